Background: an optimization exercise with open tools, aiming at small area. Do not read the settings as production practice.
The RTL was checked by simulation tests, not by an equivalence proof against the original design.
Runs are listed by start time; runs that overlapped did not see each other's results, and the first one shown may already differ from the original design.
Some runs may be left out. An edit can pass the tests and still lose a function that they never use.
Power figures rest on the tool's default switching activity, not on a simulated workload.

==> flow/design.v <==
module trading_core #(
    parameter RSI_PERIOD = 14
)(
    input  logic        clk,
    input  logic        rst,
    input  logic [31:0] price_in,
    input  logic        price_valid,
    output logic [1:0]  action,         
    output logic        action_valid,
    output logic [15:0] rsi_value       
);
    logic [31:0] prices [0:15];   
    logic [3:0]  write_ptr;
    logic [4:0]  num_samples;     
    logic [31:0] gains_sum;
    logic [31:0] losses_sum;
    logic [31:0] avg_gain;
    logic [31:0] avg_loss;
    logic [15:0] rsi;
    logic        holding;
    logic [31:0] entry_price;
    typedef enum logic [2:0] {
        IDLE,
        CALC_RSI,
        DECIDE,
        OUTPUT
    } state_t;
    state_t state;
    logic [3:0] calc_step;
    localparam HOLD = 2'b00;
    localparam BUY  = 2'b01;
    localparam SELL = 2'b10;
    always_ff @(posedge clk) begin
        if (rst) begin
            state <= IDLE;
            write_ptr <= 4'd0;
            num_samples <= 5'd0;
            holding <= 1'b0;
            action <= HOLD;
            action_valid <= 1'b0;
            rsi <= 16'd5000;   
            calc_step <= 4'd0;
        end else begin
            case (state)
                IDLE: begin
                    action_valid <= 1'b0;
                    if (price_valid) begin
                        prices[write_ptr] <= price_in;
                        write_ptr <= write_ptr + 4'd1;
                        if (num_samples < 5'd16)
                            num_samples <= num_samples + 5'd1;
                        if (num_samples >= RSI_PERIOD) begin
                            state <= CALC_RSI;
                            calc_step <= 4'd0;
                            gains_sum <= 32'd0;
                            losses_sum <= 32'd0;
                        end
                    end
                end
                CALC_RSI: begin
                    if (calc_step < RSI_PERIOD - 1) begin
                        logic [3:0] idx_curr, idx_prev;
                        logic signed [31:0] change;
                        idx_curr = write_ptr - calc_step - 4'd1;
                        idx_prev = write_ptr - calc_step - 4'd2;
                        change = $signed(prices[idx_curr]) - $signed(prices[idx_prev]);
                        if (change > 0)
                            gains_sum <= gains_sum + change;
                        else if (change < 0)
                            losses_sum <= losses_sum + (-change);
                        calc_step <= calc_step + 4'd1;
                    end else begin
                        avg_gain <= gains_sum >> 4;
                        avg_loss <= losses_sum >> 4;
                        state <= DECIDE;
                    end
                end
                DECIDE: begin
                    if (avg_loss == 32'd0) begin
                        rsi <= 16'd10000;   
                    end else if (avg_gain == 32'd0) begin
                        rsi <= 16'd0;
                    end else begin
                        logic [47:0] num, den;
                        logic [31:0] ratio;
                        num = avg_gain << 16;
                        den = avg_gain + avg_loss;
                        ratio = num / den;
                        rsi <= (ratio * 10000) >> 16;
                    end
                    state <= OUTPUT;
                end
                OUTPUT: begin
                    if (!holding && rsi < 16'd3000) begin   
                        action <= BUY;
                        holding <= 1'b1;
                        entry_price <= prices[write_ptr - 4'd1];
                    end else if (holding && rsi > 16'd7000) begin   
                        action <= SELL;
                        holding <= 1'b0;
                    end else begin
                        action <= HOLD;
                    end
                    action_valid <= 1'b1;
                    state <= IDLE;
                end
            endcase
        end
    end
    assign rsi_value = rsi;
endmodule
module uart_txrx #(
    parameter CLK_FREQ = 50_000_000,
    parameter BAUD_RATE = 9600
)(
    input  logic       clk,
    input  logic       rst,
    input  logic       rx,
    output logic       tx,
    input  logic [7:0] tx_data,
    input  logic       tx_start,
    output logic       tx_busy,
    output logic [7:0] rx_data,
    output logic       rx_ready
);
    localparam CLKS_PER_BIT = CLK_FREQ / BAUD_RATE;
    typedef enum logic [2:0] {
        TX_IDLE,
        TX_START,
        TX_DATA,
        TX_STOP,
        TX_DONE
    } tx_state_t;
    tx_state_t tx_state;
    logic [31:0] tx_clk_count;
    logic [2:0]  tx_bit_index;
    logic [7:0]  tx_data_reg;
    always_ff @(posedge clk) begin
        if (rst) begin
            tx_state <= TX_IDLE;
            tx <= 1'b1;
            tx_busy <= 1'b0;
            tx_clk_count <= 32'd0;
            tx_bit_index <= 3'd0;
        end else begin
            case (tx_state)
                TX_IDLE: begin
                    tx <= 1'b1;
                    tx_busy <= 1'b0;
                    tx_clk_count <= 32'd0;
                    tx_bit_index <= 3'd0;
                    if (tx_start) begin
                        tx_data_reg <= tx_data;
                        tx_busy <= 1'b1;
                        tx_state <= TX_START;
                    end
                end
                TX_START: begin
                    tx <= 1'b0;   
                    if (tx_clk_count < CLKS_PER_BIT - 1) begin
                        tx_clk_count <= tx_clk_count + 1;
                    end else begin
                        tx_clk_count <= 32'd0;
                        tx_state <= TX_DATA;
                    end
                end
                TX_DATA: begin
                    tx <= tx_data_reg[tx_bit_index];
                    if (tx_clk_count < CLKS_PER_BIT - 1) begin
                        tx_clk_count <= tx_clk_count + 1;
                    end else begin
                        tx_clk_count <= 32'd0;
                        if (tx_bit_index < 7) begin
                            tx_bit_index <= tx_bit_index + 1;
                        end else begin
                            tx_bit_index <= 3'd0;
                            tx_state <= TX_STOP;
                        end
                    end
                end
                TX_STOP: begin
                    tx <= 1'b1;   
                    if (tx_clk_count < CLKS_PER_BIT - 1) begin
                        tx_clk_count <= tx_clk_count + 1;
                    end else begin
                        tx_clk_count <= 32'd0;
                        tx_state <= TX_DONE;
                    end
                end
                TX_DONE: begin
                    tx_busy <= 1'b0;
                    tx_state <= TX_IDLE;
                end
            endcase
        end
    end
    typedef enum logic [2:0] {
        RX_IDLE,
        RX_START,
        RX_DATA,
        RX_STOP,
        RX_DONE
    } rx_state_t;
    rx_state_t rx_state;
    logic [31:0] rx_clk_count;
    logic [2:0]  rx_bit_index;
    logic [7:0]  rx_data_reg;
    logic        rx_sync1, rx_sync2;   
    always_ff @(posedge clk) begin
        if (rst) begin
            rx_sync1 <= 1'b1;
            rx_sync2 <= 1'b1;
        end else begin
            rx_sync1 <= rx;
            rx_sync2 <= rx_sync1;
        end
    end
    always_ff @(posedge clk) begin
        if (rst) begin
            rx_state <= RX_IDLE;
            rx_ready <= 1'b0;
            rx_clk_count <= 32'd0;
            rx_bit_index <= 3'd0;
            rx_data <= 8'd0;
        end else begin
            case (rx_state)
                RX_IDLE: begin
                    rx_ready <= 1'b0;
                    rx_clk_count <= 32'd0;
                    rx_bit_index <= 3'd0;
                    if (rx_sync2 == 1'b0) begin   
                        rx_state <= RX_START;
                    end
                end
                RX_START: begin
                    if (rx_clk_count < (CLKS_PER_BIT / 2) - 1) begin
                        rx_clk_count <= rx_clk_count + 1;
                    end else begin
                        if (rx_sync2 == 1'b0) begin   
                            rx_clk_count <= 32'd0;
                            rx_state <= RX_DATA;
                        end else begin
                            rx_state <= RX_IDLE;   
                        end
                    end
                end
                RX_DATA: begin
                    if (rx_clk_count < CLKS_PER_BIT - 1) begin
                        rx_clk_count <= rx_clk_count + 1;
                    end else begin
                        rx_clk_count <= 32'd0;
                        rx_data_reg[rx_bit_index] <= rx_sync2;
                        if (rx_bit_index < 7) begin
                            rx_bit_index <= rx_bit_index + 1;
                        end else begin
                            rx_bit_index <= 3'd0;
                            rx_state <= RX_STOP;
                        end
                    end
                end
                RX_STOP: begin
                    if (rx_clk_count < CLKS_PER_BIT - 1) begin
                        rx_clk_count <= rx_clk_count + 1;
                    end else begin
                        rx_clk_count <= 32'd0;
                        rx_data <= rx_data_reg;
                        rx_ready <= 1'b1;
                        rx_state <= RX_DONE;
                    end
                end
                RX_DONE: begin
                    rx_ready <= 1'b0;
                    rx_state <= RX_IDLE;
                end
            endcase
        end
    end
endmodule
module hft_accelerator #(
    parameter CLK_FREQ = 5_000_000,
    parameter BAUD_RATE = 115200
)(
    input  logic clk,
    input  logic rst,
    input  logic uart_rx,
    output logic uart_tx
);
    logic [7:0] rx_data;
    logic       rx_ready;
    logic [7:0] tx_data;
    logic       tx_start;
    logic       tx_busy;
    typedef enum logic [2:0] {
        WAIT_PRICE,
        RCV_BYTE0,
        RCV_BYTE1,
        RCV_BYTE2,
        RCV_BYTE3,
        PROCESS
    } rx_state_t;
    rx_state_t rx_state;
    logic [31:0] price_buffer;
    logic [1:0]  byte_count;
    logic [31:0] current_price;
    logic        price_valid;
    logic [1:0]  action;
    logic        action_valid;
    logic [15:0] rsi_value;
    typedef enum logic [1:0] {
        TX_IDLE,
        TX_ACTION,
        TX_RSI_LOW,
        TX_RSI_HIGH
    } tx_state_t;
    tx_state_t tx_state;
    uart_txrx #(
        .CLK_FREQ(CLK_FREQ),
        .BAUD_RATE(BAUD_RATE)
    ) uart (
        .clk(clk),
        .rst(rst),
        .rx(uart_rx),
        .tx(uart_tx),
        .tx_data(tx_data),
        .tx_start(tx_start),
        .tx_busy(tx_busy),
        .rx_data(rx_data),
        .rx_ready(rx_ready)
    );
    trading_core trading (
        .clk(clk),
        .rst(rst),
        .price_in(current_price),
        .price_valid(price_valid),
        .action(action),
        .action_valid(action_valid),
        .rsi_value(rsi_value)
    );
    always_ff @(posedge clk) begin
        if (rst) begin
            rx_state <= WAIT_PRICE;
            byte_count <= 2'd0;
            price_valid <= 1'b0;
            current_price <= 32'd0;
        end else begin
            price_valid <= 1'b0;   
            case (rx_state)
                WAIT_PRICE: begin
                    if (rx_ready) begin
                        price_buffer[31:24] <= rx_data;
                        rx_state <= RCV_BYTE1;
                    end
                end
                RCV_BYTE1: begin
                    if (rx_ready) begin
                        price_buffer[23:16] <= rx_data;
                        rx_state <= RCV_BYTE2;
                    end
                end
                RCV_BYTE2: begin
                    if (rx_ready) begin
                        price_buffer[15:8] <= rx_data;
                        rx_state <= RCV_BYTE3;
                    end
                end
                RCV_BYTE3: begin
                    if (rx_ready) begin
                        price_buffer[7:0] <= rx_data;
                        rx_state <= PROCESS;
                    end
                end
                PROCESS: begin
                    current_price <= price_buffer;
                    price_valid <= 1'b1;
                    rx_state <= WAIT_PRICE;
                end
            endcase
        end
    end
    always_ff @(posedge clk) begin
        if (rst) begin
            tx_state <= TX_IDLE;
            tx_start <= 1'b0;
            tx_data <= 8'd0;
        end else begin
            tx_start <= 1'b0;   
            case (tx_state)
                TX_IDLE: begin
                    if (action_valid) begin
                        tx_data <= {6'd0, action};   
                        tx_start <= 1'b1;
                        tx_state <= TX_ACTION;
                    end
                end
                TX_ACTION: begin
                    if (!tx_busy && !tx_start) begin
                        tx_data <= rsi_value[7:0];   
                        tx_start <= 1'b1;
                        tx_state <= TX_RSI_LOW;
                    end
                end
                TX_RSI_LOW: begin
                    if (!tx_busy && !tx_start) begin
                        tx_data <= rsi_value[15:8];   
                        tx_start <= 1'b1;
                        tx_state <= TX_RSI_HIGH;
                    end
                end
                TX_RSI_HIGH: begin
                    if (!tx_busy && !tx_start) begin
                        tx_state <= TX_IDLE;
                    end
                end
            endcase
        end
    end
endmodule
==> flow/run.sh <==
#!/bin/bash
# synth_recipe.tcl (not shown) runs the flow's synth.tcl, then flattens the netlist and writes it again
# the make line also repeats each setting of config.mk as NAME=value (left out here)
make -C /OpenROAD-flow-scripts/flow DESIGN_CONFIG=/design/flow/config.mk WORK_HOME=/design/flow/orfs CLKGATE_MAP_FILE= SYNTH_SCRIPT=/design/flow/synth_recipe.tcl finish
==> flow/config.mk <==
export PLATFORM = sky130hd
export DESIGN_NAME = hft_accelerator
export DESIGN_NICKNAME = hft_accelerator
export VERILOG_FILES = /design/flow/design.v
export SDC_FILE = /design/flow/constraint.sdc
export NUM_CORES = 4
export LEC_CHECK = 0
export CAP_MARGIN = 20
export CORE_MARGIN = 2
export CORE_UTILIZATION = 40
export SLEW_MARGIN = 20
==> flow/constraint.sdc <==
create_clock -name core_clock -period 200.0 [get_ports {clk}]
set_input_delay 40.0000 -clock core_clock [delete_from_list [all_inputs] [get_ports {clk}]]
set_output_delay 40.0000 -clock core_clock [all_outputs]
set_load 0.01 [all_outputs]
==> results by group, run 1 <==
Detailed routing
  • Drt via density: 6.07
  • ANT nets after route: 0
  • Total wire length after detailed routing: 350000 um
  • Via count of the routed design: about 95000
  • Count of TritonRoute iterations in the first routing pass: 7
  • Wirelength per Cell: 22.4 um
  • DRT iter0 DRCs: approximately 8800
  • Remaining DRCs: 0

Worst hold path
  • Worst hold stages: 0
  • Beginning of the worst hold path: tx_data[5]$_SDFFE_PP0P_
  • Hold Crit Endpoint: uart.tx_data_reg[5]$_DFFE_PP_
  • Path class of the lowest-slack min-delay path: reg -> reg

Pwr
  • Clock network power: 161 uW
  • Power Dens Cells: between 3 and 4 nW/um^2
  • Fraction of power consumed by the clock network: 0.367
  • Logic power comb: 82.2 uW
  • Power group with the highest consumption: sequential cells
  • Sequential power: ~200 uW
  • Internal cell power: 319 uW
  • Leakage: 0.0449 uW
  • Net switching share of the total power: 0.270
  • Net Switching: 118 uW
  • Part of the total power dissipated in combinational logic: 0.188
  • Proportion of power drawn by flip-flops and latches: 0.445
  • VDD IR-drop max: 8.45 uV

Layout
  • Register with the highest flop count: trading.prices
  • Max FFs per register: 512
  • Cell Count, Final, Fillers Out: between 15000 and 20000
  • Final net count: 13300
  • Filler Cell Count: between 20000 and 30000
  • Synthesis-to-layout area growth: 6.68%
  • Final antenna diode count: 0
  • Final std cell area, no fill: 113000 sq um
  • Layout cells sized above 1: 0.105

Critical path
  • Cell at the slowest stage of the critical path: sky130_fd_sc_hd__or4_1
  • Worst setup slack for register-to-register paths: 15550 ps
  • Arrival @ worst endpoint: 184990 ps
  • Worst-case reg-to-reg path depth: 875
  • CP most frequent cell: sky130_fd_sc_hd__nor2_1
  • Number of gates on the worst path with buffers counted: a little over 900
  • First element of the critical path: trading.avg_gain[0]$_DFFE_PP_
  • Maximum fanout along the worst path: 64
  • Kind of cell adding the most delay to the critical path: compound AO/OA/AOI/OAI gates
  • Kind of launch point of the worst setup path: flip-flop
  • Worst r2r src: trading.avg_gain[0]$_DFFE_PP_
  • Worst Path Class, Setup: reg -> reg
  • Worst R2R End: trading.rsi[12]$_SDFFE_PP1P_
  • Worst path bufs/invs: 53
  • Worst EP required: 200540 ps
  • Peak per-stage delay on the critical path: just over 800 ps
  • Kind of end point of the critical path: flip-flop
  • End point of the critical path: trading.rsi[12]$_SDFFE_PP1P_

Floorplan
  • Die Outline Area: 269000 sq um
  • Starting Density: 0.403
  • Vertical extent of the die: 519 um
  • Placeable core area: ~260000 sq um
  • Standard-cell rows: ~190
  • IO Pins: 4
  • Die width: 519 um

STA
  • Post-route clock skew: 53.1 ps
  • Peak clock frequency supported by timing: 5.42 MHz
  • Rel. slew slack: 0.237
  • Post-route fraction of the period consumed by the critical path: 0.922
  • Final setup violation count: 0
  • Final Critical Period: 184450 ps
  • Total count of max-transition violations in the final report: 0
  • Final-report hold violation count: 0
  • Total Neg Setup Slack: 0 ps
  • Worst-Margin Slew: ~1100 ps

Clock network
  • Clock latency at the later pin of the worst-skew pair: 690 ps
  • Cts bufs inserted: 82
  • Count of H-tree levels built during CTS: 3
  • Root Driver: sky130_fd_sc_hd__clkbuf_16
  • Clock-pin slew on the worst setup and hold paths: 60 ps
  • Number of buffers between clock root and the deepest sink: 3
  • TritonCTS clock tree: yes
  • Number of clock sinks: 851

Global routing
  • Antenna violations before repair: 2
  • Wire length of the first global-routing pass: roughly 530000 um
  • Largest net degree at the start of global routing: 129
  • Vias in the first global route: around 90000
  • Grt total ovfl: 0
  • All-layer global routing usage: 0.249

Synth
  • Count of mapped cells out of synthesis: 12200
  • Share of synthesized registers carrying an async set or reset: 0
  • Main synth FF type: sky130_fd_sc_hd__edfxtp_1
  • Synthesis-stage register bit count: 851
  • Portion of the post-synthesis area used by sequential elements: 0.225
  • Synthesized area per cell: 8.66 sq um
  • Number of warning messages in the yosys log: 3
  • Count of cell types in the netlist: 155
  • EDFF count, synth: 680
  • Synthesized cell area: 106000 sq um

Placed design
  • Half-perimeter wire length after placement: 264000 um
  • Number of buffer cells added on primary ports: 3
  • Placed inst area: around 110000 sq um
  • Dpl cells: 15500
  • Routability-driven placement congestion ratio: between 0.9 and 1

Run status
  • Run status: finished clean

Run
  • Number of max-capacitance violations reported: 0
[timing repair]
action,4_1_cts,5_1_grt
resized for setup,0,63
hold buffers,0,0
endpoints found under the hold margin,0,0
setup endpoints to repair,0,16
buffers inserted,0,9
[cell usage after synthesis, types with 26 or more instances]
| library cell | number | area share |
|---|---|---|
| sky130_fd_sc_hd__clkbuf_1 | 250 | 0.0089 |
| sky130_fd_sc_hd__o21a_1 | 294 | 0.021 |
| sky130_fd_sc_hd__nor3_1 | 350 | 0.017 |
| sky130_fd_sc_hd__o211ai_1 | 75 | 0.0053 |
| sky130_fd_sc_hd__xnor2_1 | 613 | 0.051 |
| sky130_fd_sc_hd__nor2b_1 | 118 | 0.0070 |
| sky130_fd_sc_hd__o31ai_1 | 76 | 0.0054 |
| sky130_fd_sc_hd__o31a_1 | 32 | 0.0026 |
| sky130_fd_sc_hd__mux4_2 | 322 | 0.068 |
| sky130_fd_sc_hd__buf_6 | 26 | 0.0028 |
| sky130_fd_sc_hd__a221oi_1 | 26 | 0.0022 |
| sky130_fd_sc_hd__o21ai_1 | 52 | 0.0025 |
| sky130_fd_sc_hd__and4_1 | 34 | 0.0028 |
| sky130_fd_sc_hd__a31o_2 | 26 | 0.0022 |
| sky130_fd_sc_hd__nand4_1 | 187 | 0.011 |
| sky130_fd_sc_hd__dfxtp_1 | 171 | 0.032 |
| sky130_fd_sc_hd__a2111oi_0 | 28 | 0.0023 |
| sky130_fd_sc_hd__nand3_1 | 254 | 0.012 |
| sky130_fd_sc_hd__fa_1 | 63 | 0.012 |
| sky130_fd_sc_hd__a31oi_1 | 116 | 0.0069 |
| sky130_fd_sc_hd__a41oi_1 | 29 | 0.0024 |
| sky130_fd_sc_hd__nand2b_1 | 93 | 0.0055 |
| sky130_fd_sc_hd__a21oi_1 | 1246 | 0.059 |
| sky130_fd_sc_hd__ha_1 | 1184 | 0.14 |
| sky130_fd_sc_hd__o21bai_1 | 280 | 0.020 |
| sky130_fd_sc_hd__or2_2 | 103 | 0.0061 |
| sky130_fd_sc_hd__mux2i_1 | 59 | 0.0056 |
| sky130_fd_sc_hd__nor2_1 | 1304 | 0.046 |
| sky130_fd_sc_hd__a211o_1 | 30 | 0.0025 |
| sky130_fd_sc_hd__and3_1 | 98 | 0.0058 |
| sky130_fd_sc_hd__nor4_1 | 112 | 0.0066 |
| sky130_fd_sc_hd__a21boi_0 | 28 | 0.0020 |
| sky130_fd_sc_hd__o2111ai_1 | 27 | 0.0022 |
| sky130_fd_sc_hd__buf_4 | 52 | 0.0037 |
| sky130_fd_sc_hd__a21o_1 | 307 | 0.022 |
| sky130_fd_sc_hd__o21ai_0 | 478 | 0.023 |
| sky130_fd_sc_hd__nand2_1 | 835 | 0.030 |
| sky130_fd_sc_hd__buf_1 | 59 | 0.0021 |
| sky130_fd_sc_hd__edfxtp_1 | 680 | 0.19 |
| sky130_fd_sc_hd__or3_1 | 92 | 0.0054 |
| sky130_fd_sc_hd__mux2_2 | 234 | 0.025 |
| sky130_fd_sc_hd__and2_1 | 147 | 0.0087 |
| sky130_fd_sc_hd__inv_1 | 608 | 0.022 |
| sky130_fd_sc_hd__a211oi_1 | 97 | 0.0069 |
| sky130_fd_sc_hd__xor2_1 | 283 | 0.023 |
[metal layers]
| layer | track usage | vias to the layer above | wire length, um |
|---|---|---|---|
| met1 | 0.349 | 45200 | 157000 |
| li1 | - | 45700 | - |
| met2 | 0.406 | 3446 | 158000 |
| met5 | 0 | - | 0 |
| met4 | 0.0727 | 0 | 11100 |
| met3 | 0.0224 | 601 | 24100 |
[through the flow]
step	power, uW	hold WS, ps	utilization	worst slack (ps)
after global routing	456	410	0.430	-115
after detailed placement	281	404	0.418	10850
final	437	415	0.430	15550
after floorplan	261	389	-	36830
after CTS	441	409	0.429	10100
after global placement	280	415	0.418	14010
[kinds of logic after synthesis]
| logic type | after synthesis | synth area share |
|---|---|---|
| mux | 622 | 0.0999 |
| other cells | 1 | 0.0000354 |
| xor+xnor | 902 | 0.0752 |
| buf+inv | 1042 | 0.0412 |
| fa+ha+maj | 1247 | 0.152 |
| simple gates | 3942 | 0.182 |
| compound gates | 3626 | 0.225 |
| flops | 851 | 0.225 |
[placed cells by master (no fill, tap or decap), types with 34 or more instances in the layout]
cell,count
sky130_fd_sc_hd__a211oi_1,92
sky130_fd_sc_hd__fa_1,61
sky130_fd_sc_hd__a21o_1,307
sky130_fd_sc_hd__o21a_1,293
sky130_fd_sc_hd__o21ai_0,476
sky130_fd_sc_hd__nand4_1,187
sky130_fd_sc_hd__nor4_1,112
sky130_fd_sc_hd__or2_2,104
sky130_fd_sc_hd__o21bai_1,279
sky130_fd_sc_hd__a21oi_1,1242
sky130_fd_sc_hd__o31ai_1,75
sky130_fd_sc_hd__xnor2_1,608
sky130_fd_sc_hd__edfxtp_1,680
sky130_fd_sc_hd__a31oi_1,116
sky130_fd_sc_hd__nor3_1,337
sky130_fd_sc_hd__inv_1,593
sky130_fd_sc_hd__and2_1,147
sky130_fd_sc_hd__buf_4,156
sky130_fd_sc_hd__mux2_2,234
sky130_fd_sc_hd__o21ai_1,53
sky130_fd_sc_hd__o211ai_1,75
sky130_fd_sc_hd__clkbuf_16,83
sky130_fd_sc_hd__and4_1,34
sky130_fd_sc_hd__dfxtp_1,171
sky130_fd_sc_hd__nor2_1,1280
sky130_fd_sc_hd__or3_1,89
sky130_fd_sc_hd__nand2b_1,92
sky130_fd_sc_hd__ha_1,1179
sky130_fd_sc_hd__xor2_1,280
sky130_fd_sc_hd__nand3_1,250
sky130_fd_sc_hd__and3_1,97
sky130_fd_sc_hd__mux4_2,322
sky130_fd_sc_hd__mux2i_1,59
sky130_fd_sc_hd__nand2_1,828
sky130_fd_sc_hd__nor2b_1,118
[layout make-up]
cell class | instances | area (sq um) | area share
Timing Repair inverter | 1 | 5.00 | 0.0000443
Clock buffer | 101 | 2180 | 0.0193
Inverter | 629 | 2400 | 0.0213
Tap cell | 3515 | 4400 | 0.0389
Clock inverter | 51 | 604 | 0.00535
Sequential cell | 851 | 23800 | 0.211
Multi-Input combinational cell | 10300 | 78300 | 0.693
Timing Repair Buffer | 162 | 1240 | 0.0110
==> inputs of run 2 (changes only) <==
==> flow/design.v (replaced) <==
module hft_accelerator #(
    parameter CLK_FREQ = 5_000_000,
    parameter BAUD_RATE = 115200
)(
    input  logic clk,
    input  logic rst,
    input  logic uart_rx,
    output logic uart_tx
);
    localparam int CPB = CLK_FREQ / BAUD_RATE;    
    localparam logic [31:0] K_BUY  = 32'd12288000;
    localparam logic [31:0] K_SELL = 32'd28676096;
    logic [31:0] pr [14];           
    logic [13:0] tl;                
    logic [31:0] acc;               
    logic [15:0] qr;                
    logic [4:0]  ph;                
    logic [5:0]  pc;                
    logic        run;               
    logic        rxact, txact;      
    logic [5:0]  timer;             
    logic [3:0]  bitc;              
    logic [1:0]  bcnt;              
    logic [3:0]  npr;               
    logic        rxs;               
    logic        tx, nb;            
    logic        c0, c1, pos, sub, alnz, adel, holding;
    wire ph0   = (ph == 5'd0);
    wire ph31  = (ph == 5'd31);
    wire ph_lo28 = ~&ph[4:2];                                
    wire t_end = (timer == 6'(CPB - 1));
    wire g_rng  = run & (pc >= 6'd35) & (pc <= 6'd60);
    wire g_cmp  = g_rng & ~pc[0];                            
    wire g_add  = g_rng &  pc[0];                            
    wire l_pass = run & (pc == 6'd34);                       
    wire d_pass = run & (pc == 6'd33);                       
    wire div_p  = run & (pc >= 6'd17) & (pc <= 6'd32);       
    wire qwr_p  = run & (pc[5:4] == 2'b01);                  
    wire mul_p  = run & (pc >= 6'd7) & (pc <= 6'd16);        
    wire mfirst = (pc == 6'd16);
    wire mlast  = run & (pc == 6'd7);
    logic bconst;
    always_comb begin
        case (pc[3:0])
            4'd0, 4'd13, 4'd12, 4'd11, 4'd7: bconst = 1'b1;
            default:                         bconst = 1'b0;
        endcase
    end
    wire rx_shift = rxact & (bcnt == 2'd0) & (bitc == 4'd15) & ~timer[5];
    wire shift    = rx_shift | g_add | l_pass;
    wire rx_wr    = rxact & ~bitc[3] & ~timer[5] & (ph == {~bcnt, bitc[2:0]});
    wire a    = pr[12][31];
    wire b    = pr[13][31];
    wire at   = acc[31];
    wire a27  = acc[27] & ph_lo28;           
    wire m27  = pr[13][27] & ph_lo28;        
    wire xdel = adel & ~ph0;                 
    wire gl   = g_add | l_pass;
    wire en   = l_pass | pos;
    wire qwr  = qwr_p & (ph[3:0] == pc[3:0]);
    wire qin  = qwr ? sub : qr[15];
    wire qs   = alnz ? (~ph[4] & qin) : (ph == 5'd16);
    logic x1, y1;
    always_comb begin
        if (d_pass)                         x1 = a27;
        else if (div_p | (mul_p & ~mfirst)) x1 = xdel;
        else if (gl)                        x1 = at;
        else                                x1 = 1'b0;
        if (d_pass)      y1 = m27;
        else if (div_p)  y1 = b ^ sub;
        else if (mul_p)  y1 = bconst & qs;
        else             y1 = gl & en & a;
    end
    wire ci1 = ph0 ? (div_p & sub) : c0;
    wire s1  = x1 ^ y1 ^ ci1;
    wire co1 = (x1 & y1) | (x1 & ci1) | (y1 & ci1);
    wire y2  = gl & en & ~b;
    wire ci2 = ph0 ? (gl & en) : c1;
    wire s2  = s1 ^ y2 ^ ci2;
    wire co2 = (s1 & y2) | (s1 & ci2) | (y2 & ci2);
    wire bwi  = ~ph0 & c0;
    wire dd   = a ^ b ^ bwi;
    wire bwo  = (~a & b) | (~(a ^ b) & bwi);
    wire nzo  = (~ph0 & c1) | dd;
    wire kb   = K_BUY[ph];
    wire ks   = K_SELL[ph];
    wire b1i  = ~ph0 & c1;
    wire b1o  = (~s1 & kb) | (~(s1 ^ kb) & b1i);
    wire b2i  = ~ph0 & pos;
    wire b2o  = (~s1 & ks) | (~(s1 ^ ks) & b2i);
    logic [13:0] pin;                        
    always_comb begin
        pin[0] = rx_wr ? rxs : (shift ? pr[13][31] : pr[0][31]);
        for (int k = 1; k < 13; k++)
            pin[k] = shift ? tl[k-1] : tl[k];
        if (l_pass)      pin[13] = s2;
        else if (d_pass) pin[13] = s1;
        else             pin[13] = shift ? pr[12][31] : pr[13][31];
    end
    for (genvar k = 0; k < 14; k++) begin : g_ring
        assign tl[k] = pr[k][31];
        always_ff @(posedge clk)
            pr[k] <= {pr[k][30:0], pin[k]};
    end
    always_ff @(posedge clk) begin
        acc[31:1] <= acc[30:0];
        if (run & (pc == 6'd60))  acc[0] <= 1'b0;
        else if (g_add)           acc[0] <= s2;
        else if (d_pass)          acc[0] <= a27;
        else if (div_p | mul_p)   acc[0] <= s1;
        else                      acc[0] <= at;
        qr <= {qr[14:0], qin};
        adel <= at;
        rxs <= uart_rx;
    end
    always_ff @(posedge clk) begin
        if (g_cmp) begin
            c0 <= bwo;
            c1 <= nzo;
            if (ph31) pos <= ~dd & nzo;
        end else if (gl) begin
            c0 <= co1;
            c1 <= co2;
        end else if (d_pass | div_p | mul_p) begin
            c0 <= co1;
        end
        if (mlast) begin
            c1  <= ph31 ? (~holding & b1o) : b1o;     
            pos <= ph31 ? ( holding & ~b2o) : b2o;    
        end
        if (d_pass) begin
            sub  <= 1'b1;
            alnz <= (~ph0 & alnz) | m27;
        end else if (div_p & ph31) begin
            sub <= ~s1;
        end
        if (rst)                holding <= 1'b0;
        else if (mlast & ph31)  holding <= holding ? b2o : b1o;
    end
    always_ff @(posedge clk) begin
        if (rst) begin
            ph    <= 5'd0;
            run   <= 1'b0;
            rxact <= 1'b0;
            txact <= 1'b0;
            bcnt  <= 2'd0;
            npr   <= 4'd0;
            tx    <= 1'b1;
        end else begin
            ph <= ph + 5'd1;
            if (rxact | txact) begin
                if (t_end) begin
                    timer <= 6'd0;
                    bitc  <= bitc + 4'd1;
                end else begin
                    timer <= timer + 6'd1;
                end
            end
            if (~rxact & ~run & ~txact & ~rxs) begin
                rxact <= 1'b1;
                timer <= 6'd0;
                bitc  <= 4'd15;
            end
            if (rxact & t_end & (bitc == 4'd7)) begin
                rxact <= 1'b0;
                bcnt  <= bcnt + 2'd1;
                if (bcnt == 2'd3) begin
                    if (npr == 4'd14) begin
                        run <= 1'b1;
                        pc  <= 6'd61;
                    end else begin
                        npr <= npr + 4'd1;
                    end
                end
            end
            if (run & ph31) begin
                pc <= pc - 6'd1;
                if (pc == 6'd7) begin
                    run   <= 1'b0;
                    txact <= 1'b1;
                    timer <= 6'd0;
                    bitc  <= 4'd0;
                    tx    <= 1'b0;
                end
            end
            if (txact & ~bitc[3] & (ph == {bcnt, bitc[2:0]}))
                nb <= (bcnt == 2'd0) ? ((bitc[2:0] == 3'd0) ? c1 :
                                        (bitc[2:0] == 3'd1) ? pos : 1'b0)
                                     : acc[27];
            if (txact & t_end) begin
                if (bitc == 4'd9) begin
                    bitc <= 4'd0;
                    if (bcnt == 2'd2) begin
                        txact <= 1'b0;
                        bcnt  <= 2'd0;
                    end else begin
                        bcnt <= bcnt + 2'd1;
                        tx   <= 1'b0;
                    end
                end else begin
                    tx <= (bitc == 4'd8) ? 1'b1 : nb;
                end
            end
        end
    end
    assign uart_tx = tx;
endmodule
==> run 2 against run 1 <==
Critical endpoint is now nb$_DFFE_PP_. Non-clock buffer count is 159 lower. Wire length is 95% lower. Clock skew is 36 ps lower. Largest power group unchanged. Power is 54% lower. Hold slack worse by 97 ps. Maximum frequency grew to 4.5 times the previous value. Still clean on timing, DRC and antenna. Clock power is 44% lower. Setup slack better by 140000 ps. Utilization is 3.9 points higher. Largest cell class is now flip-flops and latches. Die area is 87% lower.
==> results by group, run 2 <==
Floorplan
  • Starting Density: 0.404
  • Vertical extent of the die: 185 um
  • IO Pins: 4
  • Die width: 185 um
  • Standard-cell rows: 66
  • Placeable core area: roughly 32000 sq um
  • Die Outline Area: around 34000 sq um

Clock network
  • Number of buffers between clock root and the deepest sink: 3
  • Clock-pin slew on the worst setup and hold paths: around 70 ps
  • Count of H-tree levels built during CTS: 2
  • TritonCTS clock tree: yes
  • Number of clock sinks: 536
  • Cts bufs inserted: 47
  • Post-CTS setup-driven buffer insertion count: 0
  • Hold buffer count at cts: 0
  • Root Driver: sky130_fd_sc_hd__clkbuf_16
  • Post-CTS resize count: 0
  • Clock latency at the later pin of the worst-skew pair: 550 ps

STA
  • Post-route clock skew: 17.4 ps
  • Peak clock frequency supported by timing: 24.1 MHz
  • Total count of max-transition violations in the final report: 0
  • Worst-Margin Slew: around 850 ps
  • Total Neg Setup Slack: 0 ps
  • Final-report hold violation count: 0
  • Rel. slew slack: 0.431
  • Post-route fraction of the period consumed by the critical path: 0.207
  • Final Critical Period: 41410 ps
  • Final setup violation count: 0
  • RSZ-0062 raised after global routing: false

Synth
  • Count of cell types in the netlist: 61
  • Number of warning messages in the yosys log: 2
  • Main synth FF type: sky130_fd_sc_hd__dfxtp_1
  • Portion of synthesized cell area occupied by the leading cell type: 0.789
  • Portion of the post-synthesis area used by sequential elements: 0.837
  • EDFF count, synth: 21
  • Count of mapped cells out of synthesis: 848
  • Dominant cell type by area after synthesis: sky130_fd_sc_hd__dfxtp_1
  • Top area cells in the synthesized netlist: sky130_fd_sc_hd__dfxtp_1 79%, sky130_fd_sc_hd__edfxtp_1 4.8%, sky130_fd_sc_hd__ha_1 2.4%, sky130_fd_sc_hd__nor2_1 1.1%, sky130_fd_sc_hd__xor2_1 1.1%
  • Synthesis-stage register bit count: 536
  • Synthesized area per cell: 15.4 sq um
  • Synthesized cell area: 13100 sq um
  • Ranking of synthesized cells by instance count: 515 x sky130_fd_sc_hd__dfxtp_1, 39 x sky130_fd_sc_hd__nor2_1, 32 x sky130_fd_sc_hd__nand2_1
  • Most common cell in the netlist: sky130_fd_sc_hd__dfxtp_1
  • Share of synthesized registers carrying an async set or reset: 0

Layout
  • Synthesis-to-layout area growth: 16.1%
  • Commonest cells after routing, fill and taps aside: 515 x sky130_fd_sc_hd__dfxtp_1, 49 x sky130_fd_sc_hd__clkbuf_16, 39 x sky130_fd_sc_hd__nor2_1
  • Cell Count, Final, Fillers Out: 1361
  • Final std cell area, no fill: 15200 sq um
  • Most frequent standard cell in the layout excluding fill and tap cells: sky130_fd_sc_hd__dfxtp_1
  • Layout Utilization: 0.469
  • Biggest registers after layout: pr: 448 flops, acc: 32 flops, qr: 16 flops
  • Final net count: 913
  • Layout cells sized above 1: 0.107
  • Max FFs per register: 448
  • Final antenna diode count: 0
  • Register with the highest flop count: pr

Global routing
  • Vias in the first global route: 5513
  • Grt total ovfl: 0
  • Antenna violations before repair: 0
  • Wire length of the first global-routing pass: ~28000 um
  • Largest net degree at the start of global routing: 17
  • All-layer global routing usage: 0.102

Placed design
  • Half-perimeter wire length after placement: 9150 um
  • Dpl cells: 1276
  • Placed inst area: 13600 sq um
  • Number of buffer cells added on primary ports: 3
  • Routability-driven placement congestion ratio: 0.813

Detailed routing
  • Drt via density: 4.13
  • Met1 layer wirelength in the final routing: 9060 um
  • ANT nets after route: 0
  • Remaining DRCs: 0
  • Wirelength per Cell: 12.3 um
  • Met3 layer wire length in the routed design: around 690 um
  • Highest layer used for signal routing: met4
  • Wire length on met2: between 6000 and 7000 um
  • Total wire length after detailed routing: 16700 um
  • Via count of the routed design: 5625
  • Count of TritonRoute iterations in the first routing pass: 4
  • DRT iter0 DRCs: 243

Run status
  • Run status: finished clean

Critical path
  • Kind of end point of the critical path: flip-flop
  • Kind of launch point of the worst setup path: input pin
  • Worst Path Class, Setup: in -> reg
  • Worst setup slack for register-to-register paths: 195810 ps
  • Maximum fanout along the worst path: 15
  • Arrival @ worst endpoint: 41650 ps
  • Worst EP required: between 200000 and 250000 ps

Pwr
  • VDD IR-drop max: 7.87 uV
  • Power Dens Cells: 13.2 nW/um^2
  • Leakage: 0.00605 uW
  • Power Total: 201 uW

Worst hold path
  • Path class of the lowest-slack min-delay path: reg -> reg

Run
  • Number of max-capacitance violations reported: 0
==> run 2: cell count changes in the layout (fill, tap and decap cells not counted), sizes merged, moves of 322 or more <==
cell	change
a21oi	-1244
dfxtp	+344
edfxtp	-659
ha	-1159
inv	-598
mux4	-322
nand2	-814
nor2	-1268
nor3	-354
o21ai	-531
xnor2	-605
==> run 2: per-layer routing <==
metal  GRT usage  vias up
met5           0        -
met4      0.0476        0
met3      0.0285       40
met2       0.136       83
met1       0.152     2658
li1            -     2844
==> run 2: final timing paths <==
path,cells after the start,to,startpoint
max reg2reg,12,pr[13][0]$_DFF_P_,pc[0]$_SDFFCE_PN1P_
min,0,pr[7][30]$_DFF_P_,pr[7][29]$_DFF_P_
min reg2reg,0,pr[7][30]$_DFF_P_,pr[7][29]$_DFF_P_
max,4,nb$_DFFE_PP_,rst
==> run 2: cell type report <==
cell class	count	area (sq um)
timing repair buffer	3	30.0
fill	2851	17200
clock buffer	68	1400
sequential	536	10900
tap	442	553
inverter	22	82.6
multi-input combinational	273	1960
clock inverter	17	218
==> run 2: critical path: stages <==
cell                              delay [ps]
sky130_fd_sc_hd__clkdlybuf4s50_1         700
sky130_fd_sc_hd__inv_1                   540
sky130_fd_sc_hd__nand2_1                 100
sky130_fd_sc_hd__nor4_1                  310
==> run 2: where the power goes <==
| group | internal, uW | switching [uW] | total [uW] | leakage, uW |
|---|---|---|---|---|
| Combinational | 0.655 | 0.928 | 1.58 | 0.000911 |
| Clock | 53.1 | 37.7 | 90.7 | 0.000796 |
| Sequential | 108 | 0.410 | 108 | 0.00434 |
==> run 2: per-stage QoR <==
step           setup WS, ps  hold slack (ps)
6_report             158590              317
5_1_grt              158410              324
4_1_cts              158560              322
3_5_place_dp         158030              312
3_3_place_gp         158000              311
2_1_floorplan        159060              310
==> run 2: kinds of logic (layout without fill, tap and decap cells) <==
| group | Yosys count | count (layout) | synth area share |
|---|---|---|---|
| AOI/OAI and AO/OA | 56 | 56 | 0.0298 |
| xor gates and xnor gates | 27 | 27 | 0.0181 |
| adders and majority gates | 27 | 27 | 0.0270 |
| buffers and inverters | 39 | 110 | 0.0134 |
| DFF | 536 | 536 | 0.837 |
| muxes | 21 | 21 | 0.0177 |
| and+or+nand+nor | 142 | 142 | 0.0571 |
==> inputs of run 3 (changes only) <==
--- a/flow/config.mk
+++ b/flow/config.mk
@@ -7,5 +7,8 @@
 export LEC_CHECK = 0
 export CAP_MARGIN = 20
 export CORE_MARGIN = 2
-export CORE_UTILIZATION = 40
+export CORE_UTILIZATION = 70
+export CTS_BUF_LIST = sky130_fd_sc_hd__clkbuf_16
+export CTS_CLUSTER_DIAMETER = 60
+export CTS_CLUSTER_SIZE = 30
 export SLEW_MARGIN = 20
==> run 3 against run 2 <==
Register-to-register slack improved by 40 ps. Wire length increased by 16%. Critical path depth decreased by 3. Critical path type is now reg -> out. Design area decreased by 6.8%. Setup slack improved by 12 ps. Utilization increased by 31 points. Clock power decreased by 33%. Final cell count decreased by 19%. Synthesized cell count unchanged. Still clean. Maximum frequency about the same. Sequential share of layout area increased by 5.2 points. Sequential power about the same.
==> results by group, run 3 <==
Run status
  • Run status: finished clean

Placed design
  • Number of buffer cells added on primary ports: 3
  • Half-perimeter wire length after placement: 10700 um
  • Setup slack after placement: about 160000 ps
  • Placed inst area: approximately 13000 sq um
  • Routability-driven placement congestion ratio: 0.840

Synth
  • Count of mapped cells out of synthesis: around 850
  • Synthesized cell area: between 10000 and 15000 sq um
  • Count of cell types in the netlist: 61
  • Main synth FF type: sky130_fd_sc_hd__dfxtp_1
  • Share of synthesized registers carrying an async set or reset: 0
  • Portion of the post-synthesis area used by sequential elements: 0.837
  • Dominant cell type by area after synthesis: sky130_fd_sc_hd__dfxtp_1
  • EDFF count, synth: 21
  • Synthesis-stage register bit count: 536
  • Synthesized area per cell: about 15 sq um
  • Number of warning messages in the yosys log: 2
  • Ranking of synthesized cells by instance count: 515 x sky130_fd_sc_hd__dfxtp_1, 39 x sky130_fd_sc_hd__nor2_1, 32 x sky130_fd_sc_hd__nand2_1
  • Portion of synthesized cell area occupied by the leading cell type: 0.789
  • Top area cells in the synthesized netlist: sky130_fd_sc_hd__dfxtp_1 79%, sky130_fd_sc_hd__edfxtp_1 4.8%, sky130_fd_sc_hd__ha_1 2.4%, sky130_fd_sc_hd__nor2_1 1.1%, sky130_fd_sc_hd__xor2_1 1.1%
  • Most common cell in the netlist: sky130_fd_sc_hd__dfxtp_1

Floorplan
  • Die width: 141 um
  • Vertical extent of the die: 141 um
  • Placeable core area: 18100 sq um
  • Starting Density: 0.720
  • IO Pins: 4
  • Standard-cell rows: 49
  • Die Outline Area: a little under 20000 sq um

Pwr
  • Leakage: about 0.0057 uW
  • VDD IR-drop max: around 8.6 uV
  • Power Dens Cells: 12.1 nW/um^2

Critical path
  • Kind of end point of the critical path: primary output
  • Arrival @ worst endpoint: 1400 ps
  • Kind of cell adding the most delay to the critical path: buffers and inverters
  • Cells along the critical path: clkdlybuf4s50_1
  • Worst path bufs/invs: 1
  • Worst Path Class, Setup: reg -> out
  • Cell at the slowest stage of the critical path: sky130_fd_sc_hd__clkdlybuf4s50_1
  • Peak per-stage delay on the critical path: between 500 and 600 ps
  • Kind of launch point of the worst setup path: flip-flop
  • Worst EP required: ~160000 ps
  • Maximum fanout along the worst path: 2

Detailed routing
  • Total wire length after detailed routing: 19300 um
  • Wirelength per Cell: 17.6 um
  • Via count of the routed design: roughly 5600
  • Drt via density: 5.10
  • Remaining DRCs: 0
  • Count of TritonRoute iterations in the first routing pass: 5
  • ANT nets after route: 0
  • DRT iter0 DRCs: 307

Worst hold path
  • Path class of the lowest-slack min-delay path: reg -> reg

Global routing
  • Largest net degree at the start of global routing: 31
  • Wire length of the first global-routing pass: between 30000 and 40000 um
  • All-layer global routing usage: 0.204
  • Antenna violations before repair: 0
  • Vias in the first global route: 5982
  • Grt total ovfl: 0

Clock network
  • Cts bufs inserted: 25
  • Post-CTS setup-driven buffer insertion count: 0
  • Clock-pin slew on the worst setup and hold paths: 100 ps
  • Hold buffer count at cts: 0
  • Clock latency at the later pin of the worst-skew pair: 550 ps
  • Number of buffers between clock root and the deepest sink: 3
  • Post-CTS resize count: 0
  • Count of H-tree levels built during CTS: 1
  • Root Driver: sky130_fd_sc_hd__clkbuf_16
  • TritonCTS clock tree: yes
  • Number of clock sinks: 536

STA
  • Final setup violation count: 0
  • Peak clock frequency supported by timing: 24.2 MHz
  • Hold Slack: 311 ps
  • Total Neg Setup Slack: 0 ps
  • Rel. slew slack: 0.388
  • Post-route fraction of the period consumed by the critical path: 0.207
  • Post-route clock skew: 28.8 ps
  • Total count of max-transition violations in the final report: 0
  • Post-layout worst setup margin: 158600 ps
  • RSZ-0062 raised after global routing: false
  • Final Critical Period: 41400 ps
  • Worst-Margin Slew: 915 ps
  • Final-report hold violation count: 0

Layout
  • Filler Cell Count: 1009
  • Layout cells sized above 1: 0.0667
  • Commonest cells after routing, fill and taps aside: 515 x sky130_fd_sc_hd__dfxtp_1, 39 x sky130_fd_sc_hd__nor2_1, 32 x sky130_fd_sc_hd__nand2_1
  • Final antenna diode count: 0
  • Layout Utilization: 0.780
  • Register with the highest flop count: pr
  • Final std cell area, no fill: 14200 sq um
  • Area taken by flip-flops and latches: approximately 11000 sq um
  • Max FFs per register: between 400 and 500
  • Final net count: just under 900
  • Synthesis-to-layout area growth: 8.25%
  • Most frequent standard cell in the layout excluding fill and tap cells: sky130_fd_sc_hd__dfxtp_1
  • Biggest registers after layout: pr: 448 flops, acc: 32 flops, qr: 16 flops
  • Area occupied by multi-input gates: 1960 sq um

Run
  • Number of max-capacitance violations reported: 0
run 3: path summary, 6_finish.rpt:
| check | start | to | slack [ps] | cells after the start |
|---|---|---|---|---|
| max | tx$_SDFF_PP1_ | uart_tx | 158600 | 1 |
| min | pr[3][4]$_DFF_P_ | pr[3][5]$_DFF_P_ | 310 | 0 |
| max reg2reg | pc[0]$_SDFFCE_PN1P_ | c1$_DFFE_PP_ | 195850 | 12 |
| min reg2reg | pr[3][4]$_DFF_P_ | pr[3][5]$_DFF_P_ | 310 | 0 |
run 3: final cells by class:
cell class / instances / share of cell area
clock inverters: 11 / 0.0162
multi-input cells: 273 / 0.138
inverters: 22 / 0.00584
clock buffers: 25 / 0.0442
well taps: 229 / 0.0202
flip-flops and latches: 536 / 0.773
repair buffers: 3 / 0.00212
run 3: through the flow:
step	std cells	total power [uW]
6_report	1099	171
5_1_grt	1099	176
4_1_cts	1099	172
3_5_place_dp	1063	112
3_3_place_gp	1063	112
2_1_floorplan	848	112
run 3: logic make-up after synthesis:
logic type	Yosys count	share of synthesized area
flops	536	0.837
simple gates	142	0.0571
mux	21	0.0177
compound gates	56	0.0298
xor+xnor	27	0.0181
fa+ha+maj	27	0.0270
buf+inv	39	0.0134
run 3: power by group:
| part | internal (uW) | leakage (uW) | total (uW) | switching (uW) |
|---|---|---|---|---|
| clock network | 28.1 | 0.000412 | 61.2 | 33.1 |
| registers | 108 | 0.00434 | 108 | 0.431 |
| logic | 0.670 | 0.000911 | 1.71 | 1.04 |
run 3: metal layers:
layer  part of all wire  GRT usage
met5                  0          0
met4              0.020     0.0532
met3              0.037     0.0333
met2               0.47      0.337
met1               0.47      0.285
==> inputs of run 4 (changes only) <==
--- a/flow/config.mk
+++ b/flow/config.mk
@@ -8,7 +8,7 @@
 export CAP_MARGIN = 20
 export CORE_MARGIN = 2
 export CORE_UTILIZATION = 70
-export CTS_BUF_LIST = sky130_fd_sc_hd__clkbuf_16
-export CTS_CLUSTER_DIAMETER = 60
-export CTS_CLUSTER_SIZE = 30
+export CTS_BUF_LIST = sky130_fd_sc_hd__clkbuf_8
+export CTS_CLUSTER_DIAMETER = 50
+export CTS_CLUSTER_SIZE = 16
 export SLEW_MARGIN = 20
==> run 4 against run 3 <==
Synthesized cell count unchanged. Setup slack got worse by 21 ps. First-iteration DRC count decreased by 16%. Final cell count increased by 1.8%. Design area decreased by 0.93%. Synthesized area unchanged. Hold slack improved by 6.8 ps. Sequential power about the same. Non-clock buffer count unchanged. Via count decreased by 0.34%. Largest cell class unchanged. Highest routed layer unchanged.
==> results by group, run 4 <==
Synth
  • Count of mapped cells out of synthesis: between 800 and 900
  • Synthesized cell area: 13100 sq um
  • Main synth FF type: sky130_fd_sc_hd__dfxtp_1
  • Synthesis-stage register bit count: ~540
  • Top area cells in the synthesized netlist: sky130_fd_sc_hd__dfxtp_1 79%, sky130_fd_sc_hd__edfxtp_1 4.8%, sky130_fd_sc_hd__ha_1 2.4%, sky130_fd_sc_hd__nor2_1 1.1%, sky130_fd_sc_hd__xor2_1 1.1%
  • Most common cell in the netlist: sky130_fd_sc_hd__dfxtp_1
  • Share of synthesized registers carrying an async set or reset: 0
  • EDFF count, synth: 21
  • Number of warning messages in the yosys log: 2
  • Portion of synthesized cell area occupied by the leading cell type: 0.789
  • Count of cell types in the netlist: 61
  • Portion of the post-synthesis area used by sequential elements: 0.837
  • Dominant cell type by area after synthesis: sky130_fd_sc_hd__dfxtp_1
  • Ranking of synthesized cells by instance count: 515 x sky130_fd_sc_hd__dfxtp_1, 39 x sky130_fd_sc_hd__nor2_1, 32 x sky130_fd_sc_hd__nand2_1
  • Synthesized area per cell: 15.4 sq um

STA
  • Total count of max-transition violations in the final report: 0
  • Post-route fraction of the period consumed by the critical path: 0.207
  • Final Critical Period: roughly 41000 ps
  • Worst-Margin Slew: between 900 and 1000 ps
  • Peak clock frequency supported by timing: around 24 MHz
  • Post-layout worst setup margin: between 150000 and 200000 ps
  • Total Neg Setup Slack: 0 ps
  • Final setup violation count: 0
  • Rel. slew slack: 0.390
  • Final-report hold violation count: 0
  • Post-route clock skew: 24.9 ps
  • RSZ-0062 raised after global routing: false

Layout
  • Layout cells sized above 1: 0.0854
  • Filler Cell Count: 1011
  • Final antenna diode count: 0
  • Final std cell area, no fill: 14000 sq um
  • Final net count: 909
  • Most frequent standard cell in the layout excluding fill and tap cells: sky130_fd_sc_hd__dfxtp_1
  • Synthesis-to-layout area growth: 7.25%
  • Commonest cells after routing, fill and taps aside: 515 x sky130_fd_sc_hd__dfxtp_1, 44 x sky130_fd_sc_hd__clkbuf_8, 39 x sky130_fd_sc_hd__nor2_1
  • Max FFs per register: 448
  • Biggest registers after layout: pr: 448 flops, acc: 32 flops, qr: 16 flops
  • Register with the highest flop count: pr

Clock network
  • Hold buffer count at cts: 0
  • Count of H-tree levels built during CTS: 2
  • Number of clock sinks: ~540
  • Post-CTS resize count: 0
  • Root Driver: sky130_fd_sc_hd__clkbuf_8
  • Post-CTS setup-driven buffer insertion count: 0
  • Number of buffers between clock root and the deepest sink: 3
  • TritonCTS clock tree: yes
  • Clock latency at the later pin of the worst-skew pair: 560 ps
  • Clock-pin slew on the worst setup and hold paths: 90 ps
  • Cts bufs inserted: 43

Detailed routing
  • Drt via density: between 4 and 5
  • Count of TritonRoute iterations in the first routing pass: 5
  • ANT nets after route: 0
  • Wirelength per Cell: around 16 um
  • Total wire length after detailed routing: 17800 um
  • DRT iter0 DRCs: 259
  • Remaining DRCs: 0
  • Via count of the routed design: 5582

Critical path
  • Cell at the slowest stage of the critical path: sky130_fd_sc_hd__clkdlybuf4s50_1
  • Worst setup slack for register-to-register paths: a little under 200000 ps
  • Arrival @ worst endpoint: 1420 ps
  • Worst EP required: 160000 ps
  • Maximum fanout along the worst path: 2
  • Worst Path Class, Setup: reg -> out
  • Kind of launch point of the worst setup path: flip-flop
  • Worst path bufs/invs: 1
  • Kind of cell adding the most delay to the critical path: buffers and inverters
  • Cells along the critical path: clkdlybuf4s50_1
  • Peak per-stage delay on the critical path: 540 ps
  • Kind of end point of the critical path: primary output

Worst hold path
  • Path class of the lowest-slack min-delay path: reg -> reg

Placed design
  • Number of buffer cells added on primary ports: 3
  • Setup slack after placement: 158020 ps
  • Placed inst area: 13300 sq um
  • Routability-driven placement congestion ratio: 0.840
  • Half-perimeter wire length after placement: 10700 um

Pwr
  • Leakage: 0.00562 uW
  • Power Dens Cells: 11.6 nW/um^2
  • VDD IR-drop max: 9.65 uV

Floorplan
  • Vertical extent of the die: 141 um
  • Die width: 141 um
  • IO Pins: 4
  • Starting Density: 0.720
  • Die Outline Area: 19800 sq um
  • Standard-cell rows: 49
  • Placeable core area: about 18000 sq um

Global routing
  • All-layer global routing usage: 0.190
  • Largest net degree at the start of global routing: 18
  • Wire length of the first global-routing pass: 29700 um
  • Grt total ovfl: 0
  • Vias in the first global route: 5869
  • Antenna violations before repair: 0

Run status
  • Run status: finished clean

Run
  • Number of max-capacitance violations reported: 0
==> run 4: path summary, 6_finish.rpt <==
| kind | from | end | cells after the start |
|---|---|---|---|
| setup / recovery | tx$_SDFF_PP1_ | uart_tx | 1 |
| hold reg to reg | acc[9]$_DFF_P_ | acc[10]$_DFF_P_ | 0 |
| setup reg to reg | pc[0]$_SDFFCE_PN1P_ | c1$_DFFE_PP_ | 12 |
| hold / removal | acc[9]$_DFF_P_ | acc[10]$_DFF_P_ | 0 |
==> run 4: through the flow <==
stage / hold slack (ps) / utilization / cells / power (uW)
finish: 317 / 0.773 / 1119 / 163
global route: 315 / 0.773 / 1119 / 168
CTS: 321 / 0.773 / 1119 / 164
detailed placement: 312 / 0.733 / 1063 / 112
global placement: 311 / 0.733 / 1063 / 112
floorplan: 310 / - / 848 / 112
==> run 4: cell families (layout without fill, tap and decap cells) <==
logic type / after synthesis / count (layout) / share of synthesized area
xor gates and xnor gates: 27 / 27 / 0.0181
muxes: 21 / 21 / 0.0177
AOI/OAI and AO/OA: 56 / 56 / 0.0298
DFF: 536 / 536 / 0.837
adders and majority gates: 27 / 27 / 0.0270
and+or+nand+nor: 142 / 142 / 0.0571
buffers and inverters: 39 / 81 / 0.0134
==> run 4: where the power goes <==
part | internal (uW) | switching [uW] | total, uW
Clock | 21.1 | 31.9 | 52.9
Combinational | 0.665 | 0.997 | 1.66
Sequential | 108 | 0.405 | 108
==> run 4: final cells by class <==
cell class | count | area, sq um | area share
sequential | 536 | 10900 | 0.780
multi-input combinational | 273 | 1960 | 0.140
clock buffer | 44 | 606 | 0.0432
tap | 229 | 287 | 0.0204
clock inverter | 12 | 118 | 0.00839
inverter | 22 | 82.6 | 0.00589
timing repair buffer | 3 | 30.0 | 0.00214
==> run 4: layer usage <==
layer	GRT usage	vias to the layer above	share of wire
li1	-	2806	-
met1	0.269	2650	0.49
met2	0.299	99	0.45
met3	0.0414	27	0.042
met4	0.0605	0	0.019
met5	0	-	0
==> inputs of run 5 (changes only) <==
--- a/flow/design.v
+++ b/flow/design.v
@@ -15,7 +15,6 @@
     logic [31:0] acc;               
     logic [15:0] qr;                
     logic [4:0]  ph;                
-    logic [5:0]  pc;                
     logic        run;               
     logic        rxact, txact;      
     logic [5:0]  timer;             
@@ -29,21 +28,22 @@
     wire ph31  = (ph == 5'd31);
     wire ph_lo28 = ~&ph[4:2];                                
     wire t_end = (timer == 6'(CPB - 1));
-    wire g_rng  = run & (pc >= 6'd35) & (pc <= 6'd60);
-    wire g_cmp  = g_rng & ~pc[0];                            
-    wire g_add  = g_rng &  pc[0];                            
-    wire l_pass = run & (pc == 6'd34);                       
-    wire d_pass = run & (pc == 6'd33);                       
-    wire div_p  = run & (pc >= 6'd17) & (pc <= 6'd32);       
-    wire qwr_p  = run & (pc[5:4] == 2'b01);                  
-    wire mul_p  = run & (pc >= 6'd7) & (pc <= 6'd16);        
-    wire mfirst = (pc == 6'd16);
-    wire mlast  = run & (pc == 6'd7);
+    wire [5:0] pc = timer;
+    wire g_rng  = run & (pc >= 6'd3) & (pc <= 6'd28);
+    wire g_cmp  = g_rng &  pc[0];                            
+    wire g_add  = g_rng & ~pc[0];                            
+    wire l_pass = run & (pc == 6'd29);                       
+    wire d_pass = run & (pc == 6'd30);                       
+    wire div_p  = run & (pc >= 6'd31) & (pc <= 6'd46);       
+    wire qwr_p  = run & (pc[5:4] == 2'b10);                  
+    wire mul_p  = run & (pc >= 6'd47) & (pc <= 6'd56);       
+    wire mfirst = (pc == 6'd47);
+    wire mlast  = run & (pc == 6'd56);
     logic bconst;
     always_comb begin
         case (pc[3:0])
-            4'd0, 4'd13, 4'd12, 4'd11, 4'd7: bconst = 1'b1;
-            default:                         bconst = 1'b0;
+            4'd15, 4'd2, 4'd3, 4'd4, 4'd8: bconst = 1'b1;
+            default:                       bconst = 1'b0;
         endcase
     end
     wire rx_shift = rxact & (bcnt == 2'd0) & (bitc == 4'd15) & ~timer[5];
@@ -57,7 +57,7 @@
     wire xdel = adel & ~ph0;                 
     wire gl   = g_add | l_pass;
     wire en   = l_pass | pos;
-    wire qwr  = qwr_p & (ph[3:0] == pc[3:0]);
+    wire qwr  = qwr_p & (ph[3:0] == ~pc[3:0]);
     wire qin  = qwr ? sub : qr[15];
     wire qs   = alnz ? (~ph[4] & qin) : (ph == 5'd16);
     logic x1, y1;
@@ -104,7 +104,7 @@
     end
     always_ff @(posedge clk) begin
         acc[31:1] <= acc[30:0];
-        if (run & (pc == 6'd60))  acc[0] <= 1'b0;
+        if (run & (pc == 6'd3))   acc[0] <= 1'b0;
         else if (g_add)           acc[0] <= s2;
         else if (d_pass)          acc[0] <= a27;
         else if (div_p | mul_p)   acc[0] <= s1;
@@ -166,16 +166,16 @@
                 bcnt  <= bcnt + 2'd1;
                 if (bcnt == 2'd3) begin
                     if (npr == 4'd14) begin
-                        run <= 1'b1;
-                        pc  <= 6'd61;
+                        run   <= 1'b1;
+                        timer <= 6'd2;
                     end else begin
                         npr <= npr + 4'd1;
                     end
                 end
             end
             if (run & ph31) begin
-                pc <= pc - 6'd1;
-                if (pc == 6'd7) begin
+                timer <= timer + 6'd1;
+                if (pc == 6'd56) begin
                     run   <= 1'b0;
                     txact <= 1'b1;
                     timer <= 6'd0;
--- a/flow/config.mk
+++ b/flow/config.mk
@@ -7,8 +7,8 @@
 export LEC_CHECK = 0
 export CAP_MARGIN = 20
 export CORE_MARGIN = 2
-export CORE_UTILIZATION = 70
-export CTS_BUF_LIST = sky130_fd_sc_hd__clkbuf_8
-export CTS_CLUSTER_DIAMETER = 50
-export CTS_CLUSTER_SIZE = 16
+export CORE_UTILIZATION = 85
+export CTS_BUF_LIST = sky130_fd_sc_hd__clkbuf_4
+export CTS_CLUSTER_DIAMETER = 40
+export CTS_CLUSTER_SIZE = 10
 export SLEW_MARGIN = 20
==> run 5 against run 4 <==
The run now fails in detailed placement (3_5_place_dp). Synthesized area is 2.2% lower. Synthesized cell count is 1.7% lower.
==> results by group, run 5 <==
Run status
  • Run status: did not finish
  • Stopped at: detailed placement (3_5_place_dp)
  • Run Error: [ERROR DPL-0033] detailed placement checks failed during check placement.

Floorplan
  • Starting Density: 0.876
  • Die width: 127 um
  • IO Pins: 4
  • Standard-cell rows: 44
  • Vertical extent of the die: 127 um

Synth
  • Count of mapped cells out of synthesis: 834
  • Most common cell in the netlist: sky130_fd_sc_hd__dfxtp_1
  • Dominant cell type by area after synthesis: sky130_fd_sc_hd__dfxtp_1
  • Portion of synthesized cell area occupied by the leading cell type: 0.806
  • Top area cells in the synthesized netlist: sky130_fd_sc_hd__dfxtp_1 81%, sky130_fd_sc_hd__edfxtp_1 3.5%, sky130_fd_sc_hd__ha_1 2.2%, sky130_fd_sc_hd__mux2_2 1.3%, sky130_fd_sc_hd__nand2_1 0.91%
  • Portion of the post-synthesis area used by sequential elements: 0.842
  • EDFF count, synth: 15
  • Synthesized area per cell: 15.3 sq um
  • Synthesized cell area: 12800 sq um
  • Synthesis-stage register bit count: 530
  • Number of warning messages in the yosys log: 2
  • Ranking of synthesized cells by instance count: 515 x sky130_fd_sc_hd__dfxtp_1, 31 x sky130_fd_sc_hd__nand2_1, 24 x sky130_fd_sc_hd__nor2_1
  • Main synth FF type: sky130_fd_sc_hd__dfxtp_1
  • Share of synthesized registers carrying an async set or reset: 0
  • Count of cell types in the netlist: 55

Placed design
  • Number of buffer cells added on primary ports: 3
  • Half-perimeter wire length after placement: between 15000 and 20000 um
  • Routability-driven placement congestion ratio: 0.850
-- run 5: cells by family after synthesis --
| group | Yosys count | share of synthesized area |
|---|---|---|
| AO/OA/AOI/OAI | 75 | 0.0389 |
| buffers and inverters | 36 | 0.0119 |
| flip-flops | 530 | 0.842 |
| XOR/XNOR | 19 | 0.0130 |
| adder cells (fa/ha/maj) | 24 | 0.0247 |
| AND/OR/NAND/NOR | 131 | 0.0530 |
| multiplexers | 19 | 0.0168 |
-- run 5: power by group through the flow --
stage             registers (uW)  logic (uW)  clock network (uW)
global placement             109        2.20                   0
floorplan                    109        2.12                   0
-- run 5: worst max path at each step --
stage	startpoint	end	slack, ps	depth (start not counted)
floorplan	rst	bitc[0]$_DFFE_PN_	158960	3
global placement	rst	timer[0]$_DFFE_PN_	158440	2
-- run 5: metrics by stage --
stage	instances	cell area, sq um	setup WS (ps)
after floorplan	834	12800	158960
after global placement	1005	13000	158440
==> inputs of run 6 (changes only) <==
--- a/flow/config.mk
+++ b/flow/config.mk
@@ -8,7 +8,7 @@
 export CAP_MARGIN = 20
 export CORE_MARGIN = 2
 export CORE_UTILIZATION = 85
-export CTS_BUF_LIST = sky130_fd_sc_hd__clkbuf_4
-export CTS_CLUSTER_DIAMETER = 40
-export CTS_CLUSTER_SIZE = 10
+export CTS_BUF_LIST = sky130_fd_sc_hd__clkbuf_8
+export CTS_CLUSTER_DIAMETER = 60
+export CTS_CLUSTER_SIZE = 20
 export SLEW_MARGIN = 20
==> run 6 against run 5 <==
The run again fails in detailed placement (3_5_place_dp). Synthesized cell count stayed put. Synthesized area stayed put.
==> results by group, run 6 <==
Synth
  • Ranking of synthesized cells by instance count: 515 x sky130_fd_sc_hd__dfxtp_1, 31 x sky130_fd_sc_hd__nand2_1, 24 x sky130_fd_sc_hd__nor2_1
  • Top area cells in the synthesized netlist: sky130_fd_sc_hd__dfxtp_1 81%, sky130_fd_sc_hd__edfxtp_1 3.5%, sky130_fd_sc_hd__ha_1 2.2%, sky130_fd_sc_hd__mux2_2 1.3%, sky130_fd_sc_hd__nand2_1 0.91%
  • Number of warning messages in the yosys log: 2
  • EDFF count, synth: 15
  • Count of cell types in the netlist: 55
  • Main combinational cell family by area after synthesis: simple AND/OR/NAND/NOR gates
  • Compound-Gate Fraction of Synth Area: 0.0389
  • Count of mapped cells out of synthesis: around 830
  • Synthesized area per cell: 15.3 sq um
  • Dominant cell type by area after synthesis: sky130_fd_sc_hd__dfxtp_1
  • Post-Synth Simple-Gate Area: 0.0530
  • Portion of the post-synthesis area used by sequential elements: 0.842
  • Share of synthesized registers carrying an async set or reset: 0
  • Main synth FF type: sky130_fd_sc_hd__dfxtp_1
  • Most common cell in the netlist: sky130_fd_sc_hd__dfxtp_1
  • Post-synthesis xor/xnor area fraction: 0.0130
  • Portion of synthesized cell area occupied by the leading cell type: 0.806
  • Portion of netlist area occupied by mux cells: 0.0168
  • Synthesized cell area: 12800 sq um
  • Share of synthesized cell area in full adder, half adder and majority cells: 0.0247
  • Synthesis-stage register bit count: 530

Floorplan
  • Die width: 127 um
  • Standard-cell rows: 44
  • Vertical extent of the die: 127 um
  • Starting Density: 0.876
  • IO Pins: 4

Placed design
  • Half-perimeter wire length after placement: 18500 um
  • Routability-driven placement congestion ratio: ~0.85
  • Number of buffer cells added on primary ports: 3

Run status
  • Stopped at: detailed placement (3_5_place_dp)
  • Run status: did not finish
  • Run Error: [ERROR DPL-0033] detailed placement checks failed during check placement.
## run 6: worst max path at each step
stage,slack (ps),cells past startpoint,to,start
after floorplan,158960,3,bitc[0]$_DFFE_PN_,rst
after global placement,158440,2,timer[0]$_DFFE_PN_,rst
## run 6: per-stage QoR
step / hold slack (ps) / instance area (sq um) / power, uW / worst slack (ps)
2_1_floorplan: 310 / 12800 / 111 / 158960
3_3_place_gp: 311 / 13000 / 112 / 158440
## run 6: power groups by stage
stage             Clock, uW  Sequential [uW]  Combinational, uW
global placement          0              109               2.20
floorplan                 0              109               2.12
## run 6: cell families after synthesis
| kind of cell | Yosys count |
|---|---|
| adders and majority gates | 24 |
| DFF | 530 |
| muxes | 19 |
| AOI/OAI and AO/OA | 75 |
| buffers and inverters | 36 |
| and+or+nand+nor | 131 |
| xor gates and xnor gates | 19 |
==> inputs of run 7 (changes only) <==
--- a/flow/config.mk
+++ b/flow/config.mk
@@ -7,8 +7,8 @@
 export LEC_CHECK = 0
 export CAP_MARGIN = 20
 export CORE_MARGIN = 2
-export CORE_UTILIZATION = 85
-export CTS_BUF_LIST = sky130_fd_sc_hd__clkbuf_8
-export CTS_CLUSTER_DIAMETER = 60
+export CORE_UTILIZATION = 72
+export CTS_BUF_LIST = sky130_fd_sc_hd__clkbuf_4 sky130_fd_sc_hd__clkbuf_8
+export CTS_CLUSTER_DIAMETER = 40
 export CTS_CLUSTER_SIZE = 20
 export SLEW_MARGIN = 20
==> run 7 against run 6 <==
Now clean on timing, DRC and antenna. Synthesized area unchanged. Synthesized cell count stayed put.
==> results by group, run 7 <==
Global routing
  • Wire length of the first global-routing pass: a little over 30000 um
  • Vias in the first global route: 5724
  • Met1 usage in global routing: 0.304
  • Global routing's busiest layer: met2
  • Antenna violations before repair: 0
  • All-layer global routing usage: 0.212
  • Global routing usage on met3: 0.0449
  • M2 GR Usage: 0.324
  • Grt total ovfl: 0
  • Largest net degree at the start of global routing: 22

Clock network
  • Cts bufs inserted: 39
  • Number of clock sinks: 530
  • Clock latency at the later pin of the worst-skew pair: 560 ps
  • Post-CTS setup-driven buffer insertion count: 0
  • Hold buffer count at cts: 0
  • Post-CTS resize count: 0
  • Root Driver: sky130_fd_sc_hd__clkbuf_8
  • TritonCTS clock tree: yes
  • Number of buffers between clock root and the deepest sink: 3
  • Count of H-tree levels built during CTS: 2
  • Clock-pin slew on the worst setup and hold paths: 110 ps

Floorplan
  • Die Outline Area: 18800 sq um
  • IO Pins: 4
  • Die width: roughly 140 um
  • Vertical extent of the die: 137 um
  • Starting Density: 0.737
  • Placeable core area: 17400 sq um
  • Standard-cell rows: 48

Layout
  • Final antenna diode count: 0
  • Biggest registers after layout: pr: 448 flops, acc: 32 flops, qr: 16 flops
  • Cell Count, Final, Fillers Out: 1107
  • Synthesis-to-layout area growth: 8.09%
  • Most frequent standard cell in the layout excluding fill and tap cells: sky130_fd_sc_hd__dfxtp_1
  • Max FFs per register: approximately 450
  • Final std cell area, no fill: 13800 sq um
  • Commonest cells after routing, fill and taps aside: 515 x sky130_fd_sc_hd__dfxtp_1, 40 x sky130_fd_sc_hd__clkbuf_8, 31 x sky130_fd_sc_hd__nand2_1
  • Register with the highest flop count: pr
  • Layout cells sized above 1: 0.0975
  • Final net count: 889

Synth
  • Number of warning messages in the yosys log: 2
  • Portion of netlist area occupied by mux cells: 0.0168
  • Dominant cell type by area after synthesis: sky130_fd_sc_hd__dfxtp_1
  • Ranking of synthesized cells by instance count: 515 x sky130_fd_sc_hd__dfxtp_1, 31 x sky130_fd_sc_hd__nand2_1, 24 x sky130_fd_sc_hd__nor2_1
  • Portion of the post-synthesis area used by sequential elements: 0.842
  • EDFF count, synth: 15
  • Count of cell types in the netlist: 55
  • Compound-Gate Fraction of Synth Area: 0.0389
  • Most common cell in the netlist: sky130_fd_sc_hd__dfxtp_1
  • Post-synthesis xor/xnor area fraction: 0.0130
  • Synthesized cell area: about 13000 sq um
  • Main combinational cell family by area after synthesis: simple AND/OR/NAND/NOR gates
  • Count of mapped cells out of synthesis: about 830
  • Main synth FF type: sky130_fd_sc_hd__dfxtp_1
  • Portion of synthesized cell area occupied by the leading cell type: 0.806
  • Top area cells in the synthesized netlist: sky130_fd_sc_hd__dfxtp_1 81%, sky130_fd_sc_hd__edfxtp_1 3.5%, sky130_fd_sc_hd__ha_1 2.2%, sky130_fd_sc_hd__mux2_2 1.3%, sky130_fd_sc_hd__nand2_1 0.91%
  • Synthesis-stage register bit count: 530
  • Post-Synth Simple-Gate Area: 0.0530
  • Share of synthesized registers carrying an async set or reset: 0
  • Share of synthesized cell area in full adder, half adder and majority cells: 0.0247
  • Synthesized area per cell: 15.3 sq um

Detailed routing
  • Count of TritonRoute iterations in the first routing pass: 5
  • Drt via density: 5.18
  • Wirelength per Cell: 16.9 um
  • Remaining DRCs: 0
  • DRT iter0 DRCs: 332
  • Via count of the routed design: about 5700
  • ANT nets after route: 0
  • Total wire length after detailed routing: 18700 um

Critical path
  • Kind of cell adding the most delay to the critical path: buffers and inverters
  • Arrival @ worst endpoint: 1410 ps
  • Cell at the slowest stage of the critical path: sky130_fd_sc_hd__clkdlybuf4s50_1
  • Maximum fanout along the worst path: 2
  • Worst Path Class, Setup: reg -> out
  • Worst EP required: 160000 ps
  • First element of the critical path: tx$_SDFF_PP1_
  • Kind of launch point of the worst setup path: flip-flop
  • Worst r2r src: timer[0]$_DFFE_PN_
  • Peak per-stage delay on the critical path: 550 ps
  • Kind of end point of the critical path: primary output
  • Cells along the critical path: clkdlybuf4s50_1
  • Worst path bufs/invs: 1

Placed design
  • Dpl cells: 1046
  • Routability-driven placement congestion ratio: 0.851
  • Half-perimeter wire length after placement: 11100 um
  • Placed inst area: 13000 sq um
  • Number of buffer cells added on primary ports: 3

STA
  • Post-route clock skew: 37.5 ps
  • Total Neg Setup Slack: 0 ps
  • Rel. slew slack: 0.570
  • Peak clock frequency supported by timing: around 24 MHz
  • Post-route fraction of the period consumed by the critical path: 0.207
  • Final Critical Period: just over 40000 ps
  • RSZ-0062 raised after global routing: false
  • Final-report hold violation count: 0
  • Total count of max-transition violations in the final report: 0
  • Final setup violation count: 0
  • Worst-Margin Slew: 645 ps

Pwr
  • Leakage: 0.00552 uW
  • Power Dens Cells: 12.0 nW/um^2
  • Power Total: 166 uW
  • VDD IR-drop max: around 8.7 uV

Run
  • Number of max-capacitance violations reported: 0

Worst hold path
  • Path class of the lowest-slack min-delay path: reg -> reg
  • Beginning of the worst hold path: acc[12]$_DFF_P_

Run status
  • Run status: finished clean
## run 7: cell type report
class | count | area [sq um]
Clock buffer | 45 | 588
Multi-Input combinational cell | 268 | 1870
Fill cell | 842 | 3540
Tap cell | 225 | 282
Clock inverter | 16 | 205
Inverter | 18 | 67.6
Sequential cell | 530 | 10800
Timing Repair Buffer | 5 | 45.0
## run 7: per-stage QoR
step / hold slack [ps] / setup slack (ps) / util
after CTS: 291 / 158550 / 0.796
after global routing: 299 / 158520 / 0.796
after floorplan: 310 / 158960 / -
final: 297 / 158590 / 0.796
after detailed placement: 312 / 158400 / 0.750
after global placement: 312 / 158410 / 0.750
## run 7: worst paths after layout
kind / slack, ps / cells past startpoint / endpoint
max reg2reg: 195600 / 14 / c1$_DFFE_PP_
min: 300 / 0 / acc[13]$_DFF_P_
max: 158590 / 1 / uart_tx
min reg2reg: 300 / 0 / acc[13]$_DFF_P_
## run 7: power by group
part / leakage, uW / internal, uW / switching [uW]
clock: 0.000406 / 25.3 / 31.5
sequential: 0.00429 / 106 / 0.704
combinational: 0.000832 / 0.984 / 1.45
total: 0.00552 / 133 / 33.6
## run 7: routing by layer
metal | vias up | part of all wire
met5 | - | 0
met4 | 0 | 0.028
met3 | 53 | 0.058
met2 | 206 | 0.45
met1 | 2683 | 0.46
li1 | 2796 | -
## run 7: logic make-up after synthesis
kind of cell,Yosys count
buffers and inverters,36
DFF,530
adders and majority gates,24
xor gates and xnor gates,19
AOI/OAI and AO/OA,75
muxes,19
and+or+nand+nor,131
==> inputs of run 8 (changes only) <==
--- a/flow/config.mk
+++ b/flow/config.mk
@@ -8,7 +8,7 @@
 export CAP_MARGIN = 20
 export CORE_MARGIN = 2
 export CORE_UTILIZATION = 72
-export CTS_BUF_LIST = sky130_fd_sc_hd__clkbuf_4 sky130_fd_sc_hd__clkbuf_8
-export CTS_CLUSTER_DIAMETER = 40
-export CTS_CLUSTER_SIZE = 20
+export CTS_BUF_LIST = sky130_fd_sc_hd__clkbuf_8
+export CTS_CLUSTER_DIAMETER = 50
+export CTS_CLUSTER_SIZE = 18
 export SLEW_MARGIN = 20
==> run 8 against run 7 <==
Critical path type unchanged. Count of clock-buffer cells in the layout down 7. Clock power down 13%. Design area down 1.2%. Critical endpoint unchanged. Synthesized area unchanged. Clock skew down 4.3 ps. Power down 4.4%. Sequential share of layout area up 0.95 points. Flip-flop and latch count unchanged. Still clean. Maximum frequency about the same.
==> results by group, run 8 <==
Global routing
  • Antenna violations before repair: 1
  • Largest net degree at the start of global routing: 20
  • Wire length of the first global-routing pass: 30000 um
  • All-layer global routing usage: 0.209
  • Vias in the first global route: between 5000 and 6000
  • Grt total ovfl: 0

STA
  • Worst-Margin Slew: ~610 ps
  • Post-route fraction of the period consumed by the critical path: 0.207
  • Total count of max-transition violations in the final report: 0
  • Rel. slew slack: 0.589
  • Final setup violation count: 0
  • Final Critical Period: 41450 ps
  • RSZ-0062 raised after global routing: false
  • Peak clock frequency supported by timing: 24.1 MHz
  • Total Neg Setup Slack: 0 ps
  • Post-layout worst setup margin: 158550 ps
  • Final-report hold violation count: 0
  • Post-route clock skew: around 33 ps

Layout
  • Area occupied by multi-input gates: 1870 sq um
  • Final antenna diode count: 0
  • Layout Utilization: 0.787
  • Area taken by flip-flops and latches: about 11000 sq um
  • Layout cells sized above 1: 0.0817
  • Most frequent standard cell in the layout excluding fill and tap cells: sky130_fd_sc_hd__dfxtp_1
  • Register with the highest flop count: pr
  • Synthesis-to-layout area growth: 6.79%
  • Commonest cells after routing, fill and taps aside: 515 x sky130_fd_sc_hd__dfxtp_1, 38 x sky130_fd_sc_hd__clkbuf_8, 31 x sky130_fd_sc_hd__nand2_1
  • Filler Cell Count: 865
  • Biggest registers after layout: pr: 448 flops, acc: 32 flops, qr: 16 flops
  • Max FFs per register: 448
  • Final net count: 887

Critical path
  • Worst-case reg-to-reg path depth: 14
  • Arrival @ worst endpoint: ~1500 ps
  • Cells along the critical path: clkdlybuf4s50_1
  • Worst path bufs/invs: 1
  • Kind of end point of the critical path: primary output
  • Kind of launch point of the worst setup path: flip-flop
  • Worst Path Class, Setup: reg -> out
  • Maximum fanout along the worst path: 2
  • Cell at the slowest stage of the critical path: sky130_fd_sc_hd__clkdlybuf4s50_1
  • Number of gates on the worst path with buffers counted: 1
  • Worst EP required: 160000 ps
  • Peak per-stage delay on the critical path: 550 ps
  • Kind of cell adding the most delay to the critical path: buffers and inverters
  • Worst setup slack for register-to-register paths: 195670 ps

Pwr
  • VDD IR-drop max: 11.2 uV
  • Power Dens Cells: approximately 12 nW/um^2
  • Proportion of power drawn by flip-flops and latches: 0.673
  • Fraction of power consumed by the clock network: 0.311
  • Part of the total power dissipated in combinational logic: 0.015
  • Leakage: about 0.0054 uW
  • Net switching share of the total power: 0.203
  • Net Switching: 32.3 uW
  • Internal cell power: 126 uW

Floorplan
  • Standard-cell rows: 48
  • Placeable core area: about 17000 sq um
  • Starting Density: 0.737
  • Vertical extent of the die: 137 um
  • Die Outline Area: 18800 sq um
  • Die width: 137 um
  • IO Pins: 4

Detailed routing
  • DRT iter0 DRCs: 333
  • ANT nets after route: 0
  • Wirelength per Cell: 16.8 um
  • Total wire length after detailed routing: approximately 18000 um
  • Remaining DRCs: 0
  • Via count of the routed design: between 5000 and 6000
  • Count of TritonRoute iterations in the first routing pass: 5
  • Drt via density: 5.15

Synth
  • Count of cell types in the netlist: 55
  • Synthesized cell area: between 10000 and 15000 sq um
  • Count of mapped cells out of synthesis: 834
  • Ranking of synthesized cells by instance count: 515 x sky130_fd_sc_hd__dfxtp_1, 31 x sky130_fd_sc_hd__nand2_1, 24 x sky130_fd_sc_hd__nor2_1
  • Synthesized area per cell: 15.3 sq um
  • Portion of the post-synthesis area used by sequential elements: 0.842
  • Dominant cell type by area after synthesis: sky130_fd_sc_hd__dfxtp_1
  • Share of synthesized registers carrying an async set or reset: 0
  • Top area cells in the synthesized netlist: sky130_fd_sc_hd__dfxtp_1 81%, sky130_fd_sc_hd__edfxtp_1 3.5%, sky130_fd_sc_hd__ha_1 2.2%, sky130_fd_sc_hd__mux2_2 1.3%, sky130_fd_sc_hd__nand2_1 0.91%
  • Portion of synthesized cell area occupied by the leading cell type: 0.806
  • Most common cell in the netlist: sky130_fd_sc_hd__dfxtp_1
  • EDFF count, synth: 15
  • Main synth FF type: sky130_fd_sc_hd__dfxtp_1
  • Synthesis-stage register bit count: 530
  • Number of warning messages in the yosys log: 2

Placed design
  • Half-perimeter wire length after placement: 11100 um
  • Setup slack after placement: 158400 ps
  • Routability-driven placement congestion ratio: ~0.85
  • Number of buffer cells added on primary ports: 3

Worst hold path
  • Path class of the lowest-slack min-delay path: reg -> reg
  • Worst hold stages: 0

Clock network
  • Number of clock sinks: 530
  • Cts bufs inserted: 37
  • Root Driver: sky130_fd_sc_hd__clkbuf_8
  • TritonCTS clock tree: yes
  • Number of buffers between clock root and the deepest sink: 3
  • Hold buffer count at cts: 0
  • Count of H-tree levels built during CTS: 2
  • Post-CTS resize count: 0
  • Post-CTS setup-driven buffer insertion count: 0
  • Clock latency at the later pin of the worst-skew pair: between 500 and 600 ps
  • Clock-pin slew on the worst setup and hold paths: 120 ps

Run status
  • Run status: finished clean

Run
  • Number of max-capacitance violations reported: 0
[run 8: cell counts after synthesis]
Identical to the previous run, type by type.
[run 8: per-stage QoR]
step,hold slack (ps),area [sq um],total power [uW],cells
2_1_floorplan,310,12800,111,834
3_3_place_gp,312,13000,112,1046
3_5_place_dp,312,13000,112,1046
4_1_cts,320,13700,160,1094
5_1_grt,325,13700,164,1094
6_report,308,13700,159,1094
[run 8: kinds of logic (layout without fill, tap and decap cells)]
| kind of cell | after synthesis | in the layout | synth area share |
|---|---|---|---|
| adder cells (fa/ha/maj) | 24 | 24 | 0.0247 |
| AO/OA/AOI/OAI | 75 | 75 | 0.0389 |
| multiplexers | 19 | 19 | 0.0168 |
| AND/OR/NAND/NOR | 131 | 131 | 0.0530 |
| flip-flops | 530 | 530 | 0.842 |
| buffers and inverters | 36 | 71 | 0.0119 |
| XOR/XNOR | 19 | 19 | 0.0130 |
[run 8: metal layers]
layer,GRT usage,up-vias,part of all wire
li1,-,2783,-
met1,0.302,2632,0.47
met2,0.318,175,0.45
met3,0.0526,46,0.060
met4,0.0601,0,0.022
met5,0,-,0
[run 8: final timing paths]
check / end / from
setup / recovery: uart_tx / tx$_SDFF_PP1_
hold / removal: pr[3][25]$_DFF_P_ / pr[3][24]$_DFF_P_
setup reg to reg: c1$_DFFE_PP_ / timer[0]$_DFFE_PN_
hold reg to reg: pr[3][25]$_DFF_P_ / pr[3][24]$_DFF_P_
[run 8: power by group through the flow]
| stage | Sequential (uW) | Clock [uW] | Combinational [uW] |
|---|---|---|---|
| after global placement | 109 | 0 | 2.22 |
| after CTS | 107 | 50.7 | 2.36 |
| after floorplan | 109 | 0 | 2.12 |
| after detailed placement | 109 | 0 | 2.34 |
| after global routing | 107 | 54.2 | 2.68 |
| final | 107 | 49.4 | 2.42 |
[run 8: cell type report]
class / instances / share of cell area
flip-flops and latches: 530 / 0.788
well taps: 225 / 0.0206
inverters: 18 / 0.00495
multi-input cells: 268 / 0.137
clock buffers: 38 / 0.0383
repair buffers: 5 / 0.00330
clock inverters: 10 / 0.00761
==> inputs of run 9 (changes only) <==
--- a/flow/config.mk
+++ b/flow/config.mk
@@ -8,7 +8,7 @@
 export CAP_MARGIN = 20
 export CORE_MARGIN = 2
 export CORE_UTILIZATION = 72
-export CTS_BUF_LIST = sky130_fd_sc_hd__clkbuf_8
-export CTS_CLUSTER_DIAMETER = 50
-export CTS_CLUSTER_SIZE = 18
+export CTS_BUF_LIST = sky130_fd_sc_hd__clkbuf_4
+export CTS_CLUSTER_DIAMETER = 40
+export CTS_CLUSTER_SIZE = 10
 export SLEW_MARGIN = 20
==> run 9 against run 8 <==
Still clean. First-iteration DRC count increased by 0.90%. Design area fell by 0.16%. Hold slack worse by 15 ps. Clock skew increased by 17 ps. Power fell by 0.69%. Non-clock buffer count did not move. Critical path type unchanged.
==> results by group, run 9 <==
Run status
  • Run status: finished clean

Worst hold path
  • Path class of the lowest-slack min-delay path: reg -> reg
  • Worst hold stages: 0

Synth
  • Ranking of synthesized cells by instance count: 515 x sky130_fd_sc_hd__dfxtp_1, 31 x sky130_fd_sc_hd__nand2_1, 24 x sky130_fd_sc_hd__nor2_1
  • Post-Synth Simple-Gate Area: 0.0530
  • Count of cell types in the netlist: 55
  • Portion of netlist area occupied by mux cells: 0.0168
  • Synthesized cell area: 12800 sq um
  • Post-synthesis xor/xnor area fraction: 0.0130
  • Portion of the post-synthesis area used by sequential elements: 0.842
  • EDFF count, synth: 15
  • Number of warning messages in the yosys log: 2
  • Dominant cell type by area after synthesis: sky130_fd_sc_hd__dfxtp_1
  • Share of synthesized registers carrying an async set or reset: 0
  • Portion of synthesized cell area occupied by the leading cell type: 0.806
  • Synthesis-stage register bit count: 530
  • Compound-Gate Fraction of Synth Area: 0.0389
  • Top area cells in the synthesized netlist: sky130_fd_sc_hd__dfxtp_1 81%, sky130_fd_sc_hd__edfxtp_1 3.5%, sky130_fd_sc_hd__ha_1 2.2%, sky130_fd_sc_hd__mux2_2 1.3%, sky130_fd_sc_hd__nand2_1 0.91%
  • Count of mapped cells out of synthesis: 834
  • Main synth FF type: sky130_fd_sc_hd__dfxtp_1
  • Synthesized area per cell: 15.3 sq um
  • Share of synthesized cell area in full adder, half adder and majority cells: 0.0247
  • Most common cell in the netlist: sky130_fd_sc_hd__dfxtp_1
  • Main combinational cell family by area after synthesis: simple AND/OR/NAND/NOR gates

Clock network
  • Number of clock sinks: 530
  • TritonCTS clock tree: yes
  • Number of buffers between clock root and the deepest sink: 3
  • Hold buffer count at cts: 0
  • Clock latency at the later pin of the worst-skew pair: 730 ps
  • Clock-pin slew on the worst setup and hold paths: 100 ps
  • Post-CTS setup-driven buffer insertion count: 0
  • Cts bufs inserted: 61
  • Post-CTS resize count: 0
  • Count of H-tree levels built during CTS: 2
  • Root Driver: sky130_fd_sc_hd__clkbuf_4

Critical path
  • Worst path bufs/invs: 1
  • Arrival @ worst endpoint: 1590 ps
  • Worst Path Class, Setup: reg -> out
  • Peak per-stage delay on the critical path: 550 ps
  • Kind of cell adding the most delay to the critical path: buffers and inverters
  • Worst EP required: 160000 ps
  • Kind of launch point of the worst setup path: flip-flop
  • Worst-case reg-to-reg path depth: 14
  • Kind of end point of the critical path: primary output
  • Worst setup slack for register-to-register paths: 195590 ps
  • Number of gates on the worst path with buffers counted: 1
  • Maximum fanout along the worst path: 2
  • Cell at the slowest stage of the critical path: sky130_fd_sc_hd__clkdlybuf4s50_1
  • Cells along the critical path: clkdlybuf4s50_1

Global routing
  • Antenna violations before repair: 1
  • Vias in the first global route: 5859
  • Largest net degree at the start of global routing: 20
  • All-layer global routing usage: 0.207
  • Grt total ovfl: 0
  • Wire length of the first global-routing pass: 29800 um

STA
  • Final-report hold violation count: 0
  • Final setup violation count: 0
  • Total count of max-transition violations in the final report: 0
  • RSZ-0062 raised after global routing: false
  • Post-route clock skew: approximately 50 ps
  • Total Neg Setup Slack: 0 ps
  • Worst-Margin Slew: between 600 and 700 ps
  • Final Critical Period: 41590 ps
  • Rel. slew slack: 0.587
  • Post-route fraction of the period consumed by the critical path: 0.208
  • Peak clock frequency supported by timing: 24.0 MHz

Pwr
  • Power Dens Cells: roughly 12 nW/um^2
  • VDD IR-drop max: 8.06 uV
  • Power Total: 158 uW
  • Leakage: about 0.0055 uW

Detailed routing
  • Wirelength per Cell: between 15 and 20 um
  • Count of TritonRoute iterations in the first routing pass: 5
  • Drt via density: 5.20
  • DRT iter0 DRCs: about 340
  • Via count of the routed design: 5829
  • ANT nets after route: 0
  • Remaining DRCs: 0
  • Total wire length after detailed routing: 18500 um

Run
  • Number of max-capacitance violations reported: 0

Layout
  • Final net count: 911
  • Commonest cells after routing, fill and taps aside: 515 x sky130_fd_sc_hd__dfxtp_1, 66 x sky130_fd_sc_hd__clkbuf_4, 31 x sky130_fd_sc_hd__nand2_1
  • Register with the highest flop count: pr
  • Layout cells sized above 1: 0.110
  • Synthesis-to-layout area growth: 6.63%
  • Biggest registers after layout: pr: 448 flops, acc: 32 flops, qr: 16 flops
  • Filler Cell Count: between 900 and 1000
  • Max FFs per register: 448
  • Most frequent standard cell in the layout excluding fill and tap cells: sky130_fd_sc_hd__dfxtp_1

Floorplan
  • IO Pins: 4
  • Standard-cell rows: 48
  • Die width: 137 um
  • Starting Density: 0.737
  • Vertical extent of the die: 137 um
  • Placeable core area: 17400 sq um
  • Die Outline Area: 18800 sq um

Placed design
  • Half-perimeter wire length after placement: 11100 um
  • Routability-driven placement congestion ratio: 0.851
  • Number of buffer cells added on primary ports: 3
run 9: changes by cell type in the layout (fill, tap and decap cells not counted):
cell / change
sky130_fd_sc_hd__clkinvlp_4: +1
sky130_fd_sc_hd__clkinv_8: -1
sky130_fd_sc_hd__diode_2: +1
sky130_fd_sc_hd__clkbuf_4: +66
sky130_fd_sc_hd__bufinv_16: +1
sky130_fd_sc_hd__clkbuf_8: -38
sky130_fd_sc_hd__inv_1: -2
sky130_fd_sc_hd__inv_4: +1
sky130_fd_sc_hd__clkinv_1: +1
sky130_fd_sc_hd__clkinv_4: -1
sky130_fd_sc_hd__inv_8: -1
run 9: through the flow:
stage | instances | hold slack, ps | worst slack (ps) | utilization | instance area, sq um
floorplan | 834 | 310 | 158960 | - | 12800
global placement | 1046 | 312 | 158410 | 0.750 | 13000
detailed placement | 1046 | 312 | 158400 | 0.750 | 13000
CTS | 1121 | 297 | 158360 | 0.785 | 13600
global route | 1122 | 280 | 158340 | 0.785 | 13600
finish | 1122 | 293 | 158410 | 0.785 | 13600
run 9: area by class of cell:
cell class,count,area [sq um],share of cell area
sequential,530,10800,0.789
multi-input combinational,268,1870,0.137
clock buffer,66,495,0.0364
tap,225,282,0.0207
clock inverter,9,108,0.00789
inverter,18,67.6,0.00496
timing repair buffer,5,45.0,0.00330
antenna,1,2.50,0.000184
run 9: logic make-up after synthesis:
kind of cell / Yosys count
adder cells (fa/ha/maj): 24
XOR/XNOR: 19
flip-flops: 530
AND/OR/NAND/NOR: 131
buffers and inverters: 36
multiplexers: 19
AO/OA/AOI/OAI: 75
run 9: worst paths after layout:
| kind | end | startpoint |
|---|---|---|
| setup / recovery | uart_tx | tx$_SDFF_PP1_ |
| hold / removal | pr[11][3]$_DFF_P_ | pr[11][2]$_DFF_P_ |
| setup reg to reg | c1$_DFFE_PP_ | timer[0]$_DFFE_PN_ |
| hold reg to reg | pr[11][3]$_DFF_P_ | pr[11][2]$_DFF_P_ |
run 9: layer usage:
metal,up-vias,GRT usage,routed length (um)
met5,-,0,0
met4,0,0.0836,452
met3,42,0.0467,1040
met2,204,0.318,8450
met1,2732,0.289,8510
li1,2851,-,-
run 9: power breakdown:
| group | leakage, uW | total [uW] | switching [uW] | internal [uW] |
|---|---|---|---|---|
| combinational | 0.000832 | 2.42 | 1.43 | 0.983 |
| sequential | 0.00429 | 107 | 0.698 | 106 |
| clock | 0.000351 | 48.3 | 30.2 | 18.2 |
| total | 0.00547 | 158 | 32.3 | 125 |
==> inputs of run 10 (changes only) <==
==> flow/flow/run.sh (new file) <==
#!/bin/bash
set -euo pipefail
export CTS_ARGS="-sink_clustering_enable -repair_clock_nets -dont_use_dummy_load -buf_list sky130_fd_sc_hd__clkbuf_8 -root_buf sky130_fd_sc_hd__clkbuf_16 -sink_clustering_size 16 -sink_clustering_max_diameter 45"
bash standard.sh > standard_flow.log 2>&1
==> flow/standard.sh (new file) <==
#!/bin/bash
# synth_recipe.tcl (not shown) runs the flow's synth.tcl, then flattens the netlist and writes it again
# the make line also repeats each setting of config.mk as NAME=value (left out here)
make -C /OpenROAD-flow-scripts/flow DESIGN_CONFIG=/design/flow/config.mk WORK_HOME=/design/flow/orfs CLKGATE_MAP_FILE= SYNTH_SCRIPT=/design/flow/synth_recipe.tcl "${@:-finish}"
--- a/flow/config.mk
+++ b/flow/config.mk
@@ -8,7 +8,4 @@
 export CAP_MARGIN = 20
 export CORE_MARGIN = 2
 export CORE_UTILIZATION = 72
-export CTS_BUF_LIST = sky130_fd_sc_hd__clkbuf_4
-export CTS_CLUSTER_DIAMETER = 40
-export CTS_CLUSTER_SIZE = 10
 export SLEW_MARGIN = 20
removed: flow/run.sh
==> run 10 against run 9 <==
Still clean on timing, DRC and antenna. Sequential power about the same. Combinational power rose by 2%. Clock power up 4%. Synthesized area unchanged. Non-clock buffer count unchanged. First-iteration DRC count is 7.7% lower. Sequential share of layout area barely moved. Critical path type unchanged.
==> results by group, run 10 <==
Synth
  • Count of mapped cells out of synthesis: 834
  • Portion of the post-synthesis area used by sequential elements: 0.842
  • Most common cell in the netlist: sky130_fd_sc_hd__dfxtp_1
  • Share of synthesized registers carrying an async set or reset: 0
  • Number of warning messages in the yosys log: 2
  • Dominant cell type by area after synthesis: sky130_fd_sc_hd__dfxtp_1
  • Synthesized cell area: 12800 sq um
  • Synthesis-stage register bit count: 530
  • EDFF count, synth: 15
  • Portion of synthesized cell area occupied by the leading cell type: 0.806
  • Main synth FF type: sky130_fd_sc_hd__dfxtp_1
  • Top area cells in the synthesized netlist: sky130_fd_sc_hd__dfxtp_1 81%, sky130_fd_sc_hd__edfxtp_1 3.5%, sky130_fd_sc_hd__ha_1 2.2%, sky130_fd_sc_hd__mux2_2 1.3%, sky130_fd_sc_hd__nand2_1 0.91%
  • Count of cell types in the netlist: 55
  • Ranking of synthesized cells by instance count: 515 x sky130_fd_sc_hd__dfxtp_1, 31 x sky130_fd_sc_hd__nand2_1, 24 x sky130_fd_sc_hd__nor2_1
  • Synthesized area per cell: 15.3 sq um

Layout
  • Final std cell area, no fill: roughly 14000 sq um
  • Commonest cells after routing, fill and taps aside: 515 x sky130_fd_sc_hd__dfxtp_1, 35 x sky130_fd_sc_hd__clkbuf_8, 31 x sky130_fd_sc_hd__nand2_1
  • Filler Cell Count: 854
  • Synthesis-to-layout area growth: 6.64%
  • Layout cells sized above 1: 0.0755
  • Biggest registers after layout: pr: 448 flops, acc: 32 flops, qr: 16 flops
  • Max FFs per register: roughly 450
  • Final antenna diode count: 0
  • Register with the highest flop count: pr
  • Final net count: 890
  • Most frequent standard cell in the layout excluding fill and tap cells: sky130_fd_sc_hd__dfxtp_1

Critical path
  • Worst Path Class, Setup: reg -> out
  • Cells along the critical path: clkdlybuf4s50_1
  • Maximum fanout along the worst path: 2
  • Worst EP required: around 160000 ps
  • Cell at the slowest stage of the critical path: sky130_fd_sc_hd__clkdlybuf4s50_1
  • Peak per-stage delay on the critical path: between 500 and 600 ps
  • Worst path bufs/invs: 1
  • Kind of launch point of the worst setup path: flip-flop
  • Arrival @ worst endpoint: 1330 ps
  • Kind of cell adding the most delay to the critical path: buffers and inverters
  • Kind of end point of the critical path: primary output

Worst hold path
  • Path class of the lowest-slack min-delay path: reg -> reg

Detailed routing
  • Drt via density: 5.31
  • Via count of the routed design: 5767
  • Count of TritonRoute iterations in the first routing pass: 19
  • Total wire length after detailed routing: between 20000 and 25000 um
  • DRT iter0 DRCs: 310
  • Wirelength per Cell: around 18 um
  • ANT nets after route: 0
  • Remaining DRCs: 0

Global routing
  • Antenna violations before repair: 0
  • Vias in the first global route: 5939
  • Largest net degree at the start of global routing: 20
  • All-layer global routing usage: 0.225
  • Grt total ovfl: 0
  • Wire length of the first global-routing pass: 31900 um

STA
  • Worst-Margin Slew: 633 ps
  • Final Critical Period: 41330 ps
  • Total count of max-transition violations in the final report: 0
  • Total Neg Setup Slack: 0 ps
  • Post-route clock skew: 56.4 ps
  • Rel. slew slack: 0.578
  • Final setup violation count: 0
  • Post-route fraction of the period consumed by the critical path: 0.207
  • Peak clock frequency supported by timing: 24.2 MHz
  • RSZ-0062 raised after global routing: false
  • Final-report hold violation count: 0

Clock network
  • Clock-pin slew on the worst setup and hold paths: 90 ps
  • Root Driver: sky130_fd_sc_hd__clkbuf_16
  • Clock latency at the later pin of the worst-skew pair: 500 ps
  • Post-CTS setup-driven buffer insertion count: 0
  • Count of H-tree levels built during CTS: 2
  • Cts bufs inserted: 40
  • Hold buffer count at cts: 0
  • Number of buffers between clock root and the deepest sink: 3
  • Post-CTS resize count: 0
  • TritonCTS clock tree: yes
  • Number of clock sinks: 530

Floorplan
  • Standard-cell rows: between 40 and 50
  • Placeable core area: 17400 sq um
  • Die Outline Area: 18800 sq um
  • IO Pins: 4
  • Vertical extent of the die: 137 um
  • Die width: approximately 140 um
  • Starting Density: 0.737

Pwr
  • Leakage: 0.00543 uW
  • VDD IR-drop max: 9.91 uV
  • Power Dens Cells: about 12 nW/um^2

Run status
  • Run status: finished clean

Placed design
  • Number of buffer cells added on primary ports: 3
  • Routability-driven placement congestion ratio: roughly 0.85
  • Half-perimeter wire length after placement: around 11000 um
  • Placed inst area: 13000 sq um

Run
  • Number of max-capacitance violations reported: 0
[run 10: cell counts after synthesis]
Identical to the previous run, type by type.
[run 10: final timing paths]
path / start / end / slack [ps] / cells past startpoint
max reg2reg: timer[0]$_DFFE_PN_ / c1$_DFFE_PP_ / 195620 / 14
min: pr[0][2]$_DFF_P_ / pr[0][3]$_DFF_P_ / 300 / 0
max: tx$_SDFF_PP1_ / uart_tx / 158670 / 1
min reg2reg: pr[0][2]$_DFF_P_ / pr[0][3]$_DFF_P_ / 300 / 0
[run 10: layout make-up]
class	count	area (sq um)	share of cell area
clock buffer	40	607	0.0445
inverter	18	67.6	0.00496
multi-input combinational	268	1870	0.137
sequential	530	10800	0.789
tap	225	282	0.0207
timing repair buffer	5	45.0	0.00330
[run 10: cell families after synthesis]
kind of cell | synth area share
muxes | 0.0168
AOI/OAI and AO/OA | 0.0389
buffers and inverters | 0.0119
and+or+nand+nor | 0.0530
xor gates and xnor gates | 0.0130
adders and majority gates | 0.0247
DFF | 0.842
[run 10: stage by stage]
step	total power, uW	instances	setup slack (ps)	util	hold slack (ps)
after global placement	112	1046	158410	0.750	312
after CTS	161	1086	158660	0.785	296
after global routing	164	1086	158620	0.785	301
final	160	1086	158670	0.785	301
after floorplan	111	834	158960	-	310
after detailed placement	112	1046	158400	0.750	312
[run 10: power by group]
group          switching [uW]  internal (uW)  total, uW
Clock                    29.9           20.3       50.2
Sequential              0.694            106        107
Combinational            1.47          0.986       2.46
[run 10: layer usage]
layer / vias up / GRT usage / wire length (um)
met5: - / 0 / 0
met4: 0 / 0.0670 / 482
met3: 63 / 0.0482 / 1090
met2: 201 / 0.372 / 9680
met1: 2729 / 0.303 / 8800
li1: 2774 / - / -
==> inputs of run 11 (changes only) <==
==> flow/flow/run.sh (replaced) <==
#!/bin/bash
# The standard layout (standard.sh) with two changes:
#  * synthesis maps combinational logic with an area-oriented ABC script and
#    without half/full-adder cell extraction (registers are unchanged);
#  * the clock tree is built from clkbuf_8 leaf buffers in small clusters,
#    without dummy loads.
set -euo pipefail
W=$(pwd)
export FLOW_SYNTH_TCL=$W/synth_recipe.tcl
export AREA_ABC_SCRIPT=$W/flow/abc_area.script
export CTS_ARGS="-sink_clustering_enable -repair_clock_nets -dont_use_dummy_load -buf_list sky130_fd_sc_hd__clkbuf_8 -root_buf sky130_fd_sc_hd__clkbuf_16 -sink_clustering_size 16 -sink_clustering_max_diameter 45"
sed -e "s|SYNTH_SCRIPT=[^ ]*|SYNTH_SCRIPT=$W/flow/area_synth.tcl ADDER_MAP_FILE=|" standard.sh > area_standard.sh
grep -q "SYNTH_SCRIPT=$W/flow/area_synth.tcl" area_standard.sh
bash area_standard.sh > flow_make.log 2>&1
==> flow/flow/abc_area.script (new file) <==
strash
&get -n
&fraig -x
&put
dc2
strash
&get -n
&dch -f
&nf -R 1000
&put
==> flow/flow/area_synth.tcl (new file) <==
# The standard synthesis (synth_recipe.tcl), except that ABC maps the
# combinational logic with an area-oriented script (flow/abc_area.script) and
# without the speed script's timing constraints. Registers are not affected:
# the flip-flop mapping and naming happen before ABC runs.
proc abc {args} {
  set out {}
  set skip 0
  foreach a $args {
    if {$skip} { set skip 0; continue }
    if {$a eq "-script" || $a eq "-constr" || $a eq "-D"} { set skip 1; continue }
    lappend out $a
  }
  if {[lsearch $out "-dff"] >= 0} { yosys abc {*}$args; return }
  yosys abc -script $::env(AREA_ABC_SCRIPT) {*}$out
}
source $::env(FLOW_SYNTH_TCL)
==> run 11 against run 10 <==
Count of clock-buffer cells in the layout is the same. Hold slack got worse by 24 ps. Synthesized area shrank 4.4%. Critical endpoint unchanged.
==> results by group, run 11 <==
Run status
  • Run status: finished clean

STA
  • Post-route fraction of the period consumed by the critical path: 0.207
  • Final Critical Period: 41330 ps
  • Total count of max-transition violations in the final report: 0
  • Rel. slew slack: 0.457
  • Worst-Margin Slew: 808 ps
  • Final setup violation count: 0
  • Peak clock frequency supported by timing: 24.2 MHz
  • Post-route clock skew: 75.8 ps
  • Final-report hold violation count: 0
  • RSZ-0062 raised after global routing: false
  • Hold Slack: 277 ps
  • Total Neg Setup Slack: 0 ps

Detailed routing
  • Count of TritonRoute iterations in the first routing pass: 5
  • Wirelength per Cell: around 19 um
  • ANT nets after route: 0
  • Drt via density: 5.39
  • Total wire length after detailed routing: 20000 um
  • Via count of the routed design: 5624
  • Remaining DRCs: 0
  • DRT iter0 DRCs: between 400 and 500

Layout
  • Layout Utilization: 0.794
  • Biggest registers after layout: pr: 448 flops, acc: 32 flops, qr: 16 flops
  • Register with the highest flop count: pr
  • Layout cells sized above 1: 0.0510
  • Synthesis-to-layout area growth: 7.67%
  • Commonest cells after routing, fill and taps aside: 515 x sky130_fd_sc_hd__dfxtp_1, 35 x sky130_fd_sc_hd__clkbuf_8, 34 x sky130_fd_sc_hd__nand2_1
  • Final net count: 829
  • Area occupied by multi-input gates: 1470 sq um
  • Area taken by flip-flops and latches: 10800 sq um
  • Most frequent standard cell in the layout excluding fill and tap cells: sky130_fd_sc_hd__dfxtp_1
  • Max FFs per register: about 450
  • Filler Cell Count: 776
  • Final antenna diode count: 0

Floorplan
  • Die width: 134 um
  • Die Outline Area: 18000 sq um
  • IO Pins: 4
  • Standard-cell rows: 47
  • Vertical extent of the die: 134 um
  • Starting Density: 0.737
  • Placeable core area: 16600 sq um

Synth
  • Number of warning messages in the yosys log: 2
  • Synthesized area per cell: 15.7 sq um
  • Ranking of synthesized cells by instance count: 515 x sky130_fd_sc_hd__dfxtp_1, 34 x sky130_fd_sc_hd__nand2_1, 33 x sky130_fd_sc_hd__nor2_1
  • Count of mapped cells out of synthesis: 781
  • Main synth FF type: sky130_fd_sc_hd__dfxtp_1
  • Count of cell types in the netlist: 41
  • Dominant cell type by area after synthesis: sky130_fd_sc_hd__dfxtp_1
  • Synthesized cell area: about 12000 sq um
  • Portion of synthesized cell area occupied by the leading cell type: 0.843
  • Portion of the post-synthesis area used by sequential elements: 0.880
  • EDFF count, synth: 15
  • Share of synthesized registers carrying an async set or reset: 0
  • Top area cells in the synthesized netlist: sky130_fd_sc_hd__dfxtp_1 84%, sky130_fd_sc_hd__edfxtp_1 3.7%, sky130_fd_sc_hd__o21ai_0 1.2%, sky130_fd_sc_hd__mux2_1 1.1%, sky130_fd_sc_hd__nand2_1 1.0%
  • Most common cell in the netlist: sky130_fd_sc_hd__dfxtp_1
  • Synthesis-stage register bit count: between 500 and 600

Global routing
  • Met1 usage in global routing: 0.318
  • Global routing usage on met3: 0.0491
  • Global routing's busiest layer: met2
  • Wire length of the first global-routing pass: 32500 um
  • Vias in the first global route: around 5900
  • Grt total ovfl: 0
  • M2 GR Usage: 0.380
  • Largest net degree at the start of global routing: 18
  • All-layer global routing usage: 0.237
  • Antenna violations before repair: 1

Worst hold path
  • Hold Crit Endpoint: pr[0][8]$_DFF_P_
  • Path class of the lowest-slack min-delay path: reg -> reg
  • Worst hold stages: 0
  • Beginning of the worst hold path: pr[0][7]$_DFF_P_

Run
  • Number of max-capacitance violations reported: 0

Placed design
  • Half-perimeter wire length after placement: 10900 um
  • Routability-driven placement congestion ratio: approximately 0.84
  • Number of buffer cells added on primary ports: 3

Critical path
  • Cells along the critical path: clkdlybuf4s50_1
  • Worst Path Class, Setup: reg -> out
  • Maximum fanout along the worst path: 2
  • Worst EP required: 160000 ps
  • Kind of cell adding the most delay to the critical path: buffers and inverters
  • Peak per-stage delay on the critical path: 540 ps
  • Worst R2R End: c1$_DFFE_PP_
  • Worst setup slack for register-to-register paths: 195590 ps
  • Cell at the slowest stage of the critical path: sky130_fd_sc_hd__clkdlybuf4s50_1
  • Kind of end point of the critical path: primary output
  • Worst-case reg-to-reg path depth: 14
  • Arrival @ worst endpoint: 1330 ps
  • Worst r2r src: timer[3]$_DFFE_PN_
  • Kind of launch point of the worst setup path: flip-flop
  • Worst path bufs/invs: 1

Clock network
  • Post-CTS resize count: 0
  • Post-CTS setup-driven buffer insertion count: 0
  • Count of H-tree levels built during CTS: 2
  • Clock-pin slew on the worst setup and hold paths: 90 ps
  • Number of buffers between clock root and the deepest sink: 3
  • Cts bufs inserted: 40
  • Hold buffer count at cts: 0
  • Root Driver: sky130_fd_sc_hd__clkbuf_16
  • Number of clock sinks: 530
  • Clock latency at the later pin of the worst-skew pair: 520 ps
  • TritonCTS clock tree: yes

Pwr
  • Leakage: between 0.005 and 0.006 uW
  • Power Total: 159 uW
  • VDD IR-drop max: 8.65 uV
  • Power Dens Cells: 12.1 nW/um^2
[run 11: worst max path at each step]
| stage | start | end | slack, ps | depth (start not counted) |
|---|---|---|---|---|
| 2_1_floorplan | rst | ph[1]$_SDFF_PP0_ | 159370 | 2 |
| 3_3_place_gp | rst | bitc[0]$_DFFE_PN_ | 158280 | 2 |
| 3_5_place_dp | rst | npr[2]$_SDFFE_PP0P_ | 158280 | 4 |
| 4_1_cts | tx$_SDFF_PP1_ | uart_tx | 158650 | 1 |
| 5_1_grt | rst | ph[4]$_SDFF_PP0_ | 158590 | 4 |
| 6_report | tx$_SDFF_PP1_ | uart_tx | 158670 | 1 |
[run 11: stage by stage]
| stage | setup slack, ps | cells | cell area (sq um) |
|---|---|---|---|
| detailed placement | 158280 | 1004 | 12500 |
| CTS | 158650 | 1044 | 13100 |
| global route | 158590 | 1044 | 13200 |
| global placement | 158280 | 1004 | 12500 |
| floorplan | 159370 | 781 | 12200 |
| finish | 158670 | 1044 | 13200 |
[run 11: routing by layer]
layer	wire length, um	up-vias
li1	-	2643
met1	8550	2627
met2	9420	269
met3	1260	85
met4	796	0
met5	0	-
[run 11: final cells by class]
type	count	share of cell area
timing repair buffer	3	0.00228
tap	220	0.0209
multi-input combinational	245	0.111
clock buffer	40	0.0461
sequential	530	0.818
inverter	6	0.00171
[run 11: cells by family after synthesis]
| group | synth area share |
|---|---|
| AO/OA/AOI/OAI | 0.0379 |
| AND/OR/NAND/NOR | 0.0543 |
| flip-flops | 0.880 |
| adder cells (fa/ha/maj) | 0.000819 |
| XOR/XNOR | 0.0122 |
| multiplexers | 0.0127 |
| buffers and inverters | 0.00184 |
[run 11: power breakdown]
group	total, uW	internal, uW	switching, uW
Combinational	1.79	0.695	1.10
Sequential	107	106	0.720
Clock	50.3	20.3	30.0
Total	159	127	31.8
==> inputs of run 12 (changes only) <==
--- a/flow/flow/run.sh
+++ b/flow/flow/run.sh
@@ -8,7 +8,7 @@
 W=$(pwd)
 export FLOW_SYNTH_TCL=$W/synth_recipe.tcl
 export AREA_ABC_SCRIPT=$W/flow/abc_area.script
-export CTS_ARGS="-sink_clustering_enable -repair_clock_nets -dont_use_dummy_load -buf_list sky130_fd_sc_hd__clkbuf_8 -root_buf sky130_fd_sc_hd__clkbuf_16 -sink_clustering_size 16 -sink_clustering_max_diameter 45"
+export CTS_ARGS="-sink_clustering_enable -repair_clock_nets -dont_use_dummy_load -buf_list sky130_fd_sc_hd__clkbuf_8 -root_buf sky130_fd_sc_hd__clkbuf_16 -sink_clustering_size 18 -sink_clustering_max_diameter 40"
 sed -e "s|SYNTH_SCRIPT=[^ ]*|SYNTH_SCRIPT=$W/flow/area_synth.tcl ADDER_MAP_FILE=|" standard.sh > area_standard.sh
 grep -q "SYNTH_SCRIPT=$W/flow/area_synth.tcl" area_standard.sh
 bash area_standard.sh > flow_make.log 2>&1
--- a/flow/config.mk
+++ b/flow/config.mk
@@ -7,5 +7,5 @@
 export LEC_CHECK = 0
 export CAP_MARGIN = 20
 export CORE_MARGIN = 2
-export CORE_UTILIZATION = 72
+export CORE_UTILIZATION = 78
 export SLEW_MARGIN = 20
==> run 12 against run 11 <==
Sequential share of layout area up 0.19 points. Critical endpoint unchanged. Synthesized area unchanged. Sequential power hardly changed. Global-route usage is 8.6 points higher. Largest power group unchanged. Clock power decreased by 1%. Maximum frequency about the same.
==> results by group, run 12 <==
Layout
  • Final std cell area, no fill: 13100 sq um
  • Biggest registers after layout: pr: 448 flops, acc: 32 flops, qr: 16 flops
  • Final net count: 828
  • Most frequent standard cell in the layout excluding fill and tap cells: sky130_fd_sc_hd__dfxtp_1
  • Commonest cells after routing, fill and taps aside: 515 x sky130_fd_sc_hd__dfxtp_1, 34 x sky130_fd_sc_hd__nand2_1, 33 x sky130_fd_sc_hd__nor2_1, 33 x sky130_fd_sc_hd__clkbuf_8, 29 x sky130_fd_sc_hd__o21ai_0
  • Max FFs per register: 448
  • Filler Cell Count: 520
  • Layout cells sized above 1: 0.0486
  • Synthesis-to-layout area growth: 7.42%
  • Area taken by flip-flops and latches: 10800 sq um
  • Area occupied by multi-input gates: 1460 sq um
  • Register with the highest flop count: pr

Detailed routing
  • Total wire length after detailed routing: between 20000 and 25000 um
  • Wirelength per Cell: between 20 and 25 um
  • Via count of the routed design: between 6000 and 7000
  • DRT iter0 DRCs: 773
  • ANT nets after route: 0
  • Remaining DRCs: 0
  • Count of TritonRoute iterations in the first routing pass: 6
  • Drt via density: between 5 and 6

STA
  • Total count of max-transition violations in the final report: 0
  • RSZ-0062 raised after global routing: false
  • Rel. slew slack: 0.419
  • Post-route fraction of the period consumed by the critical path: 0.207
  • Final-report hold violation count: 0
  • Total Neg Setup Slack: 0 ps
  • Final Critical Period: around 41000 ps
  • Post-route clock skew: about 38 ps
  • Worst-Margin Slew: 867 ps
  • Peak clock frequency supported by timing: 24.2 MHz
  • Post-layout worst setup margin: between 150000 and 200000 ps
  • Final setup violation count: 0

Pwr
  • VDD IR-drop max: around 9 uV
  • Power Total: between 150 and 200 uW
  • Leakage: just over 0.005 uW
  • Power Dens Cells: approximately 12 nW/um^2

Global routing
  • All-layer global routing usage: 0.323
  • Wire length of the first global-routing pass: 38600 um
  • Vias in the first global route: approximately 6300
  • Grt total ovfl: 0
  • Largest net degree at the start of global routing: 19
  • Antenna violations before repair: 5

Critical path
  • Kind of end point of the critical path: primary output
  • Arrival @ worst endpoint: between 1000 and 1500 ps
  • Worst EP required: around 160000 ps
  • Cells along the critical path: clkdlybuf4s50_1
  • Peak per-stage delay on the critical path: 530 ps
  • Maximum fanout along the worst path: 2
  • Kind of launch point of the worst setup path: flip-flop
  • Cell at the slowest stage of the critical path: sky130_fd_sc_hd__clkdlybuf4s50_1
  • Worst Path Class, Setup: reg -> out
  • Worst path bufs/invs: 1
  • Kind of cell adding the most delay to the critical path: buffers and inverters

Synth
  • EDFF count, synth: 15
  • Synthesized area per cell: 15.7 sq um
  • Synthesis-stage register bit count: between 500 and 600
  • Count of cell types in the netlist: 41
  • Main synth FF type: sky130_fd_sc_hd__dfxtp_1
  • Top area cells in the synthesized netlist: sky130_fd_sc_hd__dfxtp_1 84%, sky130_fd_sc_hd__edfxtp_1 3.7%, sky130_fd_sc_hd__o21ai_0 1.2%, sky130_fd_sc_hd__mux2_1 1.1%, sky130_fd_sc_hd__nand2_1 1.0%
  • Number of warning messages in the yosys log: 2
  • Most common cell in the netlist: sky130_fd_sc_hd__dfxtp_1
  • Portion of the post-synthesis area used by sequential elements: 0.880
  • Synthesized cell area: 12200 sq um
  • Dominant cell type by area after synthesis: sky130_fd_sc_hd__dfxtp_1
  • Ranking of synthesized cells by instance count: 515 x sky130_fd_sc_hd__dfxtp_1, 34 x sky130_fd_sc_hd__nand2_1, 33 x sky130_fd_sc_hd__nor2_1
  • Share of synthesized registers carrying an async set or reset: 0
  • Count of mapped cells out of synthesis: around 780
  • Portion of synthesized cell area occupied by the leading cell type: 0.843

Placed design
  • Routability-driven placement congestion ratio: 0.869
  • Number of buffer cells added on primary ports: 3
  • Setup slack after placement: 158310 ps
  • Placed inst area: ~13000 sq um
  • Half-perimeter wire length after placement: 12800 um

Clock network
  • TritonCTS clock tree: yes
  • Post-CTS setup-driven buffer insertion count: 0
  • Clock latency at the later pin of the worst-skew pair: 510 ps
  • Number of buffers between clock root and the deepest sink: 3
  • Post-CTS resize count: 0
  • Root Driver: sky130_fd_sc_hd__clkbuf_16
  • Clock-pin slew on the worst setup and hold paths: 110 ps
  • Hold buffer count at cts: 0
  • Count of H-tree levels built during CTS: 2
  • Cts bufs inserted: 38
  • Number of clock sinks: 530

Floorplan
  • Placeable core area: 15300 sq um
  • Die width: 129 um
  • Standard-cell rows: 45
  • Die Outline Area: 16700 sq um
  • Starting Density: 0.801
  • Vertical extent of the die: 129 um
  • IO Pins: 4

Run status
  • Run status: finished clean

Worst hold path
  • Path class of the lowest-slack min-delay path: reg -> reg

Run
  • Number of max-capacitance violations reported: 0
## run 12: cell counts after synthesis
No cell type changed its count.
## run 12: power by group
part	switching (uW)	leakage, uW	total (uW)	internal [uW]
Clock	30.2	0.000299	49.7	19.5
Combinational	1.39	0.000516	2.10	0.713
Sequential	0.861	0.00429	107	107
## run 12: final timing paths
kind	from	to	slack [ps]	cells past startpoint
hold / removal	pr[13][23]$_DFF_P_	pr[13][24]$_DFF_P_	300	0
setup / recovery	tx$_SDFF_PP1_	uart_tx	158640	1
hold reg to reg	pr[13][23]$_DFF_P_	pr[13][24]$_DFF_P_	300	0
setup reg to reg	timer[1]$_DFFE_PN_	acc[0]$_SDFF_PP0_	194870	14
## run 12: cells by family after synthesis
| kind of cell | count (synthesis) | share of synthesized area |
|---|---|---|
| compound gates | 76 | 0.0379 |
| xor+xnor | 17 | 0.0122 |
| fa+ha+maj | 1 | 0.000819 |
| mux | 14 | 0.0127 |
| flops | 530 | 0.880 |
| buf+inv | 6 | 0.00184 |
| simple gates | 137 | 0.0543 |
## run 12: metal layers
metal | vias to the layer above | track usage | part of all wire
li1 | 2637 | - | -
met4 | 0 | 0.196 | 0.077
met5 | - | 0 | 0
met2 | 402 | 0.525 | 0.48
met1 | 2840 | 0.377 | 0.35
met3 | 164 | 0.104 | 0.087
## run 12: metrics by stage
| step | hold slack [ps] | instances | util |
|---|---|---|---|
| after floorplan | 310 | 781 | - |
| after global placement | 310 | 996 | 0.821 |
| after detailed placement | 312 | 996 | 0.821 |
| after CTS | 296 | 1034 | 0.859 |
| after global routing | 295 | 1034 | 0.860 |
| final | 297 | 1037 | 0.861 |
## run 12: final cells by class
| class | instances | share of cell area |
|---|---|---|
| antenna | 3 | 0.000572 |
| timing repair buffer | 4 | 0.00286 |
| tap | 211 | 0.0201 |
| multi-input combinational | 245 | 0.111 |
| inverter | 6 | 0.00172 |
| sequential | 530 | 0.820 |
| clock buffer | 38 | 0.0441 |
==> inputs of run 13 (changes only) <==
--- a/flow/flow/run.sh
+++ b/flow/flow/run.sh
@@ -8,7 +8,7 @@
 W=$(pwd)
 export FLOW_SYNTH_TCL=$W/synth_recipe.tcl
 export AREA_ABC_SCRIPT=$W/flow/abc_area.script
-export CTS_ARGS="-sink_clustering_enable -repair_clock_nets -dont_use_dummy_load -buf_list sky130_fd_sc_hd__clkbuf_8 -root_buf sky130_fd_sc_hd__clkbuf_16 -sink_clustering_size 18 -sink_clustering_max_diameter 40"
+export CTS_ARGS="-sink_clustering_enable -repair_clock_nets -dont_use_dummy_load -buf_list sky130_fd_sc_hd__clkbuf_4 -root_buf sky130_fd_sc_hd__clkbuf_16 -sink_clustering_size 11 -sink_clustering_max_diameter 35"
 sed -e "s|SYNTH_SCRIPT=[^ ]*|SYNTH_SCRIPT=$W/flow/area_synth.tcl ADDER_MAP_FILE=|" standard.sh > area_standard.sh
 grep -q "SYNTH_SCRIPT=$W/flow/area_synth.tcl" area_standard.sh
 bash area_standard.sh > flow_make.log 2>&1
--- a/flow/config.mk
+++ b/flow/config.mk
@@ -7,5 +7,5 @@
 export LEC_CHECK = 0
 export CAP_MARGIN = 20
 export CORE_MARGIN = 2
-export CORE_UTILIZATION = 78
+export CORE_UTILIZATION = 72
 export SLEW_MARGIN = 20
==> run 13 against run 12 <==
Maximum frequency about the same. Highest routed layer unchanged. Utilization down 7.2 points. Largest power group unchanged. Via count down 7.0%. Sequential share of layout area up 0.38 points. Still clean on timing, DRC and antenna. Register-to-register slack better by 650 ps.
==> results by group, run 13 <==
Critical path
  • Worst setup slack for register-to-register paths: 195520 ps
  • Worst path bufs/invs: 1
  • Cells along the critical path: clkdlybuf4s50_1
  • Kind of end point of the critical path: primary output
  • Worst Path Class, Setup: reg -> out
  • Maximum fanout along the worst path: 2
  • Worst EP required: 160000 ps
  • Worst R2R End: pr[13][0]$_DFF_P_
  • Arrival @ worst endpoint: roughly 1300 ps
  • Number of gates on the worst path with buffers counted: 1
  • Peak per-stage delay on the critical path: 540 ps
  • Worst-case reg-to-reg path depth: 14
  • Worst r2r src: timer[2]$_DFFE_PN_
  • Kind of cell adding the most delay to the critical path: buffers and inverters
  • Kind of launch point of the worst setup path: flip-flop
  • Cell at the slowest stage of the critical path: sky130_fd_sc_hd__clkdlybuf4s50_1

Synth
  • Portion of the post-synthesis area used by sequential elements: 0.880
  • Synthesis-stage register bit count: 530
  • Main synth FF type: sky130_fd_sc_hd__dfxtp_1
  • Number of warning messages in the yosys log: 2
  • Synthesized area per cell: about 16 sq um
  • Synthesized cell area: around 12000 sq um
  • Most common cell in the netlist: sky130_fd_sc_hd__dfxtp_1
  • Count of cell types in the netlist: 41
  • Top area cells in the synthesized netlist: sky130_fd_sc_hd__dfxtp_1 84%, sky130_fd_sc_hd__edfxtp_1 3.7%, sky130_fd_sc_hd__o21ai_0 1.2%, sky130_fd_sc_hd__mux2_1 1.1%, sky130_fd_sc_hd__nand2_1 1.0%
  • Ranking of synthesized cells by instance count: 515 x sky130_fd_sc_hd__dfxtp_1, 34 x sky130_fd_sc_hd__nand2_1, 33 x sky130_fd_sc_hd__nor2_1
  • Count of mapped cells out of synthesis: 781
  • Dominant cell type by area after synthesis: sky130_fd_sc_hd__dfxtp_1
  • Share of synthesized registers carrying an async set or reset: 0
  • EDFF count, synth: 15
  • Portion of synthesized cell area occupied by the leading cell type: 0.843

STA
  • Worst-Margin Slew: slightly above 800 ps
  • Final setup violation count: 0
  • Rel. slew slack: 0.444
  • Peak clock frequency supported by timing: 24.2 MHz
  • Post-route clock skew: 73.0 ps
  • Final-report hold violation count: 0
  • Post-route fraction of the period consumed by the critical path: 0.207
  • RSZ-0062 raised after global routing: false
  • Final Critical Period: 41330 ps
  • Total count of max-transition violations in the final report: 0
  • Total Neg Setup Slack: 0 ps

Floorplan
  • IO Pins: 4
  • Starting Density: 0.737
  • Die Outline Area: 18000 sq um
  • Die width: around 130 um
  • Standard-cell rows: 47
  • Placeable core area: 16600 sq um
  • Vertical extent of the die: 134 um

Layout
  • Area occupied by multi-input gates: between 1000 and 1500 sq um
  • Max FFs per register: 448
  • Layout cells sized above 1: 0.0702
  • Cell Count, Final, Fillers Out: 1061
  • Final std cell area, no fill: about 13000 sq um
  • Synthesis-to-layout area growth: 6.92%
  • Biggest registers after layout: pr: 448 flops, acc: 32 flops, qr: 16 flops
  • Area taken by flip-flops and latches: 10800 sq um
  • Most frequent standard cell in the layout excluding fill and tap cells: sky130_fd_sc_hd__dfxtp_1
  • Filler Cell Count: 824
  • Final antenna diode count: 0
  • Final net count: 846
  • Commonest cells after routing, fill and taps aside: 515 x sky130_fd_sc_hd__dfxtp_1, 52 x sky130_fd_sc_hd__clkbuf_4, 34 x sky130_fd_sc_hd__nand2_1
  • Layout Utilization: 0.788
  • Register with the highest flop count: pr

Clock network
  • Hold buffer count at cts: 0
  • TritonCTS clock tree: yes
  • Post-CTS setup-driven buffer insertion count: 0
  • Root Driver: sky130_fd_sc_hd__clkbuf_16
  • Clock latency at the later pin of the worst-skew pair: 520 ps
  • Cts bufs inserted: 57
  • Clock-pin slew on the worst setup and hold paths: 100 ps
  • Number of buffers between clock root and the deepest sink: 3
  • Number of clock sinks: 530
  • Count of H-tree levels built during CTS: 2
  • Post-CTS resize count: 0

Pwr
  • Leakage: 0.00510 uW
  • VDD IR-drop max: 9.14 uV
  • Power Dens Cells: 11.9 nW/um^2

Detailed routing
  • Drt via density: 5.30
  • Remaining DRCs: 0
  • DRT iter0 DRCs: 270
  • Wirelength per Cell: approximately 18 um
  • ANT nets after route: 0
  • Total wire length after detailed routing: 19300 um
  • Via count of the routed design: 5621
  • Count of TritonRoute iterations in the first routing pass: 6

Placed design
  • Half-perimeter wire length after placement: 10900 um
  • Routability-driven placement congestion ratio: roughly 0.84
  • Number of buffer cells added on primary ports: 3
  • Placed inst area: 12500 sq um
  • Dpl cells: 1004

Worst hold path
  • Hold Crit Endpoint: pr[6][17]$_DFF_P_
  • Path class of the lowest-slack min-delay path: reg -> reg
  • Worst hold stages: 0
  • Beginning of the worst hold path: pr[6][16]$_DFF_P_

Run
  • Number of max-capacitance violations reported: 0

Global routing
  • Grt total ovfl: 0
  • Wire length of the first global-routing pass: 31300 um
  • Antenna violations before repair: 1
  • Largest net degree at the start of global routing: 18
  • All-layer global routing usage: 0.227
  • Vias in the first global route: slightly below 6000

Run status
  • Run status: finished clean
run 13: layer usage:
metal,wire length [um],GRT usage,vias to the layer above
met5,0,0,-
met4,679,0.112,0
met3,1100,0.0472,72
met2,9270,0.366,229
met1,8280,0.297,2625
li1,-,-,2695
run 13: where the power goes:
group	internal (uW)	switching, uW
Sequential	107	0.722
Clock	16.6	29.6
Combinational	0.695	1.13
run 13: cell families (layout without fill, tap and decap cells):
logic type                 Yosys count  count (layout)  synth area share
AOI/OAI and AO/OA                   76              76            0.0379
adders and majority gates            1               1          0.000819
muxes                               14              14            0.0127
xor gates and xnor gates            17              17            0.0122
and+or+nand+nor                    137             137            0.0543
DFF                                530             530             0.880
buffers and inverters                6              66           0.00184
run 13: worst max-delay path by stage:
stage | endpoint | start | slack [ps]
2_1_floorplan | ph[1]$_SDFF_PP0_ | rst | 159370
3_3_place_gp | bitc[0]$_DFFE_PN_ | rst | 158280
3_5_place_dp | npr[2]$_SDFFE_PP0P_ | rst | 158280
4_1_cts | uart_tx | tx$_SDFF_PP1_ | 158650
5_1_grt | ph[4]$_SDFF_PP0_ | rst | 158580
6_report | uart_tx | tx$_SDFF_PP1_ | 158670
run 13: cell type report:
class | count | area share
clock buffer | 57 | 0.0394
inverter | 6 | 0.00172
multi-input combinational | 245 | 0.112
sequential | 530 | 0.823
tap | 220 | 0.0211
timing repair buffer | 3 | 0.00230
run 13: stage by stage:
step / worst slack [ps] / power, uW / hold WS (ps)
final: 158670 / 155 / 281
after detailed placement: 158280 / 111 / 312
after CTS: 158650 / 156 / 279
after global placement: 158280 / 111 / 311
after global routing: 158580 / 160 / 269
after floorplan: 159370 / 111 / 310
==> inputs of run 14 (changes only) <==
--- a/flow/flow/run.sh
+++ b/flow/flow/run.sh
@@ -8,7 +8,7 @@
 W=$(pwd)
 export FLOW_SYNTH_TCL=$W/synth_recipe.tcl
 export AREA_ABC_SCRIPT=$W/flow/abc_area.script
-export CTS_ARGS="-sink_clustering_enable -repair_clock_nets -dont_use_dummy_load -buf_list sky130_fd_sc_hd__clkbuf_4 -root_buf sky130_fd_sc_hd__clkbuf_16 -sink_clustering_size 11 -sink_clustering_max_diameter 35"
+export CTS_ARGS="-sink_clustering_enable -repair_clock_nets -dont_use_dummy_load -buf_list sky130_fd_sc_hd__clkbuf_4 -root_buf sky130_fd_sc_hd__clkbuf_8 -sink_clustering_size 11 -sink_clustering_max_diameter 35"
 sed -e "s|SYNTH_SCRIPT=[^ ]*|SYNTH_SCRIPT=$W/flow/area_synth.tcl ADDER_MAP_FILE=|" standard.sh > area_standard.sh
 grep -q "SYNTH_SCRIPT=$W/flow/area_synth.tcl" area_standard.sh
 bash area_standard.sh > flow_make.log 2>&1
==> run 14 against run 13 <==
Still clean. Die area unchanged. Flip-flop and latch count unchanged. Non-clock buffer count unchanged. Synthesized area unchanged. Setup slack got worse by 59 ps. Clock power decreased by 7.1%. Critical path depth unchanged. Utilization decreased by 0.34 points. Sequential power about the same. Wire length decreased by 6.2%. Via count decreased by 2.0%. Clock skew decreased by 1.5 ps. Largest cell class unchanged. Largest power group unchanged.
==> results by group, run 14 <==
Run status
  • Run status: finished clean

Clock network
  • TritonCTS clock tree: yes
  • Post-CTS resize count: 0
  • Post-CTS setup-driven buffer insertion count: 0
  • Count of H-tree levels built during CTS: 2
  • Hold buffer count at cts: 0
  • Number of buffers between clock root and the deepest sink: 3
  • Clock latency at the later pin of the worst-skew pair: 570 ps
  • Root Driver: sky130_fd_sc_hd__clkbuf_8
  • Number of clock sinks: 530
  • Cts bufs inserted: 57
  • Clock-pin slew on the worst setup and hold paths: 100 ps

Worst hold path
  • Path class of the lowest-slack min-delay path: reg -> reg
  • Beginning of the worst hold path: pr[6][16]$_DFF_P_

Critical path
  • Worst Path Class, Setup: reg -> out
  • Kind of end point of the critical path: primary output
  • Worst r2r src: timer[2]$_DFFE_PN_
  • Cell at the slowest stage of the critical path: sky130_fd_sc_hd__clkdlybuf4s50_1
  • Kind of cell adding the most delay to the critical path: buffers and inverters
  • Peak per-stage delay on the critical path: 540 ps
  • First element of the critical path: tx$_SDFF_PP1_
  • Worst path bufs/invs: 1
  • Kind of launch point of the worst setup path: flip-flop
  • Arrival @ worst endpoint: 1390 ps
  • Cells along the critical path: clkdlybuf4s50_1
  • Worst EP required: about 160000 ps
  • Maximum fanout along the worst path: 2

STA
  • Post-route clock skew: 71.5 ps
  • Worst-Margin Slew: 806 ps
  • RSZ-0062 raised after global routing: false
  • Total count of max-transition violations in the final report: 0
  • Post-route fraction of the period consumed by the critical path: 0.207
  • Final Critical Period: 41390 ps
  • Peak clock frequency supported by timing: ~24 MHz
  • Final setup violation count: 0
  • Post-layout worst setup margin: around 160000 ps
  • Total Neg Setup Slack: 0 ps
  • Rel. slew slack: 0.458
  • Final-report hold violation count: 0

Synth
  • Dominant cell type by area after synthesis: sky130_fd_sc_hd__dfxtp_1
  • Synthesized cell area: ~12000 sq um
  • Share of synthesized registers carrying an async set or reset: 0
  • Synthesized area per cell: 15.7 sq um
  • Number of warning messages in the yosys log: 2
  • Count of cell types in the netlist: 41
  • Main synth FF type: sky130_fd_sc_hd__dfxtp_1
  • Count of mapped cells out of synthesis: 781
  • EDFF count, synth: 15
  • Portion of the post-synthesis area used by sequential elements: 0.880
  • Top area cells in the synthesized netlist: sky130_fd_sc_hd__dfxtp_1 84%, sky130_fd_sc_hd__edfxtp_1 3.7%, sky130_fd_sc_hd__o21ai_0 1.2%, sky130_fd_sc_hd__mux2_1 1.1%, sky130_fd_sc_hd__nand2_1 1.0%
  • Ranking of synthesized cells by instance count: 515 x sky130_fd_sc_hd__dfxtp_1, 34 x sky130_fd_sc_hd__nand2_1, 33 x sky130_fd_sc_hd__nor2_1
  • Portion of synthesized cell area occupied by the leading cell type: 0.843
  • Synthesis-stage register bit count: 530
  • Most common cell in the netlist: sky130_fd_sc_hd__dfxtp_1

Layout
  • Most frequent standard cell in the layout excluding fill and tap cells: sky130_fd_sc_hd__dfxtp_1
  • Register with the highest flop count: pr
  • Layout cells sized above 1: 0.0702
  • Biggest registers after layout: pr: 448 flops, acc: 32 flops, qr: 16 flops
  • Final antenna diode count: 0
  • Synthesis-to-layout area growth: 6.46%
  • Max FFs per register: 448
  • Final std cell area, no fill: 13000 sq um
  • Final net count: ~850
  • Commonest cells after routing, fill and taps aside: 515 x sky130_fd_sc_hd__dfxtp_1, 52 x sky130_fd_sc_hd__clkbuf_4, 34 x sky130_fd_sc_hd__nand2_1

Global routing
  • Vias in the first global route: 5771
  • All-layer global routing usage: 0.212
  • Grt total ovfl: 0
  • Largest net degree at the start of global routing: 18
  • Wire length of the first global-routing pass: between 20000 and 30000 um
  • Antenna violations before repair: 0

Placed design
  • Number of buffer cells added on primary ports: 3
  • Half-perimeter wire length after placement: roughly 11000 um
  • Placed inst area: 12500 sq um
  • Routability-driven placement congestion ratio: 0.845
  • Setup slack after placement: 158280 ps

Pwr
  • Leakage: about 0.0051 uW
  • Power Dens Cells: between 10 and 15 nW/um^2
  • VDD IR-drop max: 9.15 uV

Detailed routing
  • Drt via density: about 5.2
  • Via count of the routed design: 5511
  • Total wire length after detailed routing: 18100 um
  • DRT iter0 DRCs: 264
  • Wirelength per Cell: 17.1 um
  • Remaining DRCs: 0
  • Count of TritonRoute iterations in the first routing pass: 5
  • ANT nets after route: 0

Run
  • Number of max-capacitance violations reported: 0

Floorplan
  • Vertical extent of the die: 134 um
  • IO Pins: 4
  • Die Outline Area: 18000 sq um
  • Starting Density: 0.737
  • Die width: 134 um
  • Standard-cell rows: 47
  • Placeable core area: roughly 17000 sq um
[run 14: cell counts after synthesis]
No cell type changed its count.
[run 14: final timing paths]
check                           slack (ps)                end  cells past startpoint
worst max-delay path                158610            uart_tx                      1
worst min-delay path                   280  pr[6][17]$_DFF_P_                      0
worst min register to register         280  pr[6][17]$_DFF_P_                      0
worst max register to register      195750       c1$_DFFE_PP_                     15
[run 14: cell families (layout without fill, tap and decap cells)]
group | after synthesis | count (layout) | share of synthesized area
DFF | 530 | 530 | 0.880
adders and majority gates | 1 | 1 | 0.000819
muxes | 14 | 14 | 0.0127
AOI/OAI and AO/OA | 76 | 76 | 0.0379
buffers and inverters | 6 | 66 | 0.00184
and+or+nand+nor | 137 | 137 | 0.0543
xor gates and xnor gates | 17 | 17 | 0.0122
[run 14: worst register-to-register path: cells and delay by family (launching register included)]
family | cells | cell delay, ps
AOI/OAI and AO/OA | 7 | 1560
and+or+nand+nor | 7 | 1360
xor gates and xnor gates | 1 | 610
DFF | 1 | 550
[run 14: layout make-up]
| class | count | area, sq um |
|---|---|---|
| Fill cell | 834 | 3570 |
| Tap cell | 220 | 275 |
| Clock buffer | 57 | 459 |
| Inverter | 6 | 22.5 |
| Timing Repair Buffer | 3 | 30.0 |
| Sequential cell | 530 | 10800 |
| Multi-Input combinational cell | 245 | 1470 |
[run 14: power by group]
group,total [uW],switching [uW],internal (uW)
combinational,1.78,1.08,0.695
clock,43.0,28.6,14.4
sequential,107,0.711,107
total,152,30.4,122
[run 14: routing by layer]
metal / vias to the layer above / track usage / wire length, um
met4: 0 / 0.107 / 566
met2: 206 / 0.323 / 8350
met3: 64 / 0.0518 / 998
li1: 2691 / - / -
met1: 2550 / 0.289 / 8220
met5: - / 0 / 0
[run 14: through the flow]
stage / util / total power, uW / cells / hold WS, ps
3_5_place_dp: 0.756 / 111 / 1004 / 312
2_1_floorplan: - / 111 / 781 / 310
3_3_place_gp: 0.756 / 111 / 1004 / 311
6_report: 0.785 / 152 / 1061 / 282
4_1_cts: 0.784 / 153 / 1061 / 279
5_1_grt: 0.785 / 157 / 1061 / 269
==> inputs of run 15 (changes only) <==
==> flow/flow/abc_area.script (replaced) <==
strash
&get -n
&fraig -x
&deepsyn -T 60
&put
strash
&get -n
&dch -f
&nf -R 1000
&put
strash
&get -n
&dch -f
&nf -R 1000
&put
==> run 15 against run 14 <==
Register-to-register slack better by 400 ps. Utilization down 0.27 points. Count of clock-buffer cells in the layout down 1. Combinational power down 5%. Highest routed layer unchanged. Sequential share of layout area up 0.58 points. Setup slack worse by 59 ps.
==> results by group, run 15 <==
Critical path
  • Worst R2R End: c1$_DFFE_PP_
  • Worst EP required: 160000 ps
  • Worst r2r src: ph[0]$_SDFF_PP0_
  • Cell at the slowest stage of the critical path: sky130_fd_sc_hd__clkdlybuf4s50_1
  • Worst Path Class, Setup: reg -> out
  • Worst-case reg-to-reg path depth: 12
  • Kind of end point of the critical path: primary output
  • Worst setup slack for register-to-register paths: 196150 ps
  • Peak per-stage delay on the critical path: 530 ps
  • Maximum fanout along the worst path: 2
  • Kind of cell adding the most delay to the critical path: buffers and inverters
  • Kind of launch point of the worst setup path: flip-flop
  • Worst path bufs/invs: 1
  • Cells along the critical path: clkdlybuf4s50_1
  • Arrival @ worst endpoint: 1450 ps

Worst hold path
  • Hold Crit Endpoint: acc[7]$_DFF_P_
  • Worst hold stages: 0
  • Beginning of the worst hold path: acc[6]$_DFF_P_
  • Path class of the lowest-slack min-delay path: reg -> reg

Pwr
  • VDD IR-drop max: 9.14 uV
  • Power Dens Cells: 11.7 nW/um^2
  • Leakage: between 0.005 and 0.006 uW

Layout
  • Final std cell area, no fill: about 13000 sq um
  • Area taken by flip-flops and latches: approximately 11000 sq um
  • Final net count: 837
  • Filler Cell Count: about 860
  • Max FFs per register: 448
  • Final antenna diode count: 0
  • Commonest cells after routing, fill and taps aside: 515 x sky130_fd_sc_hd__dfxtp_1, 51 x sky130_fd_sc_hd__clkbuf_4, 33 x sky130_fd_sc_hd__nor2_1
  • Area occupied by multi-input gates: 1360 sq um
  • Synthesis-to-layout area growth: 6.22%
  • Layout cells sized above 1: 0.0673
  • Register with the highest flop count: pr
  • Biggest registers after layout: pr: 448 flops, acc: 32 flops, qr: 16 flops
  • Most frequent standard cell in the layout excluding fill and tap cells: sky130_fd_sc_hd__dfxtp_1

Floorplan
  • Standard-cell rows: 47
  • IO Pins: 4
  • Starting Density: 0.736
  • Vertical extent of the die: 134 um
  • Placeable core area: 16500 sq um
  • Die width: 134 um
  • Die Outline Area: 18000 sq um

Synth
  • Top area cells in the synthesized netlist: sky130_fd_sc_hd__dfxtp_1 85%, sky130_fd_sc_hd__edfxtp_1 3.7%, sky130_fd_sc_hd__mux2_1 1.1%, sky130_fd_sc_hd__nor2_1 1.0%, sky130_fd_sc_hd__a21oi_1 0.99%
  • Synthesized cell area: 12200 sq um
  • Ranking of synthesized cells by instance count: 515 x sky130_fd_sc_hd__dfxtp_1, 33 x sky130_fd_sc_hd__nor2_1, 30 x sky130_fd_sc_hd__nand2_1
  • Share of synthesized registers carrying an async set or reset: 0
  • Dominant cell type by area after synthesis: sky130_fd_sc_hd__dfxtp_1
  • Synthesis-stage register bit count: 530
  • Count of cell types in the netlist: 42
  • Main synth FF type: sky130_fd_sc_hd__dfxtp_1
  • Count of mapped cells out of synthesis: 773
  • Most common cell in the netlist: sky130_fd_sc_hd__dfxtp_1
  • Number of warning messages in the yosys log: 2
  • Synthesized area per cell: 15.7 sq um
  • Portion of synthesized cell area occupied by the leading cell type: 0.848
  • EDFF count, synth: 15
  • Portion of the post-synthesis area used by sequential elements: 0.885

Run status
  • Run status: finished clean

Clock network
  • Hold buffer count at cts: 0
  • TritonCTS clock tree: yes
  • Number of buffers between clock root and the deepest sink: 3
  • Root Driver: sky130_fd_sc_hd__clkbuf_8
  • Clock-pin slew on the worst setup and hold paths: about 110 ps
  • Cts bufs inserted: between 50 and 60
  • Clock latency at the later pin of the worst-skew pair: 570 ps
  • Count of H-tree levels built during CTS: 2
  • Number of clock sinks: 530
  • Post-CTS setup-driven buffer insertion count: 0
  • Post-CTS resize count: 0

Detailed routing
  • Via count of the routed design: 5431
  • Wirelength per Cell: 17.0 um
  • Drt via density: 5.16
  • DRT iter0 DRCs: approximately 310
  • ANT nets after route: 0
  • Total wire length after detailed routing: between 15000 and 20000 um
  • Count of TritonRoute iterations in the first routing pass: 6
  • Remaining DRCs: 0

STA
  • Post-layout worst setup margin: between 150000 and 200000 ps
  • Total count of max-transition violations in the final report: 0
  • Post-route fraction of the period consumed by the critical path: 0.207
  • Final-report hold violation count: 0
  • Total Neg Setup Slack: 0 ps
  • Worst-Margin Slew: 903 ps
  • Peak clock frequency supported by timing: around 24 MHz
  • Rel. slew slack: 0.392
  • Final Critical Period: 41450 ps
  • Post-route clock skew: 46.8 ps
  • Final setup violation count: 0
  • RSZ-0062 raised after global routing: false

Global routing
  • Largest net degree at the start of global routing: 16
  • Grt total ovfl: 0
  • Vias in the first global route: about 5600
  • All-layer global routing usage: 0.214
  • Wire length of the first global-routing pass: 29300 um
  • Antenna violations before repair: 0

Placed design
  • Placed inst area: 12500 sq um
  • Number of buffer cells added on primary ports: 3
  • Half-perimeter wire length after placement: 11000 um
  • Setup slack after placement: 158170 ps
  • Routability-driven placement congestion ratio: 0.833

Run
  • Number of max-capacitance violations reported: 0
## run 15: kinds of logic (layout without fill, tap and decap cells)
group	count (synthesis)	in the layout	share of synthesized area
flops	530	530	0.885
simple gates	130	130	0.0518
compound gates	72	72	0.0362
xor+xnor	14	14	0.0101
mux	14	14	0.0128
buf+inv	12	71	0.00370
fa+ha+maj	1	1	0.000823
## run 15: worst reg2reg max path: cells and delay by family (launching register included)
kind	cells	cell delay (ps)
simple gates	5	1280
flops	1	530
xor+xnor	2	670
compound gates	4	940
buf+inv	1	180
## run 15: routing by layer
| metal | up-vias | GRT usage | routed length, um | share of wire |
|---|---|---|---|---|
| met2 | 163 | 0.332 | 8310 | 0.46 |
| met1 | 2567 | 0.287 | 8220 | 0.46 |
| li1 | 2656 | - | - | - |
| met4 | 0 | 0.0839 | 444 | 0.025 |
| met3 | 45 | 0.0620 | 905 | 0.051 |
| met5 | - | 0 | 0 | 0 |
## run 15: worst max path at each step
| stage | from | end | slack (ps) | cells past startpoint |
|---|---|---|---|---|
| global placement | rst | bcnt[0]$_SDFF_PP0_ | 158180 | 3 |
| floorplan | rst | bcnt[0]$_SDFF_PP0_ | 159410 | 2 |
| detailed placement | rst | bcnt[0]$_SDFF_PP0_ | 158170 | 3 |
| global route | tx$_SDFF_PP1_ | uart_tx | 158490 | 1 |
| finish | tx$_SDFF_PP1_ | uart_tx | 158550 | 1 |
| CTS | tx$_SDFF_PP1_ | uart_tx | 158520 | 1 |
## run 15: through the flow
step	total power (uW)	util	std cells	hold WS (ps)
5_1_grt	157	0.782	1052	288
2_1_floorplan	111	-	773	310
3_3_place_gp	111	0.755	996	312
4_1_cts	153	0.782	1052	303
6_report	152	0.782	1052	317
3_5_place_dp	111	0.755	996	312
## run 15: report_power, final
group,leakage (uW),internal (uW),switching (uW)
clock,0.000271,14.2,28.5
combinational,0.000515,0.657,1.03
sequential,0.00429,107,0.690
total,0.00508,122,30.3
## run 15: layout make-up
cell class,instances,share of cell area
Sequential cell,530,0.833
Multi-Input combinational cell,231,0.105
Clock buffer,56,0.0350
Tap cell,220,0.0213
Inverter,12,0.00349
Timing Repair Buffer,3,0.00232
==> inputs of run 16 (changes only) <==
--- a/flow/flow/run.sh
+++ b/flow/flow/run.sh
@@ -8,7 +8,7 @@
 W=$(pwd)
 export FLOW_SYNTH_TCL=$W/synth_recipe.tcl
 export AREA_ABC_SCRIPT=$W/flow/abc_area.script
-export CTS_ARGS="-sink_clustering_enable -repair_clock_nets -dont_use_dummy_load -buf_list sky130_fd_sc_hd__clkbuf_4 -root_buf sky130_fd_sc_hd__clkbuf_8 -sink_clustering_size 11 -sink_clustering_max_diameter 35"
+export CTS_ARGS="-sink_clustering_enable -repair_clock_nets -dont_use_dummy_load -buf_list sky130_fd_sc_hd__clkbuf_2 -root_buf sky130_fd_sc_hd__clkbuf_8 -sink_clustering_size 6 -sink_clustering_max_diameter 25"
 sed -e "s|SYNTH_SCRIPT=[^ ]*|SYNTH_SCRIPT=$W/flow/area_synth.tcl ADDER_MAP_FILE=|" standard.sh > area_standard.sh
 grep -q "SYNTH_SCRIPT=$W/flow/area_synth.tcl" area_standard.sh
 bash area_standard.sh > flow_make.log 2>&1
==> run 16 against run 15 <==
Wire length grew 2.4%. Design area grew 1.1%. Sequential power barely moved. Still clean on timing, DRC and antenna. Utilization rose by 0.89 points. Combinational power about the same. Synthesized area unchanged. Highest routed layer unchanged. Setup slack improved by 16 ps. Critical path type unchanged. Register-to-register slack lost 100 ps. Hold slack lost 33 ps. Die area is the same. Synthesized cell count unchanged.
==> results by group, run 16 <==
Floorplan
  • Die Outline Area: 18000 sq um
  • Starting Density: 0.736
  • Die width: 134 um
  • Standard-cell rows: 47
  • IO Pins: 4
  • Placeable core area: 16500 sq um
  • Vertical extent of the die: 134 um

Critical path
  • Maximum fanout along the worst path: 2
  • Worst Path Class, Setup: reg -> out
  • Worst R2R End: c1$_DFFE_PP_
  • Arrival @ worst endpoint: 1430 ps
  • Peak per-stage delay on the critical path: 540 ps
  • Kind of cell adding the most delay to the critical path: buffers and inverters
  • Worst-case reg-to-reg path depth: 12
  • Kind of end point of the critical path: primary output
  • Worst path bufs/invs: 1
  • Number of gates on the worst path with buffers counted: 1
  • First element of the critical path: tx$_SDFF_PP1_
  • End point of the critical path: uart_tx
  • Kind of launch point of the worst setup path: flip-flop
  • Cells along the critical path: clkdlybuf4s50_1
  • Worst setup slack for register-to-register paths: just under 200000 ps
  • Cell at the slowest stage of the critical path: sky130_fd_sc_hd__clkdlybuf4s50_1
  • Worst r2r src: ph[0]$_SDFF_PP0_
  • Worst EP required: 160000 ps

Layout
  • Register with the highest flop count: pr
  • Commonest cells after routing, fill and taps aside: 515 x sky130_fd_sc_hd__dfxtp_1, 95 x sky130_fd_sc_hd__clkbuf_2, 33 x sky130_fd_sc_hd__nor2_1
  • Final net count: ~890
  • Final antenna diode count: 0
  • Layout cells sized above 1: 0.118
  • Max FFs per register: 448
  • Layout Utilization: 0.791
  • Most frequent standard cell in the layout excluding fill and tap cells: sky130_fd_sc_hd__dfxtp_1
  • Biggest registers after layout: pr: 448 flops, acc: 32 flops, qr: 16 flops
  • Synthesis-to-layout area growth: 7.44%

Clock network
  • Number of clock sinks: 530
  • Hold buffer count at cts: 0
  • Post-CTS setup-driven buffer insertion count: 0
  • Root Driver: sky130_fd_sc_hd__clkbuf_8
  • Clock-pin slew on the worst setup and hold paths: 100 ps
  • Number of buffers between clock root and the deepest sink: 3
  • Clock latency at the later pin of the worst-skew pair: 560 ps
  • TritonCTS clock tree: yes
  • Count of H-tree levels built during CTS: 3
  • Cts bufs inserted: 104
  • Post-CTS resize count: 0

Detailed routing
  • Via count of the routed design: around 5700
  • Total wire length after detailed routing: 18300 um
  • Count of TritonRoute iterations in the first routing pass: 6
  • Remaining DRCs: 0
  • DRT iter0 DRCs: between 300 and 400
  • ANT nets after route: 0
  • Wirelength per Cell: roughly 17 um
  • Drt via density: a little over 5

Synth
  • Synthesized cell area: 12200 sq um
  • Main synth FF type: sky130_fd_sc_hd__dfxtp_1
  • EDFF count, synth: 15
  • Top area cells in the synthesized netlist: sky130_fd_sc_hd__dfxtp_1 85%, sky130_fd_sc_hd__edfxtp_1 3.7%, sky130_fd_sc_hd__mux2_1 1.1%, sky130_fd_sc_hd__nor2_1 1.0%, sky130_fd_sc_hd__a21oi_1 0.99%
  • Most common cell in the netlist: sky130_fd_sc_hd__dfxtp_1
  • Portion of the post-synthesis area used by sequential elements: 0.885
  • Number of warning messages in the yosys log: 2
  • Portion of synthesized cell area occupied by the leading cell type: 0.848
  • Share of synthesized registers carrying an async set or reset: 0
  • Dominant cell type by area after synthesis: sky130_fd_sc_hd__dfxtp_1
  • Count of cell types in the netlist: 42
  • Ranking of synthesized cells by instance count: 515 x sky130_fd_sc_hd__dfxtp_1, 33 x sky130_fd_sc_hd__nor2_1, 30 x sky130_fd_sc_hd__nand2_1
  • Count of mapped cells out of synthesis: 773
  • Synthesis-stage register bit count: 530
  • Synthesized area per cell: 15.7 sq um

Placed design
  • Routability-driven placement congestion ratio: 0.833
  • Setup slack after placement: 158170 ps
  • Number of buffer cells added on primary ports: 3
  • Half-perimeter wire length after placement: 11000 um

STA
  • Total Neg Setup Slack: 0 ps
  • Final setup violation count: 0
  • Hold Slack: 284 ps
  • Total count of max-transition violations in the final report: 0
  • Final-report hold violation count: 0
  • Peak clock frequency supported by timing: 24.1 MHz
  • Post-layout worst setup margin: 158570 ps
  • RSZ-0062 raised after global routing: false
  • Rel. slew slack: 0.408
  • Final Critical Period: 41430 ps
  • Worst-Margin Slew: approximately 900 ps
  • Post-route fraction of the period consumed by the critical path: 0.207
  • Post-route clock skew: between 60 and 70 ps

Global routing
  • Grt total ovfl: 0
  • Vias in the first global route: a little over 6000
  • All-layer global routing usage: 0.221
  • Wire length of the first global-routing pass: 30400 um
  • Antenna violations before repair: 0
  • Largest net degree at the start of global routing: 16

Worst hold path
  • Path class of the lowest-slack min-delay path: reg -> reg

Run status
  • Run status: finished clean

Pwr
  • VDD IR-drop max: 8.25 uV
  • Power Dens Cells: 12.0 nW/um^2
  • Leakage: 0.00527 uW

Run
  • Number of max-capacitance violations reported: 0
[run 16: cell count changes in the layout (fill, tap and decap cells not counted), sizes merged]
| cell | before | now |
|---|---|---|
| clkbuf | 56 | 104 |
[run 16: layout make-up]
| type | instances | area, sq um |
|---|---|---|
| fillers | 865 | 3460 |
| repair buffers | 3 | 30.0 |
| clock buffers | 104 | 599 |
| flip-flops and latches | 530 | 10800 |
| inverters | 12 | 45.0 |
| multi-input cells | 231 | 1360 |
| well taps | 220 | 275 |
[run 16: how the worst min path moves through the flow]
stage                 startpoint                 to  slack (ps)  depth (start not counted)
2_1_floorplan     acc[9]$_DFF_P_    acc[10]$_DFF_P_         310                          0
3_3_place_gp   pr[1][30]$_DFF_P_  pr[1][31]$_DFF_P_         310                          0
3_5_place_dp   pr[0][19]$_DFF_P_  pr[0][20]$_DFF_P_         310                          0
4_1_cts            qr[3]$_DFF_P_      qr[4]$_DFF_P_         270                          0
5_1_grt            qr[3]$_DFF_P_      qr[4]$_DFF_P_         280                          0
6_report           qr[3]$_DFF_P_      qr[4]$_DFF_P_         280                          0
[run 16: cells by family after synthesis]
group | Yosys count | synth area share
compound gates | 72 | 0.0362
xor+xnor | 14 | 0.0101
fa+ha+maj | 1 | 0.000823
buf+inv | 12 | 0.00370
flops | 530 | 0.885
mux | 14 | 0.0128
simple gates | 130 | 0.0518
[run 16: layer usage]
metal | vias up | share of wire | GRT usage
met5 | - | 0 | 0
met4 | 0 | 0.026 | 0.101
met3 | 52 | 0.057 | 0.0763
met2 | 176 | 0.47 | 0.343
met1 | 2696 | 0.44 | 0.282
li1 | 2772 | - | -
[run 16: report_power, final]
part	leakage (uW)	internal (uW)	switching (uW)
registers	0.00429	107	0.699
clock network	0.000459	16.7	31.4
logic	0.000515	0.658	1.04
total	0.00527	124	33.1
[run 16: through the flow]
step                      cell area [sq um]  instances  power, uW
after floorplan                       12200        773        111
after global placement                12500        996        111
after detailed placement              12500        996        111
after CTS                             13100       1100        159
after global routing                  13100       1100        164
final                                 13100       1100        157
==> inputs of run 17 (changes only) <==
--- a/flow/flow/run.sh
+++ b/flow/flow/run.sh
@@ -8,7 +8,7 @@
 W=$(pwd)
 export FLOW_SYNTH_TCL=$W/synth_recipe.tcl
 export AREA_ABC_SCRIPT=$W/flow/abc_area.script
-export CTS_ARGS="-sink_clustering_enable -repair_clock_nets -dont_use_dummy_load -buf_list sky130_fd_sc_hd__clkbuf_2 -root_buf sky130_fd_sc_hd__clkbuf_8 -sink_clustering_size 6 -sink_clustering_max_diameter 25"
+export CTS_ARGS="-sink_clustering_enable -repair_clock_nets -dont_use_dummy_load -buf_list sky130_fd_sc_hd__clkbuf_4 -root_buf sky130_fd_sc_hd__clkbuf_8 -sink_clustering_size 11 -sink_clustering_max_diameter 35"
 sed -e "s|SYNTH_SCRIPT=[^ ]*|SYNTH_SCRIPT=$W/flow/area_synth.tcl ADDER_MAP_FILE=|" standard.sh > area_standard.sh
 grep -q "SYNTH_SCRIPT=$W/flow/area_synth.tcl" area_standard.sh
 bash area_standard.sh > flow_make.log 2>&1
--- a/flow/config.mk
+++ b/flow/config.mk
@@ -7,5 +7,5 @@
 export LEC_CHECK = 0
 export CAP_MARGIN = 20
 export CORE_MARGIN = 2
-export CORE_UTILIZATION = 72
+export CORE_UTILIZATION = 78
 export SLEW_MARGIN = 20
==> run 17 against run 16 <==
Synthesized area is the same. Synthesized cell count unchanged. The run now fails in detailed placement (3_5_place_dp).
==> results by group, run 17 <==
Placed design
  • Routability-driven placement congestion ratio: 0.874
  • Half-perimeter wire length after placement: 13200 um
  • Number of buffer cells added on primary ports: 3

Floorplan
  • Die width: 129 um
  • Standard-cell rows: 45
  • IO Pins: 4
  • Starting Density: 0.800
  • Vertical extent of the die: 129 um

Synth
  • Most common cell in the netlist: sky130_fd_sc_hd__dfxtp_1
  • Portion of synthesized cell area occupied by the leading cell type: 0.848
  • Synthesized area per cell: approximately 16 sq um
  • Top area cells in the synthesized netlist: sky130_fd_sc_hd__dfxtp_1 85%, sky130_fd_sc_hd__edfxtp_1 3.7%, sky130_fd_sc_hd__mux2_1 1.1%, sky130_fd_sc_hd__nor2_1 1.0%, sky130_fd_sc_hd__a21oi_1 0.99%
  • Synthesized cell area: between 10000 and 15000 sq um
  • Main synth FF type: sky130_fd_sc_hd__dfxtp_1
  • Synthesis-stage register bit count: 530
  • Portion of the post-synthesis area used by sequential elements: 0.885
  • EDFF count, synth: 15
  • Count of cell types in the netlist: 42
  • Ranking of synthesized cells by instance count: 515 x sky130_fd_sc_hd__dfxtp_1, 33 x sky130_fd_sc_hd__nor2_1, 30 x sky130_fd_sc_hd__nand2_1
  • Number of warning messages in the yosys log: 2
  • Share of synthesized registers carrying an async set or reset: 0
  • Count of mapped cells out of synthesis: 773
  • Dominant cell type by area after synthesis: sky130_fd_sc_hd__dfxtp_1

Run status
  • Run status: did not finish
  • Run Error: [ERROR DPL-0033] detailed placement checks failed during check placement.
  • Stopped at: detailed placement (3_5_place_dp)
==> run 17: cell counts after synthesis <==
Identical to the previous run, type by type.
==> run 17: cells by family after synthesis <==
logic type	after synthesis	share of synthesized area
buffers and inverters	12	0.00370
xor gates and xnor gates	14	0.0101
adders and majority gates	1	0.000823
and+or+nand+nor	130	0.0518
muxes	14	0.0128
DFF	530	0.885
AOI/OAI and AO/OA	72	0.0362
==> run 17: power groups by stage <==
stage | Sequential [uW] | Combinational (uW) | Clock (uW)
after global placement | 110 | 1.60 | 0
after floorplan | 110 | 1.23 | 0
==> run 17: per-stage QoR <==
step / cell area (sq um) / power [uW] / hold WS, ps / setup WS [ps] / instances
3_3_place_gp: 12400 / 111 / 312 / 158220 / 965
2_1_floorplan: 12200 / 111 / 310 / 159410 / 773
==> run 17: worst max path at each step <==
stage	end	slack [ps]	cells after the start
after floorplan	bcnt[0]$_SDFF_PP0_	159410	2
after global placement	bcnt[0]$_SDFF_PP0_	158220	3
==> inputs of run 18 (changes only) <==
--- a/flow/design.v
+++ b/flow/design.v
@@ -84,7 +84,7 @@
     wire nzo  = (~ph0 & c1) | dd;
     wire kb   = K_BUY[ph];
     wire ks   = K_SELL[ph];
-    wire b1i  = ~ph0 & c1;
+    wire b1i  = ~ph0 & sub;
     wire b1o  = (~s1 & kb) | (~(s1 ^ kb) & b1i);
     wire b2i  = ~ph0 & pos;
     wire b2o  = (~s1 & ks) | (~(s1 ^ ks) & b2i);
@@ -93,8 +93,7 @@
         pin[0] = rx_wr ? rxs : (shift ? pr[13][31] : pr[0][31]);
         for (int k = 1; k < 13; k++)
             pin[k] = shift ? tl[k-1] : tl[k];
-        if (l_pass)      pin[13] = s2;
-        else if (d_pass) pin[13] = s1;
+        if (l_pass | d_pass) pin[13] = s2;
         else             pin[13] = shift ? pr[12][31] : pr[13][31];
     end
     for (genvar k = 0; k < 14; k++) begin : g_ring
@@ -105,27 +104,19 @@
     always_ff @(posedge clk) begin
         acc[31:1] <= acc[30:0];
         if (run & (pc == 6'd3))   acc[0] <= 1'b0;
-        else if (g_add)           acc[0] <= s2;
         else if (d_pass)          acc[0] <= a27;
-        else if (div_p | mul_p)   acc[0] <= s1;
+        else if (g_add | div_p | mul_p) acc[0] <= s2;
         else                      acc[0] <= at;
         qr <= {qr[14:0], qin};
         adel <= at;
         rxs <= uart_rx;
     end
     always_ff @(posedge clk) begin
-        if (g_cmp) begin
-            c0 <= bwo;
-            c1 <= nzo;
-            if (ph31) pos <= ~dd & nzo;
-        end else if (gl) begin
-            c0 <= co1;
-            c1 <= co2;
-        end else if (d_pass | div_p | mul_p) begin
-            c0 <= co1;
-        end
+        c0 <= g_cmp ? bwo : co1;
+        c1 <= g_cmp ? nzo : co2;
+        if (g_cmp & ph31) pos <= ~dd & nzo;
         if (mlast) begin
-            c1  <= ph31 ? (~holding & b1o) : b1o;     
+            sub <= ph31 ? (~holding & b1o) : b1o;     
             pos <= ph31 ? ( holding & ~b2o) : b2o;    
         end
         if (d_pass) begin
@@ -184,7 +175,7 @@
                 end
             end
             if (txact & ~bitc[3] & (ph == {bcnt, bitc[2:0]}))
-                nb <= (bcnt == 2'd0) ? ((bitc[2:0] == 3'd0) ? c1 :
+                nb <= (bcnt == 2'd0) ? ((bitc[2:0] == 3'd0) ? sub :
                                         (bitc[2:0] == 3'd1) ? pos : 1'b0)
                                      : acc[27];
             if (txact & t_end) begin
--- a/flow/config.mk
+++ b/flow/config.mk
@@ -7,5 +7,5 @@
 export LEC_CHECK = 0
 export CAP_MARGIN = 20
 export CORE_MARGIN = 2
-export CORE_UTILIZATION = 78
+export CORE_UTILIZATION = 72
 export SLEW_MARGIN = 20
==> run 18 against run 17 <==
Now clean on timing, DRC and antenna. Synthesized area decreased by 0.22%. Synthesized cell count decreased by 0.91%.
==> results by group, run 18 <==
Run status
  • Run status: finished clean

Layout
  • Area occupied by multi-input gates: 1390 sq um
  • Register with the highest flop count: pr
  • Filler Cell Count: 830
  • Most frequent standard cell in the layout excluding fill and tap cells: sky130_fd_sc_hd__dfxtp_1
  • Layout cells sized above 1: 0.0702
  • Final net count: 831
  • Max FFs per register: between 400 and 500
  • Synthesis-to-layout area growth: 6.42%
  • Biggest registers after layout: pr: 448 flops, acc: 32 flops, qr: 16 flops
  • Final antenna diode count: 0
  • Commonest cells after routing, fill and taps aside: 517 x sky130_fd_sc_hd__dfxtp_1, 51 x sky130_fd_sc_hd__clkbuf_4, 36 x sky130_fd_sc_hd__nor2_1
  • Area taken by flip-flops and latches: 10700 sq um

Synth
  • EDFF count, synth: 13
  • Count of mapped cells out of synthesis: about 770
  • Top area cells in the synthesized netlist: sky130_fd_sc_hd__dfxtp_1 85%, sky130_fd_sc_hd__edfxtp_1 3.2%, sky130_fd_sc_hd__mux2_1 1.2%, sky130_fd_sc_hd__nor2_1 1.1%, sky130_fd_sc_hd__a21oi_1 0.87%
  • Synthesized area per cell: 15.8 sq um
  • Portion of netlist area occupied by mux cells: 0.0137
  • Portion of synthesized cell area occupied by the leading cell type: 0.853
  • Share of synthesized cell area in full adder, half adder and majority cells: 0.000825
  • Dominant cell type by area after synthesis: sky130_fd_sc_hd__dfxtp_1
  • Synthesized cell area: around 12000 sq um
  • Share of synthesized registers carrying an async set or reset: 0
  • Compound-Gate Fraction of Synth Area: 0.0369
  • Synthesis-stage register bit count: 530
  • Post-Synth Simple-Gate Area: 0.0517
  • Ranking of synthesized cells by instance count: 517 x sky130_fd_sc_hd__dfxtp_1, 36 x sky130_fd_sc_hd__nor2_1, 22 x sky130_fd_sc_hd__nand2_1
  • Main combinational cell family by area after synthesis: simple AND/OR/NAND/NOR gates
  • Most common cell in the netlist: sky130_fd_sc_hd__dfxtp_1
  • Post-synthesis xor/xnor area fraction: 0.0101
  • Portion of the post-synthesis area used by sequential elements: 0.885
  • Number of warning messages in the yosys log: 2
  • Count of cell types in the netlist: a little over 40
  • Main synth FF type: sky130_fd_sc_hd__dfxtp_1

Detailed routing
  • ANT nets after route: 0
  • Via count of the routed design: 5388
  • Met1 layer wirelength in the final routing: between 8000 and 9000 um
  • Met3 layer wire length in the routed design: 953 um
  • Highest layer used for signal routing: met4
  • Count of TritonRoute iterations in the first routing pass: 5
  • Wire length on met2: 8990 um
  • DRT iter0 DRCs: 320
  • Remaining DRCs: 0
  • Total wire length after detailed routing: 19000 um
  • Wirelength per Cell: ~18 um
  • Drt via density: 5.15

Clock network
  • Post-CTS resize count: 0
  • Post-CTS setup-driven buffer insertion count: 0
  • Number of clock sinks: 530
  • Cts bufs inserted: 56
  • Count of H-tree levels built during CTS: 2
  • Number of buffers between clock root and the deepest sink: 3
  • TritonCTS clock tree: yes
  • Root Driver: sky130_fd_sc_hd__clkbuf_8
  • Clock-pin slew on the worst setup and hold paths: 100 ps
  • Hold buffer count at cts: 0
  • Clock latency at the later pin of the worst-skew pair: 560 ps

Critical path
  • Worst path bufs/invs: 1
  • Kind of launch point of the worst setup path: flip-flop
  • Cells along the critical path: clkdlybuf4s50_1
  • Worst r2r src: timer[4]$_DFFE_PN_
  • First element of the critical path: tx$_SDFF_PP1_
  • Worst setup slack for register-to-register paths: around 200000 ps
  • Peak per-stage delay on the critical path: 550 ps
  • Cell at the slowest stage of the critical path: sky130_fd_sc_hd__clkdlybuf4s50_1
  • Worst EP required: 160000 ps
  • Worst Path Class, Setup: reg -> out
  • Kind of cell adding the most delay to the critical path: buffers and inverters
  • Maximum fanout along the worst path: 2
  • Arrival @ worst endpoint: 1450 ps
  • Kind of end point of the critical path: primary output

Worst hold path
  • Path class of the lowest-slack min-delay path: reg -> reg
  • Beginning of the worst hold path: pr[4][12]$_DFF_P_

Floorplan
  • Die width: about 130 um
  • IO Pins: 4
  • Standard-cell rows: 47
  • Die Outline Area: 17900 sq um
  • Placeable core area: 16500 sq um
  • Starting Density: 0.735
  • Vertical extent of the die: approximately 130 um

STA
  • Hold Slack: between 200 and 300 ps
  • Rel. slew slack: 0.377
  • Post-route clock skew: 56.7 ps
  • Final-report hold violation count: 0
  • Final setup violation count: 0
  • Worst-Margin Slew: 922 ps
  • Peak clock frequency supported by timing: 24.1 MHz
  • Post-route fraction of the period consumed by the critical path: 0.207
  • Total Neg Setup Slack: 0 ps
  • Final Critical Period: between 40000 and 50000 ps
  • RSZ-0062 raised after global routing: false
  • Total count of max-transition violations in the final report: 0

Placed design
  • Number of buffer cells added on primary ports: 3
  • Routability-driven placement congestion ratio: 0.825
  • Half-perimeter wire length after placement: 12100 um

Run
  • Number of max-capacitance violations reported: 0

Pwr
  • Power Total: 152 uW
  • Power Dens Cells: around 12 nW/um^2
  • VDD IR-drop max: 8.20 uV
  • Leakage: 0.00510 uW

Global routing
  • Antenna violations before repair: 0
  • Largest net degree at the start of global routing: 16
  • All-layer global routing usage: 0.227
  • Vias in the first global route: 5739
  • Grt total ovfl: 0
  • Wire length of the first global-routing pass: 30700 um
## run 18: through the flow
| step | worst slack (ps) | cells | area [sq um] | util |
|---|---|---|---|---|
| after global placement | 158270 | 990 | 12500 | 0.754 |
| after CTS | 158510 | 1046 | 12900 | 0.781 |
| after detailed placement | 158160 | 990 | 12500 | 0.754 |
| after global routing | 158480 | 1046 | 12900 | 0.782 |
| after floorplan | 159410 | 766 | 12100 | - |
| final | 158550 | 1046 | 12900 | 0.782 |
## run 18: area by class of cell
cell class                      count  share of cell area
Tap cell                          220              0.0213
Sequential cell                   530               0.831
Inverter                            6             0.00174
Timing Repair Buffer                4             0.00291
Multi-Input combinational cell    230               0.108
Clock buffer                       56              0.0350
## run 18: path summary, 6_finish.rpt
check                         end  cells after the start
max                       uart_tx                      1
min             pr[4][13]$_DFF_P_                      0
max reg2reg  holding$_SDFFE_PP0P_                     15
min reg2reg     pr[4][13]$_DFF_P_                      0
## run 18: per-layer routing
layer  vias up  GRT usage
li1       2638          -
met1      2534      0.308
met2       173      0.357
met3        43     0.0503
met4         0     0.0993
met5         -          0
## run 18: power by group
part           internal [uW]  switching, uW
registers                107          0.870
logic                  0.622          0.905
clock network           14.2           28.7
## run 18: kinds of logic after synthesis
| group | count (synthesis) |
|---|---|
| buffers and inverters | 6 |
| xor gates and xnor gates | 14 |
| AOI/OAI and AO/OA | 72 |
| DFF | 530 |
| muxes | 15 |
| and+or+nand+nor | 128 |
| adders and majority gates | 1 |
==> inputs of run 19 (changes only) <==
--- a/flow/flow/run.sh
+++ b/flow/flow/run.sh
@@ -8,7 +8,7 @@
 W=$(pwd)
 export FLOW_SYNTH_TCL=$W/synth_recipe.tcl
 export AREA_ABC_SCRIPT=$W/flow/abc_area.script
-export CTS_ARGS="-sink_clustering_enable -repair_clock_nets -dont_use_dummy_load -buf_list sky130_fd_sc_hd__clkbuf_4 -root_buf sky130_fd_sc_hd__clkbuf_8 -sink_clustering_size 11 -sink_clustering_max_diameter 35"
+export CTS_ARGS="-sink_clustering_enable -repair_clock_nets -dont_use_dummy_load -buf_list sky130_fd_sc_hd__clkbuf_4 -root_buf sky130_fd_sc_hd__clkbuf_8 -sink_clustering_size 12 -sink_clustering_max_diameter 30"
 sed -e "s|SYNTH_SCRIPT=[^ ]*|SYNTH_SCRIPT=$W/flow/area_synth.tcl ADDER_MAP_FILE=|" standard.sh > area_standard.sh
 grep -q "SYNTH_SCRIPT=$W/flow/area_synth.tcl" area_standard.sh
 bash area_standard.sh > flow_make.log 2>&1
==> run 19 against run 18 <==
First-iteration DRC count fell by 14%. Combinational power barely moved. Power fell by 0.32%. Via count fell by 0.13%. Synthesized area did not move. Wire length fell by 0.69%. Count of clock-buffer cells in the layout fell by 1. Flip-flop and latch count did not move. Clock power fell by 1%. Sequential share of layout area barely moved. Synthesized cell count did not move. Largest power group unchanged. Highest routed layer unchanged.
==> results by group, run 19 <==
Clock network
  • Hold buffer count at cts: 0
  • Number of clock sinks: 530
  • Post-CTS setup-driven buffer insertion count: 0
  • Post-CTS resize count: 0
  • Clock latency at the later pin of the worst-skew pair: 580 ps
  • TritonCTS clock tree: yes
  • Cts bufs inserted: 55
  • Number of buffers between clock root and the deepest sink: 3
  • Clock-pin slew on the worst setup and hold paths: 110 ps
  • Root Driver: sky130_fd_sc_hd__clkbuf_8
  • Count of H-tree levels built during CTS: 2

Global routing
  • Vias in the first global route: between 5000 and 6000
  • Antenna violations before repair: 0
  • Wire length of the first global-routing pass: 30400 um
  • Largest net degree at the start of global routing: 16
  • All-layer global routing usage: 0.225
  • Grt total ovfl: 0

Layout
  • Commonest cells after routing, fill and taps aside: 517 x sky130_fd_sc_hd__dfxtp_1, 50 x sky130_fd_sc_hd__clkbuf_4, 36 x sky130_fd_sc_hd__nor2_1
  • Filler Cell Count: 834
  • Register with the highest flop count: pr
  • Layout cells sized above 1: 0.0691
  • Layout Utilization: 0.781
  • Most frequent standard cell in the layout excluding fill and tap cells: sky130_fd_sc_hd__dfxtp_1
  • Biggest registers after layout: pr: 448 flops, acc: 32 flops, qr: 16 flops
  • Synthesis-to-layout area growth: 6.36%
  • Final antenna diode count: 0
  • Max FFs per register: about 450
  • Final net count: a little over 800

Critical path
  • Cell at the slowest stage of the critical path: sky130_fd_sc_hd__clkdlybuf4s50_1
  • Kind of end point of the critical path: primary output
  • Worst path bufs/invs: 1
  • Arrival @ worst endpoint: between 1000 and 1500 ps
  • Kind of cell adding the most delay to the critical path: buffers and inverters
  • Worst Path Class, Setup: reg -> out
  • Worst r2r src: timer[4]$_DFFE_PN_
  • Worst setup slack for register-to-register paths: about 200000 ps
  • Cells along the critical path: clkdlybuf4s50_1
  • Maximum fanout along the worst path: 2
  • Worst-case reg-to-reg path depth: 15
  • Worst EP required: about 160000 ps
  • First element of the critical path: tx$_SDFF_PP1_
  • Worst R2R End: holding$_SDFFE_PP0P_
  • Kind of launch point of the worst setup path: flip-flop
  • Peak per-stage delay on the critical path: 550 ps

STA
  • Final setup violation count: 0
  • Total count of max-transition violations in the final report: 0
  • Final Critical Period: 41430 ps
  • Post-route clock skew: 85.7 ps
  • Rel. slew slack: 0.384
  • Total Neg Setup Slack: 0 ps
  • Peak clock frequency supported by timing: 24.1 MHz
  • Final-report hold violation count: 0
  • Worst-Margin Slew: 911 ps
  • RSZ-0062 raised after global routing: false
  • Post-route fraction of the period consumed by the critical path: 0.207

Run
  • Number of max-capacitance violations reported: 0

Pwr
  • Power Dens Cells: 11.8 nW/um^2
  • VDD IR-drop max: 8.83 uV
  • Power Total: 152 uW
  • Leakage: a little over 0.005 uW

Synth
  • Number of warning messages in the yosys log: 2
  • Main synth FF type: sky130_fd_sc_hd__dfxtp_1
  • Count of cell types in the netlist: 41
  • Synthesis-stage register bit count: 530
  • Top area cells in the synthesized netlist: sky130_fd_sc_hd__dfxtp_1 85%, sky130_fd_sc_hd__edfxtp_1 3.2%, sky130_fd_sc_hd__mux2_1 1.2%, sky130_fd_sc_hd__nor2_1 1.1%, sky130_fd_sc_hd__a21oi_1 0.87%
  • Portion of synthesized cell area occupied by the leading cell type: 0.853
  • Most common cell in the netlist: sky130_fd_sc_hd__dfxtp_1
  • Portion of the post-synthesis area used by sequential elements: 0.885
  • Synthesized cell area: 12100 sq um
  • Synthesized area per cell: 15.8 sq um
  • Share of synthesized registers carrying an async set or reset: 0
  • Dominant cell type by area after synthesis: sky130_fd_sc_hd__dfxtp_1
  • EDFF count, synth: 13
  • Count of mapped cells out of synthesis: 766
  • Ranking of synthesized cells by instance count: 517 x sky130_fd_sc_hd__dfxtp_1, 36 x sky130_fd_sc_hd__nor2_1, 22 x sky130_fd_sc_hd__nand2_1

Worst hold path
  • Worst hold stages: 0
  • Beginning of the worst hold path: pr[4][8]$_DFF_P_
  • Path class of the lowest-slack min-delay path: reg -> reg
  • Hold Crit Endpoint: pr[4][9]$_DFF_P_

Detailed routing
  • Total wire length after detailed routing: 18900 um
  • Drt via density: between 5 and 6
  • DRT iter0 DRCs: 276
  • ANT nets after route: 0
  • Via count of the routed design: approximately 5400
  • Remaining DRCs: 0
  • Wirelength per Cell: 18.1 um
  • Count of TritonRoute iterations in the first routing pass: 5

Placed design
  • Half-perimeter wire length after placement: 12100 um
  • Routability-driven placement congestion ratio: 0.825
  • Number of buffer cells added on primary ports: 3

Floorplan
  • Vertical extent of the die: 134 um
  • Die width: between 100 and 150 um
  • Starting Density: 0.735
  • Die Outline Area: 17900 sq um
  • IO Pins: 4
  • Standard-cell rows: 47
  • Placeable core area: 16500 sq um

Run status
  • Run status: finished clean
## run 19: cell count changes in the layout (fill, tap and decap cells not counted), sizes merged
cell / change
clkbuf: -1
## run 19: area by class of cell
cell class,instances,area [sq um],share of cell area
sequential,530,10700,0.832
multi-input combinational,230,1390,0.108
clock buffer,55,444,0.0344
tap,220,275,0.0213
timing repair buffer,4,37.5,0.00291
inverter,6,22.5,0.00174
## run 19: worst max path at each step
| stage | to | slack (ps) | depth (start not counted) |
|---|---|---|---|
| global placement | ph[1]$_SDFF_PP0_ | 158270 | 3 |
| floorplan | ph[1]$_SDFF_PP0_ | 159410 | 2 |
| global route | uart_tx | 158500 | 1 |
| finish | uart_tx | 158570 | 1 |
| detailed placement | rxact$_SDFFE_PP0P_ | 158160 | 4 |
| CTS | uart_tx | 158520 | 1 |
## run 19: cells by family (layout without fill, tap and decap cells)
group,Yosys count,count (layout),share of synthesized area
flip-flops,530,530,0.885
AND/OR/NAND/NOR,128,128,0.0517
AO/OA/AOI/OAI,72,72,0.0369
multiplexers,15,15,0.0137
XOR/XNOR,14,14,0.0101
buffers and inverters,6,65,0.00186
adder cells (fa/ha/maj),1,1,0.000825
## run 19: power breakdown
| part | internal (uW) | switching [uW] | total [uW] |
|---|---|---|---|
| Sequential | 107 | 0.877 | 108 |
| Clock | 13.9 | 28.4 | 42.4 |
| Combinational | 0.623 | 0.912 | 1.53 |
## run 19: routing by layer
layer / part of all wire / routed length [um] / global-route usage / up-vias
met5: 0 / 0 / 0 / -
met4: 0.033 / 630 / 0.0993 / 0
met3: 0.057 / 1070 / 0.0529 / 55
met2: 0.47 / 8950 / 0.357 / 167
met1: 0.44 / 8250 / 0.299 / 2514
li1: - / - / - / 2645
## run 19: per-stage QoR
stage | cell area [sq um] | instances | setup slack, ps | hold WS [ps]
after global routing | 12900 | 1045 | 158500 | 273
after detailed placement | 12500 | 990 | 158160 | 312
final | 12900 | 1045 | 158570 | 275
after CTS | 12900 | 1045 | 158520 | 273
after global placement | 12500 | 990 | 158270 | 310
after floorplan | 12100 | 766 | 159410 | 310
==> inputs of run 20 (changes only) <==
--- a/flow/flow/run.sh
+++ b/flow/flow/run.sh
@@ -8,7 +8,7 @@
 W=$(pwd)
 export FLOW_SYNTH_TCL=$W/synth_recipe.tcl
 export AREA_ABC_SCRIPT=$W/flow/abc_area.script
-export CTS_ARGS="-sink_clustering_enable -repair_clock_nets -dont_use_dummy_load -buf_list sky130_fd_sc_hd__clkbuf_4 -root_buf sky130_fd_sc_hd__clkbuf_8 -sink_clustering_size 12 -sink_clustering_max_diameter 30"
+export CTS_ARGS="-sink_clustering_enable -repair_clock_nets -dont_use_dummy_load -buf_list sky130_fd_sc_hd__clkbuf_4 -root_buf sky130_fd_sc_hd__clkbuf_4 -sink_clustering_size 11 -sink_clustering_max_diameter 35"
 sed -e "s|SYNTH_SCRIPT=[^ ]*|SYNTH_SCRIPT=$W/flow/area_synth.tcl ADDER_MAP_FILE=|" standard.sh > area_standard.sh
 grep -q "SYNTH_SCRIPT=$W/flow/area_synth.tcl" area_standard.sh
 bash area_standard.sh > flow_make.log 2>&1
--- a/flow/config.mk
+++ b/flow/config.mk
@@ -7,5 +7,5 @@
 export LEC_CHECK = 0
 export CAP_MARGIN = 20
 export CORE_MARGIN = 2
-export CORE_UTILIZATION = 72
+export CORE_UTILIZATION = 65
 export SLEW_MARGIN = 20
==> run 20 against run 19 <==
Via count shrank 4.1%. Synthesized cell count is the same. Synthesized area is the same. Sequential share of layout area grew 0.14 points. Setup slack lost 52 ps. Die area grew 10%. Critical path depth is the same. Hold slack lost 7.3 ps. Critical endpoint unchanged.
==> results by group, run 20 <==
Detailed routing
  • DRT iter0 DRCs: 362
  • Total wire length after detailed routing: 14800 um
  • Count of TritonRoute iterations in the first routing pass: 4
  • Via count of the routed design: 5163
  • Drt via density: 4.89
  • Wirelength per Cell: 14.0 um
  • Remaining DRCs: 0
  • ANT nets after route: 0

STA
  • Final-report hold violation count: 0
  • Total count of max-transition violations in the final report: 0
  • Rel. slew slack: 0.326
  • Final Critical Period: a little over 40000 ps
  • Post-route clock skew: 93.8 ps
  • Hold Slack: 267 ps
  • Worst-Margin Slew: 1000 ps
  • Total Neg Setup Slack: 0 ps
  • Final setup violation count: 0
  • Post-route fraction of the period consumed by the critical path: 0.207
  • RSZ-0062 raised after global routing: false
  • Peak clock frequency supported by timing: 24.1 MHz

Synth
  • Portion of synthesized cell area occupied by the leading cell type: 0.853
  • Portion of the post-synthesis area used by sequential elements: 0.885
  • Dominant cell type by area after synthesis: sky130_fd_sc_hd__dfxtp_1
  • Top area cells in the synthesized netlist: sky130_fd_sc_hd__dfxtp_1 85%, sky130_fd_sc_hd__edfxtp_1 3.2%, sky130_fd_sc_hd__mux2_1 1.2%, sky130_fd_sc_hd__nor2_1 1.1%, sky130_fd_sc_hd__a21oi_1 0.87%
  • Main synth FF type: sky130_fd_sc_hd__dfxtp_1
  • Share of synthesized registers carrying an async set or reset: 0
  • EDFF count, synth: 13
  • Ranking of synthesized cells by instance count: 517 x sky130_fd_sc_hd__dfxtp_1, 36 x sky130_fd_sc_hd__nor2_1, 22 x sky130_fd_sc_hd__nand2_1
  • Count of mapped cells out of synthesis: roughly 770
  • Synthesized area per cell: 15.8 sq um
  • Most common cell in the netlist: sky130_fd_sc_hd__dfxtp_1
  • Synthesis-stage register bit count: 530
  • Number of warning messages in the yosys log: 2
  • Synthesized cell area: 12100 sq um
  • Count of cell types in the netlist: 41

Global routing
  • Met1 usage in global routing: 0.245
  • Global routing's busiest layer: met1
  • Grt total ovfl: 0
  • All-layer global routing usage: 0.157
  • Largest net degree at the start of global routing: 16
  • Vias in the first global route: 5172
  • M2 GR Usage: 0.210
  • Global routing usage on met3: 0.0380
  • Wire length of the first global-routing pass: 25100 um
  • Antenna violations before repair: 0

Critical path
  • Worst EP required: 160000 ps
  • Worst R2R End: holding$_SDFFE_PP0P_
  • Kind of cell adding the most delay to the critical path: buffers and inverters
  • Worst Path Class, Setup: reg -> out
  • Peak per-stage delay on the critical path: 540 ps
  • Worst-case reg-to-reg path depth: 15
  • Arrival @ worst endpoint: 1480 ps
  • Kind of end point of the critical path: primary output
  • Worst path bufs/invs: 1
  • Cell at the slowest stage of the critical path: sky130_fd_sc_hd__clkdlybuf4s50_1
  • Kind of launch point of the worst setup path: flip-flop
  • Cells along the critical path: clkdlybuf4s50_1
  • Worst r2r src: timer[4]$_DFFE_PN_
  • Worst setup slack for register-to-register paths: 196130 ps
  • Maximum fanout along the worst path: 2

Clock network
  • Hold buffer count at cts: 0
  • Post-CTS setup-driven buffer insertion count: 0
  • Root Driver: sky130_fd_sc_hd__clkbuf_4
  • TritonCTS clock tree: yes
  • Count of H-tree levels built during CTS: 2
  • Post-CTS resize count: 0
  • Cts bufs inserted: between 50 and 60
  • Clock latency at the later pin of the worst-skew pair: 680 ps
  • Clock-pin slew on the worst setup and hold paths: around 100 ps
  • Number of clock sinks: between 500 and 600
  • Number of buffers between clock root and the deepest sink: 3

Layout
  • Synthesis-to-layout area growth: 6.18%
  • Layout Utilization: 0.710
  • Final net count: 831
  • Layout cells sized above 1: 0.0702
  • Most frequent standard cell in the layout excluding fill and tap cells: sky130_fd_sc_hd__dfxtp_1
  • Commonest cells after routing, fill and taps aside: 517 x sky130_fd_sc_hd__dfxtp_1, 56 x sky130_fd_sc_hd__clkbuf_4, 36 x sky130_fd_sc_hd__nor2_1
  • Register with the highest flop count: pr
  • Cell Count, Final, Fillers Out: 1055
  • Max FFs per register: 448
  • Final antenna diode count: 0
  • Biggest registers after layout: pr: 448 flops, acc: 32 flops, qr: 16 flops

Placed design
  • Dpl cells: 999
  • Routability-driven placement congestion ratio: 0.831
  • Half-perimeter wire length after placement: roughly 8400 um
  • Number of buffer cells added on primary ports: 3

Worst hold path
  • Beginning of the worst hold path: pr[0][15]$_DFF_P_
  • Hold Crit Endpoint: pr[0][16]$_DFF_P_
  • Path class of the lowest-slack min-delay path: reg -> reg
  • Worst hold stages: 0

Floorplan
  • Die width: 141 um
  • Die Outline Area: between 15000 and 20000 sq um
  • Starting Density: 0.669
  • Standard-cell rows: 49
  • Placeable core area: between 15000 and 20000 sq um
  • Vertical extent of the die: around 140 um
  • IO Pins: 4

Pwr
  • VDD IR-drop max: 7.60 uV
  • Power Dens Cells: 11.6 nW/um^2
  • Leakage: 0.00509 uW

Run status
  • Run status: finished clean

Run
  • Number of max-capacitance violations reported: 0
run 20: cell counts after synthesis:
No cell type changed its count.
run 20: kinds of logic after synthesis:
family	count (synthesis)	share of synthesized area
compound gates	72	0.0369
mux	15	0.0137
simple gates	128	0.0517
fa+ha+maj	1	0.000825
xor+xnor	14	0.0101
buf+inv	6	0.00186
flops	530	0.885
run 20: per-stage QoR:
step	total power, uW	setup WS (ps)	instance area, sq um
finish	150	158520	12900
CTS	152	158460	12900
global route	156	158440	12900
floorplan	111	159410	12100
detailed placement	112	158120	12500
global placement	111	158170	12500
run 20: worst max-delay path by stage:
| stage | cells after the start | endpoint | slack, ps | from |
|---|---|---|---|---|
| after floorplan | 2 | ph[1]$_SDFF_PP0_ | 159410 | rst |
| after global placement | 3 | ph[1]$_SDFF_PP0_ | 158170 | rst |
| after detailed placement | 3 | ph[1]$_SDFF_PP0_ | 158120 | rst |
| after CTS | 1 | uart_tx | 158460 | tx$_SDFF_PP1_ |
| after global routing | 1 | uart_tx | 158440 | tx$_SDFF_PP1_ |
| final | 1 | uart_tx | 158520 | tx$_SDFF_PP1_ |
run 20: per-layer routing:
metal	up-vias	wire length, um
li1	2645	-
met1	2373	7890
met2	107	5810
met3	38	658
met4	0	397
met5	-	0
run 20: final cells by class:
class                      count  area [sq um]
clock buffer                  56           420
sequential                   530         10700
multi-input combinational    230          1380
inverter                       6          22.5
tap                          229           287
timing repair buffer           4          37.5
fill                        1186          5260
run 20: power by group:
group | switching (uW) | internal [uW] | leakage, uW
sequential | 0.728 | 107 | 0.00429
clock | 27.9 | 12.9 | 0.000258
combinational | 0.816 | 0.603 | 0.000534
total | 29.4 | 120 | 0.00509
==> inputs of run 21 (changes only) <==
--- a/flow/config.mk
+++ b/flow/config.mk
@@ -7,5 +7,5 @@
 export LEC_CHECK = 0
 export CAP_MARGIN = 20
 export CORE_MARGIN = 2
-export CORE_UTILIZATION = 65
+export CORE_UTILIZATION = 72
 export SLEW_MARGIN = 20
==> run 21 against run 20 <==
Via count rose by 5.3%. Synthesized cell count did not move. Maximum frequency fell by 0.19%. Critical endpoint unchanged. Largest cell class unchanged. Highest routed layer unchanged.
==> results by group, run 21 <==
Run status
  • Run status: finished clean

Critical path
  • Worst EP required: 160000 ps
  • Arrival @ worst endpoint: 1560 ps
  • Kind of launch point of the worst setup path: flip-flop
  • Kind of cell adding the most delay to the critical path: buffers and inverters
  • Worst-case reg-to-reg path depth: 14
  • Cells along the critical path: clkdlybuf4s50_1
  • Cell at the slowest stage of the critical path: sky130_fd_sc_hd__clkdlybuf4s50_1
  • Worst setup slack for register-to-register paths: 195510 ps
  • Worst Path Class, Setup: reg -> out
  • Worst r2r src: timer[0]$_DFFE_PN_
  • Maximum fanout along the worst path: 2
  • Worst R2R End: holding$_SDFFE_PP0P_
  • Peak per-stage delay on the critical path: 550 ps
  • Kind of end point of the critical path: primary output
  • Worst path bufs/invs: 1

Pwr
  • VDD IR-drop max: approximately 8 uV
  • Power Total: approximately 150 uW
  • Power Dens Cells: between 10 and 15 nW/um^2
  • Leakage: 0.00509 uW

Layout
  • Register with the highest flop count: pr
  • Layout cells sized above 1: 0.0702
  • Most frequent standard cell in the layout excluding fill and tap cells: sky130_fd_sc_hd__dfxtp_1
  • Filler Cell Count: 840
  • Commonest cells after routing, fill and taps aside: 517 x sky130_fd_sc_hd__dfxtp_1, 56 x sky130_fd_sc_hd__clkbuf_4, 36 x sky130_fd_sc_hd__nor2_1
  • Final net count: around 830
  • Biggest registers after layout: pr: 448 flops, acc: 32 flops, qr: 16 flops
  • Area occupied by multi-input gates: around 1400 sq um
  • Max FFs per register: 448
  • Layout Utilization: 0.780
  • Synthesis-to-layout area growth: 6.18%
  • Area taken by flip-flops and latches: 10700 sq um

Detailed routing
  • DRT iter0 DRCs: about 350
  • Remaining DRCs: 0
  • Count of TritonRoute iterations in the first routing pass: 5
  • ANT nets after route: 0
  • Wirelength per Cell: 18.5 um
  • Drt via density: just over 5
  • Via count of the routed design: 5436
  • Total wire length after detailed routing: 19400 um

STA
  • Final-report hold violation count: 0
  • Total count of max-transition violations in the final report: 0
  • Peak clock frequency supported by timing: around 24 MHz
  • Final Critical Period: around 42000 ps
  • Post-route clock skew: 78.3 ps
  • RSZ-0062 raised after global routing: false
  • Final setup violation count: 0
  • Post-route fraction of the period consumed by the critical path: 0.208
  • Worst-Margin Slew: between 900 and 1000 ps
  • Rel. slew slack: 0.368
  • Total Neg Setup Slack: 0 ps

Synth
  • Synthesis-stage register bit count: 530
  • Dominant cell type by area after synthesis: sky130_fd_sc_hd__dfxtp_1
  • Ranking of synthesized cells by instance count: 517 x sky130_fd_sc_hd__dfxtp_1, 36 x sky130_fd_sc_hd__nor2_1, 22 x sky130_fd_sc_hd__nand2_1
  • Synthesized cell area: 12100 sq um
  • Count of cell types in the netlist: 41
  • Most common cell in the netlist: sky130_fd_sc_hd__dfxtp_1
  • Portion of synthesized cell area occupied by the leading cell type: 0.853
  • Synthesized area per cell: 15.8 sq um
  • Portion of the post-synthesis area used by sequential elements: 0.885
  • Number of warning messages in the yosys log: 2
  • Share of synthesized registers carrying an async set or reset: 0
  • Count of mapped cells out of synthesis: 766
  • EDFF count, synth: 13
  • Main synth FF type: sky130_fd_sc_hd__dfxtp_1
  • Top area cells in the synthesized netlist: sky130_fd_sc_hd__dfxtp_1 85%, sky130_fd_sc_hd__edfxtp_1 3.2%, sky130_fd_sc_hd__mux2_1 1.2%, sky130_fd_sc_hd__nor2_1 1.1%, sky130_fd_sc_hd__a21oi_1 0.87%

Run
  • Number of max-capacitance violations reported: 0

Clock network
  • Number of buffers between clock root and the deepest sink: 3
  • TritonCTS clock tree: yes
  • Root Driver: sky130_fd_sc_hd__clkbuf_4
  • Post-CTS setup-driven buffer insertion count: 0
  • Hold buffer count at cts: 0
  • Count of H-tree levels built during CTS: 2
  • Clock latency at the later pin of the worst-skew pair: 690 ps
  • Post-CTS resize count: 0
  • Clock-pin slew on the worst setup and hold paths: 110 ps
  • Number of clock sinks: 530
  • Cts bufs inserted: 56

Placed design
  • Routability-driven placement congestion ratio: a little over 0.8
  • Number of buffer cells added on primary ports: 3
  • Half-perimeter wire length after placement: 12100 um

Global routing
  • Grt total ovfl: 0
  • Largest net degree at the start of global routing: 16
  • Antenna violations before repair: 1
  • Wire length of the first global-routing pass: approximately 31000 um
  • Vias in the first global route: about 5800
  • All-layer global routing usage: 0.230

Worst hold path
  • Worst hold stages: 0
  • Hold Crit Endpoint: pr[4][13]$_DFF_P_
  • Beginning of the worst hold path: pr[4][12]$_DFF_P_
  • Path class of the lowest-slack min-delay path: reg -> reg

Floorplan
  • Placeable core area: 16500 sq um
  • Standard-cell rows: 47
  • Vertical extent of the die: ~130 um
  • Starting Density: 0.735
  • Die width: 134 um
  • Die Outline Area: 17900 sq um
  • IO Pins: 4
run 21: final cells by class:
type	count	area share
Antenna cell	1	0.000194
Clock buffer	56	0.0326
Tap cell	220	0.0214
Timing Repair Buffer	4	0.00291
Sequential cell	530	0.833
Multi-Input combinational cell	230	0.108
Inverter	6	0.00175
run 21: metal layers:
metal  global-route usage  routed length, um
met1                0.311               8540
met2                0.361               9120
met3               0.0525               1120
met4                0.102                605
met5                    0                  0
run 21: stage by stage:
stage	instances	setup slack, ps	hold WS [ps]	cell area (sq um)
5_1_grt	1047	158350	270	12900
3_3_place_gp	990	158270	310	12500
2_1_floorplan	766	159410	310	12100
3_5_place_dp	990	158160	312	12500
4_1_cts	1046	158390	272	12900
6_report	1047	158440	273	12900
run 21: how the worst max path moves through the flow:
| stage | cells past startpoint | from | endpoint | slack (ps) |
|---|---|---|---|---|
| 2_1_floorplan | 2 | rst | ph[1]$_SDFF_PP0_ | 159410 |
| 3_3_place_gp | 3 | rst | ph[1]$_SDFF_PP0_ | 158270 |
| 3_5_place_dp | 4 | rst | rxact$_SDFFE_PP0P_ | 158160 |
| 4_1_cts | 1 | tx$_SDFF_PP1_ | uart_tx | 158390 |
| 5_1_grt | 1 | tx$_SDFF_PP1_ | uart_tx | 158350 |
| 6_report | 1 | tx$_SDFF_PP1_ | uart_tx | 158440 |
run 21: cells by family (layout without fill, tap and decap cells):
family	Yosys count	after routing	synth area share
AO/OA/AOI/OAI	72	72	0.0369
XOR/XNOR	14	14	0.0101
adder cells (fa/ha/maj)	1	1	0.000825
buffers and inverters	6	66	0.00186
flip-flops	530	530	0.885
multiplexers	15	15	0.0137
other	0	1	0
AND/OR/NAND/NOR	128	128	0.0517
run 21: power by group:
group	switching [uW]	total (uW)	internal [uW]	leakage (uW)
logic	0.933	1.56	0.623	0.000537
clock network	28.6	41.5	12.9	0.000258
registers	0.877	108	107	0.00429
total	30.4	151	120	0.00509
==> inputs of run 22 (changes only) <==
--- a/flow/flow/run.sh
+++ b/flow/flow/run.sh
@@ -8,7 +8,7 @@
 W=$(pwd)
 export FLOW_SYNTH_TCL=$W/synth_recipe.tcl
 export AREA_ABC_SCRIPT=$W/flow/abc_area.script
-export CTS_ARGS="-sink_clustering_enable -repair_clock_nets -dont_use_dummy_load -buf_list sky130_fd_sc_hd__clkbuf_4 -root_buf sky130_fd_sc_hd__clkbuf_4 -sink_clustering_size 11 -sink_clustering_max_diameter 35"
+export CTS_ARGS="-sink_clustering_enable -repair_clock_nets -dont_use_dummy_load -buf_list sky130_fd_sc_hd__clkbuf_4 -root_buf sky130_fd_sc_hd__clkbuf_4 -sink_clustering_size 12 -sink_clustering_max_diameter 35"
 sed -e "s|SYNTH_SCRIPT=[^ ]*|SYNTH_SCRIPT=$W/flow/area_synth.tcl ADDER_MAP_FILE=|" standard.sh > area_standard.sh
 grep -q "SYNTH_SCRIPT=$W/flow/area_synth.tcl" area_standard.sh
 bash area_standard.sh > flow_make.log 2>&1
--- a/flow/config.mk
+++ b/flow/config.mk
@@ -7,5 +7,5 @@
 export LEC_CHECK = 0
 export CAP_MARGIN = 20
 export CORE_MARGIN = 2
-export CORE_UTILIZATION = 72
+export CORE_UTILIZATION = 60
 export SLEW_MARGIN = 20
==> run 22 against run 21 <==
Setup slack improved by 70 ps. Design area grew 0.26%. Final cell count rose by 4.6%. First-iteration DRC count shrank 16%. Critical endpoint unchanged.
==> results by group, run 22 <==
Layout
  • Max FFs per register: 448
  • Layout cells sized above 1: 0.0668
  • Most frequent standard cell in the layout excluding fill and tap cells: sky130_fd_sc_hd__dfxtp_1
  • Biggest registers after layout: pr: 448 flops, acc: 32 flops, qr: 16 flops
  • Cell Count, Final, Fillers Out: 1095
  • Register with the highest flop count: pr
  • Synthesis-to-layout area growth: 6.46%
  • Commonest cells after routing, fill and taps aside: 517 x sky130_fd_sc_hd__dfxtp_1, 54 x sky130_fd_sc_hd__clkbuf_4, 36 x sky130_fd_sc_hd__nor2_1
  • Final net count: 828

Clock network
  • Post-CTS setup-driven buffer insertion count: 0
  • Count of H-tree levels built during CTS: 2
  • TritonCTS clock tree: yes
  • Cts bufs inserted: 54
  • Number of clock sinks: 530
  • Clock-pin slew on the worst setup and hold paths: 110 ps
  • Root Driver: sky130_fd_sc_hd__clkbuf_4
  • Hold buffer count at cts: 0
  • Clock latency at the later pin of the worst-skew pair: 660 ps
  • Post-CTS resize count: 0
  • Number of buffers between clock root and the deepest sink: 3

Synth
  • Synthesized area per cell: 15.8 sq um
  • Dominant cell type by area after synthesis: sky130_fd_sc_hd__dfxtp_1
  • Count of cell types in the netlist: 41
  • Main synth FF type: sky130_fd_sc_hd__dfxtp_1
  • Count of mapped cells out of synthesis: 766
  • Synthesized cell area: 12100 sq um
  • Ranking of synthesized cells by instance count: 517 x sky130_fd_sc_hd__dfxtp_1, 36 x sky130_fd_sc_hd__nor2_1, 22 x sky130_fd_sc_hd__nand2_1
  • Portion of synthesized cell area occupied by the leading cell type: 0.853
  • EDFF count, synth: 13
  • Most common cell in the netlist: sky130_fd_sc_hd__dfxtp_1
  • Synthesis-stage register bit count: 530
  • Number of warning messages in the yosys log: 2
  • Share of synthesized registers carrying an async set or reset: 0
  • Top area cells in the synthesized netlist: sky130_fd_sc_hd__dfxtp_1 85%, sky130_fd_sc_hd__edfxtp_1 3.2%, sky130_fd_sc_hd__mux2_1 1.2%, sky130_fd_sc_hd__nor2_1 1.1%, sky130_fd_sc_hd__a21oi_1 0.87%
  • Portion of the post-synthesis area used by sequential elements: 0.885

Placed design
  • Half-perimeter wire length after placement: just under 9000 um
  • Routability-driven placement congestion ratio: roughly 0.81
  • Number of buffer cells added on primary ports: 3
  • Dpl cells: between 1000 and 1500
  • Setup slack after placement: between 150000 and 200000 ps

Global routing
  • Antenna violations before repair: 1
  • Global routing's busiest layer: met1
  • Vias in the first global route: 5294
  • Global routing usage on met3: 0.0409
  • All-layer global routing usage: 0.148
  • Grt total ovfl: 0
  • M2 GR Usage: 0.203
  • Wire length of the first global-routing pass: 25700 um
  • Met1 usage in global routing: 0.221
  • Largest net degree at the start of global routing: 16

Critical path
  • Maximum fanout along the worst path: 2
  • Kind of launch point of the worst setup path: flip-flop
  • Cell at the slowest stage of the critical path: sky130_fd_sc_hd__clkdlybuf4s50_1
  • Worst EP required: 160000 ps
  • First element of the critical path: tx$_SDFF_PP1_
  • Worst r2r src: timer[0]$_DFFE_PN_
  • Kind of end point of the critical path: primary output
  • Arrival @ worst endpoint: ~1500 ps
  • Worst path bufs/invs: 1
  • Worst Path Class, Setup: reg -> out
  • Peak per-stage delay on the critical path: 530 ps
  • Kind of cell adding the most delay to the critical path: buffers and inverters
  • Cells along the critical path: clkdlybuf4s50_1

STA
  • Final-report hold violation count: 0
  • Worst-Margin Slew: 1020 ps
  • Total Neg Setup Slack: 0 ps
  • Post-route clock skew: approximately 64 ps
  • Rel. slew slack: 0.315
  • RSZ-0062 raised after global routing: false
  • Total count of max-transition violations in the final report: 0
  • Final Critical Period: between 40000 and 50000 ps
  • Post-layout worst setup margin: between 150000 and 200000 ps
  • Final setup violation count: 0
  • Peak clock frequency supported by timing: 24.1 MHz
  • Post-route fraction of the period consumed by the critical path: 0.207

Floorplan
  • IO Pins: 4
  • Die width: 146 um
  • Die Outline Area: 21400 sq um
  • Placeable core area: 20000 sq um
  • Vertical extent of the die: 146 um
  • Standard-cell rows: 52
  • Starting Density: 0.606

Run status
  • Run status: finished clean

Detailed routing
  • DRT iter0 DRCs: 292
  • Remaining DRCs: 0
  • Drt via density: 4.79
  • Wirelength per Cell: ~14 um
  • ANT nets after route: 0
  • Total wire length after detailed routing: 15100 um
  • Count of TritonRoute iterations in the first routing pass: 5
  • Via count of the routed design: 5246

Pwr
  • VDD IR-drop max: 7.80 uV
  • Power Dens Cells: 11.6 nW/um^2
  • Leakage: just over 0.005 uW

Run
  • Number of max-capacitance violations reported: 0

Worst hold path
  • Path class of the lowest-slack min-delay path: reg -> reg
  • Beginning of the worst hold path: pr[12][12]$_DFF_P_
[run 22: cell counts after synthesis]
Identical to the previous run, type by type.
[run 22: cell families (layout without fill, tap and decap cells)]
kind of cell / Yosys count / after routing / synth area share
xor gates and xnor gates: 14 / 14 / 0.0101
AOI/OAI and AO/OA: 72 / 72 / 0.0369
muxes: 15 / 15 / 0.0137
and+or+nand+nor: 128 / 128 / 0.0517
buffers and inverters: 6 / 63 / 0.00186
other: 0 / 2 / 0
adders and majority gates: 1 / 1 / 0.000825
DFF: 530 / 530 / 0.885
[run 22: per-stage QoR]
stage / hold slack [ps] / cell area (sq um) / total power, uW / utilization
finish: 271 / 12900 / 149 / 0.645
global route: 252 / 12900 / 156 / 0.645
CTS: 264 / 12900 / 152 / 0.645
detailed placement: 312 / 12500 / 112 / 0.624
global placement: 311 / 12500 / 111 / 0.624
floorplan: 310 / 12100 / 111 / -
[run 22: worst paths after layout]
check                         end  slack (ps)  cells past startpoint
max                       uart_tx      158510                      1
min            pr[12][13]$_DFF_P_         270                      0
max reg2reg  holding$_SDFFE_PP0P_      195880                     14
min reg2reg    pr[12][13]$_DFF_P_         270                      0
[run 22: power breakdown]
| group | internal [uW] | total, uW | switching, uW |
|---|---|---|---|
| Clock | 12.4 | 40.2 | 27.7 |
| Combinational | 0.596 | 1.41 | 0.816 |
| Sequential | 107 | 108 | 0.747 |
| Total | 120 | 149 | 29.3 |
[run 22: area by class of cell]
type	instances	area, sq um
multi-input combinational	230	1380
fill	1489	7120
antenna	2	5.00
sequential	530	10700
tap	270	338
inverter	6	22.5
timing repair buffer	3	30.0
clock buffer	54	405
[run 22: layer usage]
metal,share of wire,vias up
met3,0.051,37
met2,0.40,116
met5,0,-
li1,-,2641
met1,0.52,2452
met4,0.025,0
==> inputs of run 23 (changes only) <==
--- a/flow/flow/run.sh
+++ b/flow/flow/run.sh
@@ -8,7 +8,7 @@
 W=$(pwd)
 export FLOW_SYNTH_TCL=$W/synth_recipe.tcl
 export AREA_ABC_SCRIPT=$W/flow/abc_area.script
-export CTS_ARGS="-sink_clustering_enable -repair_clock_nets -dont_use_dummy_load -buf_list sky130_fd_sc_hd__clkbuf_4 -root_buf sky130_fd_sc_hd__clkbuf_4 -sink_clustering_size 12 -sink_clustering_max_diameter 35"
+export CTS_ARGS="-sink_clustering_enable -repair_clock_nets -dont_use_dummy_load -buf_list sky130_fd_sc_hd__clkbuf_4 -root_buf sky130_fd_sc_hd__clkbuf_2 -sink_clustering_size 12 -sink_clustering_max_diameter 35"
 sed -e "s|SYNTH_SCRIPT=[^ ]*|SYNTH_SCRIPT=$W/flow/area_synth.tcl ADDER_MAP_FILE=|" standard.sh > area_standard.sh
 grep -q "SYNTH_SCRIPT=$W/flow/area_synth.tcl" area_standard.sh
 bash area_standard.sh > flow_make.log 2>&1
==> run 23 against run 22 <==
Still clean. Global-route usage hardly changed. Count of clock-buffer cells in the layout unchanged. Non-clock buffer count unchanged. Synthesized cell count unchanged. Clock power shrank 2%. Via count fell by 0.74%. Final cell count unchanged. Wire length is essentially flat.
==> results by group, run 23 <==
Pwr
  • Leakage: 0.00507 uW
  • Proportion of power drawn by flip-flops and latches: 0.725
  • Power Dens Cells: about 12 nW/um^2
  • VDD IR-drop max: 7.73 uV
  • Power Total: 149 uW
  • Part of the total power dissipated in combinational logic: 0.009
  • Fraction of power consumed by the clock network: 0.266
  • Internal cell power: 119 uW
  • Net Switching: 29.3 uW
  • Net switching share of the total power: 0.197

STA
  • Final setup violation count: 0
  • Final-report hold violation count: 0
  • Worst-Margin Slew: 1020 ps
  • Peak clock frequency supported by timing: 24.0 MHz
  • Total Neg Setup Slack: 0 ps
  • Post-route clock skew: roughly 79 ps
  • Rel. slew slack: 0.315
  • Post-layout worst setup margin: 158370 ps
  • Final Critical Period: 41630 ps
  • Post-route fraction of the period consumed by the critical path: 0.208
  • Total count of max-transition violations in the final report: 0
  • RSZ-0062 raised after global routing: false

Run status
  • Run status: finished clean

Clock network
  • Post-CTS setup-driven buffer insertion count: 0
  • Count of H-tree levels built during CTS: 2
  • Root Driver: sky130_fd_sc_hd__clkbuf_2
  • Number of buffers between clock root and the deepest sink: 3
  • TritonCTS clock tree: yes
  • Post-CTS resize count: 0
  • Hold buffer count at cts: 0
  • Cts bufs inserted: 54
  • Number of clock sinks: 530
  • Clock latency at the later pin of the worst-skew pair: 810 ps
  • Clock-pin slew on the worst setup and hold paths: 110 ps

Layout
  • Final net count: 828
  • Most frequent standard cell in the layout excluding fill and tap cells: sky130_fd_sc_hd__dfxtp_1
  • Cell Count, Final, Fillers Out: ~1100
  • Synthesis-to-layout area growth: 6.36%
  • Max FFs per register: 448
  • Commonest cells after routing, fill and taps aside: 517 x sky130_fd_sc_hd__dfxtp_1, 49 x sky130_fd_sc_hd__clkbuf_4, 36 x sky130_fd_sc_hd__nor2_1
  • Filler Cell Count: 1488
  • Register with the highest flop count: pr
  • Biggest registers after layout: pr: 448 flops, acc: 32 flops, qr: 16 flops
  • Layout cells sized above 1: 0.0668

Floorplan
  • Starting Density: 0.606
  • Placeable core area: between 20000 and 25000 sq um
  • Vertical extent of the die: approximately 150 um
  • IO Pins: 4
  • Die Outline Area: 21400 sq um
  • Standard-cell rows: 52
  • Die width: 146 um

Synth
  • Top area cells in the synthesized netlist: sky130_fd_sc_hd__dfxtp_1 85%, sky130_fd_sc_hd__edfxtp_1 3.2%, sky130_fd_sc_hd__mux2_1 1.2%, sky130_fd_sc_hd__nor2_1 1.1%, sky130_fd_sc_hd__a21oi_1 0.87%
  • Dominant cell type by area after synthesis: sky130_fd_sc_hd__dfxtp_1
  • Post-synthesis xor/xnor area fraction: 0.0101
  • Number of warning messages in the yosys log: 2
  • Portion of netlist area occupied by mux cells: 0.0137
  • Synthesized cell area: ~12000 sq um
  • Count of cell types in the netlist: just over 40
  • Ranking of synthesized cells by instance count: 517 x sky130_fd_sc_hd__dfxtp_1, 36 x sky130_fd_sc_hd__nor2_1, 22 x sky130_fd_sc_hd__nand2_1
  • Post-Synth Simple-Gate Area: 0.0517
  • Share of synthesized cell area in full adder, half adder and majority cells: 0.000825
  • Compound-Gate Fraction of Synth Area: 0.0369
  • Count of mapped cells out of synthesis: 766
  • Portion of synthesized cell area occupied by the leading cell type: 0.853
  • Main synth FF type: sky130_fd_sc_hd__dfxtp_1
  • Portion of the post-synthesis area used by sequential elements: 0.885
  • Most common cell in the netlist: sky130_fd_sc_hd__dfxtp_1
  • Synthesized area per cell: 15.8 sq um
  • Main combinational cell family by area after synthesis: simple AND/OR/NAND/NOR gates
  • Share of synthesized registers carrying an async set or reset: 0
  • Synthesis-stage register bit count: 530
  • EDFF count, synth: 13

Detailed routing
  • Wirelength per Cell: 13.8 um
  • Remaining DRCs: 0
  • Via count of the routed design: 5207
  • Count of TritonRoute iterations in the first routing pass: 4
  • ANT nets after route: 0
  • Total wire length after detailed routing: 15100 um
  • Drt via density: 4.76
  • DRT iter0 DRCs: 290

Critical path
  • Worst Path Class, Setup: reg -> out
  • Cells along the critical path: clkdlybuf4s50_1
  • Kind of launch point of the worst setup path: flip-flop
  • Cell at the slowest stage of the critical path: sky130_fd_sc_hd__clkdlybuf4s50_1
  • Peak per-stage delay on the critical path: 530 ps
  • Maximum fanout along the worst path: 2
  • Arrival @ worst endpoint: 1630 ps
  • Kind of cell adding the most delay to the critical path: buffers and inverters
  • Worst EP required: 160000 ps
  • Kind of end point of the critical path: primary output
  • Worst path bufs/invs: 1

Global routing
  • Vias in the first global route: 5293
  • Antenna violations before repair: 1
  • Largest net degree at the start of global routing: 16
  • Wire length of the first global-routing pass: 25800 um
  • All-layer global routing usage: 0.148
  • Grt total ovfl: 0

Placed design
  • Setup slack after placement: 158220 ps
  • Number of buffer cells added on primary ports: 3
  • Routability-driven placement congestion ratio: 0.812
  • Dpl cells: 1039
  • Half-perimeter wire length after placement: between 8000 and 9000 um

Worst hold path
  • Path class of the lowest-slack min-delay path: reg -> reg

Run
  • Number of max-capacitance violations reported: 0
## run 23: cell counts after synthesis
Identical to the previous run, type by type.
## run 23: final cells by class
class / count / area [sq um] / share of cell area
Clock buffer: 54 / 393 / 0.0304
Multi-Input combinational cell: 230 / 1380 / 0.107
Sequential cell: 530 / 10700 / 0.832
Timing Repair Buffer: 3 / 30.0 / 0.00233
Antenna cell: 2 / 5.00 / 0.000388
Inverter: 6 / 22.5 / 0.00174
Tap cell: 270 / 338 / 0.0262
## run 23: path summary, 6_finish.rpt
kind	from	cells past startpoint	endpoint	slack [ps]
setup / recovery	tx$_SDFF_PP1_	1	uart_tx	158370
hold / removal	pr[12][12]$_DFF_P_	0	pr[12][13]$_DFF_P_	260
setup reg to reg	timer[0]$_DFFE_PN_	14	holding$_SDFFE_PP0P_	195860
hold reg to reg	pr[12][12]$_DFF_P_	0	pr[12][13]$_DFF_P_	260
## run 23: cell families (layout without fill, tap and decap cells)
| family | count (synthesis) | in the layout |
|---|---|---|
| DFF | 530 | 530 |
| and+or+nand+nor | 128 | 128 |
| AOI/OAI and AO/OA | 72 | 72 |
| muxes | 15 | 15 |
| xor gates and xnor gates | 14 | 14 |
| buffers and inverters | 6 | 63 |
| adders and majority gates | 1 | 1 |
| other | 0 | 2 |
## run 23: power by group through the flow
stage | sequential, uW | combinational (uW) | clock (uW)
final | 108 | 1.41 | 39.5
after global routing | 108 | 1.59 | 45.9
after CTS | 108 | 1.41 | 41.8
after detailed placement | 110 | 1.40 | 0
after global placement | 110 | 1.37 | 0
after floorplan | 110 | 1.07 | 0
## run 23: metal layers
layer  up-vias  share of wire  track usage
met4         0          0.025       0.0660
met3        35          0.057       0.0409
met1      2419           0.52        0.221
met2       112           0.40        0.203
met5         -              0            0
li1       2641              -            -
## run 23: per-stage QoR
stage               hold WS (ps)  utilization  instance area, sq um
finish                       257        0.644                 12900
global placement             311        0.624                 12500
floorplan                    310            -                 12100
global route                 231        0.644                 12900
detailed placement           312        0.624                 12500
CTS                          244        0.644                 12900
==> inputs of run 24 (changes only) <==
--- a/flow/flow/run.sh
+++ b/flow/flow/run.sh
@@ -8,7 +8,7 @@
 W=$(pwd)
 export FLOW_SYNTH_TCL=$W/synth_recipe.tcl
 export AREA_ABC_SCRIPT=$W/flow/abc_area.script
-export CTS_ARGS="-sink_clustering_enable -repair_clock_nets -dont_use_dummy_load -buf_list sky130_fd_sc_hd__clkbuf_4 -root_buf sky130_fd_sc_hd__clkbuf_2 -sink_clustering_size 12 -sink_clustering_max_diameter 35"
+export CTS_ARGS="-sink_clustering_enable -repair_clock_nets -dont_use_dummy_load -buf_list sky130_fd_sc_hd__clkbuf_4 -root_buf sky130_fd_sc_hd__clkbuf_4 -sink_clustering_size 12 -sink_clustering_max_diameter 40"
 sed -e "s|SYNTH_SCRIPT=[^ ]*|SYNTH_SCRIPT=$W/flow/area_synth.tcl ADDER_MAP_FILE=|" standard.sh > area_standard.sh
 grep -q "SYNTH_SCRIPT=$W/flow/area_synth.tcl" area_standard.sh
 bash area_standard.sh > flow_make.log 2>&1
--- a/flow/config.mk
+++ b/flow/config.mk
@@ -7,5 +7,5 @@
 export LEC_CHECK = 0
 export CAP_MARGIN = 20
 export CORE_MARGIN = 2
-export CORE_UTILIZATION = 60
+export CORE_UTILIZATION = 55
 export SLEW_MARGIN = 20
==> run 24 against run 23 <==
Highest routed layer unchanged. Synthesized area unchanged. Clock power up 1%. Sequential power hardly changed. Still clean. Global-route usage down 1.4 points. Count of clock-buffer cells in the layout did not move. Power is 0.30% higher. Flip-flop and latch count unchanged.
==> results by group, run 24 <==
Synth
  • Share of synthesized registers carrying an async set or reset: 0
  • Number of warning messages in the yosys log: 2
  • Count of mapped cells out of synthesis: 766
  • EDFF count, synth: 13
  • Main synth FF type: sky130_fd_sc_hd__dfxtp_1
  • Synthesized area per cell: 15.8 sq um
  • Synthesized cell area: 12100 sq um
  • Portion of the post-synthesis area used by sequential elements: 0.885
  • Count of cell types in the netlist: slightly above 40
  • Ranking of synthesized cells by instance count: 517 x sky130_fd_sc_hd__dfxtp_1, 36 x sky130_fd_sc_hd__nor2_1, 22 x sky130_fd_sc_hd__nand2_1
  • Portion of synthesized cell area occupied by the leading cell type: 0.853
  • Dominant cell type by area after synthesis: sky130_fd_sc_hd__dfxtp_1
  • Top area cells in the synthesized netlist: sky130_fd_sc_hd__dfxtp_1 85%, sky130_fd_sc_hd__edfxtp_1 3.2%, sky130_fd_sc_hd__mux2_1 1.2%, sky130_fd_sc_hd__nor2_1 1.1%, sky130_fd_sc_hd__a21oi_1 0.87%
  • Synthesis-stage register bit count: 530
  • Most common cell in the netlist: sky130_fd_sc_hd__dfxtp_1

Detailed routing
  • Via count of the routed design: 5189
  • Wirelength per Cell: 13.5 um
  • Total wire length after detailed routing: 14900 um
  • ANT nets after route: 0
  • Count of TritonRoute iterations in the first routing pass: 4
  • DRT iter0 DRCs: about 250
  • Remaining DRCs: 0
  • Drt via density: roughly 4.7

Placed design
  • Placed inst area: roughly 13000 sq um
  • Number of buffer cells added on primary ports: 3
  • Routability-driven placement congestion ratio: 0.793
  • Dpl cells: 1050
  • Half-perimeter wire length after placement: 8610 um

Run
  • Number of max-capacitance violations reported: 0

Global routing
  • Vias in the first global route: 5234
  • Grt total ovfl: 0
  • Largest net degree at the start of global routing: 16
  • Wire length of the first global-routing pass: between 20000 and 30000 um
  • All-layer global routing usage: 0.134
  • Antenna violations before repair: 1

Floorplan
  • Die width: 153 um
  • Vertical extent of the die: 153 um
  • Starting Density: 0.558
  • Placeable core area: 21800 sq um
  • Standard-cell rows: 54
  • Die Outline Area: about 23000 sq um
  • IO Pins: 4

Layout
  • Final std cell area, no fill: 12900 sq um
  • Register with the highest flop count: pr
  • Filler Cell Count: 1672
  • Most frequent standard cell in the layout excluding fill and tap cells: sky130_fd_sc_hd__dfxtp_1
  • Max FFs per register: 448
  • Commonest cells after routing, fill and taps aside: 517 x sky130_fd_sc_hd__dfxtp_1, 54 x sky130_fd_sc_hd__clkbuf_4, 36 x sky130_fd_sc_hd__nor2_1
  • Cell Count, Final, Fillers Out: 1106
  • Synthesis-to-layout area growth: 6.63%
  • Layout cells sized above 1: 0.0680
  • Biggest registers after layout: pr: 448 flops, acc: 32 flops, qr: 16 flops
  • Final net count: between 800 and 900

Critical path
  • Cells along the critical path: clkdlybuf4s50_1
  • Cell at the slowest stage of the critical path: sky130_fd_sc_hd__clkdlybuf4s50_1
  • Arrival @ worst endpoint: 1490 ps
  • Kind of cell adding the most delay to the critical path: buffers and inverters
  • Peak per-stage delay on the critical path: approximately 530 ps
  • Worst EP required: 160000 ps
  • Kind of launch point of the worst setup path: flip-flop
  • Maximum fanout along the worst path: 2
  • Worst Path Class, Setup: reg -> out
  • Worst path bufs/invs: 1
  • Kind of end point of the critical path: primary output
  • Worst setup slack for register-to-register paths: a little under 200000 ps

STA
  • Peak clock frequency supported by timing: around 24 MHz
  • Post-route fraction of the period consumed by the critical path: 0.207
  • Worst-Margin Slew: 1090 ps
  • Final-report hold violation count: 0
  • Final Critical Period: 41490 ps
  • Final setup violation count: 0
  • RSZ-0062 raised after global routing: false
  • Rel. slew slack: 0.272
  • Post-route clock skew: 95.0 ps
  • Total Neg Setup Slack: 0 ps
  • Total count of max-transition violations in the final report: 0

Clock network
  • Post-CTS resize count: 0
  • Post-CTS setup-driven buffer insertion count: 0
  • Root Driver: sky130_fd_sc_hd__clkbuf_4
  • TritonCTS clock tree: yes
  • Number of buffers between clock root and the deepest sink: 3
  • Cts bufs inserted: 54
  • Clock-pin slew on the worst setup and hold paths: roughly 110 ps
  • Count of H-tree levels built during CTS: 2
  • Clock latency at the later pin of the worst-skew pair: 640 ps
  • Hold buffer count at cts: 0
  • Number of clock sinks: 530

Pwr
  • Power Dens Cells: approximately 12 nW/um^2
  • VDD IR-drop max: 6.14 uV
  • Leakage: 0.00508 uW

Worst hold path
  • Path class of the lowest-slack min-delay path: reg -> reg

Run status
  • Run status: finished clean
==> run 24: final timing paths <==
kind / end / startpoint / cells after the start
worst max-delay path: uart_tx / tx$_SDFF_PP1_ / 1
worst min-delay path: pr[13][26]$_DFF_P_ / pr[13][25]$_DFF_P_ / 0
worst max register to register: holding$_SDFFE_PP0P_ / timer[4]$_DFFE_PN_ / 15
worst min register to register: pr[13][26]$_DFF_P_ / pr[13][25]$_DFF_P_ / 0
==> run 24: power by group <==
part | internal, uW | leakage, uW | switching [uW]
clock | 12.4 | 0.000248 | 27.5
combinational | 0.596 | 0.000535 | 0.814
sequential | 107 | 0.00429 | 0.750
==> run 24: metal layers <==
layer	vias to the layer above	track usage	wire length (um)
li1	2640	-	-
met1	2427	0.197	7790
met2	94	0.188	6090
met3	28	0.0390	781
met4	0	0.0511	270
met5	-	0	0
==> run 24: cell families after synthesis <==
| family | Yosys count | synth area share |
|---|---|---|
| compound gates | 72 | 0.0369 |
| buf+inv | 6 | 0.00186 |
| fa+ha+maj | 1 | 0.000825 |
| xor+xnor | 14 | 0.0101 |
| flops | 530 | 0.885 |
| mux | 15 | 0.0137 |
| simple gates | 128 | 0.0517 |
==> run 24: metrics by stage <==
step                      utilization  setup WS [ps]  total power, uW  hold slack (ps)
after global routing            0.595         158430              156              245
after CTS                       0.595         158450              152              251
after floorplan                     -         159410              111              310
final                           0.595         158510              149              253
after detailed placement        0.576         158240              112              312
after global placement          0.576         158340              111              310
==> run 24: area by class of cell <==
| class | count | area [sq um] | share of cell area |
|---|---|---|---|
| inverter | 6 | 22.5 | 0.00174 |
| multi-input combinational | 230 | 1380 | 0.107 |
| tap | 280 | 350 | 0.0271 |
| antenna | 2 | 5.00 | 0.000387 |
| sequential | 530 | 10700 | 0.830 |
| clock buffer | 54 | 405 | 0.0313 |
| timing repair buffer | 4 | 37.5 | 0.00290 |
==> inputs of run 25 (changes only) <==
==> flow/flow/run.sh (replaced) <==
#!/bin/bash
# The standard layout (standard.sh) with two changes:
#  * synthesis maps combinational logic with an area-oriented ABC script and
#    without half/full-adder cell extraction (registers are unchanged);
#  * the clock tree is built from clkbuf_4 buffers (clkbuf_2 at the root)
#    with small sink clusters, without dummy loads.
set -euo pipefail
W=$(pwd)
export FLOW_SYNTH_TCL=$W/synth_recipe.tcl
export AREA_ABC_SCRIPT=$W/flow/abc_area.script
export CTS_ARGS="-sink_clustering_enable -repair_clock_nets -dont_use_dummy_load -buf_list sky130_fd_sc_hd__clkbuf_4 -root_buf sky130_fd_sc_hd__clkbuf_2 -sink_clustering_size 12 -sink_clustering_max_diameter 35"
sed -e "s|SYNTH_SCRIPT=[^ ]*|SYNTH_SCRIPT=$W/flow/area_synth.tcl ADDER_MAP_FILE=|" standard.sh > area_standard.sh
grep -q "SYNTH_SCRIPT=$W/flow/area_synth.tcl" area_standard.sh
bash area_standard.sh > flow_make.log 2>&1
--- a/flow/config.mk
+++ b/flow/config.mk
@@ -7,5 +7,5 @@
 export LEC_CHECK = 0
 export CAP_MARGIN = 20
 export CORE_MARGIN = 2
-export CORE_UTILIZATION = 55
+export CORE_UTILIZATION = 60
 export SLEW_MARGIN = 20
==> run 25 against run 24 <==
Power shrank 0.30%. Synthesized cell count stayed put. Largest power group unchanged. First-iteration DRC count up 15%. Setup slack worse by 150 ps. Critical path depth is the same.
==> results by group, run 25 <==
Synth
  • Portion of synthesized cell area occupied by the leading cell type: 0.853
  • Ranking of synthesized cells by instance count: 517 x sky130_fd_sc_hd__dfxtp_1, 36 x sky130_fd_sc_hd__nor2_1, 22 x sky130_fd_sc_hd__nand2_1
  • Synthesized area per cell: 15.8 sq um
  • Count of cell types in the netlist: 41
  • Synthesized cell area: 12100 sq um
  • Synthesis-stage register bit count: 530
  • Top area cells in the synthesized netlist: sky130_fd_sc_hd__dfxtp_1 85%, sky130_fd_sc_hd__edfxtp_1 3.2%, sky130_fd_sc_hd__mux2_1 1.2%, sky130_fd_sc_hd__nor2_1 1.1%, sky130_fd_sc_hd__a21oi_1 0.87%
  • Count of mapped cells out of synthesis: roughly 770
  • Portion of the post-synthesis area used by sequential elements: 0.885
  • Number of warning messages in the yosys log: 2
  • Most common cell in the netlist: sky130_fd_sc_hd__dfxtp_1
  • Share of synthesized registers carrying an async set or reset: 0
  • Main synth FF type: sky130_fd_sc_hd__dfxtp_1
  • Dominant cell type by area after synthesis: sky130_fd_sc_hd__dfxtp_1
  • EDFF count, synth: 13

STA
  • Final-report hold violation count: 0
  • Total count of max-transition violations in the final report: 0
  • Post-route fraction of the period consumed by the critical path: 0.208
  • Worst-Margin Slew: just over 1000 ps
  • Rel. slew slack: 0.315
  • RSZ-0062 raised after global routing: false
  • Total Neg Setup Slack: 0 ps
  • Final Critical Period: 41630 ps
  • Peak clock frequency supported by timing: 24.0 MHz
  • Post-route clock skew: 79.4 ps
  • Final setup violation count: 0

Global routing
  • Grt total ovfl: 0
  • Largest net degree at the start of global routing: 16
  • Antenna violations before repair: 1
  • All-layer global routing usage: 0.148
  • Wire length of the first global-routing pass: 25800 um
  • Vias in the first global route: 5293

Critical path
  • Worst path bufs/invs: 1
  • Cells along the critical path: clkdlybuf4s50_1
  • Worst EP required: 160000 ps
  • Worst Path Class, Setup: reg -> out
  • Kind of launch point of the worst setup path: flip-flop
  • Arrival @ worst endpoint: between 1500 and 2000 ps
  • Cell at the slowest stage of the critical path: sky130_fd_sc_hd__clkdlybuf4s50_1
  • Kind of end point of the critical path: primary output
  • Maximum fanout along the worst path: 2
  • Kind of cell adding the most delay to the critical path: buffers and inverters
  • Peak per-stage delay on the critical path: 530 ps

Detailed routing
  • Wirelength per Cell: 13.8 um
  • Total wire length after detailed routing: ~15000 um
  • Count of TritonRoute iterations in the first routing pass: 4
  • ANT nets after route: 0
  • Drt via density: between 4 and 5
  • Remaining DRCs: 0
  • DRT iter0 DRCs: 290
  • Via count of the routed design: 5207

Clock network
  • Post-CTS setup-driven buffer insertion count: 0
  • TritonCTS clock tree: yes
  • Count of H-tree levels built during CTS: 2
  • Number of clock sinks: 530
  • Clock latency at the later pin of the worst-skew pair: roughly 810 ps
  • Cts bufs inserted: between 50 and 60
  • Clock-pin slew on the worst setup and hold paths: 110 ps
  • Post-CTS resize count: 0
  • Number of buffers between clock root and the deepest sink: 3
  • Hold buffer count at cts: 0
  • Root Driver: sky130_fd_sc_hd__clkbuf_2

Run status
  • Run status: finished clean

Layout
  • Commonest cells after routing, fill and taps aside: 517 x sky130_fd_sc_hd__dfxtp_1, 49 x sky130_fd_sc_hd__clkbuf_4, 36 x sky130_fd_sc_hd__nor2_1
  • Synthesis-to-layout area growth: 6.36%
  • Biggest registers after layout: pr: 448 flops, acc: 32 flops, qr: 16 flops
  • Register with the highest flop count: pr
  • Max FFs per register: 448
  • Layout cells sized above 1: 0.0668
  • Filler Cell Count: 1488
  • Final net count: 828
  • Most frequent standard cell in the layout excluding fill and tap cells: sky130_fd_sc_hd__dfxtp_1

Run
  • Number of max-capacitance violations reported: 0

Floorplan
  • Starting Density: 0.606
  • Placeable core area: 20000 sq um
  • Die width: 146 um
  • Die Outline Area: 21400 sq um
  • Vertical extent of the die: 146 um
  • Standard-cell rows: 52
  • IO Pins: 4

Placed design
  • Number of buffer cells added on primary ports: 3
  • Half-perimeter wire length after placement: 8670 um
  • Routability-driven placement congestion ratio: slightly above 0.8

Worst hold path
  • Path class of the lowest-slack min-delay path: reg -> reg

Pwr
  • Leakage: 0.00507 uW
  • Power Dens Cells: 11.5 nW/um^2
  • VDD IR-drop max: slightly below 8 uV
  • Power Total: 149 uW
run 25: layer usage:
layer  wire [um]  global-route usage  up-vias
li1            -                   -     2641
met1        7820               0.221     2419
met2        6040               0.203      112
met3         854              0.0409       35
met4         379              0.0660        0
met5           0                   0        -
run 25: logic make-up after synthesis:
group	after synthesis	share of synthesized area
AOI/OAI and AO/OA	72	0.0369
xor gates and xnor gates	14	0.0101
muxes	15	0.0137
DFF	530	0.885
adders and majority gates	1	0.000825
buffers and inverters	6	0.00186
and+or+nand+nor	128	0.0517
run 25: stage by stage:
step                instances  hold WS, ps   util  setup WS [ps]  instance area (sq um)
floorplan                 766          310      -         159410                  12100
global placement         1039          311  0.624         158320                  12500
detailed placement       1039          312  0.624         158220                  12500
CTS                      1093          244  0.644         158220                  12900
global route             1095          231  0.644         158180                  12900
finish                   1095          257  0.644         158370                  12900
run 25: where the power goes:
| group | switching (uW) | total, uW | internal [uW] |
|---|---|---|---|
| combinational | 0.813 | 1.41 | 0.596 |
| sequential | 0.745 | 108 | 107 |
| clock | 27.8 | 39.5 | 11.8 |
| total | 29.3 | 149 | 119 |
run 25: final cells by class:
type	instances	area, sq um	share of cell area
Antenna cell	2	5.00	0.000388
Clock buffer	54	393	0.0304
Inverter	6	22.5	0.00174
Multi-Input combinational cell	230	1380	0.107
Sequential cell	530	10700	0.832
Tap cell	270	338	0.0262
Timing Repair Buffer	3	30.0	0.00233
run 25: final timing paths:
| check | slack, ps | cells past startpoint | end | start |
|---|---|---|---|---|
| min reg2reg | 260 | 0 | pr[12][13]$_DFF_P_ | pr[12][12]$_DFF_P_ |
| min | 260 | 0 | pr[12][13]$_DFF_P_ | pr[12][12]$_DFF_P_ |
| max reg2reg | 195860 | 14 | holding$_SDFFE_PP0P_ | timer[0]$_DFFE_PN_ |
| max | 158370 | 1 | uart_tx | tx$_SDFF_PP1_ |

==> what the ideal ports hide <==
The flow's constraints put no driver on any port. The routed layouts listed below were extracted and timed again, unchanged, in two steps.
Step 1 assumes that a clkbuf_16 drives the clock port and a buf_2 every other input.
Step 2 moves the port delays by t, midway between the first and last clock arrival at a register: inputs arrive t later, outputs are due t later. That takes back most of the time a late clock gives input paths.
Slacks: ideal / step 1 / step 2; pairs: ideal / step 1.
| run | t, ns | setup slack, ns | clock arrival spread, ns |
|---|---|---|---|
| run 1 | 0.713 | 15.551 / 15.551 / 15.551 | 0.054 / 0.054 |
| run 2 | 0.589 | 158.586 / 158.542 / 158.023 | 0.018 / 0.018 |
| run 3 | 0.577 | 158.598 / 158.552 / 158.085 | 0.029 / 0.029 |
| run 4 | 0.587 | 158.577 / 158.536 / 158.082 | 0.028 / 0.028 |
| run 7 | 0.579 | 158.592 / 158.557 / 158.348 | 0.041 / 0.040 |
| run 8 | 0.585 | 158.554 / 158.515 / 158.386 | 0.037 / 0.037 |
| run 9 | 0.742 | 158.411 / 158.371 / 158.389 | 0.054 / 0.054 |
| run 10 | 0.520 | 158.669 / 158.624 / 158.359 | 0.057 / 0.056 |
| run 11 | 0.534 | 158.671 / 158.627 / 158.188 | 0.090 / 0.090 |
| run 12 | 0.537 | 158.641 / 158.598 / 158.242 | 0.038 / 0.038 |
| run 13 | 0.529 | 158.672 / 158.627 / 158.201 | 0.082 / 0.083 |
| run 14 | 0.571 | 158.613 / 158.575 / 158.208 | 0.078 / 0.079 |
| run 15 | 0.589 | 158.554 / 158.514 / 158.140 | 0.047 / 0.047 |
| run 16 | 0.581 | 158.570 / 158.529 / 158.123 | 0.081 / 0.080 |
| run 18 | 0.571 | 158.547 / 158.507 / 158.108 | 0.063 / 0.062 |
| run 19 | 0.579 | 158.574 / 158.534 / 158.095 | 0.088 / 0.088 |
| run 20 | 0.665 | 158.522 / 158.486 / 158.090 | 0.094 / 0.095 |
| run 21 | 0.684 | 158.441 / 158.402 / 158.079 | 0.083 / 0.083 |
| run 22 | 0.668 | 158.511 / 158.474 / 158.187 | 0.068 / 0.068 |
| run 23 | 0.803 | 158.366 / 158.330 / 158.203 | 0.083 / 0.083 |
| run 24 | 0.647 | 158.512 / 158.475 / 158.251 | 0.123 / 0.123 |
| run 25 | 0.803 | 158.366 / 158.330 / 158.203 | 0.083 / 0.083 |
After both steps every run listed still meets setup and hold. The setup slack of run 2, which loses most, moves by -0.044 ns with the drivers and by -0.563 ns with both steps.
